Context: an optimization exercise on an open-source flow, tuned for small area. The choices shown serve that exercise and are no tape-out recipe. At most, simulation tests tie the RTL to the original design; equivalence was not proved. Runs are listed by start time; runs that overlapped did not see each other's results, and the first one shown may already differ from the original design. Some runs may be left out. An edit can pass the tests and still lose a function that they never use. For runs 3 and 4, only the layout was checked, not whether the RTL still works.

==> design.v <==
module dff #(
  parameter gp_data_width = 8                   
) 
(
  input  wire                     i_rst_an,     
  input  wire                     i_ena,        
  input  wire                     i_clk,        
  input  wire [gp_data_width-1:0] i_data,       
  output wire [gp_data_width-1:0] o_data        
);
  reg [gp_data_width-1:0] r_data;
  always @(posedge i_clk or negedge i_rst_an)
    begin: p_dff
      if (!i_rst_an)
        r_data <= 'd0;
      else if (i_ena)
        r_data <= i_data;  
    end
  assign o_data = r_data;
endmodule
module filt_fir #(
  parameter gp_inp_width         = 8,                               
  parameter gp_coeff_length      = 17,
  parameter gp_coeff_width       = 8,
  parameter gp_tf_df             = 1,                               
  parameter gp_symm              = 1,
  parameter gp_oup_width         = gp_inp_width+gp_coeff_width+$clog2(gp_coeff_length)
) (
  input  wire                           i_rst_an,
  input  wire                           i_ena,
  input  wire                           i_clk,
  input  wire signed [gp_inp_width-1:0] i_data,
  output wire signed [gp_oup_width-1:0] o_data
);
  localparam c_mul_oup_width = gp_inp_width   + gp_coeff_width;
  localparam c_add_oup_width = c_mul_oup_width + $clog2(gp_coeff_length);
  localparam c_filler_length = c_add_oup_width - c_mul_oup_width;
  localparam c_coeff_2       = (gp_symm) ? (gp_coeff_length%2==0) ? (gp_coeff_length/2) : (gp_coeff_length/2+1) : gp_coeff_length;
  wire signed [gp_coeff_length*c_mul_oup_width-1:0]     w_mul;
  wire signed [gp_coeff_length*c_add_oup_width-1:0]     w_add; 
  wire signed [gp_coeff_width-1:0]                      c_coeff [0:c_coeff_2-1];
  genvar i;
  assign c_coeff[0] =  8'sd5;
  assign c_coeff[1] = -8'sd7;
  assign c_coeff[2] = -8'sd15;
  assign c_coeff[3] = -8'sd18;
  assign c_coeff[4] = -8'sd4;
  assign c_coeff[5] =  8'sd28;
  assign c_coeff[6] =  8'sd73;
  assign c_coeff[7] =  8'sd112;
  assign c_coeff[8] =  8'sd127;
  generate
    if (gp_tf_df)
      begin:g_fir_tf
        wire signed [(gp_coeff_length-1)*c_add_oup_width-1:0] r_dly_tf;
        for (i=0; i<gp_coeff_length; i=i+1)
	  begin: g_fir
	    if (gp_symm)
	      begin: g_fir_symm
	        if (i<c_coeff_2)
	          begin: g_fir_0_n_2
                    assign w_mul[(i+1)*c_mul_oup_width-1 -: c_mul_oup_width] = $signed(i_data) * c_coeff[i];
	          end
                else
	          begin: g_fir_n_2_n
                    assign w_mul[(i+1)*c_mul_oup_width-1 -: c_mul_oup_width] = $signed(i_data) * c_coeff[gp_coeff_length-1-i];
                  end
	      end
	    else
	      begin: g_fir_unsymm
	        assign w_mul[(i+1)*c_mul_oup_width-1 -: c_mul_oup_width] = $signed(i_data) * c_coeff[i];
	      end
	    if (i==gp_coeff_length-1)
	      begin: g_fir_add_last
                assign w_add[(i+1)*c_add_oup_width-1 -: c_add_oup_width] = $signed(w_mul[(i+1)*c_mul_oup_width-1 -: c_mul_oup_width]);  
	      end
            else
	      begin: g_fir_add
                assign w_add[(i+1)*c_add_oup_width-1 -: c_add_oup_width] = $signed(w_mul[(i+1)*c_mul_oup_width-1 -: c_mul_oup_width]) + $signed(r_dly_tf[(i+1)*c_add_oup_width-1 -: c_add_oup_width]);
              end
	    if (i>0)
              begin: g_fir_dly_tf
                dff #(
                  .gp_data_width (c_add_oup_width)
                ) FIR_TF_DFF (
                  .i_rst_an (i_rst_an),
	          .i_ena    (i_ena),
	          .i_clk    (i_clk),
                  .i_data   (w_add[(i+1)*c_add_oup_width-1 -: c_add_oup_width]),
                  .o_data   (r_dly_tf[i*c_add_oup_width-1 -: c_add_oup_width])
                );
              end
	  end 
      end 
    else
      begin: g_fir_df
        wire signed [gp_coeff_length*gp_inp_width-1:0]       r_dly_df;
	if (gp_symm)
	  begin: g_fir_symm
	    for (i=0; i<gp_coeff_length; i=i+1)
              begin: g_mul
		if (i<c_coeff_2)
	          begin: g_fir_0_n_2
                    assign w_mul[(i+1)*c_mul_oup_width-1 -: c_mul_oup_width] = $signed(r_dly_df[(i+1)*gp_inp_width-1 -: gp_inp_width]) * c_coeff[i];
	          end
                else
	          begin: g_fir_n_2_n
                    assign w_mul[(i+1)*c_mul_oup_width-1 -: c_mul_oup_width] = $signed(r_dly_df[(i+1)*gp_inp_width-1 -: gp_inp_width]) * c_coeff[gp_coeff_length-1-i];
                  end
              end 
	  end
	else
	  begin: g_fir_unsymm
	    for (i=0; i<gp_coeff_length; i=i+1)
	      begin: g_mul
	        assign w_mul[(i+1)*c_mul_oup_width-1 -: c_mul_oup_width] = $signed(r_dly_df[(i+1)*gp_inp_width-1 -: gp_inp_width]) * c_coeff[i];
              end 
	  end 
	for (i=0; i<gp_coeff_length; i=i+1)
	  begin: g_add    
	    if (i==0)
	      begin: g_fir_add_first
	        assign w_add[(i+1)*c_add_oup_width-1 -: c_add_oup_width] = $signed(w_mul[(i+1)*c_mul_oup_width-1 -: c_mul_oup_width]);
	      end
	    else
	      begin: g_fir_add
	        assign w_add[(i+1)*c_add_oup_width-1 -: c_add_oup_width] = $signed(w_mul[(i+1)*c_mul_oup_width-1 -: c_mul_oup_width]) + $signed(w_add[i*c_add_oup_width-1 -: c_add_oup_width]);
	      end
	  end 
	for (i=0; i<gp_coeff_length; i=i+1)
	  begin: g_dly 
	    if (i==0)
	      begin: g_fir_dly_first
	        assign  r_dly_df[(i+1)*gp_inp_width-1 -: gp_inp_width] = i_data;
	      end
	    else
              begin: g_fir_dly
                dff #(
                  .gp_data_width (gp_inp_width)
                ) FIR_TF_DFF (
                  .i_rst_an (i_rst_an),
	          .i_ena    (i_ena),
	          .i_clk    (i_clk),
                  .i_data   (r_dly_df[i*gp_inp_width-1 -: gp_inp_width]),
                  .o_data   (r_dly_df[(i+1)*gp_inp_width-1 -: gp_inp_width])
                );
              end	    
	  end 
      end
  endgenerate
generate
  if (gp_tf_df)
    assign o_data = w_add[c_add_oup_width-1:0];
  else
    assign o_data = w_add[gp_coeff_length*c_add_oup_width-1 -: gp_oup_width];
endgenerate
endmodule
==> run.sh <==
#!/bin/bash
# synth_recipe.tcl (not shown) runs the flow's synth.tcl, then flattens the netlist and writes it again
# the make line also repeats each setting of config.mk as NAME=value (left out here)
make -C /OpenROAD-flow-scripts/flow DESIGN_CONFIG=/design/flow/config.mk WORK_HOME=/design/flow/orfs CLKGATE_MAP_FILE= SYNTH_SCRIPT=/design/flow/synth_recipe.tcl finish
==> config.mk <==
export PLATFORM = sky130hd
export DESIGN_NAME = filt_fir
export DESIGN_NICKNAME = filt_fir
export VERILOG_FILES = /design/flow/design.v
export SDC_FILE = /design/flow/constraint.sdc
export NUM_CORES = 4
export LEC_CHECK = 0
export CAP_MARGIN = 20
export CORE_MARGIN = 2
export CORE_UTILIZATION = 40
export SLEW_MARGIN = 20
==> constraint.sdc <==
create_clock -name core_clock -period 20.0 [get_ports {i_clk}]
set_input_delay 4.0000 -clock core_clock [delete_from_list [all_inputs] [get_ports {i_clk}]]
set_output_delay 4.0000 -clock core_clock [all_outputs]
set_load 0.01 [all_outputs]
==> flow_summary.json, run 1 <==
{
  "nets": 3676,
  "cts-root-buf": "clkbuf_16",
  "cts_hold_buf": 0,
  "r2r_slack_ns": 15.35,
  "syn_area_um2": 29800,
  "drt-initial-drc-count": 1230,
  "worst-slew-pin-transition_ns": 1.03,
  "synth-edff-count": 0,
  "critPathSlowestCell": "clkdlybuf4s50_1",
  "critPathCaptureType": "primary output",
  "fin_tns_setup_ns": 0,
  "ys_seq_area_share_pct": 26.8,
  "clock_skew_ns": 0.0217,
  "cts_resized": 0,
  "die_x_um": 277,
  "max-slew-margin-rel_pct": 30.7,
  "cp_top_family": "buffers and inverters",
  "crit_buf_inv": 6,
  "ys_types": 88,
  "start_kind": "input port",
  "antenna_found_initial": 0,
  "setup_viol": 0,
  "clkLatencyLatePin_ns": 0.58,
  "ys_ff_latch": 319,
  "synthCells": 3121,
  "critPathMaxFanout": 14,
  "fin_crit_sh_pct": 68.2,
  "htreeDepth": 2,
  "syn_to_final_growth_pct": 9.36,
  "fmax_mhz": 73.3,
  "via_per_inst": 5.45,
  "top_layer_used": "met4",
  "numCtsBuffers": 41,
  "postRouteAntennaNets": 0,
  "hpwl_mm": 57.8,
  "drv_cap": 0,
  "reg_top3": "g_fir_tf.g_fir.g_fir_dly_tf.FIR_TF_DFF.r_data (319)",
  "finalNonFillerCells": 4144,
  "post_cts_buffers": 0,
  "cp.required_ns": 16.00,
  "synthArstFlopShare_pct": 100,
  "path_cells": "clkdlybuf4s50_1 > buf_4 > inv_1 > ha_1 > inv_1 > ha_1 > nor2b_1 > o21ai_1 > a21boi_1 > o21ai_0 > a21oi_1 > xnor2_1 > inv_1 > ha_1 > a21o_1 > a21o_1 > a21oi_1 > o21ai_1 > a211o_1 > a21oi_1 > xnor2_1 > clkdlybuf4s50_1",
  "synth_nets": 3650,
  "grt_pass1_wl_mm": 121,
  "layout-drive-gt1-share_pct": 10.2,
  "clock_path_buffers": 3,
  "grt_max_degree": 146,
  "core_area_um2": 74200,
  "cts_tree": "done",
  "avgSynthCellArea_um2": 9.56,
  "hold_viol": 0,
  "vias": 22600,
  "antennaDiodeCount": 0,
  "drt-met1-wl_mm": 34.5,
  "status": "finished clean",
  "ys_warn_count": 2,
  "placed_cells": 4073,
  "num_rows": 100,
  "die_h_um": 277,
  "ys.flop_type": "dfrtp_1",
  "largest_reg_flops": 319,
  "min_period_ns": 13.63,
  "hold_path_class": "flop to flop",
  "design.die.area_um2": 76800,
  "clkSlewWorstSetupHoldPaths_ns": 0.06,
  "firstDrtPassIters": 5,
  "drcViolationCount": 0,
  "slowest_delay_ns": 0.54,
  "grt_setup_unrepaired": "no",
  "post_drt_wl_per_cell_um": 18.2,
  "io_buffers": 31,
  "critPathKind": "input port to primary output",
  "globalRouteOverflowTotal": 0,
  "finalWirelength_mm": 75.3,
  "slew_violations": 0,
  "grt_pass1_vias": 22500,
  "dr_wl_met2_mm": 36.0,
  "largest-register": "g_fir_tf.g_fir.g_fir_dly_tf.FIR_TF_DFF.r_data",
  "grt_use_total_pct": 19.6,
  "io_pins": 32,
  "cts_sinks": 319,
  "initial_utilization_pct": 40.2,
  "gp_congestion": 0.914,
  "met3_length_mm": 2.43,
  "cp.arrival_ns": 9.63
}
==> stage by stage <==
step | worst slack [ns] | hold slack [ns] | area, um2 | utilization (%)
2_1_floorplan | 7.83 | 0.448 | 29800 | -
3_3_place_gp | 6.47 | 0.465 | 31300 | 42.2
3_5_place_dp | 6.37 | 0.470 | 31300 | 42.2
4_1_cts | 6.35 | 0.485 | 32600 | 44.0
5_1_grt | 5.90 | 0.501 | 32600 | 44.0
6_report | 6.37 | 0.481 | 32600 | 44.0
==> cells by family (layout without fill, tap and decap cells) <==
kind of cell | count (synthesis) | after routing | synth area share, %
AND/OR/NAND/NOR | 639 | 639 | 10.5
multiplexers | 214 | 214 | 8.06
flip-flops | 319 | 319 | 26.8
buffers and inverters | 327 | 381 | 4.13
AO/OA/AOI/OAI | 826 | 826 | 18.2
adder cells (fa/ha/maj) | 518 | 518 | 24.1
XOR/XNOR | 278 | 278 | 8.25
==> cells in the final DEF (no fill, tap or decap), drive strengths merged, types with 26 or more instances in the layout <==
cell,count
o211ai,35
o21a,28
dfrtp,319
and3,26
clkdlybuf4s50,28
fa,93
a31oi,42
o21bai,35
a211oi,38
mux2,208
nor2,177
nor2b,30
xnor2,206
nor3,65
inv,257
a21o,123
clkbuf,59
nand2,135
ha,425
a21oi,222
o21ai,159
xor2,70
nand3,60
==> Yosys cell counts (60+ instances only) <==
master | instances | area [um2]
ha_1 | 425 | 5320
nor3_1 | 65 | 325
xor2_1 | 70 | 613
clkbuf_1 | 60 | 225
a21o_1 | 121 | 908
a21oi_1 | 222 | 1110
mux2_2 | 206 | 2320
fa_1 | 93 | 1860
nand3_1 | 60 | 300
o21ai_1 | 62 | 310
inv_1 | 255 | 957
xnor2_1 | 206 | 1800
dfrtp_1 | 319 | 7980
o21ai_0 | 96 | 480
nand2_1 | 135 | 507
nor2_1 | 176 | 661
==> worst reg2reg max path, cell delays in order (launching register included) <==
cell and delay, ns:
dfrtp_1 0.39, fa_1 0.48, inv_1 0.05, fa_1 0.52, inv_1 0.04, ha_1 0.26
inv_1 0.05, fa_1 0.53, fa_1 0.48, nor2b_1 0.13, o21a_1 0.17, o21ai_1 0.14
a211o_1 0.34, a21oi_1 0.25, nor3_1 0.12, or4_1 0.54, nand3_1 0.08
==> area by class of cell <==
class	count	area, um2
clock buffer	59	1170
clock inverter	12	159
fill	7197	41600
inverter	257	967
multi-input combinational	2475	20600
sequential	319	7980
tap	969	1210
timing repair buffer	53	505
==> metal layers <==
layer,GRT usage (%),vias to the layer above
li1,-,11300
met1,25.8,10800
met2,33.9,361
met3,1.92,116
met4,6.33,0
met5,0,-
==> worst paths after layout <==
kind	from	to	cells after the start
worst min-delay path	flop	flop	2
worst max register to register	flop	flop	16
worst max-delay path	i_data[3]	o_data[19]	22
max in group asynchronous	i_rst_an	asynchronous set/reset pin	2
min in group asynchronous	i_rst_an	asynchronous set/reset pin	1
worst min register to register	flop	flop	2
Power of run 1 is not shown: the default activity estimate is doubtful for this run.
==> run 2: changes to the inputs <==
==> design.v (replaced) <==
module dff #(
  parameter gp_data_width = 8
)
(
  input  wire                     i_rst_an,
  input  wire                     i_ena,
  input  wire                     i_clk,
  input  wire [gp_data_width-1:0] i_data,
  output wire [gp_data_width-1:0] o_data
);
  reg [gp_data_width-1:0] r_data;
  always @(posedge i_clk or negedge i_rst_an)
    if (!i_rst_an) r_data <= 'd0;
    else if (i_ena) r_data <= i_data;
  assign o_data = r_data;
endmodule
module filt_fir (
  input  wire        i_rst_an,
  input  wire        i_ena,
  input  wire        i_clk,
  input  wire [7:0]  i_data,
  output wire [20:0] o_data
);
  reg  [7:0] s1;
  reg  [7:0] s2;
  reg  [7:0] s3;
  reg  [7:0] s4;
  reg  [7:0] s5;
  reg  [7:0] s6;
  reg  [7:0] s7;
  reg  [7:0] s8;
  reg  [7:0] s9;
  reg  [7:0] s10;
  reg  [7:0] s11;
  reg  [7:0] s12;
  reg  [7:0] s13;
  reg  [7:0] s14;
  reg  [7:0] s15;
  reg  [7:0] s16;
  wire       ena_n = ~i_ena;
  wire [7:0] d1;
  fir_hold u_h1 [7:0] (.e(i_ena), .en(ena_n), .d(i_data), .q(s1), .y(d1));
  wire [7:0] d2;
  fir_hold u_h2 [7:0] (.e(i_ena), .en(ena_n), .d(s1), .q(s2), .y(d2));
  wire [7:0] d3;
  fir_hold u_h3 [7:0] (.e(i_ena), .en(ena_n), .d(s2), .q(s3), .y(d3));
  wire [7:0] d4;
  fir_hold u_h4 [7:0] (.e(i_ena), .en(ena_n), .d(s3), .q(s4), .y(d4));
  wire [7:0] d5;
  fir_hold u_h5 [7:0] (.e(i_ena), .en(ena_n), .d(s4), .q(s5), .y(d5));
  wire [7:0] d6;
  fir_hold u_h6 [7:0] (.e(i_ena), .en(ena_n), .d(s5), .q(s6), .y(d6));
  wire [7:0] d7;
  fir_hold u_h7 [7:0] (.e(i_ena), .en(ena_n), .d(s6), .q(s7), .y(d7));
  wire [7:0] d8;
  fir_hold u_h8 [7:0] (.e(i_ena), .en(ena_n), .d(s7), .q(s8), .y(d8));
  wire [7:0] d9;
  fir_hold u_h9 [7:0] (.e(i_ena), .en(ena_n), .d(s8), .q(s9), .y(d9));
  wire [7:0] d10;
  fir_hold u_h10 [7:0] (.e(i_ena), .en(ena_n), .d(s9), .q(s10), .y(d10));
  wire [7:0] d11;
  fir_hold u_h11 [7:0] (.e(i_ena), .en(ena_n), .d(s10), .q(s11), .y(d11));
  wire [7:0] d12;
  fir_hold u_h12 [7:0] (.e(i_ena), .en(ena_n), .d(s11), .q(s12), .y(d12));
  wire [7:0] d13;
  fir_hold u_h13 [7:0] (.e(i_ena), .en(ena_n), .d(s12), .q(s13), .y(d13));
  wire [7:0] d14;
  fir_hold u_h14 [7:0] (.e(i_ena), .en(ena_n), .d(s13), .q(s14), .y(d14));
  wire [7:0] d15;
  fir_hold u_h15 [7:0] (.e(i_ena), .en(ena_n), .d(s14), .q(s15), .y(d15));
  wire [7:0] d16;
  fir_hold u_h16 [7:0] (.e(i_ena), .en(ena_n), .d(s15), .q(s16), .y(d16));
  always @(posedge i_clk or negedge i_rst_an)
    if (!i_rst_an) begin
      s1 <= 8'd0;
      s2 <= 8'd0;
      s3 <= 8'd0;
      s4 <= 8'd0;
      s5 <= 8'd0;
      s6 <= 8'd0;
      s7 <= 8'd0;
      s8 <= 8'd0;
      s9 <= 8'd0;
      s10 <= 8'd0;
      s11 <= 8'd0;
      s12 <= 8'd0;
      s13 <= 8'd0;
      s14 <= 8'd0;
      s15 <= 8'd0;
      s16 <= 8'd0;
    end else begin
      s1 <= d1;
      s2 <= d2;
      s3 <= d3;
      s4 <= d4;
      s5 <= d5;
      s6 <= d6;
      s7 <= d7;
      s8 <= d8;
      s9 <= d9;
      s10 <= d10;
      s11 <= d11;
      s12 <= d12;
      s13 <= d13;
      s14 <= d14;
      s15 <= d15;
      s16 <= d16;
    end
  wire t_s1, t_c2;
  fir_ha u_t_s1 (s1[0], s15[0], t_s1, t_c2);
  wire t_s3, t_c4;
  fir_fa u_t_s3 (s1[1], s15[1], t_c2, t_s3, t_c4);
  wire t_s5, t_c6;
  fir_fa u_t_s5 (s1[2], s15[2], t_c4, t_s5, t_c6);
  wire t_s7, t_c8;
  fir_fa u_t_s7 (s1[3], s15[3], t_c6, t_s7, t_c8);
  wire t_s9, t_c10;
  fir_fa u_t_s9 (s1[4], s15[4], t_c8, t_s9, t_c10);
  wire t_s11, t_c12;
  fir_fa u_t_s11 (s1[5], s15[5], t_c10, t_s11, t_c12);
  wire t_s13, t_c14;
  fir_fa u_t_s13 (s1[6], s15[6], t_c12, t_s13, t_c14);
  wire t_n15 = ~t_c14;
  wire t_s16, t_c17;
  fir_fa u_t_s16 (s1[7], s15[7], t_n15, t_s16, t_c17);
  wire t_s18, t_c19;
  fir_ha u_t_s18 (s2[0], s14[0], t_s18, t_c19);
  wire t_s20, t_c21;
  fir_fa u_t_s20 (s2[1], s14[1], t_c19, t_s20, t_c21);
  wire t_s22, t_c23;
  fir_fa u_t_s22 (s2[2], s14[2], t_c21, t_s22, t_c23);
  wire t_s24, t_c25;
  fir_fa u_t_s24 (s2[3], s14[3], t_c23, t_s24, t_c25);
  wire t_s26, t_c27;
  fir_fa u_t_s26 (s2[4], s14[4], t_c25, t_s26, t_c27);
  wire t_s28, t_c29;
  fir_fa u_t_s28 (s2[5], s14[5], t_c27, t_s28, t_c29);
  wire t_s30, t_c31;
  fir_fa u_t_s30 (s2[6], s14[6], t_c29, t_s30, t_c31);
  wire t_n32 = ~t_c31;
  wire t_s33, t_c34;
  fir_fa u_t_s33 (s2[7], s14[7], t_n32, t_s33, t_c34);
  wire t_s35, t_c36;
  fir_ha u_t_s35 (s3[0], s13[0], t_s35, t_c36);
  wire t_s37, t_c38;
  fir_fa u_t_s37 (s3[1], s13[1], t_c36, t_s37, t_c38);
  wire t_s39, t_c40;
  fir_fa u_t_s39 (s3[2], s13[2], t_c38, t_s39, t_c40);
  wire t_s41, t_c42;
  fir_fa u_t_s41 (s3[3], s13[3], t_c40, t_s41, t_c42);
  wire t_s43, t_c44;
  fir_fa u_t_s43 (s3[4], s13[4], t_c42, t_s43, t_c44);
  wire t_s45, t_c46;
  fir_fa u_t_s45 (s3[5], s13[5], t_c44, t_s45, t_c46);
  wire t_s47, t_c48;
  fir_fa u_t_s47 (s3[6], s13[6], t_c46, t_s47, t_c48);
  wire t_n49 = ~t_c48;
  wire t_s50, t_c51;
  fir_fa u_t_s50 (s3[7], s13[7], t_n49, t_s50, t_c51);
  wire t_s52, t_c53;
  fir_ha u_t_s52 (s5[0], s11[0], t_s52, t_c53);
  wire t_s54, t_c55;
  fir_fa u_t_s54 (s5[1], s11[1], t_c53, t_s54, t_c55);
  wire t_s56, t_c57;
  fir_fa u_t_s56 (s5[2], s11[2], t_c55, t_s56, t_c57);
  wire t_s58, t_c59;
  fir_fa u_t_s58 (s5[3], s11[3], t_c57, t_s58, t_c59);
  wire t_s60, t_c61;
  fir_fa u_t_s60 (s5[4], s11[4], t_c59, t_s60, t_c61);
  wire t_s62, t_c63;
  fir_fa u_t_s62 (s5[5], s11[5], t_c61, t_s62, t_c63);
  wire t_s64, t_c65;
  fir_fa u_t_s64 (s5[6], s11[6], t_c63, t_s64, t_c65);
  wire t_n66 = ~t_c65;
  wire t_s67, t_c68;
  fir_fa u_t_s67 (s5[7], s11[7], t_n66, t_s67, t_c68);
  wire t_s69, t_c70;
  fir_ha u_t_s69 (s6[0], s10[0], t_s69, t_c70);
  wire t_s71, t_c72;
  fir_fa u_t_s71 (s6[1], s10[1], t_c70, t_s71, t_c72);
  wire t_s73, t_c74;
  fir_fa u_t_s73 (s6[2], s10[2], t_c72, t_s73, t_c74);
  wire t_s75, t_c76;
  fir_fa u_t_s75 (s6[3], s10[3], t_c74, t_s75, t_c76);
  wire t_s77, t_c78;
  fir_fa u_t_s77 (s6[4], s10[4], t_c76, t_s77, t_c78);
  wire t_s79, t_c80;
  fir_fa u_t_s79 (s6[5], s10[5], t_c78, t_s79, t_c80);
  wire t_s81, t_c82;
  fir_fa u_t_s81 (s6[6], s10[6], t_c80, t_s81, t_c82);
  wire t_n83 = ~t_c82;
  wire t_s84, t_c85;
  fir_fa u_t_s84 (s6[7], s10[7], t_n83, t_s84, t_c85);
  wire t_s86, t_c87;
  fir_ha u_t_s86 (s7[0], s9[0], t_s86, t_c87);
  wire t_s88, t_c89;
  fir_fa u_t_s88 (s7[1], s9[1], t_c87, t_s88, t_c89);
  wire t_s90, t_c91;
  fir_fa u_t_s90 (s7[2], s9[2], t_c89, t_s90, t_c91);
  wire t_s92, t_c93;
  fir_fa u_t_s92 (s7[3], s9[3], t_c91, t_s92, t_c93);
  wire t_s94, t_c95;
  fir_fa u_t_s94 (s7[4], s9[4], t_c93, t_s94, t_c95);
  wire t_s96, t_c97;
  fir_fa u_t_s96 (s7[5], s9[5], t_c95, t_s96, t_c97);
  wire t_s98, t_c99;
  fir_fa u_t_s98 (s7[6], s9[6], t_c97, t_s98, t_c99);
  wire t_n100 = ~t_c99;
  wire t_s101, t_c102;
  fir_fa u_t_s101 (s7[7], s9[7], t_n100, t_s101, t_c102);
  wire t_s103, t_c104;
  fir_fa u_t_s103 (t_s1, t_s18, t_s69, t_s103, t_c104);
  wire t_n105 = ~t_s103;
  wire t_s106, t_c107;
  fir_fa u_t_s106 (s8[0], s16[0], t_n105, t_s106, t_c107);
  wire t_s108 = t_s106 ^ i_data[0];
  wire t_c109 = ~t_s106 & i_data[0];
  wire t_s110, t_c111;
  fir_fa u_t_s110 (s8[1], s16[1], t_s35, t_s110, t_c111);
  wire t_s112, t_c113;
  fir_fa u_t_s112 (s16[0], t_s3, t_s20, t_s112, t_c113);
  wire t_s114, t_c115;
  fir_fa u_t_s114 (t_s71, t_c104, t_s112, t_s114, t_c115);
  wire t_n116 = ~t_s114;
  wire t_s117, t_c118;
  fir_fa u_t_s117 (t_s110, t_c107, t_n116, t_s117, t_c118);
  wire t_n119 = ~t_s117;
  wire t_s120, t_c121;
  fir_fa u_t_s120 (t_n119, i_data[1], t_c109, t_s120, t_c121);
  wire t_s122, t_c123;
  fir_fa u_t_s122 (s4[0], s12[0], s8[2], t_s122, t_c123);
  wire t_s124, t_c125;
  fir_fa u_t_s124 (s16[0], t_s52, t_s122, t_s124, t_c125);
  wire t_s126, t_c127;
  fir_fa u_t_s126 (t_s37, t_c111, t_s124, t_s126, t_c127);
  wire t_s128, t_c129;
  fir_fa u_t_s128 (s16[2], s16[1], t_s5, t_s128, t_c129);
  wire t_s130, t_c131;
  fir_fa u_t_s130 (t_s22, t_s73, t_c113, t_s130, t_c131);
  wire t_s132, t_c133;
  fir_fa u_t_s132 (t_c115, t_s128, t_s130, t_s132, t_c133);
  wire t_n134 = ~t_s132;
  wire t_s135, t_c136;
  fir_fa u_t_s135 (t_s126, t_n134, t_c118, t_s135, t_c136);
  wire t_n137 = ~t_s135;
  wire t_s138, t_c139;
  fir_fa u_t_s138 (t_n137, i_data[0], i_data[2], t_s138, t_c139);
  wire t_s140, t_c141;
  fir_ha u_t_s140 (t_s138, t_c121, t_s140, t_c141);
  wire t_s142, t_c143;
  fir_fa u_t_s142 (s16[1], s16[3], s16[0], t_s142, t_c143);
  wire t_s144, t_c145;
  fir_fa u_t_s144 (s4[1], s12[1], s8[3], t_s144, t_c145);
  wire t_s146, t_c147;
  fir_fa u_t_s146 (t_s1, t_c123, t_s144, t_s146, t_c147);
  wire t_s148, t_c149;
  fir_fa u_t_s148 (t_s54, t_c125, t_s146, t_s148, t_c149);
  wire t_s150, t_c151;
  fir_fa u_t_s150 (t_s39, t_c127, t_s148, t_s150, t_c151);
  wire t_s152, t_c153;
  fir_fa u_t_s152 (t_s69, t_s142, t_s7, t_s152, t_c153);
  wire t_s154, t_c155;
  fir_fa u_t_s154 (t_s24, t_s75, t_c129, t_s154, t_c155);
  wire t_s156, t_c157;
  fir_fa u_t_s156 (t_c131, t_c133, t_s152, t_s156, t_c157);
  wire t_n158 = ~t_s150;
  wire t_s159, t_c160;
  fir_fa u_t_s159 (t_n158, t_s154, t_s156, t_s159, t_c160);
  wire t_s161, t_c162;
  fir_fa u_t_s161 (t_s159, i_data[1], i_data[3], t_s161, t_c162);
  wire t_n163 = ~t_c136;
  wire t_s164, t_c165;
  fir_fa u_t_s164 (t_n163, t_c139, t_s161, t_s164, t_c165);
  wire t_s166, t_c167;
  fir_ha u_t_s166 (t_s164, t_c141, t_s166, t_c167);
  wire t_s168, t_c169;
  fir_fa u_t_s168 (s4[2], s12[2], s8[4], t_s168, t_c169);
  wire t_s170, t_c171;
  fir_fa u_t_s170 (t_s18, t_s35, t_s86, t_s170, t_c171);
  wire t_s172, t_c173;
  fir_fa u_t_s172 (s16[2], s16[4], t_c143, t_s172, t_c173);
  wire t_s174, t_c175;
  fir_fa u_t_s174 (t_c145, t_s168, t_s3, t_s174, t_c175);
  wire t_s176, t_c177;
  fir_fa u_t_s176 (t_s170, t_c147, t_s56, t_s176, t_c177);
  wire t_s178, t_c179;
  fir_fa u_t_s178 (t_s174, t_c149, t_s41, t_s178, t_c179);
  wire t_s180, t_c181;
  fir_fa u_t_s180 (t_s71, t_s172, t_s9, t_s180, t_c181);
  wire t_s182, t_c183;
  fir_fa u_t_s182 (t_s176, t_c151, t_s178, t_s182, t_c183);
  wire t_s184, t_c185;
  fir_fa u_t_s184 (t_s26, t_s77, t_c153, t_s184, t_c185);
  wire t_s186, t_c187;
  fir_fa u_t_s186 (t_c155, t_c157, t_s180, t_s186, t_c187);
  wire t_s188, t_c189;
  fir_fa u_t_s188 (t_s184, t_c160, t_s186, t_s188, t_c189);
  wire t_s190, t_c191;
  fir_fa u_t_s190 (t_s188, i_data[2], i_data[4], t_s190, t_c191);
  wire t_s192, t_c193;
  fir_fa u_t_s192 (t_c162, t_s190, t_c165, t_s192, t_c193);
  wire t_n194 = ~t_s182;
  wire t_s195, t_c196;
  fir_fa u_t_s195 (t_n194, t_c167, t_s192, t_s195, t_c196);
  wire t_s197, t_c198;
  fir_fa u_t_s197 (s4[3], s12[3], s8[5], t_s197, t_c198);
  wire t_s199, t_c200;
  fir_fa u_t_s199 (s16[3], s16[5], t_s52, t_s199, t_c200);
  wire t_s201, t_c202;
  fir_fa u_t_s201 (t_c169, t_s197, t_s20, t_s201, t_c202);
  wire t_s203, t_c204;
  fir_fa u_t_s203 (t_s37, t_s88, t_c171, t_s203, t_c204);
  wire t_s205, t_c206;
  fir_fa u_t_s205 (t_s199, t_c173, t_s73, t_s205, t_c206);
  wire t_s207, t_c208;
  fir_fa u_t_s207 (t_s5, t_c175, t_s201, t_s207, t_c208);
  wire t_s209, t_c210;
  fir_fa u_t_s209 (t_s203, t_s58, t_c177, t_s209, t_c210);
  wire t_s211, t_c212;
  fir_fa u_t_s211 (t_s207, t_s43, t_c179, t_s211, t_c212);
  wire t_s213, t_c214;
  fir_fa u_t_s213 (t_s205, t_s11, t_s28, t_s213, t_c214);
  wire t_s215, t_c216;
  fir_fa u_t_s215 (t_s79, t_c181, t_c185, t_s215, t_c216);
  wire t_s217, t_c218;
  fir_fa u_t_s217 (t_s209, t_c183, t_s211, t_s217, t_c218);
  wire t_s219, t_c220;
  fir_fa u_t_s219 (t_c187, t_s213, t_s215, t_s219, t_c220);
  wire t_s221, t_c222;
  fir_fa u_t_s221 (t_c189, t_s219, i_data[3], t_s221, t_c222);
  wire t_s223, t_c224;
  fir_fa u_t_s223 (i_data[5], t_c191, t_s221, t_s223, t_c224);
  wire t_s225, t_c226;
  fir_fa u_t_s225 (t_s223, t_c193, t_c196, t_s225, t_c226);
  wire t_s227 = t_s217 ^ t_s225;
  wire t_c228 = ~t_s217 & t_s225;
  wire t_s229, t_c230;
  fir_fa u_t_s229 (s4[4], s12[4], s8[6], t_s229, t_c230);
  wire t_s231, t_c232;
  fir_fa u_t_s231 (s16[4], t_c198, t_s229, t_s231, t_c232);
  wire t_s233, t_c234;
  fir_fa u_t_s233 (s16[6], t_s69, t_s54, t_s233, t_c234);
  wire t_s235, t_c236;
  fir_fa u_t_s235 (t_s231, t_s22, t_s39, t_s235, t_c236);
  wire t_s237, t_c238;
  fir_fa u_t_s237 (t_s90, t_c202, t_c204, t_s237, t_c238);
  wire t_s239, t_c240;
  fir_fa u_t_s239 (t_c200, t_s233, t_s75, t_s239, t_c240);
  wire t_s241, t_c242;
  fir_fa u_t_s241 (t_s7, t_c208, t_s235, t_s241, t_c242);
  wire t_s243, t_c244;
  fir_fa u_t_s243 (t_s237, t_s60, t_c210, t_s243, t_c244);
  wire t_s245, t_c246;
  fir_fa u_t_s245 (t_s241, t_s45, t_c212, t_s245, t_c246);
  wire t_s247, t_c248;
  fir_fa u_t_s247 (t_c206, t_s239, t_s13, t_s247, t_c248);
  wire t_s249, t_c250;
  fir_fa u_t_s249 (t_s30, t_s81, t_c214, t_s249, t_c250);
  wire t_s251, t_c252;
  fir_fa u_t_s251 (t_s243, t_c218, t_s245, t_s251, t_c252);
  wire t_s253, t_c254;
  fir_fa u_t_s253 (t_c216, t_c220, t_s247, t_s253, t_c254);
  wire t_s255, t_c256;
  fir_fa u_t_s255 (t_s249, i_data[4], i_data[6], t_s255, t_c256);
  wire t_s257, t_c258;
  fir_fa u_t_s257 (t_s253, t_c222, t_s255, t_s257, t_c258);
  wire t_n259 = ~t_s251;
  wire t_s260, t_c261;
  fir_fa u_t_s260 (t_n259, t_c224, t_s257, t_s260, t_c261);
  wire t_s262, t_c263;
  fir_fa u_t_s262 (t_s260, t_c226, t_c228, t_s262, t_c263);
  wire t_s264, t_c265;
  fir_fa u_t_s264 (s16[7], s4[5], s12[5], t_s264, t_c265);
  wire t_s266, t_c267;
  fir_fa u_t_s266 (s8[0], s8[7], s16[4], t_s266, t_c267);
  wire t_s268, t_c269;
  fir_fa u_t_s268 (s16[5], t_c230, t_s264, t_s268, t_c269);
  wire t_s270, t_c271;
  fir_fa u_t_s270 (t_s86, t_s266, t_s71, t_s270, t_c271);
  wire t_s272, t_c273;
  fir_fa u_t_s272 (t_s56, t_c234, t_s270, t_s272, t_c273);
  wire t_s274, t_c275;
  fir_fa u_t_s274 (t_c232, t_s268, t_s24, t_s274, t_c275);
  wire t_s276, t_c277;
  fir_fa u_t_s276 (t_s41, t_s92, t_c236, t_s276, t_c277);
  wire t_s278, t_c279;
  fir_fa u_t_s278 (t_c238, t_s9, t_c242, t_s278, t_c279);
  wire t_s280, t_c281;
  fir_fa u_t_s280 (t_s272, t_s77, t_c240, t_s280, t_c281);
  wire t_s282, t_c283;
  fir_fa u_t_s282 (t_s274, t_s276, t_s62, t_s282, t_c283);
  wire t_s284, t_c285;
  fir_fa u_t_s284 (t_c244, t_s278, t_s47, t_s284, t_c285);
  wire t_s286, t_c287;
  fir_fa u_t_s286 (t_s280, t_c248, t_c250, t_s286, t_c287);
  wire t_s288, t_c289;
  fir_fa u_t_s288 (t_c246, t_s282, t_c252, t_s288, t_c289);
  wire t_s290, t_c291;
  fir_fa u_t_s290 (t_s284, t_s16, t_s33, t_s290, t_c291);
  wire t_s292, t_c293;
  fir_fa u_t_s292 (t_s84, i_data[7], t_s288, t_s292, t_c293);
  wire t_s294, t_c295;
  fir_fa u_t_s294 (i_data[5], t_c254, t_s286, t_s294, t_c295);
  wire t_s296, t_c297;
  fir_fa u_t_s296 (t_c256, t_s294, t_c258, t_s296, t_c297);
  wire t_n298 = ~t_c261;
  wire t_s299, t_c300;
  fir_fa u_t_s299 (t_s290, t_s292, t_n298, t_s299, t_c300);
  wire t_n301 = ~t_s299;
  wire t_s302, t_c303;
  fir_fa u_t_s302 (t_s296, t_n301, t_c263, t_s302, t_c303);
  wire t_s304, t_c305;
  fir_fa u_t_s304 (s4[6], s12[6], s16[6], t_s304, t_c305);
  wire t_s306, t_c307;
  fir_fa u_t_s306 (s8[1], s16[5], t_c267, t_s306, t_c307);
  wire t_s308, t_c309;
  fir_fa u_t_s308 (t_c265, t_s304, t_c269, t_s308, t_c309);
  wire t_s310, t_c311;
  fir_fa u_t_s310 (t_s88, t_s306, t_s73, t_s310, t_c311);
  wire t_s312, t_c313;
  fir_fa u_t_s312 (t_c271, t_s58, t_c273, t_s312, t_c313);
  wire t_s314, t_c315;
  fir_fa u_t_s314 (t_s308, t_s26, t_s43, t_s314, t_c315);
  wire t_s316, t_c317;
  fir_fa u_t_s316 (t_s94, t_c275, t_c277, t_s316, t_c317);
  wire t_s318, t_c319;
  fir_fa u_t_s318 (t_s310, t_s312, t_s79, t_s318, t_c319);
  wire t_s320, t_c321;
  fir_fa u_t_s320 (t_s11, t_c279, t_s314, t_s320, t_c321);
  wire t_s322, t_c323;
  fir_fa u_t_s322 (t_s316, t_s64, t_c283, t_s322, t_c323);
  wire t_s324, t_c325;
  fir_fa u_t_s324 (t_s320, t_c285, t_s322, t_s324, t_c325);
  wire t_s326, t_c327;
  fir_fa u_t_s326 (t_c281, t_s318, t_s50, t_s326, t_c327);
  wire t_s328, t_c329;
  fir_fa u_t_s328 (t_c17, t_c34, t_c85, t_s328, t_c329);
  wire t_s330, t_c331;
  fir_fa u_t_s330 (i_data[6], t_c287, t_s326, t_s330, t_c331);
  wire t_s332, t_c333;
  fir_fa u_t_s332 (t_c289, t_s324, t_c291, t_s332, t_c333);
  wire t_s334, t_c335;
  fir_fa u_t_s334 (t_s328, t_c293, t_s332, t_s334, t_c335);
  wire t_s336, t_c337;
  fir_fa u_t_s336 (t_c295, t_s330, t_c297, t_s336, t_c337);
  wire t_n338 = ~t_s336;
  wire t_s339, t_c340;
  fir_fa u_t_s339 (t_s334, t_n338, t_c300, t_s339, t_c340);
  wire t_s341 = t_s339 ^ t_c303;
  wire t_c342 = ~t_s339 & t_c303;
  wire t_s343, t_c344;
  fir_fa u_t_s343 (s4[7], s12[7], s8[2], t_s343, t_c344);
  wire t_s345, t_c346;
  fir_fa u_t_s345 (s16[6], t_s343, t_c307, t_s345, t_c346);
  wire t_s347, t_c348;
  fir_fa u_t_s347 (s16[7], t_c305, t_c309, t_s347, t_c348);
  wire t_s349, t_c350;
  fir_fa u_t_s349 (t_s90, t_s345, t_s75, t_s349, t_c350);
  wire t_s351, t_c352;
  fir_fa u_t_s351 (t_c311, t_s60, t_c313, t_s351, t_c352);
  wire t_s353, t_c354;
  fir_fa u_t_s353 (t_s347, t_s28, t_s45, t_s353, t_c354);
  wire t_s355, t_c356;
  fir_fa u_t_s355 (t_s96, t_c315, t_c317, t_s355, t_c356);
  wire t_s357, t_c358;
  fir_fa u_t_s357 (t_s349, t_s351, t_s81, t_s357, t_c358);
  wire t_s359, t_c360;
  fir_fa u_t_s359 (t_s13, t_c321, t_s353, t_s359, t_c360);
  wire t_s361, t_c362;
  fir_fa u_t_s361 (t_s355, t_c323, t_s359, t_s361, t_c362);
  wire t_s363, t_c364;
  fir_fa u_t_s363 (t_c319, t_s357, t_c51, t_s363, t_c364);
  wire t_s365, t_c366;
  fir_fa u_t_s365 (i_data[7], t_c325, t_s361, t_s365, t_c366);
  wire t_s367, t_c368;
  fir_fa u_t_s367 (t_s67, t_c327, t_s363, t_s367, t_c368);
  wire t_s369, t_c370;
  fir_fa u_t_s369 (t_c329, t_s365, t_c333, t_s369, t_c370);
  wire t_n371 = ~t_c335;
  wire t_s372, t_c373;
  fir_fa u_t_s372 (t_c331, t_s367, t_n371, t_s372, t_c373);
  wire t_n374 = ~t_s369;
  wire t_s375, t_c376;
  fir_fa u_t_s375 (t_n374, t_s372, t_c337, t_s375, t_c376);
  wire t_n377 = ~t_c340;
  wire t_s378, t_c379;
  fir_fa u_t_s378 (t_s375, t_n377, t_c342, t_s378, t_c379);
  wire t_s380, t_c381;
  fir_fa u_t_s380 (t_c344, t_c346, t_s92, t_s380, t_c381);
  wire t_s382, t_c383;
  fir_fa u_t_s382 (t_s77, t_c350, t_s380, t_s382, t_c383);
  wire t_s384, t_c385;
  fir_fa u_t_s384 (t_s62, t_c352, t_s382, t_s384, t_c385);
  wire t_s386, t_c387;
  fir_fa u_t_s386 (s8[3], t_c348, t_s30, t_s386, t_c387);
  wire t_s388, t_c389;
  fir_fa u_t_s388 (t_s47, t_s98, t_c354, t_s388, t_c389);
  wire t_s390, t_c391;
  fir_fa u_t_s390 (t_c356, t_c360, t_s386, t_s390, t_c391);
  wire t_s392, t_c393;
  fir_fa u_t_s392 (t_s384, t_c358, t_s16, t_s392, t_c393);
  wire t_s394, t_c395;
  fir_fa u_t_s394 (t_s388, t_s84, t_c362, t_s394, t_c395);
  wire t_s396, t_c397;
  fir_fa u_t_s396 (t_c68, t_c364, t_s392, t_s396, t_c397);
  wire t_s398, t_c399;
  fir_fa u_t_s398 (t_s390, t_c366, t_s394, t_s398, t_c399);
  wire t_n400 = ~t_s398;
  wire t_s401, t_c402;
  fir_fa u_t_s401 (t_c368, t_s396, t_n400, t_s401, t_c402);
  wire t_n403 = ~t_c370;
  wire t_s404, t_c405;
  fir_fa u_t_s404 (t_n403, t_s401, t_c373, t_s404, t_c405);
  wire t_s406, t_c407;
  fir_fa u_t_s406 (t_s404, t_c376, t_c379, t_s406, t_c407);
  wire t_s408, t_c409;
  fir_fa u_t_s408 (s8[3], t_s94, t_c381, t_s408, t_c409);
  wire t_s410, t_c411;
  fir_fa u_t_s410 (t_s79, t_c383, t_s408, t_s410, t_c411);
  wire t_s412, t_c413;
  fir_fa u_t_s412 (t_s64, t_c385, t_s410, t_s412, t_c413);
  wire t_s414, t_c415;
  fir_fa u_t_s414 (s8[4], t_c387, t_c389, t_s414, t_c415);
  wire t_s416, t_c417;
  fir_fa u_t_s416 (t_s412, t_c17, t_s33, t_s416, t_c417);
  wire t_s418, t_c419;
  fir_fa u_t_s418 (t_c85, t_c391, t_s414, t_s418, t_c419);
  wire t_s420, t_c421;
  fir_fa u_t_s420 (t_s50, t_s101, t_c393, t_s420, t_c421);
  wire t_s422, t_c423;
  fir_fa u_t_s422 (t_s416, t_c397, t_s420, t_s422, t_c423);
  wire t_s424, t_c425;
  fir_fa u_t_s424 (t_c395, t_s418, t_c399, t_s424, t_c425);
  wire t_n426 = ~t_s424;
  wire t_s427, t_c428;
  fir_fa u_t_s427 (t_s422, t_n426, t_c402, t_s427, t_c428);
  wire t_s429, t_c430;
  fir_fa u_t_s429 (t_s427, t_c405, t_c407, t_s429, t_c430);
  wire t_s431, t_c432;
  fir_fa u_t_s431 (s8[5], s8[4], t_s96, t_s431, t_c432);
  wire t_s433, t_c434;
  fir_fa u_t_s433 (t_c409, t_s81, t_c411, t_s433, t_c434);
  wire t_s435, t_c436;
  fir_fa u_t_s435 (t_s431, t_c413, t_s433, t_s435, t_c436);
  wire t_s437, t_c438;
  fir_fa u_t_s437 (t_c34, t_c51, t_c102, t_s437, t_c438);
  wire t_s439, t_c440;
  fir_fa u_t_s439 (t_s435, t_c417, t_s437, t_s439, t_c440);
  wire t_s441, t_c442;
  fir_fa u_t_s441 (t_s67, t_c415, t_c419, t_s441, t_c442);
  wire t_s443, t_c444;
  fir_fa u_t_s443 (t_c421, t_s439, t_c423, t_s443, t_c444);
  wire t_n445 = ~t_s443;
  wire t_s446, t_c447;
  fir_fa u_t_s446 (t_s441, t_c425, t_n445, t_s446, t_c447);
  wire t_n448 = ~t_s446;
  wire t_s449, t_c450;
  fir_fa u_t_s449 (t_c428, t_n448, t_c430, t_s449, t_c450);
  wire t_s451, t_c452;
  fir_fa u_t_s451 (s8[6], t_s98, t_c432, t_s451, t_c452);
  wire t_s453, t_c454;
  fir_fa u_t_s453 (t_c434, t_s451, t_c436, t_s453, t_c454);
  wire t_s455, t_c456;
  fir_fa u_t_s455 (t_c438, t_s453, t_c440, t_s455, t_c456);
  wire t_s457, t_c458;
  fir_fa u_t_s457 (t_c68, t_s84, t_c442, t_s457, t_c458);
  wire t_n459 = ~t_s457;
  wire t_s460, t_c461;
  fir_fa u_t_s460 (t_s455, t_n459, t_c444, t_s460, t_c461);
  wire t_n462 = ~t_c447;
  wire t_s463, t_c464;
  fir_fa u_t_s463 (t_s460, t_n462, t_c450, t_s463, t_c464);
  wire t_s465, t_c466;
  fir_fa u_t_s465 (s8[7], t_c85, t_s101, t_s465, t_c466);
  wire t_n467 = ~t_s465;
  wire t_s468, t_c469;
  fir_fa u_t_s468 (t_c452, t_n467, t_c454, t_s468, t_c469);
  wire t_n470 = ~t_c458;
  wire t_s471, t_c472;
  fir_fa u_t_s471 (t_s468, t_c456, t_n470, t_s471, t_c472);
  wire t_s473, t_c474;
  fir_fa u_t_s473 (t_s471, t_c461, t_c464, t_s473, t_c474);
  wire t_n475 = ~t_c466;
  wire t_s476, t_c477;
  fir_fa u_t_s476 (t_c102, t_n475, t_c469, t_s476, t_c477);
  wire t_s478, t_c479;
  fir_fa u_t_s478 (t_s476, t_c472, t_c474, t_s478, t_c479);
  wire t_n480 = ~t_c102;
  wire t_s481, t_c482;
  fir_fa u_t_s481 (t_n480, t_c477, t_c479, t_s481, t_c482);
  wire t_n483 = ~t_s108;
  wire t_n484 = ~t_s227;
  wire t_n485 = ~t_s341;
  wire t_n486 = ~t_c482;
  assign o_data = {t_n486, t_n486, t_n486, t_n486, t_s481, t_s478, t_s473, t_s463, t_s449, t_s429, t_s406, t_s378, t_n485, t_s302, t_s262, t_n484, t_s195, t_s166, t_s140, t_s120, t_n483};
endmodule
module fir_fa (input wire a, input wire b, input wire c, output wire s, output wire co);
  assign s  = a ^ b ^ c;
  assign co = (a & b) | (a & c) | (b & c);
endmodule
module fir_ha (input wire a, input wire b, output wire s, output wire co);
  assign s  = a ^ b;
  assign co = a & b;
endmodule
module fir_hold (input wire e, input wire en, input wire d, input wire q, output wire y);
  assign y = (e & d) | (en & q);
endmodule
--- a/config.mk
+++ b/config.mk
@@ -9,3 +9,5 @@
 export CORE_MARGIN = 2
 export CORE_UTILIZATION = 40
 export SLEW_MARGIN = 20
+export SYNTH_HIERARCHICAL = 1
+export SYNTH_MINIMUM_KEEP_SIZE = 0
==> run 2 against run 1 <==
  * Still clean on timing, DRC and antenna
  * Clock skew fell by 0.012 ns
  * Setup slack got worse by 2.1 ns
  * Core utilization rose by 1.6 points
  * Register-to-register slack improved by 3.7 ns
  * Non-clock buffer count fell by 18
  * First-iteration DRC count fell by 72%
  * Fmax fell by 14%
  * Clock-buffer cell count fell by 40
  * Flip-flop and latch count fell by 191
  * Largest cell class unchanged
==> flow_summary.json, run 2 <==
{
  "synthArstFlopShare_pct": 100,
  "layout_common_cells": "fa_1 (214), a22o_1 (128), dfrtp_1 (128), inv_1 (36), clkdlybuf4s50_1 (29)",
  "min_to": "s8[0]",
  "gr-max-usage-layer": "met2",
  "cts_resized": 0,
  "hold_path_class": "flop to flop",
  "syn_area_um2": 9040,
  "ys_types": 6,
  "min_path_cells": 1,
  "clock_skew_ns": 0.00987,
  "avgSynthCellArea_um2": 16.8,
  "setup_viol": 0,
  "cp.required_ns": 16.00,
  "cp.arrival_ns": 11.76,
  "yosys.area.top_type": "fa_1",
  "worst-slew-pin-transition_ns": 1.10,
  "firstDrtPassIters": 4,
  "post_drt_wl_per_cell_um": 22.4,
  "grt_setup_unrepaired": "no",
  "die_x_um": 154,
  "hold_viol": 0,
  "drcViolationCount": 0,
  "critPathCaptureType": "primary output",
  "core_area_um2": 22400,
  "min_period_ns": 15.76,
  "reg2reg_depth": 1,
  "r2r-start": "s8[3]",
  "htreeDepth": 4,
  "r2r_slack_ns": 19.08,
  "fmax_mhz": 63.4,
  "gp_congestion": 0.832,
  "synth_nets": 775,
  "drv_cap": 0,
  "cts_hold_buf": 0,
  "grt_pass1_wl_mm": 32.1,
  "ys_warn_count": 7,
  "antennaDiodeCount": 0,
  "drt-initial-drc-count": 349,
  "yosysMostFrequentCell": "fa_1",
  "synthCells": 539,
  "cts_tree": "done",
  "clkSlewWorstSetupHoldPaths_ns": 0.06,
  "nets": 808,
  "cts-root-buf": "clkbuf_16",
  "num_rows": 55,
  "critPathMaxFanout": 3,
  "clkLatencyLatePin_ns": 0.42,
  "hold_start": "s7[0]",
  "globalRouteOverflowTotal": 0,
  "critPathKind": "input port to primary output",
  "io_buffers": 31,
  "status": "finished clean",
  "post_cts_buffers": 0,
  "ys_ff_latch": 128,
  "finalWirelength_mm": 19.5,
  "grt_use_total_pct": 18.0,
  "start_kind": "input port",
  "grt_use_met1_pct": 25.6,
  "antenna_found_initial": 0,
  "layout-drive-gt1-share_pct": 6.50,
  "die_h_um": 154,
  "numCtsBuffers": 17,
  "clock_path_buffers": 2,
  "ys_seq_area_share_pct": 35.4,
  "r2r_end": "s9[3]",
  "design.die.area_um2": 23800,
  "use_met3_pct": 4.01,
  "netlist.area_leader.share_pct": 47.4,
  "initial_utilization_pct": 40.3,
  "synth_commonest_cells": "fa_1 (214), a22o_1 (128), dfrtp_1 (128)",
  "vias": 4762,
  "use_met2_pct": 28.0,
  "hpwl_mm": 14.9,
  "fin_crit_sh_pct": 78.8,
  "mostFrequentLayoutCell": "fa_1",
  "slew_violations": 0,
  "postRouteAntennaNets": 0,
  "ys.flop_type": "dfrtp_1",
  "grt_pass1_vias": 5555,
  "cts_sinks": 128,
  "max-slew-margin-rel_pct": 26.7,
  "io_pins": 32,
  "syn_to_final_growth_pct": 13.1,
  "synth_area_leaders": "fa_1 (47%), dfrtp_1 (35%), a22o_1 (12%)",
  "synth-edff-count": 0,
  "fin_tns_setup_ns": 0,
  "via_per_inst": 5.47,
  "grt_max_degree": 99
}
-- run 2: changes by cell type after synthesis, sizes merged, moves of 135 or more --
cell | before | now
ha | 425 | 11
a21oi | 222 | 0
inv | 256 | 37
mux2 | 208 | 0
xnor2 | 206 | 0
dfrtp | 319 | 128
nor2 | 177 | 0
o21ai | 159 | 0
nand2 | 135 | 0
-- run 2: cells by family (layout without fill, tap and decap cells) --
group,count (synthesis),after routing,synth area share [%]
DFF,128,128,35.4
buffers and inverters,58,104,3.28
adders and majority gates,225,225,48.9
AOI/OAI and AO/OA,128,128,12.4
-- run 2: worst max path at each step --
stage	slack [ns]	cells past startpoint	endpoint	from
6_report	4.24	19	o_data[16]	i_data[1]
3_3_place_gp	4.27	20	o_data[17]	i_data[1]
4_1_cts	4.15	19	o_data[16]	i_data[1]
5_1_grt	3.94	20	o_data[18]	i_data[1]
2_1_floorplan	5.52	18	o_data[16]	i_data[1]
3_5_place_dp	4.15	19	o_data[16]	i_data[1]
-- run 2: worst max-delay path, stage by stage --
cell             delay [ns]
clkdlybuf4s50_1        0.57
fa_1                   0.46
fa_1                   0.39
fa_1                   0.46
fa_1                   0.40
fa_1                   0.44
ha_1                   0.20
fa_1                   0.41
fa_1                   0.40
ha_1                   0.22
fa_1                   0.39
fa_1                   0.39
fa_1                   0.39
fa_1                   0.41
fa_1                   0.42
fa_1                   0.41
fa_1                   0.39
fa_1                   0.49
clkdlybuf4s50_1        0.53
-- run 2: stage by stage --
| step | cell area, um2 | worst slack [ns] | utilization [%] | hold WS [ns] | std cells |
|---|---|---|---|---|---|
| after global routing | 10200 | 3.94 | 45.6 | 0.560 | 870 |
| after detailed placement | 9570 | 4.15 | 42.7 | 0.523 | 837 |
| after global placement | 9570 | 4.27 | 42.7 | 0.519 | 837 |
| after floorplan | 9040 | 5.52 | - | 0.490 | 539 |
| after CTS | 10200 | 4.15 | 45.5 | 0.547 | 869 |
| final | 10200 | 4.24 | 45.6 | 0.542 | 870 |
-- run 2: layer usage --
metal  part of all wire, %  vias to the layer above
met2                    50                      117
li1                      -                     1919
met5                     0                        -
met3                   4.8                       19
met4                   1.3                        0
met1                    44                     2707
-- run 2: Yosys stat by module, one instance, submodules excluded --
module	copies in the design	flops+latches	cells
fir_hold	128	0	1
filt_fir	1	128	189
fir_ha	8	0	1
fir_fa	214	0	1
-- run 2: final cells by class --
| cell class | count | area (um2) |
|---|---|---|
| Fill cell | 1932 | 12200 |
| Multi-Input combinational cell | 353 | 5540 |
| Sequential cell | 128 | 3200 |
| Clock buffer | 19 | 443 |
| Tap cell | 285 | 357 |
| Timing Repair Buffer | 35 | 355 |
| Clock inverter | 13 | 186 |
| Inverter | 37 | 140 |
Power of run 2 is left out: the tool's default activity adds up to more than one toggle a clock period on the data nets, which glitch-free logic cannot reach.
==> run 3: changes to the inputs <==
--- a/design.v
+++ b/design.v
@@ -1,17 +1,21 @@
 module dff #(
-  parameter gp_data_width = 8
-)
+  parameter gp_data_width = 8                   
+) 
 (
-  input  wire                     i_rst_an,
-  input  wire                     i_ena,
-  input  wire                     i_clk,
-  input  wire [gp_data_width-1:0] i_data,
-  output wire [gp_data_width-1:0] o_data
+  input  wire                     i_rst_an,     
+  input  wire                     i_ena,        
+  input  wire                     i_clk,        
+  input  wire [gp_data_width-1:0] i_data,       
+  output wire [gp_data_width-1:0] o_data        
 );
   reg [gp_data_width-1:0] r_data;
   always @(posedge i_clk or negedge i_rst_an)
-    if (!i_rst_an) r_data <= 'd0;
-    else if (i_ena) r_data <= i_data;
+    begin: p_dff
+      if (!i_rst_an)
+        r_data <= 'd0;
+      else if (i_ena)
+        r_data <= i_data;  
+    end
   assign o_data = r_data;
 endmodule
 module filt_fir (
--- a/config.mk
+++ b/config.mk
@@ -7,7 +7,8 @@
 export LEC_CHECK = 0
 export CAP_MARGIN = 20
 export CORE_MARGIN = 2
-export CORE_UTILIZATION = 40
+export CORE_UTILIZATION = 70
+export CTS_BUF_LIST = sky130_fd_sc_hd__clkbuf_4
 export SLEW_MARGIN = 20
 export SYNTH_HIERARCHICAL = 1
 export SYNTH_MINIMUM_KEEP_SIZE = 0
==> run 3 against run 2 <==
  * Core utilization is 31 points higher
  * Register-to-register slack worse by 0.02 ns
  * Wire length is 5.0% lower
  * Clock-buffer cell count stayed put
  * Critical path depth is 1 higher
  * Global-route usage is 12 points higher
  * Flip-flop and latch count stayed put
  * Critical path type unchanged
==> flow_summary.json, run 3 <==
{
  "fin_crit_sh_pct": 78.7,
  "r2r_slack_ns": 19.06,
  "antennaDiodeCount": 0,
  "cp.arrival_ns": 11.73,
  "synth_top_family_by_area": "adder cells",
  "synthXorXnorAreaFrac_pct": 0,
  "via_per_inst": 6.42,
  "antenna_found_initial": 0,
  "initial_utilization_pct": 71.7,
  "r2r-start": "s8[3]",
  "fin_tns_setup_ns": 0,
  "start_kind": "input port",
  "postRouteAntennaNets": 0,
  "grt_pass1_vias": 5358,
  "reg2reg_depth": 1,
  "clock_skew_ns": 0.0142,
  "post-route-util_pct": 76.6,
  "drcViolationCount": 0,
  "critPathLaunch": "i_data[1]",
  "grt_pass1_wl_mm": 30.4,
  "grt_setup_unrepaired": "no",
  "synth_adder_area_share_pct": 48.9,
  "synthMuxAreaShare_pct": 0,
  "design.die.area_um2": 13800,
  "synthCells": 539,
  "hold_viol": 0,
  "hpwl_mm": 14.6,
  "layout_common_cells": "fa_1 (214), a22o_1 (128), dfrtp_1 (128), inv_1 (36), clkdlybuf4s50_1 (29)",
  "die_x_um": 118,
  "critPathKind": "input port to primary output",
  "nets": 807,
  "hold_path_class": "flop to flop",
  "grt_use_total_pct": 30.1,
  "synth_nets": 775,
  "fmax_mhz": 63.6,
  "gr-max-usage-layer": "met1",
  "setup_viol": 0,
  "r2r_end": "s9[3]",
  "cp.required_ns": 16.00,
  "synth-edff-count": 0,
  "syn_to_final_growth_pct": 6.95,
  "io_buffers": 31,
  "netlist.area_leader.share_pct": 47.4,
  "max-slew-margin-rel_pct": 42.1,
  "ys.flop_type": "dfrtp_1",
  "clkSlewWorstSetupHoldPaths_ns": 0.09,
  "clock_path_buffers": 2,
  "worst-slew-pin-transition_ns": 0.868,
  "ys_warn_count": 7,
  "min_period_ns": 15.73,
  "slew_violations": 0,
  "yosysMostFrequentCell": "fa_1",
  "layout-drive-gt1-share_pct": 5.66,
  "post_cts_buffers": 0,
  "grt_use_met1_pct": 46.9,
  "critPathCaptureType": "primary output",
  "drt-initial-drc-count": 298,
  "ys_ff_latch": 128,
  "synth_compound_area_share_pct": 12.4,
  "die_h_um": 118,
  "numCtsBuffers": 17,
  "grt_max_degree": 83,
  "vias": 4844,
  "cts_resized": 0,
  "cts_sinks": 128,
  "ys_seq_area_share_pct": 35.4,
  "post_drt_wl_per_cell_um": 24.5,
  "globalRouteOverflowTotal": 0,
  "yosys.area.top_type": "fa_1",
  "cts-root-buf": "clkbuf_4",
  "core_area_um2": 12600,
  "synthArstFlopShare_pct": 100,
  "mostFrequentLayoutCell": "fa_1",
  "syn_area_um2": 9040,
  "status": "finished clean",
  "num_rows": 41,
  "endpoint": "o_data[19]",
  "cts_tree": "done",
  "drv_cap": 0,
  "gp_congestion": 0.881,
  "critPathMaxFanout": 4,
  "htreeDepth": 4,
  "synth_commonest_cells": "fa_1 (214), a22o_1 (128), dfrtp_1 (128)",
  "io_pins": 32,
  "clkLatencyLatePin_ns": 0.54,
  "avgSynthCellArea_um2": 16.8,
  "cts_hold_buf": 0,
  "ys_types": 6,
  "synthSimpleGateAreaFrac_pct": 0,
  "use_met2_pct": 45.6,
  "synth_area_leaders": "fa_1 (47%), dfrtp_1 (35%), a22o_1 (12%)",
  "use_met3_pct": 6.69,
  "firstDrtPassIters": 5,
  "finalWirelength_mm": 18.5
}
## run 3: cell counts after synthesis
Identical to the previous run, type by type.
## run 3: cell families (layout without fill, tap and decap cells)
| group | count (synthesis) | in the layout |
|---|---|---|
| AO/OA/AOI/OAI | 128 | 128 |
| buffers and inverters | 58 | 102 |
| adder cells (fa/ha/maj) | 225 | 225 |
| flip-flops | 128 | 128 |
## run 3: critical path, cell delays in order
cell and delay (ns):
clkdlybuf4s50_1 0.57, fa_1 0.47, fa_1 0.39, fa_1 0.46, fa_1 0.39, fa_1 0.46
ha_1 0.21, fa_1 0.42, fa_1 0.38, ha_1 0.21, fa_1 0.37, fa_1 0.40
fa_1 0.39, fa_1 0.41, fa_1 0.40, fa_1 0.39, fa_1 0.39, fa_1 0.37
inv_1 0.10, clkdlybuf4s50_1 0.54
## run 3: stage by stage
stage	hold slack (ns)	worst slack (ns)	instances	cell area [um2]
finish	0.547	4.27	755	9670
global route	0.576	4.03	755	9670
CTS	0.547	4.20	755	9670
detailed placement	0.522	4.22	724	9430
global placement	0.512	4.33	724	9430
floorplan	0.490	5.52	539	9040
## run 3: final cells by class
type	count	area, um2
clock buffers	19	143
clock inverters	12	95.1
fillers	781	2950
inverters	37	140
multi-input cells	353	5540
flip-flops and latches	128	3200
well taps	172	215
repair buffers	34	332
## run 3: per-layer routing
metal | routed length, um | vias up | part of all wire (%)
met1 | 8010 | 2740 | 43
met3 | 1060 | 13 | 5.7
met2 | 9250 | 160 | 50
met4 | 182 | 0 | 0.98
met5 | 0 | - | 0
li1 | - | 1931 | -
## run 3: Yosys stat by module (local to each module, per instance)
module | cell area, um2 | cells | flip-flops and latches | copies in the design
fir_ha | 12.5 | 1 | 0 | 8
fir_hold | 8.76 | 1 | 0 | 128
filt_fir | 3540 | 189 | 128 | 1
fir_fa | 20.0 | 1 | 0 | 214
## run 3: worst min-delay path by stage
| stage | start | cells after the start | to |
|---|---|---|---|
| 3_5_place_dp | s9[0] | 1 | s9[0] |
| 5_1_grt | s9[0] | 1 | s9[0] |
| 3_3_place_gp | s10[0] | 1 | s10[0] |
| 4_1_cts | s9[0] | 1 | s9[0] |
| 6_report | s14[0] | 1 | s14[0] |
| 2_1_floorplan | s10[0] | 1 | s10[0] |
Power of run 3 is left out for the same reason.
==> run 4: changes to the inputs <==
--- a/config.mk
+++ b/config.mk
@@ -7,8 +7,9 @@
 export LEC_CHECK = 0
 export CAP_MARGIN = 20
 export CORE_MARGIN = 2
-export CORE_UTILIZATION = 70
-export CTS_BUF_LIST = sky130_fd_sc_hd__clkbuf_4
+export CORE_UTILIZATION = 40
+export CTS_BUF_LIST = sky130_fd_sc_hd__clkbuf_2 sky130_fd_sc_hd__clkbuf_4 sky130_fd_sc_hd__clkbuf_8
+export CTS_CLUSTER_SIZE = 40
 export SLEW_MARGIN = 20
 export SYNTH_HIERARCHICAL = 1
 export SYNTH_MINIMUM_KEEP_SIZE = 0
==> run 4 against run 3 <==
  * Critical path type unchanged
  * Final area increased by 2.7%
  * Critical endpoint is now o_data[16]
  * Core utilization decreased by 32 points
  * Hold slack got worse by 0.0030 ns
  * Flip-flop and latch count did not move
  * Clock-buffer cell count rose by 1
  * Via count is 2.6% lower
  * Fmax is 0.13% lower
  * Cell count up 15%
  * Clock skew down 0.0069 ns
  * Register-to-register slack better by 0.03 ns
==> flow_summary.json, run 4 <==
{
  "cp.required_ns": 16.00,
  "postRouteAntennaNets": 0,
  "min_path_cells": 1,
  "avgSynthCellArea_um2": 16.8,
  "io_buffers": 31,
  "numCtsBuffers": 17,
  "status": "finished clean",
  "nets": 807,
  "max-slew-margin-rel_pct": 28.4,
  "io_pins": 32,
  "syn_to_final_growth_pct": 9.82,
  "mostFrequentLayoutCell": "fa_1",
  "via_per_inst": 5.43,
  "layout_common_cells": "fa_1 (214), a22o_1 (128), dfrtp_1 (128), inv_1 (36), clkdlybuf4s50_1 (29)",
  "critPathSlowestCell": "clkdlybuf4s50_1",
  "synth_nets": 775,
  "finalWirelength_mm": 19.1,
  "synth-edff-count": 0,
  "cts-root-buf": "clkbuf_8",
  "reg2reg_depth": 1,
  "slowest_delay_ns": 0.57,
  "grt_pass1_vias": 5434,
  "drt-initial-drc-count": 323,
  "num_rows": 55,
  "yosysMostFrequentCell": "fa_1",
  "clock_path_buffers": 2,
  "placed_cells": 837,
  "grt_setup_unrepaired": "no",
  "ys_ff_latch": 128,
  "r2r_end": "s9[4]",
  "drcViolationCount": 0,
  "die_x_um": 154,
  "worst-slew-pin-transition_ns": 1.07,
  "critPathCaptureType": "primary output",
  "hold_start": "s11[0]",
  "drv_cap": 0,
  "globalRouteOverflowTotal": 0,
  "ys_seq_area_share_pct": 35.4,
  "setup_viol": 0,
  "path_cells": "clkdlybuf4s50_1 > fa_1 > fa_1 > fa_1 > fa_1 > fa_1 > ha_1 > fa_1 > fa_1 > ha_1 > fa_1 > fa_1 > fa_1 > fa_1 > fa_1 > fa_1 > fa_1 > fa_1 > clkdlybuf4s50_1",
  "grt_max_degree": 98,
  "hold_path_class": "flop to flop",
  "crit_path_frequent_cell": "fa_1",
  "r2r_slack_ns": 19.09,
  "hold_slack_ns": 0.544,
  "min_to": "s11[0]",
  "die_h_um": 154,
  "synthCells": 539,
  "design.die.area_um2": 23800,
  "post-route-util_pct": 44.3,
  "fin_crit_sh_pct": 78.8,
  "cts_hold_buf": 0,
  "cts_tree": "done",
  "synth_commonest_cells": "fa_1 (214), a22o_1 (128), dfrtp_1 (128)",
  "critPathMaxFanout": 3,
  "hpwl_mm": 15.0,
  "finalNonFillerCells": 869,
  "layout-drive-gt1-share_pct": 6.51,
  "clkSlewWorstSetupHoldPaths_ns": 0.08,
  "netlist.area_leader.share_pct": 47.4,
  "antennaDiodeCount": 0,
  "clkLatencyLatePin_ns": 0.44,
  "cts_sinks": 128,
  "post_drt_wl_per_cell_um": 22.0,
  "fmax_mhz": 63.5,
  "synth_area_leaders": "fa_1 (47%), dfrtp_1 (35%), a22o_1 (12%)",
  "cp.arrival_ns": 11.76,
  "htreeDepth": 4,
  "firstDrtPassIters": 4,
  "synthArstFlopShare_pct": 100,
  "gp_congestion": 0.840,
  "grt_use_total_pct": 17.8,
  "vias": 4718,
  "start_kind": "input port",
  "ys_types": 6,
  "core_area_um2": 22400,
  "r2r-start": "s8[4]",
  "clock_skew_ns": 0.00729,
  "min_period_ns": 15.76,
  "antenna_found_initial": 0,
  "grt_pass1_wl_mm": 31.5,
  "ys_warn_count": 7,
  "hold_viol": 0,
  "slew_violations": 0,
  "critPathKind": "input port to primary output",
  "ys.flop_type": "dfrtp_1",
  "initial_utilization_pct": 40.3,
  "cts_resized": 0,
  "yosys.area.top_type": "fa_1",
  "fin_tns_setup_ns": 0,
  "post_cts_buffers": 0,
  "syn_area_um2": 9040
}
-- run 4: cell types whose count changed in the layout (fill, tap and decap cells not counted), sizes merged --
| cell | before | now |
|---|---|---|
| bufinv | 1 | 0 |
| clkinvlp | 3 | 7 |
| clkinv | 8 | 4 |
| inv | 37 | 38 |
| clkbuf | 19 | 20 |
-- run 4: area by class of cell --
class                   count  area (um2)
clock inverters            12        85.1
multi-input cells         353        5540
repair buffers             34         328
fillers                  1964       12500
well taps                 285         357
flip-flops and latches    128        3200
clock buffers              20         275
inverters                  37         140
-- run 4: per-module statistics from Yosys, one instance, submodules excluded --
module | flip-flops and latches | cells
filt_fir | 128 | 189
fir_fa | 0 | 1
fir_ha | 0 | 1
fir_hold | 0 | 1
-- run 4: metrics by stage --
| stage | instance area [um2] | setup slack (ns) |
|---|---|---|
| after floorplan | 9040 | 5.52 |
| after global placement | 9570 | 4.27 |
| after detailed placement | 9570 | 4.16 |
| after CTS | 9930 | 4.16 |
| after global routing | 9930 | 3.98 |
| final | 9930 | 4.24 |
-- run 4: kinds of logic after synthesis --
kind of cell             count (synthesis)  synth area share (%)
AO/OA/AOI/OAI                          128                  12.4
adder cells (fa/ha/maj)                225                  48.9
buffers and inverters                   58                  3.28
flip-flops                             128                  35.4
-- run 4: layer usage --
layer | routed length [um] | GRT usage [%] | vias up
met2 | 9470 | 27.8 | 96
met4 | 201 | 4.32 | 0
met5 | 0 | 0 | -
met1 | 8540 | 25.9 | 2687
li1 | - | - | 1920
met3 | 914 | 3.73 | 15
-- run 4: worst max-delay path, delay by kind of cell --
family     cells  cell delay (ns)
fa+ha+maj     17             6.64
buf+inv        2             1.10
-- run 4: worst max-delay path by stage --
stage          startpoint         end  slack (ns)  cells after the start
3_5_place_dp    i_data[1]  o_data[20]        4.16                     20
4_1_cts         i_data[1]  o_data[20]        4.16                     20
2_1_floorplan   i_data[1]  o_data[16]        5.52                     18
5_1_grt         i_data[1]  o_data[17]        3.98                     20
6_report        i_data[1]  o_data[16]        4.24                     19
3_3_place_gp    i_data[1]  o_data[16]        4.27                     19
Power of run 4 is left out for the same reason.
==> run 5: changes to the inputs <==
==> design.v (replaced) <==
module dff #(
  parameter gp_data_width = 8                   
) 
(
  input  wire                     i_rst_an,     
  input  wire                     i_ena,        
  input  wire                     i_clk,        
  input  wire [gp_data_width-1:0] i_data,       
  output wire [gp_data_width-1:0] o_data        
);
  reg [gp_data_width-1:0] r_data;
  always @(posedge i_clk or negedge i_rst_an)
    begin: p_dff
      if (!i_rst_an)
        r_data <= 'd0;
      else if (i_ena)
        r_data <= i_data;  
    end
  assign o_data = r_data;
endmodule
module filt_fir (
  input  wire        i_rst_an,
  input  wire        i_ena,
  input  wire        i_clk,
  input  wire [7:0]  i_data,
  output wire [20:0] o_data
);
  reg  [7:0] s1;
  reg  [7:0] s2;
  reg  [7:0] s3;
  reg  [7:0] s4;
  reg  [7:0] s5;
  reg  [7:0] s6;
  reg  [7:0] s7;
  reg  [7:0] s8;
  reg  [7:0] s9;
  reg  [7:0] s10;
  reg  [7:0] s11;
  reg  [7:0] s12;
  reg  [7:0] s13;
  reg  [7:0] s14;
  reg  [7:0] s15;
  reg  [7:0] s16;
  wire       ena_n = ~i_ena;
  wire [7:0] d1;
  fir_hold u_h1 [7:0] (.e(i_ena), .en(ena_n), .d(i_data), .q(s1), .y(d1));
  wire [7:0] d2;
  fir_hold u_h2 [7:0] (.e(i_ena), .en(ena_n), .d(s1), .q(s2), .y(d2));
  wire [7:0] d3;
  fir_hold u_h3 [7:0] (.e(i_ena), .en(ena_n), .d(s2), .q(s3), .y(d3));
  wire [7:0] d4;
  fir_hold u_h4 [7:0] (.e(i_ena), .en(ena_n), .d(s3), .q(s4), .y(d4));
  wire [7:0] d5;
  fir_hold u_h5 [7:0] (.e(i_ena), .en(ena_n), .d(s4), .q(s5), .y(d5));
  wire [7:0] d6;
  fir_hold u_h6 [7:0] (.e(i_ena), .en(ena_n), .d(s5), .q(s6), .y(d6));
  wire [7:0] d7;
  fir_hold u_h7 [7:0] (.e(i_ena), .en(ena_n), .d(s6), .q(s7), .y(d7));
  wire [7:0] d8;
  fir_hold u_h8 [7:0] (.e(i_ena), .en(ena_n), .d(s7), .q(s8), .y(d8));
  wire [7:0] d9;
  fir_hold u_h9 [7:0] (.e(i_ena), .en(ena_n), .d(s8), .q(s9), .y(d9));
  wire [7:0] d10;
  fir_hold u_h10 [7:0] (.e(i_ena), .en(ena_n), .d(s9), .q(s10), .y(d10));
  wire [7:0] d11;
  fir_hold u_h11 [7:0] (.e(i_ena), .en(ena_n), .d(s10), .q(s11), .y(d11));
  wire [7:0] d12;
  fir_hold u_h12 [7:0] (.e(i_ena), .en(ena_n), .d(s11), .q(s12), .y(d12));
  wire [7:0] d13;
  fir_hold u_h13 [7:0] (.e(i_ena), .en(ena_n), .d(s12), .q(s13), .y(d13));
  wire [7:0] d14;
  fir_hold u_h14 [7:0] (.e(i_ena), .en(ena_n), .d(s13), .q(s14), .y(d14));
  wire [7:0] d15;
  fir_hold u_h15 [7:0] (.e(i_ena), .en(ena_n), .d(s14), .q(s15), .y(d15));
  wire [7:0] d16;
  fir_hold u_h16 [7:0] (.e(i_ena), .en(ena_n), .d(s15), .q(s16), .y(d16));
  always @(posedge i_clk or negedge i_rst_an)
    if (!i_rst_an) begin
      s1 <= 8'd0;
      s2 <= 8'd0;
      s3 <= 8'd0;
      s4 <= 8'd0;
      s5 <= 8'd0;
      s6 <= 8'd0;
      s7 <= 8'd0;
      s8 <= 8'd0;
      s9 <= 8'd0;
      s10 <= 8'd0;
      s11 <= 8'd0;
      s12 <= 8'd0;
      s13 <= 8'd0;
      s14 <= 8'd0;
      s15 <= 8'd0;
      s16 <= 8'd0;
    end else begin
      s1 <= d1;
      s2 <= d2;
      s3 <= d3;
      s4 <= d4;
      s5 <= d5;
      s6 <= d6;
      s7 <= d7;
      s8 <= d8;
      s9 <= d9;
      s10 <= d10;
      s11 <= d11;
      s12 <= d12;
      s13 <= d13;
      s14 <= d14;
      s15 <= d15;
      s16 <= d16;
    end
  wire t_s136, t_c136;
  fir_ha u_136 (s16[0], i_data[0], t_s136, t_c136);
  wire t_s137, t_c137;
  fir_fa u_137 (s16[1], i_data[1], t_c136, t_s137, t_c137);
  wire t_s138, t_c138;
  fir_fa u_138 (s16[2], i_data[2], t_c137, t_s138, t_c138);
  wire t_s139, t_c139;
  fir_fa u_139 (s16[3], i_data[3], t_c138, t_s139, t_c139);
  wire t_s140, t_c140;
  fir_fa u_140 (s16[4], i_data[4], t_c139, t_s140, t_c140);
  wire t_s141, t_c141;
  fir_fa u_141 (s16[5], i_data[5], t_c140, t_s141, t_c141);
  wire t_s142, t_c142;
  fir_fa u_142 (s16[6], i_data[6], t_c141, t_s142, t_c142);
  wire t_n0 = ~s16[7];
  wire t_n1 = ~i_data[7];
  wire t_s143, t_c143;
  fir_fa u_143 (t_n0, t_n1, t_c142, t_s143, t_c143);
  wire t_s144, t_c144;
  fir_ha u_144 (s1[0], s15[0], t_s144, t_c144);
  wire t_s145, t_c145;
  fir_fa u_145 (s1[1], s15[1], t_c144, t_s145, t_c145);
  wire t_s146, t_c146;
  fir_fa u_146 (s15[2], s1[2], t_c145, t_s146, t_c146);
  wire t_s147, t_c147;
  fir_fa u_147 (s1[3], s15[3], t_c146, t_s147, t_c147);
  wire t_s148, t_c148;
  fir_fa u_148 (s1[4], s15[4], t_c147, t_s148, t_c148);
  wire t_s149, t_c149;
  fir_fa u_149 (s15[5], s1[5], t_c148, t_s149, t_c149);
  wire t_s150, t_c150;
  fir_fa u_150 (s15[6], s1[6], t_c149, t_s150, t_c150);
  wire t_n2 = ~t_c150;
  wire t_s151, t_c151;
  fir_fa u_151 (s15[7], s1[7], t_n2, t_s151, t_c151);
  wire t_s152, t_c152;
  fir_ha u_152 (s2[0], s14[0], t_s152, t_c152);
  wire t_s153, t_c153;
  fir_fa u_153 (s14[1], s2[1], t_c152, t_s153, t_c153);
  wire t_s154, t_c154;
  fir_fa u_154 (s14[2], s2[2], t_c153, t_s154, t_c154);
  wire t_s155, t_c155;
  fir_fa u_155 (s2[3], s14[3], t_c154, t_s155, t_c155);
  wire t_s156, t_c156;
  fir_fa u_156 (s14[4], s2[4], t_c155, t_s156, t_c156);
  wire t_s157, t_c157;
  fir_fa u_157 (s2[5], s14[5], t_c156, t_s157, t_c157);
  wire t_s158, t_c158;
  fir_fa u_158 (s2[6], s14[6], t_c157, t_s158, t_c158);
  wire t_n3 = ~t_c158;
  wire t_s159, t_c159;
  fir_fa u_159 (s14[7], s2[7], t_n3, t_s159, t_c159);
  wire t_s160, t_c160;
  fir_ha u_160 (s3[0], s13[0], t_s160, t_c160);
  wire t_s161, t_c161;
  fir_fa u_161 (s13[1], s3[1], t_c160, t_s161, t_c161);
  wire t_s162, t_c162;
  fir_fa u_162 (s13[2], s3[2], t_c161, t_s162, t_c162);
  wire t_s163, t_c163;
  fir_fa u_163 (s13[3], s3[3], t_c162, t_s163, t_c163);
  wire t_s164, t_c164;
  fir_fa u_164 (s3[4], s13[4], t_c163, t_s164, t_c164);
  wire t_s165, t_c165;
  fir_fa u_165 (s3[5], s13[5], t_c164, t_s165, t_c165);
  wire t_s166, t_c166;
  fir_fa u_166 (s13[6], s3[6], t_c165, t_s166, t_c166);
  wire t_n4 = ~t_c166;
  wire t_s167, t_c167;
  fir_fa u_167 (s13[7], s3[7], t_n4, t_s167, t_c167);
  wire t_s168, t_c168;
  fir_ha u_168 (s5[0], s11[0], t_s168, t_c168);
  wire t_s169, t_c169;
  fir_fa u_169 (s11[1], s5[1], t_c168, t_s169, t_c169);
  wire t_s170, t_c170;
  fir_fa u_170 (s5[2], s11[2], t_c169, t_s170, t_c170);
  wire t_s171, t_c171;
  fir_fa u_171 (s11[3], s5[3], t_c170, t_s171, t_c171);
  wire t_s172, t_c172;
  fir_fa u_172 (s5[4], s11[4], t_c171, t_s172, t_c172);
  wire t_s173, t_c173;
  fir_fa u_173 (s11[5], s5[5], t_c172, t_s173, t_c173);
  wire t_s174, t_c174;
  fir_fa u_174 (s5[6], s11[6], t_c173, t_s174, t_c174);
  wire t_n5 = ~s5[7];
  wire t_n6 = ~s11[7];
  wire t_s175, t_c175;
  fir_fa u_175 (t_n5, t_n6, t_c174, t_s175, t_c175);
  wire t_s176, t_c176;
  fir_ha u_176 (s6[0], s10[0], t_s176, t_c176);
  wire t_s177, t_c177;
  fir_fa u_177 (s6[1], s10[1], t_c176, t_s177, t_c177);
  wire t_s178, t_c178;
  fir_fa u_178 (s10[2], s6[2], t_c177, t_s178, t_c178);
  wire t_s179, t_c179;
  fir_fa u_179 (s10[3], s6[3], t_c178, t_s179, t_c179);
  wire t_s180, t_c180;
  fir_fa u_180 (s10[4], s6[4], t_c179, t_s180, t_c180);
  wire t_s181, t_c181;
  fir_fa u_181 (s6[5], s10[5], t_c180, t_s181, t_c181);
  wire t_s182, t_c182;
  fir_fa u_182 (s10[6], s6[6], t_c181, t_s182, t_c182);
  wire t_n7 = ~s10[7];
  wire t_n8 = ~s6[7];
  wire t_s183, t_c183;
  fir_fa u_183 (t_n7, t_n8, t_c182, t_s183, t_c183);
  wire t_s184, t_c184;
  fir_ha u_184 (s7[0], s9[0], t_s184, t_c184);
  wire t_s185, t_c185;
  fir_fa u_185 (s9[1], s7[1], t_c184, t_s185, t_c185);
  wire t_s186, t_c186;
  fir_fa u_186 (s7[2], s9[2], t_c185, t_s186, t_c186);
  wire t_s187, t_c187;
  fir_fa u_187 (s7[3], s9[3], t_c186, t_s187, t_c187);
  wire t_s188, t_c188;
  fir_fa u_188 (s9[4], s7[4], t_c187, t_s188, t_c188);
  wire t_s189, t_c189;
  fir_fa u_189 (s9[5], s7[5], t_c188, t_s189, t_c189);
  wire t_s190, t_c190;
  fir_fa u_190 (s7[6], s9[6], t_c189, t_s190, t_c190);
  wire t_n9 = ~t_c190;
  wire t_s191, t_c191;
  fir_fa u_191 (s7[7], s9[7], t_n9, t_s191, t_c191);
  wire t_s192 = ~t_s144 ^ ~t_s145;
  wire t_c192 = ~t_s144 & ~t_s145;
  wire t_n10 = ~t_s146;
  wire t_s193, t_c193;
  fir_fa u_193 (t_s168, t_c192, t_n10, t_s193, t_c193);
  wire t_n11 = ~t_s147;
  wire t_s194, t_c194;
  fir_fa u_194 (t_s169, t_c193, t_n11, t_s194, t_c194);
  wire t_s195, t_c195;
  fir_fa u_195 (t_s184, t_s170, t_c194, t_s195, t_c195);
  wire t_s196 = ~t_s148 ^ t_s195;
  wire t_c196 = ~t_s148 & t_s195;
  wire t_s197, t_c197;
  fir_fa u_197 (t_s185, t_s171, t_c195, t_s197, t_c197);
  wire t_n12 = ~t_s149;
  wire t_s198, t_c198;
  fir_fa u_198 (t_n12, t_c196, t_s197, t_s198, t_c198);
  wire t_s199, t_c199;
  fir_fa u_199 (t_s186, t_s172, t_c197, t_s199, t_c199);
  wire t_n13 = ~t_s150;
  wire t_s200, t_c200;
  fir_fa u_200 (t_n13, t_s199, t_c198, t_s200, t_c200);
  wire t_s201, t_c201;
  fir_fa u_201 (t_s187, t_s173, t_s151, t_s201, t_c201);
  wire t_s202, t_c202;
  fir_fa u_202 (t_c199, t_s201, t_c200, t_s202, t_c202);
  wire t_s203, t_c203;
  fir_fa u_203 (t_s174, t_c151, t_c201, t_s203, t_c203);
  wire t_n14 = ~t_s188;
  wire t_s204, t_c204;
  fir_fa u_204 (t_n14, t_c202, t_s203, t_s204, t_c204);
  wire t_s205, t_c205;
  fir_fa u_205 (t_n14, t_s189, t_s175, t_s205, t_c205);
  wire t_s206, t_c206;
  fir_fa u_206 (t_s205, t_c203, t_c204, t_s206, t_c206);
  wire t_s207, t_c207;
  fir_fa u_207 (t_s188, t_s190, t_c205, t_s207, t_c207);
  wire t_s208, t_c208;
  fir_fa u_208 (t_c175, t_s207, t_c206, t_s208, t_c208);
  wire t_s209, t_c209;
  fir_fa u_209 (t_s191, t_c207, t_c208, t_s209, t_c209);
  wire t_n15 = ~t_c209;
  wire t_s210, t_c210;
  fir_fa u_210 (t_s191, t_c191, t_n15, t_s210, t_c210);
  wire t_s211, t_c211;
  fir_ha u_211 (t_s160, t_s177, t_s211, t_c211);
  wire t_n16 = ~t_s160;
  wire t_n17 = ~t_s161;
  wire t_s212, t_c212;
  fir_fa u_212 (t_n16, t_n17, t_c211, t_s212, t_c212);
  wire t_s213, t_c213;
  fir_ha u_213 (t_s178, t_s212, t_s213, t_c213);
  wire t_n18 = ~t_s162;
  wire t_s214, t_c214;
  fir_fa u_214 (t_n18, t_c212, t_s179, t_s214, t_c214);
  wire t_s215, t_c215;
  fir_ha u_215 (t_c213, t_s214, t_s215, t_c215);
  wire t_s216, t_c216;
  fir_fa u_216 (t_c214, t_s180, t_c215, t_s216, t_c216);
  wire t_s217 = ~t_s163 ^ t_s216;
  wire t_c217 = ~t_s163 & t_s216;
  wire t_s218, t_c218;
  fir_fa u_218 (t_s181, t_c216, t_c217, t_s218, t_c218);
  wire t_s219 = ~t_s164 ^ t_s218;
  wire t_c219 = ~t_s164 & t_s218;
  wire t_s220, t_c220;
  fir_fa u_220 (t_s182, t_c218, t_c219, t_s220, t_c220);
  wire t_s221 = ~t_s165 ^ t_s220;
  wire t_c221 = ~t_s165 & t_s220;
  wire t_n19 = ~t_s166;
  wire t_s222, t_c222;
  fir_fa u_222 (t_n19, t_s183, t_c220, t_s222, t_c222);
  wire t_s223, t_c223;
  fir_ha u_223 (t_c221, t_s222, t_s223, t_c223);
  wire t_n20 = ~t_c183;
  wire t_s224, t_c224;
  fir_fa u_224 (t_n20, t_s167, t_c222, t_s224, t_c224);
  wire t_s225, t_c225;
  fir_ha u_225 (t_c223, t_s224, t_s225, t_c225);
  wire t_s226, t_c226;
  fir_fa u_226 (t_c167, t_c183, t_c224, t_s226, t_c226);
  wire t_s227, t_c227;
  fir_ha u_227 (t_c225, t_s226, t_s227, t_c227);
  wire t_s228 = ~(t_c226 ^ t_c227);
  wire t_n21 = ~s8[0];
  wire t_s229, t_c229;
  fir_fa u_229 (t_n21, t_s176, t_s152, t_s229, t_c229);
  wire t_n22 = ~t_s144;
  wire t_s230, t_c230;
  fir_fa u_230 (t_n22, t_s229, t_s136, t_s230, t_c230);
  wire t_s231, t_c231;
  fir_fa u_231 (s8[1], t_c229, t_s153, t_s231, t_c231);
  wire t_n23 = ~t_s192;
  wire t_s232, t_c232;
  fir_fa u_232 (t_s211, t_n23, t_s231, t_s232, t_c232);
  wire t_s233, t_c233;
  fir_fa u_233 (t_s232, t_c230, t_s137, t_s233, t_c233);
  wire t_s234, t_c234;
  fir_fa u_234 (s4[0], s8[2], s8[1], t_s234, t_c234);
  wire t_s235, t_c235;
  fir_fa u_235 (s12[0], t_s234, t_s193, t_s235, t_c235);
  wire t_s236, t_c236;
  fir_fa u_236 (t_s154, t_c231, t_c232, t_s236, t_c236);
  wire t_n24 = ~t_s235;
  wire t_s237, t_c237;
  fir_fa u_237 (t_s213, t_n24, t_s236, t_s237, t_c237);
  wire t_s238, t_c238;
  fir_fa u_238 (t_s237, t_s136, t_s138, t_s238, t_c238);
  wire t_s239, t_c239;
  fir_ha u_239 (t_c233, t_s238, t_s239, t_c239);
  wire t_s240, t_c240;
  fir_fa u_240 (s4[1], t_s144, t_s176, t_s240, t_c240);
  wire t_s241, t_c241;
  fir_fa u_241 (s12[1], s8[3], t_c234, t_s241, t_c241);
  wire t_s242, t_c242;
  fir_fa u_242 (t_s240, t_s155, t_c236, t_s242, t_c242);
  wire t_s243, t_c243;
  fir_fa u_243 (t_s241, t_s194, t_c235, t_s243, t_c243);
  wire t_n25 = ~t_s243;
  wire t_s244, t_c244;
  fir_fa u_244 (t_s215, t_n25, t_s242, t_s244, t_c244);
  wire t_s245, t_c245;
  fir_fa u_245 (t_c237, t_s244, t_s137, t_s245, t_c245);
  wire t_s246, t_c246;
  fir_fa u_246 (t_s245, t_s139, t_c238, t_s246, t_c246);
  wire t_s247, t_c247;
  fir_ha u_247 (t_c239, t_s246, t_s247, t_c247);
  wire t_s248, t_c248;
  fir_fa u_248 (s4[1], s12[2], s8[4], t_s248, t_c248);
  wire t_s249, t_c249;
  fir_fa u_249 (t_s152, t_s248, t_c241, t_s249, t_c249);
  wire t_s250, t_c250;
  fir_fa u_250 (s4[2], t_c240, t_s192, t_s250, t_c250);
  wire t_n26 = ~t_s249;
  wire t_s251, t_c251;
  fir_fa u_251 (t_s211, t_n26, t_s250, t_s251, t_c251);
  wire t_s252, t_c252;
  fir_fa u_252 (t_s251, t_s156, t_c242, t_s252, t_c252);
  wire t_n27 = ~t_c243;
  wire t_s253, t_c253;
  fir_fa u_253 (t_n27, t_c244, t_s252, t_s253, t_c253);
  wire t_n28 = ~t_s196;
  wire t_s254, t_c254;
  fir_fa u_254 (t_n28, t_s217, t_s253, t_s254, t_c254);
  wire t_s255, t_c255;
  fir_fa u_255 (t_s254, t_c245, t_s138, t_s255, t_c255);
  wire t_s256, t_c256;
  fir_fa u_256 (t_s255, t_c246, t_s140, t_s256, t_c256);
  wire t_s257, t_c257;
  fir_ha u_257 (t_c247, t_s256, t_s257, t_c257);
  wire t_s258, t_c258;
  fir_fa u_258 (s4[2], s8[5], s12[3], t_s258, t_c258);
  wire t_s259, t_c259;
  fir_fa u_259 (s4[3], t_s258, t_c248, t_s259, t_c259);
  wire t_n29 = ~t_s259;
  wire t_n30 = ~t_c249;
  wire t_s260, t_c260;
  fir_fa u_260 (t_n29, t_n30, t_c250, t_s260, t_c260);
  wire t_s261, t_c261;
  fir_fa u_261 (t_s193, t_s213, t_c251, t_s261, t_c261);
  wire t_s262, t_c262;
  fir_fa u_262 (t_s260, t_s261, t_s157, t_s262, t_c262);
  wire t_s263, t_c263;
  fir_fa u_263 (t_c252, t_s262, t_c253, t_s263, t_c263);
  wire t_s264, t_c264;
  fir_fa u_264 (t_s219, t_s263, t_c254, t_s264, t_c264);
  wire t_n31 = ~t_s153;
  wire t_n32 = ~t_s198;
  wire t_s265, t_c265;
  fir_fa u_265 (t_n31, t_n32, t_s264, t_s265, t_c265);
  wire t_s266, t_c266;
  fir_fa u_266 (t_s265, t_c255, t_s139, t_s266, t_c266);
  wire t_s267, t_c267;
  fir_fa u_267 (t_s266, t_c256, t_s141, t_s267, t_c267);
  wire t_s268, t_c268;
  fir_ha u_268 (t_c257, t_s267, t_s268, t_c268);
  wire t_s269, t_c269;
  fir_fa u_269 (s12[4], s4[4], s8[6], t_s269, t_c269);
  wire t_n33 = ~t_c258;
  wire t_n34 = ~t_s269;
  wire t_s270, t_c270;
  fir_fa u_270 (t_s176, t_n33, t_n34, t_s270, t_c270);
  wire t_n35 = ~t_c259;
  wire t_n36 = ~t_s154;
  wire t_s271, t_c271;
  fir_fa u_271 (t_s270, t_n35, t_n36, t_s271, t_c271);
  wire t_s272, t_c272;
  fir_fa u_272 (t_s271, t_c260, t_s194, t_s272, t_c272);
  wire t_s273, t_c273;
  fir_fa u_273 (t_s215, t_c261, t_s272, t_s273, t_c273);
  wire t_s274, t_c274;
  fir_fa u_274 (t_s273, t_s158, t_c262, t_s274, t_c274);
  wire t_s275, t_c275;
  fir_fa u_275 (t_s274, t_c263, t_c264, t_s275, t_c275);
  wire t_n37 = ~t_s200;
  wire t_s276, t_c276;
  fir_fa u_276 (t_n37, t_s221, t_s275, t_s276, t_c276);
  wire t_s277, t_c277;
  fir_fa u_277 (t_s276, t_s140, t_c266, t_s277, t_c277);
  wire t_s278, t_c278;
  fir_fa u_278 (t_s277, t_s142, t_c267, t_s278, t_c278);
  wire t_s279, t_c279;
  fir_fa u_279 (t_c265, t_c268, t_s278, t_s279, t_c279);
  wire t_s280, t_c280;
  fir_fa u_280 (s8[7], s8[0], s4[5], t_s280, t_c280);
  wire t_s281, t_c281;
  fir_fa u_281 (t_s280, t_s177, t_c270, t_s281, t_c281);
  wire t_s282, t_c282;
  fir_fa u_282 (s12[5], t_c269, t_s155, t_s282, t_c282);
  wire t_s283, t_c283;
  fir_fa u_283 (t_s281, t_c271, t_c272, t_s283, t_c283);
  wire t_s284, t_c284;
  fir_fa u_284 (t_s196, t_c273, t_s283, t_s284, t_c284);
  wire t_s285, t_c285;
  fir_fa u_285 (t_s217, t_c274, t_s284, t_s285, t_c285);
  wire t_s286, t_c286;
  fir_fa u_286 (t_s282, t_s159, t_s202, t_s286, t_c286);
  wire t_n38 = ~t_s286;
  wire t_s287, t_c287;
  fir_fa u_287 (t_s285, t_n38, t_c275, t_s287, t_c287);
  wire t_s288, t_c288;
  fir_fa u_288 (t_s223, t_c276, t_s287, t_s288, t_c288);
  wire t_s289, t_c289;
  fir_fa u_289 (t_s288, t_s141, t_c277, t_s289, t_c289);
  wire t_s290, t_c290;
  fir_fa u_290 (t_s289, t_c278, t_c279, t_s290, t_c290);
  wire t_s291, t_c291;
  fir_ha u_291 (t_s143, t_s290, t_s291, t_c291);
  wire t_s292, t_c292;
  fir_fa u_292 (s8[1], s4[6], t_c280, t_s292, t_c292);
  wire t_s293, t_c293;
  fir_fa u_293 (t_s292, t_s178, t_c281, t_s293, t_c293);
  wire t_s294, t_c294;
  fir_fa u_294 (s12[6], s4[5], t_s156, t_s294, t_c294);
  wire t_n39 = ~t_c282;
  wire t_n40 = ~t_s294;
  wire t_s295, t_c295;
  fir_fa u_295 (t_s293, t_n39, t_n40, t_s295, t_c295);
  wire t_s296, t_c296;
  fir_fa u_296 (t_s295, t_c283, t_c284, t_s296, t_c296);
  wire t_s297, t_c297;
  fir_fa u_297 (t_s198, t_s219, t_s296, t_s297, t_c297);
  wire t_n41 = ~t_c286;
  wire t_s298, t_c298;
  fir_fa u_298 (t_c285, t_s297, t_n41, t_s298, t_c298);
  wire t_s299, t_c299;
  fir_fa u_299 (t_c287, t_s298, t_s225, t_s299, t_c299);
  wire t_n42 = ~t_c159;
  wire t_n43 = ~t_s204;
  wire t_s300, t_c300;
  fir_fa u_300 (t_n42, t_n43, t_c288, t_s300, t_c300);
  wire t_s301, t_c301;
  fir_fa u_301 (t_s299, t_s300, t_s142, t_s301, t_c301);
  wire t_s302, t_c302;
  fir_fa u_302 (t_c289, t_c143, t_s301, t_s302, t_c302);
  wire t_s303, t_c303;
  fir_fa u_303 (t_s302, t_c290, t_c291, t_s303, t_c303);
  wire t_s304, t_c304;
  fir_fa u_304 (s8[2], s4[7], s12[7], t_s304, t_c304);
  wire t_n44 = ~s4[6];
  wire t_s305, t_c305;
  fir_fa u_305 (t_n44, t_s304, t_c292, t_s305, t_c305);
  wire t_s306, t_c306;
  fir_fa u_306 (t_s305, t_s179, t_c293, t_s306, t_c306);
  wire t_n45 = ~t_s157;
  wire t_n46 = ~t_c294;
  wire t_s307, t_c307;
  fir_fa u_307 (t_s306, t_n45, t_n46, t_s307, t_c307);
  wire t_s308, t_c308;
  fir_fa u_308 (t_s307, t_c295, t_s200, t_s308, t_c308);
  wire t_s309, t_c309;
  fir_fa u_309 (t_c296, t_c297, t_s308, t_s309, t_c309);
  wire t_s310, t_c310;
  fir_fa u_310 (t_s221, t_s309, t_c298, t_s310, t_c310);
  wire t_s311, t_c311;
  fir_fa u_311 (t_s310, t_c299, t_s227, t_s311, t_c311);
  wire t_n47 = ~t_s206;
  wire t_s312, t_c312;
  fir_fa u_312 (t_n47, t_c300, t_s311, t_s312, t_c312);
  wire t_s313, t_c313;
  fir_fa u_313 (t_s312, t_c301, t_c302, t_s313, t_c313);
  wire t_s314, t_c314;
  fir_fa u_314 (t_s143, t_s313, t_c303, t_s314, t_c314);
  wire t_s315, t_c315;
  fir_fa u_315 (s8[3], t_c304, t_c305, t_s315, t_c315);
  wire t_s316, t_c316;
  fir_fa u_316 (t_s315, t_s180, t_c306, t_s316, t_c316);
  wire t_n48 = ~t_s158;
  wire t_s317, t_c317;
  fir_fa u_317 (t_s316, t_c307, t_n48, t_s317, t_c317);
  wire t_s318, t_c318;
  fir_fa u_318 (t_s317, t_c308, t_s202, t_s318, t_c318);
  wire t_s319, t_c319;
  fir_fa u_319 (t_c309, t_s318, t_s223, t_s319, t_c319);
  wire t_n49 = ~t_s208;
  wire t_s320, t_c320;
  fir_fa u_320 (t_s319, t_c310, t_n49, t_s320, t_c320);
  wire t_s321, t_c321;
  fir_fa u_321 (t_s320, t_c311, t_c312, t_s321, t_c321);
  wire t_n50 = ~t_s228;
  wire t_s322, t_c322;
  fir_fa u_322 (t_n50, t_c143, t_s321, t_s322, t_c322);
  wire t_s323, t_c323;
  fir_fa u_323 (t_s322, t_c313, t_c314, t_s323, t_c323);
  wire t_s324, t_c324;
  fir_fa u_324 (s8[4], t_c315, t_s181, t_s324, t_c324);
  wire t_s325, t_c325;
  fir_fa u_325 (t_c316, t_s324, t_c317, t_s325, t_c325);
  wire t_s326, t_c326;
  fir_fa u_326 (t_s159, t_s325, t_s204, t_s326, t_c326);
  wire t_s327, t_c327;
  fir_fa u_327 (t_c318, t_s326, t_s225, t_s327, t_c327);
  wire t_s328, t_c328;
  fir_fa u_328 (t_c319, t_s327, t_c320, t_s328, t_c328);
  wire t_s329, t_c329;
  fir_fa u_329 (t_s328, t_c321, t_c322, t_s329, t_c329);
  wire t_n51 = ~t_s209;
  wire t_s330, t_c330;
  fir_fa u_330 (t_n51, t_s329, t_c323, t_s330, t_c330);
  wire t_s331, t_c331;
  fir_fa u_331 (s8[5], t_c324, t_s182, t_s331, t_c331);
  wire t_s332, t_c332;
  fir_fa u_332 (t_c159, t_s331, t_c325, t_s332, t_c332);
  wire t_s333, t_c333;
  fir_fa u_333 (t_s332, t_c326, t_s206, t_s333, t_c333);
  wire t_s334, t_c334;
  fir_fa u_334 (t_s333, t_c327, t_s227, t_s334, t_c334);
  wire t_s335, t_c335;
  fir_fa u_335 (t_s334, t_c328, t_s210, t_s335, t_c335);
  wire t_s336, t_c336;
  fir_fa u_336 (t_s335, t_c329, t_c330, t_s336, t_c336);
  wire t_n52 = ~s8[6];
  wire t_s337, t_c337;
  fir_fa u_337 (t_n52, t_s183, t_c331, t_s337, t_c337);
  wire t_s338, t_c338;
  fir_fa u_338 (t_s337, t_c332, t_s208, t_s338, t_c338);
  wire t_s339, t_c339;
  fir_fa u_339 (t_c333, t_s338, t_c334, t_s339, t_c339);
  wire t_s340, t_c340;
  fir_fa u_340 (t_n50, t_c210, t_s339, t_s340, t_c340);
  wire t_s341, t_c341;
  fir_fa u_341 (t_c335, t_s340, t_c336, t_s341, t_c341);
  wire t_n53 = ~s8[7];
  wire t_s342, t_c342;
  fir_fa u_342 (t_n53, s8[6], t_c183, t_s342, t_c342);
  wire t_s343, t_c343;
  fir_fa u_343 (t_c337, t_s342, t_c338, t_s343, t_c343);
  wire t_s344, t_c344;
  fir_fa u_344 (t_s209, t_s343, t_c339, t_s344, t_c344);
  wire t_s345, t_c345;
  fir_fa u_345 (t_s344, t_c340, t_c341, t_s345, t_c345);
  wire t_n54 = ~t_s210;
  wire t_s346, t_c346;
  fir_fa u_346 (t_c342, t_c343, t_n54, t_s346, t_c346);
  wire t_s347, t_c347;
  fir_fa u_347 (t_s346, t_c344, t_c345, t_s347, t_c347);
  wire t_n55 = ~t_c210;
  wire t_s348, t_c348;
  fir_fa u_348 (t_n55, t_c346, t_c347, t_s348, t_c348);
  wire t_n56 = ~t_c348;
  assign o_data = {t_n56, t_n56, t_n56, t_n56, t_s348, t_s347, t_s345, t_s341, t_s336, t_s330, t_s323, t_s314, t_s303, t_s291, t_s279, t_s268, t_s257, t_s247, t_s239, t_s233, t_s230};
endmodule
module fir_fa (input wire a, input wire b, input wire c, output wire s, output wire co);
  assign s  = a ^ b ^ c;
  assign co = (a & b) | (a & c) | (b & c);
endmodule
module fir_ha (input wire a, input wire b, output wire s, output wire co);
  assign s  = a ^ b;
  assign co = a & b;
endmodule
module fir_hold (input wire e, input wire en, input wire d, input wire q, output wire y);
  assign y = (e & d) | (en & q);
endmodule
==> config.mk (replaced) <==
export PLATFORM = sky130hd
export DESIGN_NAME = filt_fir
export DESIGN_NICKNAME = filt_fir
export VERILOG_FILES = /design/flow/design.v
export SDC_FILE = /design/flow/constraint.sdc
export NUM_CORES = 4
export LEC_CHECK = 0
export CAP_MARGIN = 20
export CORE_MARGIN = 2
export CORE_UTILIZATION = 70
export CTS_BUF_LIST = sky130_fd_sc_hd__clkbuf_4
export SLEW_MARGIN = 20
export SYNTH_HIERARCHICAL = 1
export SYNTH_MINIMUM_KEEP_SIZE = 0
==> run 5 against run 4 <==
  * Still clean
  * Cell count shrank 12%
  * Flip-flop and latch count unchanged
  * Sequential share of layout area rose by 1.6 points
  * Register-to-register slack about the same
  * Non-clock buffer count did not move
  * Hold slack lost 0.027 ns
  * Highest routed layer unchanged
  * Via count increased by 1.0%
  * Synthesized cell count grew 2.4%
==> flow_summary.json, run 5 <==
{
  "status": "finished clean",
  "globalRouteOverflowTotal": 0,
  "nets": 807,
  "post-route-util_pct": 77.7,
  "fin_tns_setup_ns": 0,
  "clkSlewWorstSetupHoldPaths_ns": 0.10,
  "initial_utilization_pct": 72.3,
  "avgSynthCellArea_um2": 15.9,
  "grt_pass1_wl_mm": 28.7,
  "hold_path_class": "flop to flop",
  "grt_max_degree": 84,
  "grt_pass1_vias": 5353,
  "ys_ff_latch": 128,
  "cts_hold_buf": 0,
  "reg2reg_depth": 1,
  "netlist.area_leader.share_pct": 43.0,
  "r2r_end": "s9[1]",
  "grt_use_total_pct": 29.6,
  "yosys.area.top_type": "fa_1",
  "drt-initial-drc-count": 343,
  "htreeDepth": 4,
  "critPathMaxFanout": 4,
  "antenna_found_initial": 0,
  "finalWirelength_mm": 17.3,
  "cp.required_ns": 16.00,
  "grt_setup_unrepaired": "no",
  "die_h_um": 116,
  "ys_warn_count": 7,
  "mostFrequentLayoutCell": "fa_1",
  "cts_tree": "done",
  "antennaDiodeCount": 0,
  "synth_commonest_cells": "fa_1 (189), a22o_1 (128), dfrtp_1 (128)",
  "cp.arrival_ns": 13.00,
  "clock_path_buffers": 2,
  "fin_crit_sh_pct": 85.0,
  "hold_viol": 0,
  "ys.flop_type": "dfrtp_1",
  "via_per_inst": 6.26,
  "synthArstFlopShare_pct": 100,
  "drcViolationCount": 0,
  "design.die.area_um2": 13500,
  "hold_start": "s16[7]",
  "min_period_ns": 17.00,
  "cts_sinks": 128,
  "synthCells": 552,
  "cts-root-buf": "clkbuf_4",
  "die_x_um": 116,
  "gp_congestion": 0.864,
  "cts_resized": 0,
  "clkLatencyLatePin_ns": 0.56,
  "critPathCaptureType": "primary output",
  "yosysMostFrequentCell": "fa_1",
  "syn_area_um2": 8790,
  "fmax_mhz": 58.8,
  "synth_area_leaders": "fa_1 (43%), dfrtp_1 (36%), a22o_1 (13%)",
  "post_drt_wl_per_cell_um": 22.7,
  "io_buffers": 31,
  "clock_skew_ns": 0.0172,
  "slew_violations": 0,
  "firstDrtPassIters": 4,
  "drv_cap": 0,
  "endpoint": "o_data[18]",
  "post_cts_buffers": 0,
  "r2r-start": "s8[1]",
  "synth_nets": 775,
  "numCtsBuffers": 17,
  "start_kind": "input port",
  "synth-edff-count": 0,
  "core_area_um2": 12200,
  "layout-drive-gt1-share_pct": 5.89,
  "critPathKind": "input port to primary output",
  "setup_viol": 0,
  "num_rows": 40,
  "io_pins": 32,
  "critPathLaunch": "i_data[0]",
  "ys_seq_area_share_pct": 36.4,
  "postRouteAntennaNets": 0,
  "vias": 4767,
  "worst-slew-pin-transition_ns": 0.925,
  "ys_types": 7,
  "hpwl_mm": 13.5,
  "max-slew-margin-rel_pct": 38.3,
  "r2r_slack_ns": 19.10,
  "syn_to_final_growth_pct": 7.51,
  "layout_common_cells": "fa_1 (189), a22o_1 (128), dfrtp_1 (128), inv_1 (61), clkdlybuf4s50_1 (29)"
}
run 5: cell families (layout without fill, tap and decap cells):
logic type / after synthesis / in the layout / share of synthesized area [%]
adder cells (fa/ha/maj): 212 / 212 / 46.3
AO/OA/AOI/OAI: 128 / 128 / 12.7
flip-flops: 128 / 128 / 36.4
buffers and inverters: 83 / 125 / 4.44
XOR/XNOR: 1 / 1 / 0.0996
run 5: cell type report:
type / instances / area (um2)
multi-input cells: 341 / 5200
inverters: 62 / 234
flip-flops and latches: 128 / 3200
fillers: 746 / 2710
repair buffers: 34 / 328
clock inverters: 11 / 144
clock buffers: 18 / 135
well taps: 168 / 210
run 5: per-stage QoR:
stage	setup slack (ns)	std cells	cell area [um2]	hold slack (ns)
5_1_grt	2.76	762	9460	0.534
2_1_floorplan	4.26	552	8790	0.463
3_5_place_dp	2.95	733	9180	0.487
4_1_cts	2.94	762	9460	0.515
3_3_place_gp	3.14	733	9180	0.483
6_report	3.00	762	9460	0.517
run 5: worst min-delay path by stage:
stage,endpoint,slack [ns],cells past startpoint
2_1_floorplan,s16[7],0.46,1
6_report,s16[7],0.52,1
3_3_place_gp,s16[7],0.48,1
3_5_place_dp,s16[7],0.49,1
4_1_cts,s16[7],0.51,1
5_1_grt,s16[7],0.53,1
run 5: critical path, cell delays in order:
cell,delay [ns]
clkdlybuf4s50_1,0.43
ha_1,0.20
fa_1,0.40
fa_1,0.40
fa_1,0.50
fa_1,0.44
fa_1,0.43
fa_1,0.43
fa_1,0.46
fa_1,0.42
fa_1,0.46
ha_1,0.21
fa_1,0.39
fa_1,0.40
fa_1,0.42
fa_1,0.39
fa_1,0.39
fa_1,0.38
fa_1,0.39
fa_1,0.40
fa_1,0.37
inv_1,0.11
clkdlybuf4s50_1,0.56
run 5: per-module statistics from Yosys, one instance, submodules excluded:
module    copies in the design  flops+latches  cell area [um2]  cells
filt_fir                     1            128             3660    217
fir_fa                     189              0             20.0      1
fir_ha                      18              0             12.5      1
fir_hold                   128              0             8.76      1
run 5: metal layers:
metal / vias to the layer above / GRT usage [%] / part of all wire [%]
li1: 1943 / - / -
met1: 2641 / 44.9 / 43
met2: 155 / 44.3 / 49
met3: 28 / 7.37 / 6.6
met4: 0 / 9.05 / 2.1
met5: - / 0 / 0
Power of run 5 is left out for the same reason.
==> run 6: changes to the inputs <==
==> flow/run.sh (new file) <==
#!/bin/bash
# The standard layout (standard.sh: the standard flow's synthesis and ORFS flow, unchanged),
# with two extra ORFS knobs:
#  - port buffers use the smallest buffer cell instead of the default choice;
#  - clock tree synthesis without dummy load cells.
set -euo pipefail
bash standard.sh \
  "BUFFER_PORTS_ARGS=-buffer_cell sky130_fd_sc_hd__buf_1" \
  "CTS_ARGS=-sink_clustering_enable -repair_clock_nets -dont_use_dummy_load -buf_list sky130_fd_sc_hd__clkbuf_4" \
  finish > standard.log 2>&1
==> standard.sh (new file) <==
#!/bin/bash
# synth_recipe.tcl (not shown) runs the flow's synth.tcl, then flattens the netlist and writes it again
# the make line also repeats each setting of config.mk as NAME=value (left out here)
make -C /OpenROAD-flow-scripts/flow DESIGN_CONFIG=/design/flow/config.mk WORK_HOME=/design/flow/orfs CLKGATE_MAP_FILE= SYNTH_SCRIPT=/design/flow/synth_recipe.tcl "${@:-finish}"
removed: run.sh
==> run 6 against run 5 <==
  * Cell count fell by 1.4%
  * Final area fell by 3.5%
  * Highest routed layer unchanged
  * Sequential share of layout area rose by 1.2 points
  * Flip-flop and latch count did not move
  * Critical path type is now flop to primary output
  * Clock-buffer cell count fell by 1
  * Wire length rose by 0.54%
==> flow_summary.json, run 6 <==
{
  "post_drt_wl_per_cell_um": 23.1,
  "drv_cap": 0,
  "ys_warn_count": 7,
  "synth_commonest_cells": "fa_1 (189), a22o_1 (128), dfrtp_1 (128)",
  "setup_ws_ns": 3.67,
  "grt_max_degree": 84,
  "grt_pass1_wl_mm": 28.0,
  "ys_types": 7,
  "crit_path_frequent_cell": "fa_1",
  "cp.arrival_ns": 12.33,
  "critPathKind": "flop to primary output",
  "dpl_worst_slack_ns": 3.68,
  "grt_use_met1_pct": 45.3,
  "critPathCaptureType": "primary output",
  "fin_tns_setup_ns": 0,
  "grt_setup_unrepaired": "no",
  "syn_area_um2": 8790,
  "start_kind": "flop",
  "cp.required_ns": 16.00,
  "io_pins": 32,
  "ys_ff_latch": 128,
  "min_period_ns": 16.33,
  "avgSynthCellArea_um2": 15.9,
  "yosysMostFrequentCell": "fa_1",
  "max-slew-margin-rel_pct": 42.6,
  "core_area_um2": 12200,
  "gp_congestion": 0.832,
  "fmax_mhz": 61.2,
  "cts_tree": "done",
  "critPathSlowestCell": "fa_1",
  "antenna_found_initial": 1,
  "gr-max-usage-layer": "met1",
  "cts_resized": 0,
  "cts_hold_buf": 0,
  "drt-initial-drc-count": 355,
  "mostFrequentLayoutCell": "fa_1",
  "finalNonFillerCells": 751,
  "placed_cells": 733,
  "r2r_slack_ns": 19.08,
  "setup_viol": 0,
  "layout_common_cells": "fa_1 (189), a22o_1 (128), dfrtp_1 (128), inv_1 (61), buf_1 (29)",
  "fin_crit_sh_pct": 81.7,
  "status": "finished clean",
  "yosys.area.top_type": "fa_1",
  "firstDrtPassIters": 4,
  "slowest_delay_ns": 0.55,
  "grt_use_total_pct": 28.9,
  "slew_violations": 0,
  "globalRouteOverflowTotal": 0,
  "design.die.area_um2": 13500,
  "numCtsBuffers": 17,
  "cts_sinks": 128,
  "cts-root-buf": "clkbuf_4",
  "htreeDepth": 4,
  "critPathMaxFanout": 4,
  "clkSlewWorstSetupHoldPaths_ns": 0.10,
  "grt_pass1_vias": 5245,
  "hold_path_class": "flop to flop",
  "netlist.area_leader.share_pct": 43.0,
  "post_cts_buffers": 0,
  "synth-edff-count": 0,
  "use_met3_pct": 6.02,
  "use_met2_pct": 43.3,
  "hold_viol": 0,
  "initial_utilization_pct": 72.3,
  "hpwl_mm": 13.5,
  "drcViolationCount": 0,
  "synth_nets": 775,
  "io_buffers": 31,
  "synth_area_leaders": "fa_1 (43%), dfrtp_1 (36%), a22o_1 (13%)",
  "nets": 807,
  "post-route-util_pct": 75.1,
  "vias": 4683,
  "ys.flop_type": "dfrtp_1",
  "layout-drive-gt1-share_pct": 3.95,
  "finalWirelength_mm": 17.4,
  "via_per_inst": 6.24,
  "fill_cells": 774,
  "multiInputGateArea_um2": 5200,
  "clkLatencyLatePin_ns": 0.53,
  "ff_latch_area_um2": 3200,
  "die_x_um": 116,
  "worst-slew-pin-transition_ns": 0.861,
  "die_h_um": 116,
  "synthCells": 552,
  "clock_path_buffers": 2,
  "syn_to_final_growth_pct": 3.80,
  "ys_seq_area_share_pct": 36.4,
  "postRouteAntennaNets": 0,
  "num_rows": 40,
  "synthArstFlopShare_pct": 100,
  "clock_skew_ns": 0.0366
}
[run 6: cell types whose count changed in the layout (fill, tap and decap cells not counted)]
cell	change
buf_6	+1
diode_2	+1
clkdlybuf4s50_1	-29
clkinvlp_4	-1
bufinv_16	-3
buf_4	-2
clkinv_2	-4
buf_1	+29
clkinv_4	-3
[run 6: layer usage]
metal	up-vias	routed length (um)
met4	0	246
met1	2610	7950
li1	1935	-
met2	120	8430
met3	18	741
met5	-	0
[run 6: area by class of cell]
class / count / share of cell area (%)
Clock buffer: 17 / 1.40
Sequential cell: 128 / 35.1
Timing Repair Buffer: 34 / 1.64
Inverter: 62 / 2.56
Tap cell: 168 / 2.30
Multi-Input combinational cell: 341 / 57.0
Antenna cell: 1 / 0.0274
[run 6: cells by family after synthesis]
logic type                 share of synthesized area, %
adders and majority gates                          46.3
AOI/OAI and AO/OA                                  12.7
DFF                                                36.4
buffers and inverters                              4.44
xor gates and xnor gates                         0.0996
[run 6: modules after synthesis (local to each module, per instance)]
module    cells inside  cell area, um2  times used  flip-flops and latches
filt_fir           217            3660           1                     128
fir_fa               1            20.0         189                       0
fir_ha               1            12.5          18                       0
fir_hold             1            8.76         128                       0
[run 6: final timing paths]
path                            startpoint    endpoint  depth (start not counted)
worst max-delay path                s15[0]  o_data[19]                         30
worst min-delay path                s16[7]      s16[7]                          1
worst max register to register       s8[1]       s9[1]                          1
worst min register to register      s16[7]      s16[7]                          1
max in group asynchronous         i_rst_an       s2[5]                          2
min in group asynchronous         i_rst_an       s1[7]                          1
[run 6: metrics by stage]
step                      cell area, um2  hold slack [ns]
final                               9130            0.511
after global routing                9130            0.548
after CTS                           9120            0.513
after detailed placement            8990            0.485
after global placement              8990            0.484
after floorplan                     8790            0.463
[run 6: critical path, delay by kind of cell, from the launching register on]
| kind | cells | cell delay [ns] |
|---|---|---|
| buffers and inverters | 4 | 0.43 |
| flip-flops | 1 | 0.42 |
| adder cells (fa/ha/maj) | 26 | 10.98 |
Power of run 6 is left out for the same reason.
==> run 7: changes to the inputs <==
--- a/flow/run.sh
+++ b/flow/run.sh
@@ -6,5 +6,5 @@
 set -euo pipefail
 bash standard.sh \
   "BUFFER_PORTS_ARGS=-buffer_cell sky130_fd_sc_hd__buf_1" \
-  "CTS_ARGS=-sink_clustering_enable -repair_clock_nets -dont_use_dummy_load -buf_list sky130_fd_sc_hd__clkbuf_4" \
+  "CTS_ARGS=-sink_clustering_enable -repair_clock_nets -dont_use_dummy_load -buf_list sky130_fd_sc_hd__clkbuf_8 -sink_clustering_size 30 -sink_clustering_max_diameter 100" \
   finish > standard.log 2>&1
==> run 7 against run 6 <==
  * Still clean
  * Hold slack lost 0.0045 ns
  * Critical path depth shrank 7
  * Wire length shrank 0.41%
  * Area after synthesis is the same
  * Setup slack gained 0.035 ns
  * Register-to-register slack is essentially flat
  * First-iteration DRC count shrank 18%
==> flow_summary.json, run 7 <==
{
  "status": "finished clean",
  "design_area_um2": 9230,
  "drv_cap": 0,
  "synthArstFlopShare_pct": 100,
  "syn_to_final_growth_pct": 4.98,
  "cp.arrival_ns": 12.30,
  "critPathKind": "input port to primary output",
  "synth_area_leaders": "fa_1 (43%), dfrtp_1 (36%), a22o_1 (13%)",
  "dpl_worst_slack_ns": 3.68,
  "hpwl_mm": 13.5,
  "cts_sinks": 128,
  "grt_use_total_pct": 28.9,
  "grt_pass1_vias": 5272,
  "fill_cells": 761,
  "ys.flop_type": "dfrtp_1",
  "slew_violations": 0,
  "finalWirelength_mm": 17.3,
  "netlist.area_leader.share_pct": 43.0,
  "min_path_cells": 1,
  "yosys.area.top_type": "fa_1",
  "critPathCaptureType": "primary output",
  "die_h_um": 116,
  "fin_crit_sh_pct": 81.5,
  "drcViolationCount": 0,
  "synth_commonest_cells": "fa_1 (189), a22o_1 (128), dfrtp_1 (128)",
  "critPathSlowestCell": "fa_1",
  "post_cts_buffers": 0,
  "nets": 807,
  "hold_viol": 0,
  "io_pins": 32,
  "post_drt_wl_per_cell_um": 23.1,
  "reg2reg_depth": 1,
  "worst-slew-pin-transition_ns": 0.867,
  "grt_pass1_wl_mm": 28.0,
  "ys_types": 7,
  "clkLatencyLatePin_ns": 0.43,
  "gp_congestion": 0.832,
  "design.die.area_um2": 13500,
  "synth_nets": 775,
  "post_dp_cell_area_um2": 8990,
  "setup_ws_ns": 3.70,
  "synth-edff-count": 0,
  "syn_area_um2": 8790,
  "grt_max_degree": 84,
  "critPathMaxFanout": 4,
  "synthCells": 552,
  "layout_common_cells": "fa_1 (189), a22o_1 (128), dfrtp_1 (128), inv_1 (61), buf_1 (29)",
  "layout-drive-gt1-share_pct": 3.95,
  "setup_viol": 0,
  "r2r-start": "s8[1]",
  "antennaDiodeCount": 0,
  "cts_tree": "done",
  "clkSlewWorstSetupHoldPaths_ns": 0.06,
  "io_buffers": 31,
  "min_to": "s16[7]",
  "hold_path_class": "flop to flop",
  "ys_warn_count": 7,
  "via_per_inst": 6.20,
  "drt-initial-drc-count": 290,
  "ys_ff_latch": 128,
  "slowest_delay_ns": 0.50,
  "firstDrtPassIters": 5,
  "crit_path_frequent_cell": "fa_1",
  "fmax_mhz": 61.4,
  "cts_resized": 0,
  "fin_tns_setup_ns": 0,
  "yosysMostFrequentCell": "fa_1",
  "globalRouteOverflowTotal": 0,
  "initial_utilization_pct": 72.3,
  "antenna_found_initial": 0,
  "numCtsBuffers": 17,
  "avgSynthCellArea_um2": 15.9,
  "ff_latch_area_um2": 3200,
  "postRouteAntennaNets": 0,
  "start_kind": "input port",
  "r2r_end": "s9[1]",
  "core_area_um2": 12200,
  "htreeDepth": 4,
  "clock_path_buffers": 2,
  "r2r_slack_ns": 19.08,
  "cts_hold_buf": 0,
  "max-slew-margin-rel_pct": 42.2,
  "path_cells": "buf_1 > ha_1 > fa_1 > fa_1 > fa_1 > fa_1 > fa_1 > fa_1 > fa_1 > fa_1 > fa_1 > ha_1 > fa_1 > fa_1 > fa_1 > fa_1 > fa_1 > fa_1 > fa_1 > fa_1 > fa_1 > inv_1 > buf_1",
  "clock_skew_ns": 0.0225,
  "multiInputGateArea_um2": 5200,
  "die_x_um": 116,
  "mostFrequentLayoutCell": "fa_1",
  "finalNonFillerCells": 750,
  "cts-root-buf": "clkbuf_8",
  "hold_start": "s16[7]",
  "num_rows": 40,
  "vias": 4651,
  "placed_cells": 733,
  "min_period_ns": 16.30,
  "ys_seq_area_share_pct": 36.4,
  "cp.required_ns": 16.00,
  "grt_setup_unrepaired": "no"
}
-- run 7: metal layers --
metal | vias up | wire length [um] | track usage (%)
met3 | 23 | 690 | 6.69
met4 | 0 | 350 | 8.10
met1 | 2589 | 7900 | 44.5
met2 | 108 | 8360 | 43.0
met5 | - | 0 | 0
li1 | 1931 | - | -
-- run 7: modules after synthesis (local to each module, per instance) --
module,copies in the design,area (um2),cells inside,flops+latches
fir_fa,189,20.0,1,0
fir_hold,128,8.76,1,0
fir_ha,18,12.5,1,0
filt_fir,1,3660,217,128
-- run 7: worst max path at each step --
stage	startpoint	end	depth (start not counted)	slack [ns]
floorplan	i_data[0]	o_data[16]	21	4.26
global placement	i_data[0]	o_data[16]	22	3.88
detailed placement	i_data[0]	o_data[19]	23	3.68
CTS	i_data[0]	o_data[19]	23	3.65
global route	s1[0]	o_data[19]	30	3.46
finish	i_data[0]	o_data[19]	23	3.70
-- run 7: per-stage QoR --
| stage | hold WS [ns] | utilization, % |
|---|---|---|
| 2_1_floorplan | 0.463 | - |
| 3_3_place_gp | 0.484 | 74.0 |
| 3_5_place_dp | 0.485 | 74.0 |
| 4_1_cts | 0.504 | 75.9 |
| 5_1_grt | 0.537 | 75.9 |
| 6_report | 0.507 | 75.9 |
-- run 7: cells by family after synthesis --
family                     synth area share (%)
AOI/OAI and AO/OA                          12.7
xor gates and xnor gates                 0.0996
adders and majority gates                  46.3
buffers and inverters                      4.44
DFF                                        36.4
-- run 7: final cells by class --
type,count,share of cell area (%)
multi-input combinational,341,56.3
sequential,128,34.7
inverter,62,2.53
tap,168,2.28
timing repair buffer,34,1.63
clock buffer,17,2.53
-- run 7: critical path, delay by kind of cell --
family	cells	cell delay [ns]
buffers and inverters	3	0.38
adder cells (fa/ha/maj)	20	7.93
Power of run 7 is left out for the same reason.
==> run 8: changes to the inputs <==
--- a/flow/run.sh
+++ b/flow/run.sh
@@ -6,5 +6,5 @@
 set -euo pipefail
 bash standard.sh \
   "BUFFER_PORTS_ARGS=-buffer_cell sky130_fd_sc_hd__buf_1" \
-  "CTS_ARGS=-sink_clustering_enable -repair_clock_nets -dont_use_dummy_load -buf_list sky130_fd_sc_hd__clkbuf_8 -sink_clustering_size 30 -sink_clustering_max_diameter 100" \
+  "CTS_ARGS=-sink_clustering_enable -repair_clock_nets -dont_use_dummy_load -buf_list sky130_fd_sc_hd__clkbuf_16 -sink_clustering_size 64 -sink_clustering_max_diameter 200" \
   finish > standard.log 2>&1
==> run 8 against run 7 <==
  * Register-to-register slack worse by 0.02 ns
  * First-iteration DRC count up 9.7%
  * Setup slack better by 0.013 ns
  * Flip-flop and latch count unchanged
  * Core utilization up 1.8 points
  * Global-route usage up 1.1 points
  * Synthesized cell count unchanged
  * Cell count up 0.13%
  * Die area unchanged
  * Wire length up 3.3%
  * Clock skew down 0.0056 ns
  * Highest routed layer unchanged
==> flow_summary.json, run 8 <==
{
  "hold_path_class": "flop to flop",
  "syn_to_final_growth_pct": 7.43,
  "grt_pass1_vias": 5309,
  "clock_skew_ns": 0.0169,
  "clkSlewWorstSetupHoldPaths_ns": 0.05,
  "globalRouteOverflowTotal": 0,
  "min_period_ns": 16.28,
  "syn_area_um2": 8790,
  "netlist.area_leader.share_pct": 43.0,
  "avgSynthCellArea_um2": 15.9,
  "fin_tns_setup_ns": 0,
  "io_buffers": 31,
  "initial_utilization_pct": 72.3,
  "ys_ff_latch": 128,
  "hold_viol": 0,
  "vias": 4662,
  "antenna_found_initial": 0,
  "drt-initial-drc-count": 318,
  "mostFrequentLayoutCell": "fa_1",
  "synth_area_leaders": "fa_1 (43%), dfrtp_1 (36%), a22o_1 (13%)",
  "yosys.area.top_type": "fa_1",
  "worst-slew-pin-transition_ns": 0.852,
  "cts_sinks": 128,
  "hold_slack_ns": 0.498,
  "ys_seq_area_share_pct": 36.4,
  "cp.required_ns": 16.00,
  "post_cts_buffers": 0,
  "grt_use_total_pct": 30.0,
  "cp.arrival_ns": 12.28,
  "slew_violations": 0,
  "numCtsBuffers": 17,
  "finalWirelength_mm": 17.9,
  "drcViolationCount": 0,
  "layout-drive-gt1-share_pct": 4.12,
  "max-slew-margin-rel_pct": 43.2,
  "synth_top_family_by_area": "adder cells",
  "critPathCaptureType": "primary output",
  "synth_nets": 775,
  "nets": 808,
  "gp_congestion": 0.832,
  "antennaDiodeCount": 0,
  "critPathMaxFanout": 4,
  "post_drt_wl_per_cell_um": 23.8,
  "firstDrtPassIters": 5,
  "yosysMostFrequentCell": "fa_1",
  "grt_setup_unrepaired": "no",
  "io_pins": 32,
  "grt_pass1_wl_mm": 28.7,
  "hpwl_mm": 13.5,
  "synthMuxAreaShare_pct": 0,
  "synthSimpleGateAreaFrac_pct": 0,
  "synthArstFlopShare_pct": 100,
  "synthXorXnorAreaFrac_pct": 0.0996,
  "synth_adder_area_share_pct": 46.3,
  "status": "finished clean",
  "num_rows": 40,
  "cts_tree": "done",
  "htreeDepth": 4,
  "via_per_inst": 6.21,
  "core_area_um2": 12200,
  "dpl_worst_slack_ns": 3.68,
  "synthCells": 552,
  "layout_common_cells": "fa_1 (189), a22o_1 (128), dfrtp_1 (128), inv_1 (61), buf_1 (29)",
  "ys.flop_type": "dfrtp_1",
  "postRouteAntennaNets": 0,
  "die_x_um": 116,
  "cts_hold_buf": 0,
  "ys_warn_count": 7,
  "cts-root-buf": "clkbuf_16",
  "clkLatencyLatePin_ns": 0.42,
  "synth-edff-count": 0,
  "ys_types": 7,
  "r2r_slack_ns": 19.06,
  "synth_compound_area_share_pct": 12.7,
  "clock_path_buffers": 2,
  "start_kind": "input port",
  "fmax_mhz": 61.4,
  "fin_crit_sh_pct": 81.4,
  "grt_max_degree": 84,
  "critPathKind": "input port to primary output",
  "cts_resized": 0,
  "design.die.area_um2": 13500,
  "setup_viol": 0,
  "setup_ws_ns": 3.72,
  "die_h_um": 116,
  "synth_commonest_cells": "fa_1 (189), a22o_1 (128), dfrtp_1 (128)",
  "drv_cap": 0
}
==> run 8: cell count changes in the layout (fill, tap and decap cells not counted) <==
cell       before  now
clkbuf_8       17    0
buf_16          0    1
clkbuf_16       0   17
buf_6           1    0
buf_4           3    4
==> run 8: cell families (layout without fill, tap and decap cells) <==
family,Yosys count,count (layout)
compound gates,128,128
flops,128,128
xor+xnor,1,1
buf+inv,83,114
fa+ha+maj,212,212
==> run 8: worst max-delay path: stages <==
cell and delay [ns]:
buf_1 0.10, ha_1 0.19, fa_1 0.42, fa_1 0.42, fa_1 0.50, fa_1 0.44
fa_1 0.44, fa_1 0.43, fa_1 0.45, fa_1 0.38, fa_1 0.44, ha_1 0.21
fa_1 0.37, fa_1 0.40, fa_1 0.41, fa_1 0.40, fa_1 0.40, fa_1 0.39
fa_1 0.41, fa_1 0.41, fa_1 0.37, inv_1 0.11, buf_1 0.17
==> run 8: area by class of cell <==
class / count / area [um2]
well taps: 168 / 210
clock buffers: 17 / 425
flip-flops and latches: 128 / 3200
multi-input cells: 341 / 5200
fillers: 734 / 2710
repair buffers: 35 / 174
inverters: 62 / 234
==> run 8: stage by stage <==
step	std cells	area (um2)	util (%)
after floorplan	552	8790	-
after global placement	733	8990	74.0
after detailed placement	733	8990	74.0
after CTS	750	9420	77.5
after global routing	751	9450	77.7
final	751	9450	77.7
==> run 8: path summary, 6_finish.rpt <==
path	end	depth (start not counted)	startpoint
worst max-delay path	o_data[19]	23	i_data[0]
worst min-delay path	s16[7]	1	s16[7]
worst max register to register	s9[1]	1	s8[1]
worst min register to register	s16[7]	1	s16[7]
max in group asynchronous	s15[5]	2	i_rst_an
min in group asynchronous	s1[7]	1	i_rst_an
==> run 8: modules after synthesis, one instance, submodules excluded <==
module    flops+latches  area [um2]  cells
filt_fir            128        3660    217
fir_fa                0        20.0      1
fir_ha                0        12.5      1
fir_hold              0        8.76      1
==> run 8: routing by layer <==
layer	up-vias	GRT usage, %	routed length (um)
li1	1935	-	-
met1	2569	44.8	7890
met2	130	46.0	8850
met3	28	6.80	741
met4	0	8.65	375
met5	-	0	0
Power of run 8 is left out for the same reason.
==> run 9: changes to the inputs <==
==> design.v (replaced) <==
module dff #(
  parameter gp_data_width = 8                   
) 
(
  input  wire                     i_rst_an,     
  input  wire                     i_ena,        
  input  wire                     i_clk,        
  input  wire [gp_data_width-1:0] i_data,       
  output wire [gp_data_width-1:0] o_data        
);
  reg [gp_data_width-1:0] r_data;
  always @(posedge i_clk or negedge i_rst_an)
    begin: p_dff
      if (!i_rst_an)
        r_data <= 'd0;
      else if (i_ena)
        r_data <= i_data;  
    end
  assign o_data = r_data;
endmodule
module filt_fir (
  input  wire        i_rst_an,
  input  wire        i_ena,
  input  wire        i_clk,
  input  wire [7:0]  i_data,
  output wire [20:0] o_data
);
  reg  [7:0] s1;
  reg  [7:0] s2;
  reg  [7:0] s3;
  reg  [7:0] s4;
  reg  [7:0] s5;
  reg  [7:0] s6;
  reg  [7:0] s7;
  reg  [7:0] s8;
  reg  [7:0] s9;
  reg  [7:0] s10;
  reg  [7:0] s11;
  reg  [7:0] s12;
  reg  [7:0] s13;
  reg  [7:0] s14;
  reg  [7:0] s15;
  reg  [7:0] s16;
  wire       ena_n = ~i_ena;
  wire [7:0] d1;
  fir_hold u_h1 [7:0] (.e(i_ena), .en(ena_n), .d(i_data), .q(s1), .y(d1));
  wire [7:0] d2;
  fir_hold u_h2 [7:0] (.e(i_ena), .en(ena_n), .d(s1), .q(s2), .y(d2));
  wire [7:0] d3;
  fir_hold u_h3 [7:0] (.e(i_ena), .en(ena_n), .d(s2), .q(s3), .y(d3));
  wire [7:0] d4;
  fir_hold u_h4 [7:0] (.e(i_ena), .en(ena_n), .d(s3), .q(s4), .y(d4));
  wire [7:0] d5;
  fir_hold u_h5 [7:0] (.e(i_ena), .en(ena_n), .d(s4), .q(s5), .y(d5));
  wire [7:0] d6;
  fir_hold u_h6 [7:0] (.e(i_ena), .en(ena_n), .d(s5), .q(s6), .y(d6));
  wire [7:0] d7;
  fir_hold u_h7 [7:0] (.e(i_ena), .en(ena_n), .d(s6), .q(s7), .y(d7));
  wire [7:0] d8;
  fir_hold u_h8 [7:0] (.e(i_ena), .en(ena_n), .d(s7), .q(s8), .y(d8));
  wire [7:0] d9;
  fir_hold u_h9 [7:0] (.e(i_ena), .en(ena_n), .d(s8), .q(s9), .y(d9));
  wire [7:0] d10;
  fir_hold u_h10 [7:0] (.e(i_ena), .en(ena_n), .d(s9), .q(s10), .y(d10));
  wire [7:0] d11;
  fir_hold u_h11 [7:0] (.e(i_ena), .en(ena_n), .d(s10), .q(s11), .y(d11));
  wire [7:0] d12;
  fir_hold u_h12 [7:0] (.e(i_ena), .en(ena_n), .d(s11), .q(s12), .y(d12));
  wire [7:0] d13;
  fir_hold u_h13 [7:0] (.e(i_ena), .en(ena_n), .d(s12), .q(s13), .y(d13));
  wire [7:0] d14;
  fir_hold u_h14 [7:0] (.e(i_ena), .en(ena_n), .d(s13), .q(s14), .y(d14));
  wire [7:0] d15;
  fir_hold u_h15 [7:0] (.e(i_ena), .en(ena_n), .d(s14), .q(s15), .y(d15));
  wire [7:0] d16;
  fir_hold u_h16 [7:0] (.e(i_ena), .en(ena_n), .d(s15), .q(s16), .y(d16));
  always @(posedge i_clk or negedge i_rst_an)
    if (!i_rst_an) begin
      s1 <= 8'h00;
      s2 <= 8'h00;
      s3 <= 8'h00;
      s4 <= 8'h00;
      s5 <= 8'h00;
      s6 <= 8'h00;
      s7 <= 8'h00;
      s8 <= 8'h00;
      s9 <= 8'h00;
      s10 <= 8'h00;
      s11 <= 8'h00;
      s12 <= 8'h00;
      s13 <= 8'h00;
      s14 <= 8'h00;
      s15 <= 8'h00;
      s16 <= 8'h00;
    end else begin
      s1 <= d1;
      s2 <= d2;
      s3 <= d3;
      s4 <= d4;
      s5 <= d5;
      s6 <= d6;
      s7 <= d7;
      s8 <= d8;
      s9 <= d9;
      s10 <= d10;
      s11 <= d11;
      s12 <= d12;
      s13 <= d13;
      s14 <= d14;
      s15 <= d15;
      s16 <= d16;
    end
  wire t_s136, t_c136;
  fir_ha u_136 (s16[0], i_data[0], t_s136, t_c136);
  wire t_s137, t_c137;
  fir_fa u_137 (s16[1], i_data[1], t_c136, t_s137, t_c137);
  wire t_s138, t_c138;
  fir_fa u_138 (s16[2], i_data[2], t_c137, t_s138, t_c138);
  wire t_s139, t_c139;
  fir_fa u_139 (s16[3], i_data[3], t_c138, t_s139, t_c139);
  wire t_s140, t_c140;
  fir_fa u_140 (s16[4], i_data[4], t_c139, t_s140, t_c140);
  wire t_s141, t_c141;
  fir_fa u_141 (s16[5], i_data[5], t_c140, t_s141, t_c141);
  wire t_s142, t_c142;
  fir_fa u_142 (s16[6], i_data[6], t_c141, t_s142, t_c142);
  wire t_n0 = ~s16[7];
  wire t_n1 = ~i_data[7];
  wire t_s143, t_c143;
  fir_fa u_143 (t_n0, t_n1, t_c142, t_s143, t_c143);
  wire t_s144, t_c144;
  fir_ha u_144 (s1[0], s15[0], t_s144, t_c144);
  wire t_s145, t_c145;
  fir_fa u_145 (s1[1], s15[1], t_c144, t_s145, t_c145);
  wire t_s146, t_c146;
  fir_fa u_146 (s15[2], s1[2], t_c145, t_s146, t_c146);
  wire t_s147, t_c147;
  fir_fa u_147 (s1[3], s15[3], t_c146, t_s147, t_c147);
  wire t_s148, t_c148;
  fir_fa u_148 (s1[4], s15[4], t_c147, t_s148, t_c148);
  wire t_s149, t_c149;
  fir_fa u_149 (s15[5], s1[5], t_c148, t_s149, t_c149);
  wire t_s150, t_c150;
  fir_fa u_150 (s15[6], s1[6], t_c149, t_s150, t_c150);
  wire t_n2 = ~t_c150;
  wire t_s151, t_c151;
  fir_fa u_151 (s15[7], s1[7], t_n2, t_s151, t_c151);
  wire t_s152, t_c152;
  fir_ha u_152 (s2[0], s14[0], t_s152, t_c152);
  wire t_s153, t_c153;
  fir_fa u_153 (s14[1], s2[1], t_c152, t_s153, t_c153);
  wire t_s154, t_c154;
  fir_fa u_154 (s14[2], s2[2], t_c153, t_s154, t_c154);
  wire t_s155, t_c155;
  fir_fa u_155 (s2[3], s14[3], t_c154, t_s155, t_c155);
  wire t_s156, t_c156;
  fir_fa u_156 (s14[4], s2[4], t_c155, t_s156, t_c156);
  wire t_s157, t_c157;
  fir_fa u_157 (s2[5], s14[5], t_c156, t_s157, t_c157);
  wire t_s158, t_c158;
  fir_fa u_158 (s2[6], s14[6], t_c157, t_s158, t_c158);
  wire t_n3 = ~t_c158;
  wire t_s159, t_c159;
  fir_fa u_159 (s14[7], s2[7], t_n3, t_s159, t_c159);
  wire t_s160, t_c160;
  fir_ha u_160 (s3[0], s13[0], t_s160, t_c160);
  wire t_s161, t_c161;
  fir_fa u_161 (s13[1], s3[1], t_c160, t_s161, t_c161);
  wire t_s162, t_c162;
  fir_fa u_162 (s13[2], s3[2], t_c161, t_s162, t_c162);
  wire t_s163, t_c163;
  fir_fa u_163 (s13[3], s3[3], t_c162, t_s163, t_c163);
  wire t_s164, t_c164;
  fir_fa u_164 (s3[4], s13[4], t_c163, t_s164, t_c164);
  wire t_s165, t_c165;
  fir_fa u_165 (s3[5], s13[5], t_c164, t_s165, t_c165);
  wire t_s166, t_c166;
  fir_fa u_166 (s13[6], s3[6], t_c165, t_s166, t_c166);
  wire t_n4 = ~t_c166;
  wire t_s167, t_c167;
  fir_fa u_167 (s13[7], s3[7], t_n4, t_s167, t_c167);
  wire t_s168, t_c168;
  fir_ha u_168 (s5[0], s11[0], t_s168, t_c168);
  wire t_s169, t_c169;
  fir_fa u_169 (s11[1], s5[1], t_c168, t_s169, t_c169);
  wire t_s170, t_c170;
  fir_fa u_170 (s5[2], s11[2], t_c169, t_s170, t_c170);
  wire t_s171, t_c171;
  fir_fa u_171 (s11[3], s5[3], t_c170, t_s171, t_c171);
  wire t_s172, t_c172;
  fir_fa u_172 (s5[4], s11[4], t_c171, t_s172, t_c172);
  wire t_s173, t_c173;
  fir_fa u_173 (s11[5], s5[5], t_c172, t_s173, t_c173);
  wire t_s174, t_c174;
  fir_fa u_174 (s5[6], s11[6], t_c173, t_s174, t_c174);
  wire t_n5 = ~s5[7];
  wire t_n6 = ~s11[7];
  wire t_s175, t_c175;
  fir_fa u_175 (t_n5, t_n6, t_c174, t_s175, t_c175);
  wire t_s176, t_c176;
  fir_ha u_176 (s6[0], s10[0], t_s176, t_c176);
  wire t_s177, t_c177;
  fir_fa u_177 (s6[1], s10[1], t_c176, t_s177, t_c177);
  wire t_s178, t_c178;
  fir_fa u_178 (s10[2], s6[2], t_c177, t_s178, t_c178);
  wire t_s179, t_c179;
  fir_fa u_179 (s10[3], s6[3], t_c178, t_s179, t_c179);
  wire t_s180, t_c180;
  fir_fa u_180 (s10[4], s6[4], t_c179, t_s180, t_c180);
  wire t_s181, t_c181;
  fir_fa u_181 (s6[5], s10[5], t_c180, t_s181, t_c181);
  wire t_s182, t_c182;
  fir_fa u_182 (s10[6], s6[6], t_c181, t_s182, t_c182);
  wire t_n7 = ~s10[7];
  wire t_n8 = ~s6[7];
  wire t_s183, t_c183;
  fir_fa u_183 (t_n7, t_n8, t_c182, t_s183, t_c183);
  wire t_s184, t_c184;
  fir_ha u_184 (s7[0], s9[0], t_s184, t_c184);
  wire t_s185, t_c185;
  fir_fa u_185 (s9[1], s7[1], t_c184, t_s185, t_c185);
  wire t_s186, t_c186;
  fir_fa u_186 (s7[2], s9[2], t_c185, t_s186, t_c186);
  wire t_s187, t_c187;
  fir_fa u_187 (s7[3], s9[3], t_c186, t_s187, t_c187);
  wire t_s188, t_c188;
  fir_fa u_188 (s9[4], s7[4], t_c187, t_s188, t_c188);
  wire t_s189, t_c189;
  fir_fa u_189 (s9[5], s7[5], t_c188, t_s189, t_c189);
  wire t_s190, t_c190;
  fir_fa u_190 (s7[6], s9[6], t_c189, t_s190, t_c190);
  wire t_n9 = ~s7[7];
  wire t_n10 = ~s9[7];
  wire t_s191, t_c191;
  fir_fa u_191 (t_n9, t_n10, t_c190, t_s191, t_c191);
  wire t_s192 = t_s168 ^ ~t_s146;
  wire t_c192 = t_s168 & ~t_s146;
  wire t_n11 = ~t_s147;
  wire t_s193, t_c193;
  fir_fa u_193 (t_s169, t_c192, t_n11, t_s193, t_c193);
  wire t_s194, t_c194;
  fir_fa u_194 (t_s184, t_s170, t_c193, t_s194, t_c194);
  wire t_s195 = ~t_s148 ^ t_s194;
  wire t_c195 = ~t_s148 & t_s194;
  wire t_s196, t_c196;
  fir_fa u_196 (t_s185, t_s171, t_c194, t_s196, t_c196);
  wire t_n12 = ~t_s149;
  wire t_s197, t_c197;
  fir_fa u_197 (t_n12, t_c195, t_s196, t_s197, t_c197);
  wire t_s198, t_c198;
  fir_fa u_198 (t_s186, t_s172, t_c196, t_s198, t_c198);
  wire t_n13 = ~t_s150;
  wire t_s199, t_c199;
  fir_fa u_199 (t_n13, t_s198, t_c197, t_s199, t_c199);
  wire t_s200, t_c200;
  fir_fa u_200 (t_s187, t_s173, t_c198, t_s200, t_c200);
  wire t_s201, t_c201;
  fir_fa u_201 (t_s151, t_s200, t_c199, t_s201, t_c201);
  wire t_s202, t_c202;
  fir_fa u_202 (t_s188, t_s174, t_c151, t_s202, t_c202);
  wire t_s203, t_c203;
  fir_fa u_203 (t_c200, t_s202, t_c201, t_s203, t_c203);
  wire t_s204, t_c204;
  fir_fa u_204 (t_s189, t_s175, t_c202, t_s204, t_c204);
  wire t_s205, t_c205;
  fir_ha u_205 (t_s204, t_c203, t_s205, t_c205);
  wire t_s206, t_c206;
  fir_fa u_206 (t_s190, t_c175, t_c204, t_s206, t_c206);
  wire t_s207, t_c207;
  fir_ha u_207 (t_s206, t_c205, t_s207, t_c207);
  wire t_s208, t_c208;
  fir_fa u_208 (t_s191, t_c206, t_c207, t_s208, t_c208);
  wire t_s209, t_c209;
  fir_ha u_209 (t_c191, t_c208, t_s209, t_c209);
  wire t_s210 = ~t_s160 ^ t_s177;
  wire t_c210 = ~t_s160 & t_s177;
  wire t_n14 = ~t_s161;
  wire t_s211, t_c211;
  fir_fa u_211 (t_n14, t_c210, t_s178, t_s211, t_c211);
  wire t_n15 = ~t_s162;
  wire t_s212, t_c212;
  fir_fa u_212 (t_n15, t_c211, t_s179, t_s212, t_c212);
  wire t_n16 = ~t_s163;
  wire t_s213, t_c213;
  fir_fa u_213 (t_n16, t_s180, t_c212, t_s213, t_c213);
  wire t_n17 = ~t_s164;
  wire t_s214, t_c214;
  fir_fa u_214 (t_n17, t_c213, t_s181, t_s214, t_c214);
  wire t_n18 = ~t_s165;
  wire t_s215, t_c215;
  fir_fa u_215 (t_n18, t_s182, t_c214, t_s215, t_c215);
  wire t_n19 = ~t_s166;
  wire t_s216, t_c216;
  fir_fa u_216 (t_n19, t_c215, t_s183, t_s216, t_c216);
  wire t_s217, t_c217;
  fir_fa u_217 (t_s167, t_c183, t_c216, t_s217, t_c217);
  wire t_s218, t_c218;
  fir_ha u_218 (t_c167, t_c217, t_s218, t_c218);
  wire t_s219, t_c219;
  fir_fa u_219 (s8[0], t_s152, t_s144, t_s219, t_c219);
  wire t_s220, t_c220;
  fir_fa u_220 (t_s176, t_s219, t_s136, t_s220, t_c220);
  wire t_s221, t_c221;
  fir_fa u_221 (s8[1], t_s153, t_c219, t_s221, t_c221);
  wire t_s222, t_c222;
  fir_fa u_222 (t_s145, t_s210, t_s221, t_s222, t_c222);
  wire t_s223, t_c223;
  fir_fa u_223 (t_s222, t_c220, t_s137, t_s223, t_c223);
  wire t_s224 = ~s8[0] ^ t_s223;
  wire t_c224 = ~s8[0] & t_s223;
  wire t_s225, t_c225;
  fir_fa u_225 (s4[0], s8[2], s12[0], t_s225, t_c225);
  wire t_s226, t_c226;
  fir_fa u_226 (s8[1], t_s225, t_s192, t_s226, t_c226);
  wire t_s227, t_c227;
  fir_fa u_227 (t_s154, t_c221, t_s211, t_s227, t_c227);
  wire t_n20 = ~t_s226;
  wire t_s228, t_c228;
  fir_fa u_228 (t_c222, t_n20, t_s227, t_s228, t_c228);
  wire t_s229, t_c229;
  fir_fa u_229 (t_s228, t_s136, t_s138, t_s229, t_c229);
  wire t_s230, t_c230;
  fir_fa u_230 (t_c223, t_c224, t_s229, t_s230, t_c230);
  wire t_s231, t_c231;
  fir_fa u_231 (s4[1], s12[1], s8[3], t_s231, t_c231);
  wire t_s232, t_c232;
  fir_fa u_232 (t_s144, t_c225, t_s231, t_s232, t_c232);
  wire t_n21 = ~t_s232;
  wire t_s233, t_c233;
  fir_fa u_233 (t_s176, t_n21, t_s155, t_s233, t_c233);
  wire t_s234, t_c234;
  fir_fa u_234 (t_s212, t_s233, t_c227, t_s234, t_c234);
  wire t_n22 = ~t_c226;
  wire t_n23 = ~t_s193;
  wire t_s235, t_c235;
  fir_fa u_235 (t_n22, t_n23, t_s234, t_s235, t_c235);
  wire t_s236, t_c236;
  fir_fa u_236 (t_c228, t_s235, t_s137, t_s236, t_c236);
  wire t_s237, t_c237;
  fir_fa u_237 (t_s236, t_s139, t_c229, t_s237, t_c237);
  wire t_s238, t_c238;
  fir_ha u_238 (t_c230, t_s237, t_s238, t_c238);
  wire t_s239, t_c239;
  fir_fa u_239 (s12[2], s8[4], t_s152, t_s239, t_c239);
  wire t_s240, t_c240;
  fir_fa u_240 (t_c231, t_s239, t_s145, t_s240, t_c240);
  wire t_n24 = ~t_c232;
  wire t_s241, t_c241;
  fir_fa u_241 (s4[2], t_n24, t_s210, t_s241, t_c241);
  wire t_n25 = ~t_s240;
  wire t_s242, t_c242;
  fir_fa u_242 (t_n25, t_s241, t_s156, t_s242, t_c242);
  wire t_s243, t_c243;
  fir_fa u_243 (t_c233, t_c234, t_s242, t_s243, t_c243);
  wire t_s244, t_c244;
  fir_fa u_244 (t_s213, t_s243, t_c235, t_s244, t_c244);
  wire t_s245, t_c245;
  fir_fa u_245 (t_s244, t_c236, t_s138, t_s245, t_c245);
  wire t_s246, t_c246;
  fir_fa u_246 (t_s245, t_c237, t_s140, t_s246, t_c246);
  wire t_n26 = ~t_s195;
  wire t_s247, t_c247;
  fir_fa u_247 (t_n26, t_c238, t_s246, t_s247, t_c247);
  wire t_s248, t_c248;
  fir_fa u_248 (s12[3], s4[2], s8[5], t_s248, t_c248);
  wire t_s249, t_c249;
  fir_fa u_249 (t_s248, t_c239, t_s153, t_s249, t_c249);
  wire t_n27 = ~t_c240;
  wire t_n28 = ~t_s249;
  wire t_s250, t_c250;
  fir_fa u_250 (s4[3], t_n27, t_n28, t_s250, t_c250);
  wire t_s251, t_c251;
  fir_fa u_251 (t_s192, t_c241, t_s250, t_s251, t_c251);
  wire t_s252, t_c252;
  fir_fa u_252 (t_s211, t_s251, t_c242, t_s252, t_c252);
  wire t_s253, t_c253;
  fir_fa u_253 (t_s157, t_c243, t_s214, t_s253, t_c253);
  wire t_s254, t_c254;
  fir_fa u_254 (t_s252, t_c244, t_s253, t_s254, t_c254);
  wire t_s255, t_c255;
  fir_fa u_255 (t_s254, t_s139, t_c245, t_s255, t_c255);
  wire t_s256, t_c256;
  fir_fa u_256 (t_s255, t_c246, t_s141, t_s256, t_c256);
  wire t_n29 = ~t_s197;
  wire t_s257, t_c257;
  fir_fa u_257 (t_n29, t_c247, t_s256, t_s257, t_c257);
  wire t_s258, t_c258;
  fir_fa u_258 (s12[4], s4[3], s4[4], t_s258, t_c258);
  wire t_n30 = ~s8[6];
  wire t_n31 = ~t_c248;
  wire t_n32 = ~t_s258;
  wire t_s259, t_c259;
  fir_fa u_259 (t_n30, t_n31, t_n32, t_s259, t_c259);
  wire t_n33 = ~t_c249;
  wire t_s260, t_c260;
  fir_fa u_260 (t_s176, t_s259, t_n33, t_s260, t_c260);
  wire t_s261, t_c261;
  fir_fa u_261 (t_s260, t_c250, t_s212, t_s261, t_c261);
  wire t_s262, t_c262;
  fir_fa u_262 (t_s193, t_c251, t_s261, t_s262, t_c262);
  wire t_s263, t_c263;
  fir_fa u_263 (t_c252, t_s262, t_s158, t_s263, t_c263);
  wire t_s264, t_c264;
  fir_fa u_264 (t_s263, t_c253, t_s215, t_s264, t_c264);
  wire t_n34 = ~t_s154;
  wire t_s265, t_c265;
  fir_fa u_265 (t_n34, t_c254, t_s264, t_s265, t_c265);
  wire t_s266, t_c266;
  fir_fa u_266 (t_s265, t_s140, t_c255, t_s266, t_c266);
  wire t_s267, t_c267;
  fir_fa u_267 (t_s266, t_s142, t_c256, t_s267, t_c267);
  wire t_n35 = ~t_s199;
  wire t_s268, t_c268;
  fir_fa u_268 (t_n35, t_s267, t_c257, t_s268, t_c268);
  wire t_s269, t_c269;
  fir_fa u_269 (s8[0], s4[5], s8[7], t_s269, t_c269);
  wire t_s270, t_c270;
  fir_fa u_270 (t_s269, t_s177, t_c259, t_s270, t_c270);
  wire t_s271, t_c271;
  fir_fa u_271 (s12[5], t_c258, t_s155, t_s271, t_c271);
  wire t_s272, t_c272;
  fir_fa u_272 (t_s270, t_c260, t_c261, t_s272, t_c272);
  wire t_s273, t_c273;
  fir_fa u_273 (t_s213, t_s195, t_s272, t_s273, t_c273);
  wire t_s274, t_c274;
  fir_fa u_274 (t_c262, t_c263, t_s273, t_s274, t_c274);
  wire t_s275, t_c275;
  fir_fa u_275 (t_s216, t_s274, t_c264, t_s275, t_c275);
  wire t_s276, t_c276;
  fir_fa u_276 (t_s271, t_s159, t_s201, t_s276, t_c276);
  wire t_n36 = ~t_s276;
  wire t_s277, t_c277;
  fir_fa u_277 (t_c265, t_s275, t_n36, t_s277, t_c277);
  wire t_s278, t_c278;
  fir_fa u_278 (t_s277, t_s141, t_c266, t_s278, t_c278);
  wire t_s279, t_c279;
  fir_fa u_279 (t_s278, t_c267, t_c268, t_s279, t_c279);
  wire t_s280, t_c280;
  fir_ha u_280 (t_s143, t_s279, t_s280, t_c280);
  wire t_s281, t_c281;
  fir_fa u_281 (s8[1], s4[6], t_c269, t_s281, t_c281);
  wire t_s282, t_c282;
  fir_fa u_282 (t_s281, t_s178, t_c270, t_s282, t_c282);
  wire t_s283, t_c283;
  fir_fa u_283 (s4[5], s12[6], t_c271, t_s283, t_c283);
  wire t_s284, t_c284;
  fir_fa u_284 (t_s282, t_s214, t_c272, t_s284, t_c284);
  wire t_s285, t_c285;
  fir_fa u_285 (t_s156, t_s283, t_c159, t_s285, t_c285);
  wire t_s286, t_c286;
  fir_fa u_286 (t_s284, t_s197, t_c273, t_s286, t_c286);
  wire t_n37 = ~t_s285;
  wire t_s287, t_c287;
  fir_fa u_287 (t_c274, t_s286, t_n37, t_s287, t_c287);
  wire t_s288, t_c288;
  fir_fa u_288 (t_c275, t_s217, t_s287, t_s288, t_c288);
  wire t_n38 = ~t_c276;
  wire t_s289, t_c289;
  fir_fa u_289 (t_n38, t_s288, t_c277, t_s289, t_c289);
  wire t_s290, t_c290;
  fir_fa u_290 (t_s289, t_s142, t_c278, t_s290, t_c290);
  wire t_n39 = ~t_s203;
  wire t_s291, t_c291;
  fir_fa u_291 (t_n39, t_s290, t_c143, t_s291, t_c291);
  wire t_s292, t_c292;
  fir_fa u_292 (t_s291, t_c279, t_c280, t_s292, t_c292);
  wire t_n40 = ~s4[7];
  wire t_n41 = ~s4[6];
  wire t_s293, t_c293;
  fir_fa u_293 (t_n40, t_n41, s8[2], t_s293, t_c293);
  wire t_s294, t_c294;
  fir_fa u_294 (s12[7], t_s293, t_c281, t_s294, t_c294);
  wire t_s295, t_c295;
  fir_fa u_295 (t_s294, t_s179, t_c282, t_s295, t_c295);
  wire t_n42 = ~t_c283;
  wire t_n43 = ~t_s157;
  wire t_s296, t_c296;
  fir_fa u_296 (t_s295, t_n42, t_n43, t_s296, t_c296);
  wire t_s297, t_c297;
  fir_fa u_297 (t_s296, t_c284, t_s215, t_s297, t_c297);
  wire t_s298, t_c298;
  fir_fa u_298 (t_c286, t_s297, t_s199, t_s298, t_c298);
  wire t_n44 = ~t_c285;
  wire t_s299, t_c299;
  fir_fa u_299 (t_n44, t_s298, t_c287, t_s299, t_c299);
  wire t_s300, t_c300;
  fir_fa u_300 (t_s218, t_s299, t_c288, t_s300, t_c300);
  wire t_n45 = ~t_s205;
  wire t_s301, t_c301;
  fir_fa u_301 (t_n45, t_s300, t_c289, t_s301, t_c301);
  wire t_s302, t_c302;
  fir_fa u_302 (t_s301, t_c290, t_c291, t_s302, t_c302);
  wire t_s303, t_c303;
  fir_fa u_303 (t_s143, t_s302, t_c292, t_s303, t_c303);
  wire t_n46 = ~s8[3];
  wire t_s304, t_c304;
  fir_fa u_304 (t_n46, s4[7], t_c293, t_s304, t_c304);
  wire t_s305, t_c305;
  fir_fa u_305 (t_s304, t_c294, t_s180, t_s305, t_c305);
  wire t_s306, t_c306;
  fir_fa u_306 (t_c295, t_s305, t_c296, t_s306, t_c306);
  wire t_s307, t_c307;
  fir_fa u_307 (t_s306, t_c297, t_s216, t_s307, t_c307);
  wire t_s308, t_c308;
  fir_fa u_308 (t_c298, t_s307, t_s201, t_s308, t_c308);
  wire t_s309, t_c309;
  fir_fa u_309 (t_c218, t_s308, t_c299, t_s309, t_c309);
  wire t_n47 = ~t_s158;
  wire t_s310, t_c310;
  fir_fa u_310 (t_n47, t_c300, t_s309, t_s310, t_c310);
  wire t_n48 = ~t_s207;
  wire t_s311, t_c311;
  fir_fa u_311 (t_n48, t_s310, t_c301, t_s311, t_c311);
  wire t_s312, t_c312;
  fir_fa u_312 (t_s311, t_c143, t_c302, t_s312, t_c312);
  wire t_s313, t_c313;
  fir_ha u_313 (t_s312, t_c303, t_s313, t_c313);
  wire t_s314, t_c314;
  fir_fa u_314 (s8[4], s8[3], t_c304, t_s314, t_c314);
  wire t_s315, t_c315;
  fir_fa u_315 (t_s314, t_s181, t_c305, t_s315, t_c315);
  wire t_s316, t_c316;
  fir_fa u_316 (t_s315, t_c306, t_s159, t_s316, t_c316);
  wire t_s317, t_c317;
  fir_fa u_317 (t_s316, t_s217, t_c307, t_s317, t_c317);
  wire t_s318, t_c318;
  fir_fa u_318 (t_s203, t_c308, t_s317, t_s318, t_c318);
  wire t_s319, t_c319;
  fir_fa u_319 (t_c309, t_s318, t_c310, t_s319, t_c319);
  wire t_n49 = ~t_s208;
  wire t_s320, t_c320;
  fir_fa u_320 (t_n49, t_s319, t_c311, t_s320, t_c320);
  wire t_s321, t_c321;
  fir_fa u_321 (t_s320, t_c312, t_c313, t_s321, t_c321);
  wire t_s322, t_c322;
  fir_fa u_322 (t_c314, t_s182, t_c315, t_s322, t_c322);
  wire t_s323, t_c323;
  fir_fa u_323 (t_s322, t_c159, t_c316, t_s323, t_c323);
  wire t_s324, t_c324;
  fir_fa u_324 (t_s323, t_s218, t_c317, t_s324, t_c324);
  wire t_s325, t_c325;
  fir_fa u_325 (t_s205, t_c318, t_s324, t_s325, t_c325);
  wire t_n50 = ~s8[5];
  wire t_n51 = ~t_s209;
  wire t_s326, t_c326;
  fir_fa u_326 (t_n50, t_s325, t_n51, t_s326, t_c326);
  wire t_s327, t_c327;
  fir_fa u_327 (t_c319, t_s326, t_c320, t_s327, t_c327);
  wire t_s328, t_c328;
  fir_ha u_328 (t_s327, t_c321, t_s328, t_c328);
  wire t_s329, t_c329;
  fir_fa u_329 (s8[5], t_n30, t_c322, t_s329, t_c329);
  wire t_s330, t_c330;
  fir_fa u_330 (t_s329, t_c323, t_c218, t_s330, t_c330);
  wire t_s331, t_c331;
  fir_fa u_331 (t_s330, t_c324, t_s207, t_s331, t_c331);
  wire t_s332, t_c332;
  fir_fa u_332 (t_s183, t_c325, t_s331, t_s332, t_c332);
  wire t_n52 = ~t_c209;
  wire t_s333, t_c333;
  fir_fa u_333 (t_n52, t_s332, t_c326, t_s333, t_c333);
  wire t_s334, t_c334;
  fir_fa u_334 (t_s333, t_c327, t_c328, t_s334, t_c334);
  wire t_s335, t_c335;
  fir_fa u_335 (s8[6], s8[7], t_c329, t_s335, t_c335);
  wire t_s336, t_c336;
  fir_fa u_336 (t_c183, t_s335, t_c330, t_s336, t_c336);
  wire t_s337, t_c337;
  fir_fa u_337 (t_s336, t_s208, t_c331, t_s337, t_c337);
  wire t_s338, t_c338;
  fir_fa u_338 (t_s337, t_c332, t_c333, t_s338, t_c338);
  wire t_s339, t_c339;
  fir_ha u_339 (t_s338, t_c334, t_s339, t_c339);
  wire t_n53 = ~s8[7];
  wire t_s340, t_c340;
  fir_fa u_340 (t_n53, t_c335, t_c336, t_s340, t_c340);
  wire t_s341, t_c341;
  fir_fa u_341 (t_s340, t_s209, t_c337, t_s341, t_c341);
  wire t_s342, t_c342;
  fir_fa u_342 (t_s341, t_c338, t_c339, t_s342, t_c342);
  wire t_s343, t_c343;
  fir_fa u_343 (t_c340, t_c209, t_c341, t_s343, t_c343);
  wire t_s344, t_c344;
  fir_ha u_344 (t_s343, t_c342, t_s344, t_c344);
  wire t_s345 = ~(t_c343 ^ t_c344);
  assign o_data = {t_s345, t_s345, t_s345, t_s345, t_s344, t_s342, t_s339, t_s334, t_s328, t_s321, t_s313, t_s303, t_s292, t_s280, t_s268, t_s257, t_s247, t_s238, t_s230, t_s224, t_s220};
endmodule
module fir_fa (input wire a, input wire b, input wire c, output wire s, output wire co);
  assign s  = a ^ b ^ c;
  assign co = (a & b) | (a & c) | (b & c);
endmodule
module fir_ha (input wire a, input wire b, output wire s, output wire co);
  assign s  = a ^ b;
  assign co = a & b;
endmodule
module fir_hold (input wire e, input wire en, input wire d, input wire q, output wire y);
  assign y = (e & d) | (en & q);
endmodule
--- a/flow/run.sh
+++ b/flow/run.sh
@@ -6,5 +6,5 @@
 set -euo pipefail
 bash standard.sh \
   "BUFFER_PORTS_ARGS=-buffer_cell sky130_fd_sc_hd__buf_1" \
-  "CTS_ARGS=-sink_clustering_enable -repair_clock_nets -dont_use_dummy_load -buf_list sky130_fd_sc_hd__clkbuf_16 -sink_clustering_size 64 -sink_clustering_max_diameter 200" \
+  "CTS_ARGS=-sink_clustering_enable -repair_clock_nets -dont_use_dummy_load -buf_list sky130_fd_sc_hd__clkbuf_4" \
   finish > standard.log 2>&1
==> run 9 against run 8 <==
  * Clock skew rose by 0.014 ns
  * Global-route usage fell by 0.66 points
  * Via count fell by 0.11%
  * Wire length fell by 5.1%
  * Sequential share of layout area rose by 1.4 points
  * Hold slack improved by 0.038 ns
  * Critical endpoint is now o_data[20]
==> flow_summary.json, run 9 <==
{
  "slew_violations": 0,
  "critPathCaptureType": "primary output",
  "hold_slack_ns": 0.536,
  "htreeDepth": 4,
  "hold_path_class": "flop to flop",
  "placed_cells": 727,
  "status": "finished clean",
  "fmax_mhz": 64.0,
  "r2r-start": "s8[1]",
  "die_x_um": 116,
  "fill_cells": 796,
  "nets": 798,
  "post-route-util_pct": 74.9,
  "max-slew-margin-rel_pct": 32.8,
  "drcViolationCount": 0,
  "io_buffers": 31,
  "critPathMaxFanout": 4,
  "synth_nets": 766,
  "cp.required_ns": 16.00,
  "cts_hold_buf": 0,
  "drt-initial-drc-count": 346,
  "cp.arrival_ns": 11.63,
  "initial_utilization_pct": 72.1,
  "ys_types": 7,
  "antenna_found_initial": 1,
  "num_rows": 40,
  "critPathSlowestCell": "fa_1",
  "clock_skew_ns": 0.0305,
  "slowest_delay_ns": 0.51,
  "min_period_ns": 15.63,
  "synthCells": 546,
  "fin_tns_setup_ns": 0,
  "design.die.area_um2": 13400,
  "r2r_slack_ns": 19.08,
  "clkLatencyLatePin_ns": 0.54,
  "synth_area_leaders": "fa_1 (43%), dfrtp_1 (37%), a22o_1 (13%)",
  "numCtsBuffers": 17,
  "grt_pass1_wl_mm": 28.1,
  "finalNonFillerCells": 745,
  "finalWirelength_mm": 16.9,
  "cts_resized": 0,
  "crit_path_frequent_cell": "fa_1",
  "layout-drive-gt1-share_pct": 3.99,
  "clock_path_buffers": 2,
  "fin_crit_sh_pct": 78.2,
  "grt_pass1_vias": 5193,
  "synth_commonest_cells": "fa_1 (188), a22o_1 (128), dfrtp_1 (128)",
  "multiInputGateArea_um2": 5160,
  "clkSlewWorstSetupHoldPaths_ns": 0.09,
  "critPathLaunch": "i_data[0]",
  "cts_sinks": 128,
  "gp_congestion": 0.863,
  "postRouteAntennaNets": 0,
  "setup_viol": 0,
  "r2r_end": "s9[1]",
  "grt_max_degree": 96,
  "critPathKind": "input port to primary output",
  "path_cells": "buf_1 > ha_1 > fa_1 > fa_1 > fa_1 > fa_1 > fa_1 > fa_1 > fa_1 > fa_1 > fa_1 > ha_1 > fa_1 > fa_1 > ha_1 > fa_1 > ha_1 > fa_1 > ha_1 > fa_1 > ha_1 > xnor2_1 > buf_1",
  "min_path_cells": 1,
  "synth-edff-count": 0,
  "reg2reg_depth": 1,
  "avgSynthCellArea_um2": 16.0,
  "post_cts_buffers": 0,
  "via_per_inst": 6.25,
  "hold_viol": 0,
  "post_drt_wl_per_cell_um": 22.7,
  "netlist.area_leader.share_pct": 43.1,
  "ys_warn_count": 7,
  "ys.flop_type": "dfrtp_1",
  "syn_area_um2": 8740,
  "layout_common_cells": "fa_1 (188), a22o_1 (128), dfrtp_1 (128), inv_1 (58), buf_1 (29)",
  "firstDrtPassIters": 5,
  "die_h_um": 116,
  "synthArstFlopShare_pct": 100,
  "start_kind": "input port",
  "mostFrequentLayoutCell": "fa_1",
  "ys_seq_area_share_pct": 36.7,
  "worst-slew-pin-transition_ns": 1.01,
  "io_pins": 32,
  "globalRouteOverflowTotal": 0,
  "cts-root-buf": "clkbuf_4",
  "hpwl_mm": 13.2,
  "grt_setup_unrepaired": "no",
  "ys_ff_latch": 128,
  "cts_tree": "done",
  "vias": 4657,
  "ff_latch_area_um2": 3200,
  "yosys.area.top_type": "fa_1",
  "syn_to_final_growth_pct": 3.78,
  "drv_cap": 0,
  "core_area_um2": 12100,
  "yosysMostFrequentCell": "fa_1",
  "endpoint": "o_data[20]",
  "grt_use_total_pct": 29.3
}
==> run 9: changes by cell type after synthesis, sizes merged <==
cell / change
fa: -1
xor2: -1
ha: -2
xnor2: +1
inv: -3
==> run 9: cell type report <==
class	count	share of cell area [%]
tap	168	2.32
sequential	128	35.3
inverter	59	2.46
multi-input combinational	338	56.9
clock buffer	17	1.41
antenna	1	0.0276
timing repair buffer	34	1.61
==> run 9: per-stage QoR <==
step	setup WS [ns]	instance area [um2]
2_1_floorplan	4.83	8740
3_3_place_gp	4.45	8940
3_5_place_dp	4.33	8940
4_1_cts	4.31	9070
5_1_grt	4.06	9070
6_report	4.37	9070
==> run 9: kinds of logic (layout without fill, tap and decap cells) <==
| logic type | count (synthesis) | count (layout) | synth area share, % |
|---|---|---|---|
| flops | 128 | 128 | 36.7 |
| fa+ha+maj | 209 | 209 | 46.1 |
| buf+inv | 80 | 110 | 4.34 |
| other cells | 0 | 1 | 0 |
| xor+xnor | 1 | 1 | 0.100 |
| compound gates | 128 | 128 | 12.8 |
==> run 9: how the worst min path moves through the flow <==
stage                      start     end
after floorplan           s16[7]  s16[7]
after global placement    s16[7]  s16[7]
after detailed placement  s16[7]  s16[7]
after CTS                 s16[7]  s16[7]
after global routing      s16[7]  s16[7]
final                     s16[7]  s16[7]
==> run 9: metal layers <==
| layer | vias to the layer above | wire, um | share of wire [%] | global-route usage, % |
|---|---|---|---|---|
| met5 | - | 0 | 0 | 0 |
| met3 | 19 | 707 | 4.2 | 6.43 |
| met4 | 0 | 241 | 1.4 | 8.10 |
| met1 | 2605 | 7760 | 46 | 45.3 |
| li1 | 1921 | - | - | - |
| met2 | 112 | 8240 | 49 | 43.7 |
==> run 9: per-module statistics from Yosys (local to each module, per instance) <==
module    cells inside  cell area (um2)  flops+latches
fir_ha               1             12.5              0
fir_hold             1             8.76              0
fir_fa               1             20.0              0
filt_fir           213             3640            128
==> run 9: critical path: cells and delay by family <==
family	cells	cell delay [ns]
XOR/XNOR	1	0.29
buffers and inverters	2	0.29
adder cells (fa/ha/maj)	20	7.05
Power of run 9 is left out for the same reason.
==> run 10: changes to the inputs <==
==> design.v (replaced) <==
module dff #(
  parameter gp_data_width = 8                   
) 
(
  input  wire                     i_rst_an,     
  input  wire                     i_ena,        
  input  wire                     i_clk,        
  input  wire [gp_data_width-1:0] i_data,       
  output wire [gp_data_width-1:0] o_data        
);
  reg [gp_data_width-1:0] r_data;
  always @(posedge i_clk or negedge i_rst_an)
    begin: p_dff
      if (!i_rst_an)
        r_data <= 'd0;
      else if (i_ena)
        r_data <= i_data;  
    end
  assign o_data = r_data;
endmodule
module filt_fir (
  input  wire        i_rst_an,
  input  wire        i_ena,
  input  wire        i_clk,
  input  wire [7:0]  i_data,
  output wire [20:0] o_data
);
  reg  [7:0] s1;
  reg  [7:0] s2;
  reg  [7:0] s3;
  reg  [7:0] s4;
  reg  [7:0] s5;
  reg  [7:0] s6;
  reg  [7:0] s7;
  reg  [7:0] s8;
  reg  [7:0] s9;
  reg  [7:0] s10;
  reg  [7:0] s11;
  reg  [7:0] s12;
  reg  [7:0] s13;
  reg  [7:0] s14;
  reg  [7:0] s15;
  reg  [7:0] s16;
  wire       ena_n = ~i_ena;
  wire [7:0] d1;
  fir_hold u_h1 [7:0] (.e(i_ena), .en(ena_n), .d(i_data), .q(s1), .y(d1));
  wire [7:0] d2;
  fir_hold u_h2 [7:0] (.e(i_ena), .en(ena_n), .d(s1), .q(s2), .y(d2));
  wire [7:0] d3;
  fir_hold u_h3 [7:0] (.e(i_ena), .en(ena_n), .d(s2), .q(s3), .y(d3));
  wire [7:0] d4;
  fir_hold u_h4 [7:0] (.e(i_ena), .en(ena_n), .d(s3), .q(s4), .y(d4));
  wire [7:0] d5;
  fir_hold u_h5 [7:0] (.e(i_ena), .en(ena_n), .d(s4), .q(s5), .y(d5));
  wire [7:0] d6;
  fir_hold u_h6 [7:0] (.e(i_ena), .en(ena_n), .d(s5), .q(s6), .y(d6));
  wire [7:0] d7;
  fir_hold u_h7 [7:0] (.e(i_ena), .en(ena_n), .d(s6), .q(s7), .y(d7));
  wire [7:0] d8;
  fir_hold u_h8 [7:0] (.e(i_ena), .en(ena_n), .d(s7), .q(s8), .y(d8));
  wire [7:0] d9;
  fir_hold u_h9 [7:0] (.e(i_ena), .en(ena_n), .d(s8), .q(s9), .y(d9));
  wire [7:0] d10;
  fir_hold u_h10 [7:0] (.e(i_ena), .en(ena_n), .d(s9), .q(s10), .y(d10));
  wire [7:0] d11;
  fir_hold u_h11 [7:0] (.e(i_ena), .en(ena_n), .d(s10), .q(s11), .y(d11));
  wire [7:0] d12;
  fir_hold u_h12 [7:0] (.e(i_ena), .en(ena_n), .d(s11), .q(s12), .y(d12));
  wire [7:0] d13;
  fir_hold u_h13 [7:0] (.e(i_ena), .en(ena_n), .d(s12), .q(s13), .y(d13));
  wire [7:0] d14;
  fir_hold u_h14 [7:0] (.e(i_ena), .en(ena_n), .d(s13), .q(s14), .y(d14));
  wire [7:0] d15;
  fir_hold u_h15 [7:0] (.e(i_ena), .en(ena_n), .d(s14), .q(s15), .y(d15));
  wire [7:0] d16;
  fir_hold u_h16 [7:0] (.e(i_ena), .en(ena_n), .d(s15), .q(s16), .y(d16));
  always @(posedge i_clk or negedge i_rst_an)
    if (!i_rst_an) begin
      s1 <= 8'h00;
      s2 <= 8'h00;
      s3 <= 8'h00;
      s4 <= 8'h00;
      s5 <= 8'h00;
      s6 <= 8'h00;
      s7 <= 8'h00;
      s8 <= 8'h00;
      s9 <= 8'h00;
      s10 <= 8'h00;
      s11 <= 8'h00;
      s12 <= 8'h00;
      s13 <= 8'h00;
      s14 <= 8'h00;
      s15 <= 8'h00;
      s16 <= 8'h00;
    end else begin
      s1 <= d1;
      s2 <= d2;
      s3 <= d3;
      s4 <= d4;
      s5 <= d5;
      s6 <= d6;
      s7 <= d7;
      s8 <= d8;
      s9 <= d9;
      s10 <= d10;
      s11 <= d11;
      s12 <= d12;
      s13 <= d13;
      s14 <= d14;
      s15 <= d15;
      s16 <= d16;
    end
  wire t_s136, t_c136;
  fir_ha u_136 (s16[0], i_data[0], t_s136, t_c136);
  wire t_s137, t_c137;
  fir_fa u_137 (s16[1], i_data[1], t_c136, t_s137, t_c137);
  wire t_s138, t_c138;
  fir_fa u_138 (s16[2], i_data[2], t_c137, t_s138, t_c138);
  wire t_s139, t_c139;
  fir_fa u_139 (s16[3], i_data[3], t_c138, t_s139, t_c139);
  wire t_s140, t_c140;
  fir_fa u_140 (s16[4], i_data[4], t_c139, t_s140, t_c140);
  wire t_s141, t_c141;
  fir_fa u_141 (s16[5], i_data[5], t_c140, t_s141, t_c141);
  wire t_s142, t_c142;
  fir_fa u_142 (s16[6], i_data[6], t_c141, t_s142, t_c142);
  wire t_n0 = ~t_c142;
  wire t_s143, t_c143;
  fir_fa u_143 (s16[7], i_data[7], t_n0, t_s143, t_c143);
  wire t_s144, t_c144;
  fir_ha u_144 (s1[0], s15[0], t_s144, t_c144);
  wire t_s145, t_c145;
  fir_fa u_145 (s1[1], s15[1], t_c144, t_s145, t_c145);
  wire t_s146, t_c146;
  fir_fa u_146 (s15[2], s1[2], t_c145, t_s146, t_c146);
  wire t_s147, t_c147;
  fir_fa u_147 (s1[3], s15[3], t_c146, t_s147, t_c147);
  wire t_s148, t_c148;
  fir_fa u_148 (s1[4], s15[4], t_c147, t_s148, t_c148);
  wire t_s149, t_c149;
  fir_fa u_149 (s15[5], s1[5], t_c148, t_s149, t_c149);
  wire t_s150, t_c150;
  fir_fa u_150 (s15[6], s1[6], t_c149, t_s150, t_c150);
  wire t_n1 = ~t_c150;
  wire t_s151, t_c151;
  fir_fa u_151 (s15[7], s1[7], t_n1, t_s151, t_c151);
  wire t_s152, t_c152;
  fir_ha u_152 (s2[0], s14[0], t_s152, t_c152);
  wire t_s153, t_c153;
  fir_fa u_153 (s14[1], s2[1], t_c152, t_s153, t_c153);
  wire t_s154, t_c154;
  fir_fa u_154 (s14[2], s2[2], t_c153, t_s154, t_c154);
  wire t_s155, t_c155;
  fir_fa u_155 (s2[3], s14[3], t_c154, t_s155, t_c155);
  wire t_s156, t_c156;
  fir_fa u_156 (s14[4], s2[4], t_c155, t_s156, t_c156);
  wire t_s157, t_c157;
  fir_fa u_157 (s2[5], s14[5], t_c156, t_s157, t_c157);
  wire t_s158, t_c158;
  fir_fa u_158 (s2[6], s14[6], t_c157, t_s158, t_c158);
  wire t_n2 = ~t_c158;
  wire t_s159, t_c159;
  fir_fa u_159 (s14[7], s2[7], t_n2, t_s159, t_c159);
  wire t_s160, t_c160;
  fir_ha u_160 (s3[0], s13[0], t_s160, t_c160);
  wire t_s161, t_c161;
  fir_fa u_161 (s13[1], s3[1], t_c160, t_s161, t_c161);
  wire t_s162, t_c162;
  fir_fa u_162 (s13[2], s3[2], t_c161, t_s162, t_c162);
  wire t_s163, t_c163;
  fir_fa u_163 (s13[3], s3[3], t_c162, t_s163, t_c163);
  wire t_s164, t_c164;
  fir_fa u_164 (s3[4], s13[4], t_c163, t_s164, t_c164);
  wire t_s165, t_c165;
  fir_fa u_165 (s3[5], s13[5], t_c164, t_s165, t_c165);
  wire t_s166, t_c166;
  fir_fa u_166 (s13[6], s3[6], t_c165, t_s166, t_c166);
  wire t_n3 = ~t_c166;
  wire t_s167, t_c167;
  fir_fa u_167 (s13[7], s3[7], t_n3, t_s167, t_c167);
  wire t_s168, t_c168;
  fir_ha u_168 (s5[0], s11[0], t_s168, t_c168);
  wire t_s169, t_c169;
  fir_fa u_169 (s11[1], s5[1], t_c168, t_s169, t_c169);
  wire t_s170, t_c170;
  fir_fa u_170 (s5[2], s11[2], t_c169, t_s170, t_c170);
  wire t_s171, t_c171;
  fir_fa u_171 (s11[3], s5[3], t_c170, t_s171, t_c171);
  wire t_s172, t_c172;
  fir_fa u_172 (s5[4], s11[4], t_c171, t_s172, t_c172);
  wire t_s173, t_c173;
  fir_fa u_173 (s11[5], s5[5], t_c172, t_s173, t_c173);
  wire t_s174, t_c174;
  fir_fa u_174 (s5[6], s11[6], t_c173, t_s174, t_c174);
  wire t_n4 = ~s5[7];
  wire t_n5 = ~s11[7];
  wire t_s175, t_c175;
  fir_fa u_175 (t_n4, t_n5, t_c174, t_s175, t_c175);
  wire t_s176, t_c176;
  fir_ha u_176 (s6[0], s10[0], t_s176, t_c176);
  wire t_s177, t_c177;
  fir_fa u_177 (s6[1], s10[1], t_c176, t_s177, t_c177);
  wire t_s178, t_c178;
  fir_fa u_178 (s10[2], s6[2], t_c177, t_s178, t_c178);
  wire t_s179, t_c179;
  fir_fa u_179 (s10[3], s6[3], t_c178, t_s179, t_c179);
  wire t_s180, t_c180;
  fir_fa u_180 (s10[4], s6[4], t_c179, t_s180, t_c180);
  wire t_s181, t_c181;
  fir_fa u_181 (s6[5], s10[5], t_c180, t_s181, t_c181);
  wire t_s182, t_c182;
  fir_fa u_182 (s10[6], s6[6], t_c181, t_s182, t_c182);
  wire t_n6 = ~s10[7];
  wire t_n7 = ~s6[7];
  wire t_s183, t_c183;
  fir_fa u_183 (t_n6, t_n7, t_c182, t_s183, t_c183);
  wire t_s184, t_c184;
  fir_ha u_184 (s7[0], s9[0], t_s184, t_c184);
  wire t_s185, t_c185;
  fir_fa u_185 (s9[1], s7[1], t_c184, t_s185, t_c185);
  wire t_s186, t_c186;
  fir_fa u_186 (s7[2], s9[2], t_c185, t_s186, t_c186);
  wire t_s187, t_c187;
  fir_fa u_187 (s7[3], s9[3], t_c186, t_s187, t_c187);
  wire t_s188, t_c188;
  fir_fa u_188 (s9[4], s7[4], t_c187, t_s188, t_c188);
  wire t_s189, t_c189;
  fir_fa u_189 (s9[5], s7[5], t_c188, t_s189, t_c189);
  wire t_s190, t_c190;
  fir_fa u_190 (s7[6], s9[6], t_c189, t_s190, t_c190);
  wire t_n8 = ~s7[7];
  wire t_n9 = ~s9[7];
  wire t_s191, t_c191;
  fir_fa u_191 (t_n8, t_n9, t_c190, t_s191, t_c191);
  wire t_s192 = t_s168 ^ ~t_s146;
  wire t_c192 = t_s168 & ~t_s146;
  wire t_n10 = ~t_s147;
  wire t_s193, t_c193;
  fir_fa u_193 (t_s169, t_c192, t_n10, t_s193, t_c193);
  wire t_s194, t_c194;
  fir_fa u_194 (t_s184, t_s170, t_c193, t_s194, t_c194);
  wire t_s195 = ~t_s148 ^ t_s194;
  wire t_c195 = ~t_s148 & t_s194;
  wire t_s196, t_c196;
  fir_fa u_196 (t_s185, t_s171, t_c194, t_s196, t_c196);
  wire t_n11 = ~t_s149;
  wire t_s197, t_c197;
  fir_fa u_197 (t_n11, t_c195, t_s196, t_s197, t_c197);
  wire t_s198, t_c198;
  fir_fa u_198 (t_s186, t_s172, t_c196, t_s198, t_c198);
  wire t_n12 = ~t_s150;
  wire t_s199, t_c199;
  fir_fa u_199 (t_n12, t_s198, t_c197, t_s199, t_c199);
  wire t_s200, t_c200;
  fir_fa u_200 (t_s187, t_s173, t_c198, t_s200, t_c200);
  wire t_s201, t_c201;
  fir_fa u_201 (t_s151, t_s200, t_c199, t_s201, t_c201);
  wire t_s202, t_c202;
  fir_fa u_202 (t_s188, t_s174, t_c151, t_s202, t_c202);
  wire t_s203, t_c203;
  fir_fa u_203 (t_c200, t_s202, t_c201, t_s203, t_c203);
  wire t_s204, t_c204;
  fir_fa u_204 (t_s189, t_c202, t_c203, t_s204, t_c204);
  wire t_s205, t_c205;
  fir_ha u_205 (t_s175, t_s204, t_s205, t_c205);
  wire t_s206, t_c206;
  fir_fa u_206 (t_s190, t_c204, t_c205, t_s206, t_c206);
  wire t_s207, t_c207;
  fir_ha u_207 (t_c175, t_s206, t_s207, t_c207);
  wire t_s208, t_c208;
  fir_fa u_208 (t_s191, t_c206, t_c207, t_s208, t_c208);
  wire t_s209, t_c209;
  fir_ha u_209 (t_c191, t_c208, t_s209, t_c209);
  wire t_s210 = ~t_s160 ^ t_s177;
  wire t_c210 = ~t_s160 & t_s177;
  wire t_n13 = ~t_s161;
  wire t_s211, t_c211;
  fir_fa u_211 (t_n13, t_c210, t_s178, t_s211, t_c211);
  wire t_n14 = ~t_s162;
  wire t_s212, t_c212;
  fir_fa u_212 (t_n14, t_c211, t_s179, t_s212, t_c212);
  wire t_n15 = ~t_s163;
  wire t_s213, t_c213;
  fir_fa u_213 (t_n15, t_s180, t_c212, t_s213, t_c213);
  wire t_n16 = ~t_s164;
  wire t_s214, t_c214;
  fir_fa u_214 (t_n16, t_c213, t_s181, t_s214, t_c214);
  wire t_n17 = ~t_s165;
  wire t_s215, t_c215;
  fir_fa u_215 (t_n17, t_s182, t_c214, t_s215, t_c215);
  wire t_n18 = ~t_s166;
  wire t_s216, t_c216;
  fir_fa u_216 (t_n18, t_c215, t_s183, t_s216, t_c216);
  wire t_s217, t_c217;
  fir_fa u_217 (t_s167, t_c183, t_c216, t_s217, t_c217);
  wire t_s218, t_c218;
  fir_ha u_218 (t_c167, t_c217, t_s218, t_c218);
  wire t_s219, t_c219;
  fir_fa u_219 (t_s176, t_s152, t_s144, t_s219, t_c219);
  wire t_s220 = ~(~s8[0] ^ t_s219);
  wire t_c220 = ~s8[0] | t_s219;
  wire t_s221, t_c221;
  fir_ha u_221 (t_s220, t_s136, t_s221, t_c221);
  wire t_s222, t_c222;
  fir_fa u_222 (t_c219, t_s145, t_s153, t_s222, t_c222);
  wire t_s223, t_c223;
  fir_fa u_223 (t_s210, t_c220, t_s222, t_s223, t_c223);
  wire t_s224 = ~(~s8[1] ^ t_s223);
  wire t_c224 = ~s8[1] | t_s223;
  wire t_s225, t_c225;
  fir_fa u_225 (t_s224, t_c221, t_s137, t_s225, t_c225);
  wire t_s226, t_c226;
  fir_fa u_226 (s12[0], s4[0], s8[2], t_s226, t_c226);
  wire t_s227, t_c227;
  fir_fa u_227 (t_s154, t_c222, t_s211, t_s227, t_c227);
  wire t_s228, t_c228;
  fir_fa u_228 (t_c223, t_c224, t_s227, t_s228, t_c228);
  wire t_n19 = ~t_s226;
  wire t_n20 = ~t_s192;
  wire t_s229, t_c229;
  fir_fa u_229 (t_n19, t_n20, t_s228, t_s229, t_c229);
  wire t_s230, t_c230;
  fir_fa u_230 (t_s229, t_s136, t_c225, t_s230, t_c230);
  wire t_s231, t_c231;
  fir_ha u_231 (t_s138, t_s230, t_s231, t_c231);
  wire t_s232, t_c232;
  fir_fa u_232 (s4[1], s12[1], s8[3], t_s232, t_c232);
  wire t_s233, t_c233;
  fir_fa u_233 (t_s144, t_c226, t_s232, t_s233, t_c233);
  wire t_n21 = ~t_s233;
  wire t_s234, t_c234;
  fir_fa u_234 (t_s176, t_n21, t_s155, t_s234, t_c234);
  wire t_s235, t_c235;
  fir_fa u_235 (t_s234, t_c227, t_s212, t_s235, t_c235);
  wire t_s236, t_c236;
  fir_fa u_236 (t_s235, t_c228, t_c229, t_s236, t_c236);
  wire t_s237, t_c237;
  fir_fa u_237 (t_s236, t_s137, t_c230, t_s237, t_c237);
  wire t_s238, t_c238;
  fir_fa u_238 (t_s139, t_c231, t_s237, t_s238, t_c238);
  wire t_s239 = ~t_s193 ^ t_s238;
  wire t_c239 = ~t_s193 & t_s238;
  wire t_s240, t_c240;
  fir_fa u_240 (s12[2], s8[4], s4[2], t_s240, t_c240);
  wire t_s241, t_c241;
  fir_fa u_241 (t_s152, t_c232, t_s240, t_s241, t_c241);
  wire t_n22 = ~t_c233;
  wire t_n23 = ~t_s241;
  wire t_s242, t_c242;
  fir_fa u_242 (t_n22, t_n23, t_s210, t_s242, t_c242);
  wire t_s243, t_c243;
  fir_fa u_243 (t_s242, t_s156, t_c234, t_s243, t_c243);
  wire t_s244, t_c244;
  fir_fa u_244 (t_s213, t_c235, t_s243, t_s244, t_c244);
  wire t_n24 = ~t_s244;
  wire t_s245, t_c245;
  fir_fa u_245 (t_s145, t_s195, t_n24, t_s245, t_c245);
  wire t_s246 = ~(~t_s245 ^ t_c236);
  wire t_c246 = ~t_s245 | t_c236;
  wire t_s247, t_c247;
  fir_fa u_247 (t_s246, t_s138, t_s140, t_s247, t_c247);
  wire t_s248, t_c248;
  fir_fa u_248 (t_c237, t_s247, t_c238, t_s248, t_c248);
  wire t_s249, t_c249;
  fir_ha u_249 (t_c239, t_s248, t_s249, t_c249);
  wire t_s250, t_c250;
  fir_fa u_250 (s8[5], s12[3], s4[3], t_s250, t_c250);
  wire t_s251, t_c251;
  fir_fa u_251 (t_c240, t_s250, t_s153, t_s251, t_c251);
  wire t_n25 = ~t_c241;
  wire t_n26 = ~t_s251;
  wire t_s252, t_c252;
  fir_fa u_252 (t_n25, t_n26, t_c242, t_s252, t_c252);
  wire t_s253, t_c253;
  fir_fa u_253 (t_s192, t_s211, t_s252, t_s253, t_c253);
  wire t_s254, t_c254;
  fir_fa u_254 (t_s253, t_s157, t_c243, t_s254, t_c254);
  wire t_s255, t_c255;
  fir_fa u_255 (t_c244, t_s214, t_s254, t_s255, t_c255);
  wire t_n27 = ~t_s197;
  wire t_n28 = ~t_c245;
  wire t_s256, t_c256;
  fir_fa u_256 (t_n27, t_s255, t_n28, t_s256, t_c256);
  wire t_s257 = ~(t_c246 ^ t_s256);
  wire t_c257 = t_c246 | t_s256;
  wire t_s258, t_c258;
  fir_fa u_258 (t_s257, t_s139, t_s141, t_s258, t_c258);
  wire t_s259, t_c259;
  fir_fa u_259 (t_c247, t_c248, t_s258, t_s259, t_c259);
  wire t_s260, t_c260;
  fir_ha u_260 (t_c249, t_s259, t_s260, t_c260);
  wire t_s261, t_c261;
  fir_fa u_261 (s4[4], s12[4], s8[6], t_s261, t_c261);
  wire t_s262, t_c262;
  fir_fa u_262 (t_s261, t_c250, t_s154, t_s262, t_c262);
  wire t_n29 = ~t_c251;
  wire t_n30 = ~t_s262;
  wire t_s263, t_c263;
  fir_fa u_263 (t_s176, t_n29, t_n30, t_s263, t_c263);
  wire t_s264, t_c264;
  fir_fa u_264 (t_c252, t_s193, t_s263, t_s264, t_c264);
  wire t_s265, t_c265;
  fir_fa u_265 (t_s212, t_c253, t_s264, t_s265, t_c265);
  wire t_s266, t_c266;
  fir_fa u_266 (t_c254, t_s158, t_s265, t_s266, t_c266);
  wire t_s267, t_c267;
  fir_fa u_267 (t_s215, t_c255, t_s266, t_s267, t_c267);
  wire t_s268, t_c268;
  fir_fa u_268 (t_c256, t_s267, t_c257, t_s268, t_c268);
  wire t_s269, t_c269;
  fir_fa u_269 (t_s268, t_s140, t_s142, t_s269, t_c269);
  wire t_s270, t_c270;
  fir_fa u_270 (t_c258, t_s269, t_c259, t_s270, t_c270);
  wire t_n31 = ~t_s199;
  wire t_s271, t_c271;
  fir_fa u_271 (t_n31, t_c260, t_s270, t_s271, t_c271);
  wire t_s272, t_c272;
  fir_fa u_272 (s12[5], s4[5], t_c261, t_s272, t_c272);
  wire t_s273, t_c273;
  fir_fa u_273 (s8[7], s8[0], t_s177, t_s273, t_c273);
  wire t_n32 = ~t_c262;
  wire t_s274, t_c274;
  fir_fa u_274 (t_s273, t_n32, t_c263, t_s274, t_c274);
  wire t_s275, t_c275;
  fir_fa u_275 (t_c264, t_s213, t_s274, t_s275, t_c275);
  wire t_s276 = ~(~t_s272 ^ ~t_s155);
  wire t_c276 = ~t_s272 | ~t_s155;
  wire t_s277, t_c277;
  fir_fa u_277 (t_s276, t_s195, t_s275, t_s277, t_c277);
  wire t_s278, t_c278;
  fir_fa u_278 (t_c265, t_c266, t_s277, t_s278, t_c278);
  wire t_s279, t_c279;
  fir_fa u_279 (t_c267, t_s278, t_s216, t_s279, t_c279);
  wire t_n33 = ~t_s159;
  wire t_n34 = ~t_s201;
  wire t_s280, t_c280;
  fir_fa u_280 (t_n33, t_n34, t_s279, t_s280, t_c280);
  wire t_s281, t_c281;
  fir_fa u_281 (t_c268, t_s280, t_s141, t_s281, t_c281);
  wire t_s282, t_c282;
  fir_fa u_282 (t_s281, t_c269, t_c270, t_s282, t_c282);
  wire t_n35 = ~t_s143;
  wire t_s283, t_c283;
  fir_fa u_283 (t_n35, t_c271, t_s282, t_s283, t_c283);
  wire t_s284, t_c284;
  fir_fa u_284 (s12[6], s4[6], t_c272, t_s284, t_c284);
  wire t_s285, t_c285;
  fir_fa u_285 (s8[1], t_c273, t_s178, t_s285, t_c285);
  wire t_s286, t_c286;
  fir_fa u_286 (t_s285, t_c276, t_c274, t_s286, t_c286);
  wire t_s287, t_c287;
  fir_fa u_287 (t_c275, t_s214, t_s286, t_s287, t_c287);
  wire t_s288 = ~(~t_s284 ^ ~t_s156);
  wire t_c288 = ~t_s284 | ~t_s156;
  wire t_s289, t_c289;
  fir_fa u_289 (t_s288, t_s287, t_s197, t_s289, t_c289);
  wire t_s290, t_c290;
  fir_fa u_290 (t_c277, t_s289, t_c278, t_s290, t_c290);
  wire t_s291, t_c291;
  fir_fa u_291 (t_c279, t_s217, t_s290, t_s291, t_c291);
  wire t_n36 = ~t_c159;
  wire t_n37 = ~t_s203;
  wire t_s292, t_c292;
  fir_fa u_292 (t_n36, t_s291, t_n37, t_s292, t_c292);
  wire t_s293, t_c293;
  fir_fa u_293 (t_c280, t_s292, t_c281, t_s293, t_c293);
  wire t_s294, t_c294;
  fir_fa u_294 (t_s142, t_s293, t_c282, t_s294, t_c294);
  wire t_n38 = ~t_c143;
  wire t_s295, t_c295;
  fir_fa u_295 (t_n38, t_c283, t_s294, t_s295, t_c295);
  wire t_s296, t_c296;
  fir_fa u_296 (s8[2], s12[7], s4[7], t_s296, t_c296);
  wire t_s297, t_c297;
  fir_fa u_297 (t_s296, t_s179, t_c285, t_s297, t_c297);
  wire t_s298, t_c298;
  fir_fa u_298 (t_s297, t_c288, t_c286, t_s298, t_c298);
  wire t_s299, t_c299;
  fir_fa u_299 (t_s215, t_c287, t_s298, t_s299, t_c299);
  wire t_s300 = ~(~t_c284 ^ ~t_s157);
  wire t_c300 = ~t_c284 | ~t_s157;
  wire t_s301, t_c301;
  fir_fa u_301 (t_s300, t_s199, t_c289, t_s301, t_c301);
  wire t_s302, t_c302;
  fir_fa u_302 (t_s299, t_s301, t_c290, t_s302, t_c302);
  wire t_s303, t_c303;
  fir_fa u_303 (t_s218, t_c291, t_s302, t_s303, t_c303);
  wire t_n39 = ~t_s205;
  wire t_s304, t_c304;
  fir_fa u_304 (t_c292, t_s303, t_n39, t_s304, t_c304);
  wire t_s305, t_c305;
  fir_fa u_305 (t_s304, t_n35, t_c293, t_s305, t_c305);
  wire t_s306, t_c306;
  fir_fa u_306 (t_s305, t_c294, t_c295, t_s306, t_c306);
  wire t_s307 = ~(s8[3] ^ t_c296);
  wire t_c307 = s8[3] | t_c296;
  wire t_s308, t_c308;
  fir_fa u_308 (t_s307, t_c297, t_s180, t_s308, t_c308);
  wire t_s309, t_c309;
  fir_fa u_309 (t_s308, t_c300, t_c298, t_s309, t_c309);
  wire t_s310, t_c310;
  fir_fa u_310 (t_s309, t_c299, t_s216, t_s310, t_c310);
  wire t_s311, t_c311;
  fir_fa u_311 (t_s310, t_s201, t_c301, t_s311, t_c311);
  wire t_s312, t_c312;
  fir_fa u_312 (t_c218, t_c302, t_s311, t_s312, t_c312);
  wire t_s313, t_c313;
  fir_fa u_313 (t_c303, t_s312, t_c304, t_s313, t_c313);
  wire t_s314, t_c314;
  fir_fa u_314 (t_s158, t_s207, t_c143, t_s314, t_c314);
  wire t_n40 = ~t_s314;
  wire t_s315, t_c315;
  fir_fa u_315 (t_s313, t_c305, t_n40, t_s315, t_c315);
  wire t_s316, t_c316;
  fir_ha u_316 (t_s315, t_c306, t_s316, t_c316);
  wire t_s317, t_c317;
  fir_fa u_317 (s8[4], t_c307, t_s181, t_s317, t_c317);
  wire t_s318, t_c318;
  fir_fa u_318 (t_c308, t_s317, t_s159, t_s318, t_c318);
  wire t_s319, t_c319;
  fir_fa u_319 (t_c309, t_s318, t_c310, t_s319, t_c319);
  wire t_s320, t_c320;
  fir_fa u_320 (t_s217, t_s319, t_c311, t_s320, t_c320);
  wire t_s321, t_c321;
  fir_fa u_321 (t_s203, t_s320, t_c312, t_s321, t_c321);
  wire t_n41 = ~t_s208;
  wire t_s322, t_c322;
  fir_fa u_322 (t_s321, t_c313, t_n41, t_s322, t_c322);
  wire t_n42 = ~t_c314;
  wire t_s323, t_c323;
  fir_fa u_323 (t_s322, t_n42, t_c315, t_s323, t_c323);
  wire t_s324, t_c324;
  fir_ha u_324 (t_s323, t_c316, t_s324, t_c324);
  wire t_s325, t_c325;
  fir_fa u_325 (s8[5], t_c317, t_s182, t_s325, t_c325);
  wire t_s326, t_c326;
  fir_fa u_326 (t_s325, t_c159, t_c318, t_s326, t_c326);
  wire t_s327, t_c327;
  fir_fa u_327 (t_s326, t_s218, t_c319, t_s327, t_c327);
  wire t_s328, t_c328;
  fir_fa u_328 (t_s327, t_c320, t_s205, t_s328, t_c328);
  wire t_s329 = ~(t_c321 ^ t_s328);
  wire t_c329 = t_c321 | t_s328;
  wire t_n43 = ~t_s209;
  wire t_s330, t_c330;
  fir_fa u_330 (t_s329, t_n43, t_c322, t_s330, t_c330);
  wire t_s331, t_c331;
  fir_fa u_331 (t_s330, t_c323, t_c324, t_s331, t_c331);
  wire t_s332, t_c332;
  fir_fa u_332 (s8[6], t_c325, t_c326, t_s332, t_c332);
  wire t_s333, t_c333;
  fir_fa u_333 (t_c218, t_s332, t_c327, t_s333, t_c333);
  wire t_s334, t_c334;
  fir_fa u_334 (t_s333, t_c328, t_c329, t_s334, t_c334);
  wire t_s335, t_c335;
  fir_fa u_335 (t_s183, t_s207, t_s334, t_s335, t_c335);
  wire t_n44 = ~t_c209;
  wire t_s336, t_c336;
  fir_fa u_336 (t_n44, t_s335, t_c330, t_s336, t_c336);
  wire t_s337 = ~(t_s336 ^ t_c331);
  wire t_c337 = t_s336 | t_c331;
  wire t_s338 = ~(~s8[7] ^ t_c183);
  wire t_c338 = ~s8[7] | t_c183;
  wire t_s339, t_c339;
  fir_fa u_339 (t_s338, t_c332, t_c333, t_s339, t_c339);
  wire t_s340, t_c340;
  fir_fa u_340 (t_s339, t_s208, t_c334, t_s340, t_c340);
  wire t_s341, t_c341;
  fir_fa u_341 (t_c335, t_s340, t_c336, t_s341, t_c341);
  wire t_s342, t_c342;
  fir_ha u_342 (t_s341, t_c337, t_s342, t_c342);
  wire t_s343, t_c343;
  fir_fa u_343 (t_c338, t_c339, t_s209, t_s343, t_c343);
  wire t_s344, t_c344;
  fir_fa u_344 (t_c340, t_s343, t_c341, t_s344, t_c344);
  wire t_s345, t_c345;
  fir_ha u_345 (t_s344, t_c342, t_s345, t_c345);
  wire t_s346, t_c346;
  fir_fa u_346 (t_c209, t_c343, t_c344, t_s346, t_c346);
  wire t_s347, t_c347;
  fir_ha u_347 (t_s346, t_c345, t_s347, t_c347);
  wire t_s348 = ~(t_c346 ^ t_c347);
  assign o_data = {t_s348, t_s348, t_s348, t_s348, t_s347, t_s345, t_s342, t_s337, t_s331, t_s324, t_s316, t_s306, t_s295, t_s283, t_s271, t_s260, t_s249, t_s239, t_s231, t_s225, t_s221};
endmodule
module fir_fa (input wire a, input wire b, input wire c, output wire s, output wire co);
  assign s  = a ^ b ^ c;
  assign co = (a & b) | (a & c) | (b & c);
endmodule
module fir_ha (input wire a, input wire b, output wire s, output wire co);
  assign s  = a ^ b;
  assign co = a & b;
endmodule
module fir_hold (input wire e, input wire en, input wire d, input wire q, output wire y);
  assign y = (e & d) | (en & q);
endmodule
--- a/flow/run.sh
+++ b/flow/run.sh
@@ -6,5 +6,5 @@
 set -euo pipefail
 bash standard.sh \
   "BUFFER_PORTS_ARGS=-buffer_cell sky130_fd_sc_hd__buf_1" \
-  "CTS_ARGS=-sink_clustering_enable -repair_clock_nets -dont_use_dummy_load -buf_list sky130_fd_sc_hd__clkbuf_4" \
+  "CTS_ARGS=-sink_clustering_enable -repair_clock_nets -dont_use_dummy_load -buf_list sky130_fd_sc_hd__clkbuf_4 sky130_fd_sc_hd__clkbuf_8" \
   finish > standard.log 2>&1
==> run 10 against run 9 <==
  * The flow now stops in clock tree synthesis
  * Synthesized cell count is 4.8% higher
  * Area after synthesis is 0.47% higher
==> flow_summary.json, run 10 <==
{
  "error_line": "[ERROR STA-0564] clock_tree_synthesis positional arguments not supported.",
  "synth-edff-count": 0,
  "ys_seq_area_share_pct": 36.5,
  "hpwl_mm": 13.1,
  "syn_area_um2": 8780,
  "num_rows": 40,
  "die_x_um": 116,
  "synthArstFlopShare_pct": 100,
  "yosys.area.top_type": "fa_1",
  "synthCells": 572,
  "ys_types": 7,
  "avgSynthCellArea_um2": 15.3,
  "netlist.area_leader.share_pct": 40.4,
  "die_h_um": 116,
  "synth_nets": 795,
  "ys_ff_latch": 128,
  "status": "stopped before the end",
  "ys.flop_type": "dfrtp_1",
  "synth_area_leaders": "fa_1 (40%), dfrtp_1 (36%), a22o_1 (13%)",
  "haltStage": "clock tree synthesis",
  "ys_warn_count": 7,
  "synth_commonest_cells": "fa_1 (177), a22o_1 (128), dfrtp_1 (128)",
  "io_buffers": 31,
  "initial_utilization_pct": 72.5,
  "yosysMostFrequentCell": "fa_1",
  "gp_congestion": 0.841,
  "io_pins": 32
}
-- run 10: cell count changes after synthesis, sizes merged --
cell	delta
fa	-11
ha	+14
inv	+23
-- run 10: logic make-up after synthesis --
logic type	Yosys count	synth area share (%)
AO/OA/AOI/OAI	128	12.8
XOR/XNOR	1	0.0998
adder cells (fa/ha/maj)	212	45.3
buffers and inverters	103	5.30
flip-flops	128	36.5
-- run 10: modules after synthesis, one instance, submodules excluded --
module | copies in the design | cells
filt_fir | 1 | 247
fir_fa | 177 | 1
fir_ha | 20 | 1
fir_hold | 128 | 1
-- run 10: worst max path at each step --
stage                       to  slack [ns]
floorplan           o_data[17]        4.98
global placement    o_data[20]        4.59
detailed placement  o_data[18]        4.48
-- run 10: per-stage QoR --
| stage | cells | cell area (um2) | utilization, % | setup WS, ns |
|---|---|---|---|---|
| 2_1_floorplan | 572 | 8780 | - | 4.98 |
| 3_3_place_gp | 753 | 8980 | 74.1 | 4.59 |
| 3_5_place_dp | 753 | 8980 | 74.1 | 4.48 |
==> run 11: changes to the inputs <==
--- a/flow/run.sh
+++ b/flow/run.sh
@@ -6,5 +6,5 @@
 set -euo pipefail
 bash standard.sh \
   "BUFFER_PORTS_ARGS=-buffer_cell sky130_fd_sc_hd__buf_1" \
-  "CTS_ARGS=-sink_clustering_enable -repair_clock_nets -dont_use_dummy_load -buf_list sky130_fd_sc_hd__clkbuf_4 sky130_fd_sc_hd__clkbuf_8" \
+  "CTS_ARGS=-sink_clustering_enable -repair_clock_nets -dont_use_dummy_load -buf_list {sky130_fd_sc_hd__clkbuf_4 sky130_fd_sc_hd__clkbuf_8}" \
   finish > standard.log 2>&1
==> run 11 against run 10 <==
  * The run now finishes clean
  * Area after synthesis is the same
  * Synthesized cell count is the same
==> flow_summary.json, run 11 <==
{
  "status": "finished clean",
  "globalRouteOverflowTotal": 0,
  "io_buffers": 31,
  "critPathCaptureType": "primary output",
  "synth-edff-count": 0,
  "placed_cells": 753,
  "cts_tree": "done",
  "drt-initial-drc-count": 346,
  "netlist.area_leader.share_pct": 40.4,
  "firstDrtPassIters": 4,
  "reg2reg_depth": 1,
  "syn_area_um2": 8780,
  "die_x_um": 116,
  "yosysMostFrequentCell": "fa_1",
  "worst-slew-pin-transition_ns": 0.973,
  "grt_pass1_vias": 5328,
  "hold_path_class": "flop to flop",
  "antenna_found_initial": 0,
  "ys_types": 7,
  "ys.flop_type": "dfrtp_1",
  "min_period_ns": 15.50,
  "cts_hold_buf": 0,
  "synth_area_leaders": "fa_1 (40%), dfrtp_1 (36%), a22o_1 (13%)",
  "clock_skew_ns": 0.0265,
  "clock_path_buffers": 2,
  "min_path_cells": 1,
  "cts_resized": 0,
  "layout_common_cells": "fa_1 (177), a22o_1 (128), dfrtp_1 (128), inv_1 (81), ha_1 (35)",
  "initial_utilization_pct": 72.5,
  "io_pins": 32,
  "post-route-util_pct": 76.3,
  "cp.required_ns": 16.00,
  "synthArstFlopShare_pct": 100,
  "grt_setup_unrepaired": "no",
  "synth_commonest_cells": "fa_1 (177), a22o_1 (128), dfrtp_1 (128)",
  "post_drt_wl_per_cell_um": 22.2,
  "nets": 828,
  "gp_congestion": 0.841,
  "postRouteAntennaNets": 0,
  "ys_ff_latch": 128,
  "ys_warn_count": 7,
  "via_per_inst": 6.20,
  "antennaDiodeCount": 0,
  "slew_violations": 0,
  "cts-root-buf": "clkbuf_8",
  "fin_tns_setup_ns": 0,
  "finalNonFillerCells": 771,
  "finalWirelength_mm": 17.2,
  "critPathKind": "input port to primary output",
  "hold_viol": 0,
  "critPathMaxFanout": 4,
  "grt_use_total_pct": 29.6,
  "cts_sinks": 128,
  "num_rows": 40,
  "synth_nets": 795,
  "hpwl_mm": 13.1,
  "design.die.area_um2": 13500,
  "grt_pass1_wl_mm": 28.6,
  "synthCells": 572,
  "fmax_mhz": 64.5,
  "drcViolationCount": 0,
  "hold_slack_ns": 0.528,
  "drv_cap": 0,
  "max-slew-margin-rel_pct": 35.1,
  "core_area_um2": 12100,
  "yosys.area.top_type": "fa_1",
  "mostFrequentLayoutCell": "fa_1",
  "start_kind": "input port",
  "fin_crit_sh_pct": 77.5,
  "layout-drive-gt1-share_pct": 3.98,
  "ys_seq_area_share_pct": 36.5,
  "cp.arrival_ns": 11.50,
  "htreeDepth": 4,
  "setup_viol": 0,
  "die_h_um": 116,
  "critPathSlowestCell": "fa_1",
  "vias": 4779,
  "slowest_delay_ns": 0.58,
  "syn_to_final_growth_pct": 5.26,
  "clkLatencyLatePin_ns": 0.46,
  "post_cts_buffers": 0,
  "crit_path_frequent_cell": "fa_1",
  "clkSlewWorstSetupHoldPaths_ns": 0.07,
  "avgSynthCellArea_um2": 15.3,
  "numCtsBuffers": 17,
  "grt_max_degree": 93
}
==> run 11: metrics by stage <==
stage | cell area [um2] | setup WS [ns]
after global placement | 8980 | 4.59
final | 9240 | 4.50
after detailed placement | 8980 | 4.48
after floorplan | 8780 | 4.98
after global routing | 9240 | 4.21
after CTS | 9210 | 4.46
==> run 11: path summary, 6_finish.rpt <==
| check | start | endpoint | slack (ns) |
|---|---|---|---|
| max | i_data[0] | o_data[18] | 4.50 |
| min | s11[7] | s11[7] | 0.53 |
| max reg2reg | s8[2] | s9[2] | 19.12 |
| min reg2reg | s11[7] | s11[7] | 0.53 |
| max in group asynchronous | i_rst_an | s4[2] | 15.50 |
| min in group asynchronous | i_rst_an | s1[7] | 3.47 |
==> run 11: layer usage <==
metal / GRT usage, % / vias up / wire length (um)
li1: - / 1977 / -
met1: 45.3 / 2648 / 7800
met2: 45.3 / 138 / 8400
met3: 6.17 / 16 / 735
met4: 6.67 / 0 / 219
met5: 0 / - / 0
==> run 11: worst max-delay path: cells and delay by family <==
| family | cells | cell delay, ns |
|---|---|---|
| fa+ha+maj | 20 | 6.81 |
| xor+xnor | 1 | 0.27 |
| buf+inv | 4 | 0.40 |
==> run 11: cells by family after synthesis <==
logic type / count (synthesis) / synth area share [%]
AO/OA/AOI/OAI: 128 / 12.8
XOR/XNOR: 1 / 0.0998
adder cells (fa/ha/maj): 212 / 45.3
buffers and inverters: 103 / 5.30
flip-flops: 128 / 36.5
==> run 11: area by class of cell <==
type	count	area [um2]
tap	168	210
sequential	128	3200
clock buffer	17	234
inverter	82	309
timing repair buffer	35	174
fill	786	2870
multi-input combinational	341	5110
==> run 11: modules after synthesis, one instance, submodules excluded <==
module | flip-flops and latches | cells | copies in the design | area (um2)
filt_fir | 128 | 247 | 1 | 3860
fir_fa | 0 | 1 | 177 | 20.0
fir_ha | 0 | 1 | 20 | 12.5
fir_hold | 0 | 1 | 128 | 8.76
Power of run 11 is left out for the same reason.

## re-timing with driven ports
In the flow no input, the clock included, has a driving cell. The finished layouts below were timed again as built, in two steps.
Step 1, drivers: a clkbuf_16 drives i_clk and a buf_2 each remaining input, both assumed.
Step 2, shift: input delay + t, output delay - t, t = (earliest + latest rising clock arrival at the registers) / 2. This alone moves slack from input paths to output paths.
Slacks: ideal / step 1 / step 2; pairs: ideal / step 1.
run	t (ns)	setup slack, ns	worst setup path after step 2	latest minus earliest clock arrival (ns)
run 1	0.628	6.367 / 6.322 / 6.322	input to output	0.022 / 0.022
run 2	0.466	4.235 / 4.207 / 4.207	input to output	0.011 / 0.011
run 3	0.567	4.266 / 4.239 / 4.239	input to output	0.018 / 0.019
run 4	0.480	4.245 / 4.213 / 4.213	input to output	0.013 / 0.012
run 5	0.584	2.999 / 2.975 / 2.975	input to output	0.020 / 0.020
run 6	0.555	3.670 / 3.628 / 3.664	input to output	0.039 / 0.039
run 7	0.459	3.704 / 3.681 / 3.681	input to output	0.023 / 0.024
run 8	0.454	3.718 / 3.694 / 3.694	input to output	0.017 / 0.017
run 9	0.568	4.366 / 4.344 / 4.344	input to output	0.040 / 0.040
run 11	0.482	4.504 / 4.482 / 4.482	input to output	0.032 / 0.033
After both steps setup and hold are still met in every run listed. The setup slack of run 1, which loses most, moves by -0.045 ns with the drivers and by -0.045 ns with both steps.
